What follows belongs to an exercise in optimizing a design on an open flow for small area; a production flow would make more cautious choices. At most, simulation tests tie the RTL to the original design; equivalence was not proved. Order is by start time. A run may have started before the one above it ended, and the first run may already hold edits. Not every run is shown, and edits may drop behaviour that the tests do not exercise. Only the layout flow was run in runs 3 to 8; the RTL was not checked for function there. Power is estimated from default activity; no workload was simulated.

$ cat run.sh
#!/bin/bash
# synth_recipe.tcl (not shown) runs the flow's synth.tcl, then flattens the netlist and writes it again
# the make line also repeats each setting of config.mk as NAME=value (left out here)
make -C /OpenROAD-flow-scripts/flow DESIGN_CONFIG=/design/flow/config.mk WORK_HOME=/design/flow/orfs CLKGATE_MAP_FILE= SYNTH_SCRIPT=/design/flow/synth_recipe.tcl finish
$ cat config.mk
export PLATFORM = sky130hd
export DESIGN_NAME = Fine_Time_Synch
export DESIGN_NICKNAME = Fine_Time_Synch
export VERILOG_FILES = /design/flow/design.v
export SDC_FILE = /design/flow/constraint.sdc
export NUM_CORES = 4
export LEC_CHECK = 0
export CAP_MARGIN = 20
export CORE_MARGIN = 2
export CORE_UTILIZATION = 40
export SLEW_MARGIN = 20
$ cat constraint.sdc
create_clock -name core_clock -period 10.0 [get_ports {clk}]
set_input_delay 2.0000 -clock core_clock [delete_from_list [all_inputs] [get_ports {clk}]]
set_output_delay 2.0000 -clock core_clock [all_outputs]
set_load 0.01 [all_outputs]
$ cat design.v
`timescale 1ns / 1ps
module Signed_Mult_tap(
   input 	 	[1:0] rxin,		 
	input			[1:0] preamble,	 
	output 	 	[1:0] mult_out_Re, mult_out_Im   
    );
wire cmp1_Re = (rxin[0] == preamble[0]);
wire cmp2_Re = (rxin[1] == preamble[1]);
assign mult_out_Re[0] =  (cmp1_Re == cmp2_Re);
assign mult_out_Re[1] = ~(cmp1_Re |  cmp2_Re);
wire cmp1_Im = (rxin[1] == preamble[0]);
wire cmp2_Im = (rxin[0] == preamble[1]);
assign mult_out_Im[0] = ~(  cmp1_Im == cmp2_Im);
assign mult_out_Im[1] =  ((~cmp1_Im) & cmp2_Im);
endmodule
`timescale 1ns / 1ps
module Delay_reg #(parameter WIDTH = 32)(
	input 	clk,rst,
	input 	ena,
	input 	  [WIDTH - 1:0] dat_in,
	output reg [WIDTH - 1:0] dat_out
    );
always @(posedge clk) begin
	if(rst) 			dat_out <= {WIDTH{1'b0}};
	else if (ena) 	dat_out <= dat_in;	
end
endmodule
`timescale 1ns / 1ps
module Appr_Mag #(parameter WIDTH = 16)(
	input 						clk, rst, ena,
	input 	[WIDTH-1:0] 	real_in, imag_in,
	output	[WIDTH:0]		mag,
	output 						val
    );
reg	[WIDTH-1:0] real_abs, imag_abs;
reg	ena_abs;
always@(posedge clk)
begin	
	if(rst) begin
		ena_abs 	<= 1'b0;
		real_abs <= 0;
		imag_abs	<= 0;
		end
	else if(ena) begin
		ena_abs 	<= 1'b1;
		real_abs <= (real_in[WIDTH-1])? (~real_in + 1'b1): real_in;
		imag_abs	<= (imag_in[WIDTH-1])? (~imag_in + 1'b1): imag_in;
		end
	else ena_abs <= 1'b0;
end
assign	mag 	= (real_abs > imag_abs)? (real_abs + (imag_abs>>1)): (imag_abs + (real_abs>>1));
assign  	val	= ena_abs;
endmodule
`timescale 1ns / 1ps
module Signed_Correlator(
    input 	clk,rst,
	input 	ena,
	input 	[1:0] CR_in,	 
	output   [6:0] CR_out_Re, CR_out_Im
   );
localparam [127:0] SYNCH_KNOWN_COEFF = 128'h25e10b5fe7dea25873fac37d4a4960a8;
wire [1:0] Synch_known_coeff 	 [63:0];  
genvar ci;
generate
   for (ci=0; ci < 64; ci = ci + 1)
   begin: coeff_rom
			assign Synch_known_coeff[ci] = SYNCH_KNOWN_COEFF[2*ci+1:2*ci];
   end
endgenerate
wire 	[1:0] iCR_in = CR_in;
wire 			iena   = ena;
wire [1:0] tap_out_Re 	 [63:0];		
wire [1:0] tap_out_Im 	 [63:0];		
genvar ML_cnt;
generate
   for (ML_cnt=0; ML_cnt < 64; ML_cnt = ML_cnt + 1) 
   begin: ML_assign
			Signed_Mult_tap Signed_Mult_tap_ins(
				.rxin(iCR_in), 	 
				.preamble(Synch_known_coeff[ML_cnt][1:0]),  
				.mult_out_Re(tap_out_Re[ML_cnt]),  
				.mult_out_Im(tap_out_Im[ML_cnt])	 
				);				
   end
endgenerate	
wire [6:0] 	add_out_Re 	 [63:0];		 
wire [6:0] 	add_out_Im 	 [63:0];		 
assign 		add_out_Re[0] = {{5{tap_out_Re[0][1]}}, tap_out_Re[0]};
assign 		add_out_Im[0] = {{5{tap_out_Im[0][1]}}, tap_out_Im[0]};
wire [6:0] reg_out_Re [62:0];			 
wire [6:0] reg_out_Im [62:0];			 
genvar cnt;
generate
   for (cnt=0; cnt < 63; cnt = cnt + 1) 
   begin: AddCmpReg_ins				
			Delay_reg #(.WIDTH(7)) CR_Re_D(
					.clk(clk), 							.rst(rst),						.ena(iena),
					.dat_in(add_out_Re[cnt][6:0]),    		
					.dat_out(reg_out_Re[cnt][6:0])
					);		
			Delay_reg #(.WIDTH(7)) CR_Im_D(
					.clk(clk), 							.rst(rst),						.ena(iena),
					.dat_in(add_out_Im[cnt][6:0]),    		
					.dat_out(reg_out_Im[cnt][6:0])
					);					
			assign add_out_Re[cnt+1] = reg_out_Re[cnt] + {{5{tap_out_Re[cnt+1][1]}}, tap_out_Re[cnt+1]};
			assign add_out_Im[cnt+1] = reg_out_Im[cnt] + {{5{tap_out_Im[cnt+1][1]}}, tap_out_Im[cnt+1]};
   end
endgenerate	
assign CR_out_Re = add_out_Re[63][6:0];		
assign CR_out_Im = add_out_Im[63][6:0];	
endmodule
`timescale 1ns / 1ps
module Fine_Time_Synch(
   input clk, rst,
	input 				cyc_i, 
	input					stb_i,
	output 				ack_o,
	output reg [31:0]	dat_out,
	output reg			cyc_o, stb_o, 
	output				we_o,
	input					ack_i,
	input [31:0] 		dat_in,
	input 				dat_in_val,
	output reg			time_syn_run,	
	output 				out_halt
	);
reg	time_syn_done;	
wire 	fine_Time_ena = dat_in_val & time_syn_run;
reg 	cyc_i_pp;
always @(posedge clk)begin 
	if(rst) cyc_i_pp <= 1'b0;
	else    cyc_i_pp <= cyc_i;
end
always @(posedge clk)begin 
	if(rst) 									time_syn_run <= 1'b0;
	else if (cyc_i & (~cyc_i_pp)) 	time_syn_run <= 1'b1;
	else if (time_syn_done) 			time_syn_run <= 1'b0;
end
wire [1:0]	CR_in  = {dat_in[31], dat_in[15]};
wire [6:0] 	CR_out_Re, CR_out_Im;
Signed_Correlator Signed_Correlator_ins(
	.clk(clk), .rst(rst),
	.ena(fine_Time_ena),
	.CR_in(CR_in),				 
	.CR_out_Re(CR_out_Re), 
	.CR_out_Im(CR_out_Im)
   );
wire [7:0] CR_out_mag;
wire       CR_out_mag_val;
Appr_Mag #(.WIDTH(7)) CR_out_mag_ins(
	.clk(clk),  .rst(rst), .ena(fine_Time_ena),
	.real_in(CR_out_Re), 
	.imag_in(CR_out_Im),
	.mag(CR_out_mag),		
	.val(CR_out_mag_val)	 
    );
reg [6:0] CR_peak_dec_cnt;  
always @(posedge clk)begin 
	if(rst) 										CR_peak_dec_cnt <= 7'd0;
	else if (cyc_i & (~cyc_i_pp)) 		CR_peak_dec_cnt <= 7'd0;
	else if (fine_Time_ena) 				CR_peak_dec_cnt <= CR_peak_dec_cnt + 1'b1;
end
reg CR_peak_dec_ena;
always @(posedge clk)begin 
	if(rst) 										CR_peak_dec_ena <= 1'b0;
	else if (CR_peak_dec_cnt == 7'd63) 	CR_peak_dec_ena <= 1'b1;
	else if (CR_peak_dec_cnt == 7'd127)	CR_peak_dec_ena <= 1'b0;
end
reg [7:0] CR_max;
wire 		 CR_cmp = (CR_max < CR_out_mag);
always @(posedge clk)begin 
	if(rst)										CR_max	<= 8'd0;
	else if (cyc_i & (~cyc_i_pp)) 		CR_max	<= 8'd0;
	else if (CR_peak_dec_ena & CR_cmp) 	CR_max	<= CR_out_mag;
end
reg [5:0] syn_cnt;	 
always @(posedge clk)begin 
	if(rst)												syn_cnt	<= 6'b011111;
	else if (CR_peak_dec_cnt == 7'd63) 			syn_cnt	<= 6'b100000;
	else if (CR_peak_dec_ena & CR_cmp) 			syn_cnt	<= 6'b100000;
	else if (CR_out_mag_val & (syn_cnt[5])) 	syn_cnt	<= syn_cnt + 1'b1;
	else if (~cyc_i) 									syn_cnt	<= 6'b011111;
end
wire syn_dec = (syn_cnt == 6'b111110);
always @(posedge clk)begin 
	if(rst) 										time_syn_done <= 1'b0;
	else if (cyc_i & (~cyc_i_pp))			time_syn_done <= 1'b0;
	else if (syn_dec) 						time_syn_done <= 1'b1;
	else if (~cyc_i & (~dat_in_val) ) 	time_syn_done <= 1'b0;
end
always @(posedge clk)begin 
	if(rst) 	begin
			dat_out <= 32'b0;
			cyc_o	  <= 1'b0;
			stb_o	  <= 1'b0;
			end
	else if ((~out_halt) & time_syn_done) begin
			cyc_o	  <= 1'b1;
			dat_out <= dat_in;
			stb_o	  <= dat_in_val;
			end
	else if (~cyc_i & (~dat_in_val)) 	begin			
			cyc_o	  <= 1'b0;
			stb_o	  <= 1'b0;
			end
end
assign  out_halt 	= stb_o & (~ack_i);
assign  ack_o 		= (cyc_i & stb_i & (~out_halt));
assign  we_o 		= stb_o;
endmodule
==> summary.txt, run 1 <==
Floorplan
  • Std-Cell Rows: 144
  • Die width: 397 um
  • Die H: 397 um
  • Die area: approximately 0.16 sq mm
  • Starting density of the core: 40.2%
  • Core area: about 0.15 sq mm
  • # IOs: 76

Power and ir drop
  • Worst VDD drop: between 100 and 150 uV
  • Clock power share: 43.9%
  • Sw frac: 27.7%
  • Net Sw Power: between 2 and 3 mW
  • Part of the power in registers: approximately two fifths
  • Int Power: 6.97 mW
  • Power Density: 142 mW/mm^2
  • P_leak: 27.6 nW
  • Comb pwr share: around 15%

Layout
  • Fillers: 15200
  • Layout Nets: 8397
  • Multi-input gate area: roughly 0.039 sq mm
  • Share of layout cells above drive strength 1: 3.47%
  • ANT cells: 0
  • Most frequent cells in the layout: dfxtp_1 (936), a21oi_1 (906), ha_1 (771)
  • Commonest non-fill, non-tap cell in the layout: dfxtp_1
  • Layout area overhead: 10.0%
  • Seq. cell area: 0.0187 sq mm

STA
  • Worst clock skew: 17.0 ps
  • # setup viols final: 0
  • FMAX: 179 MHz
  • Hold Fails Final Rpt: 0
  • Minimum clock period: 5600 ps
  • Setup ws final: 4400 ps
  • Unrepaired setup endpoints after global routing: no
  • Slew at the pin with the worst max-slew slack: about 1100 ps
  • Slew Limit Headroom: 29.1%
  • Max Slew Vio Count: 0
  • Fraction of the cycle the final worst path needs: 56.0%
  • Final TNS setup: 0 ps

Placed design
  • GPL Wtd Cong: 0.766
  • Dpl ws: 3630 ps
  • HPWL Detailed: 83800 um
  • Buffers added on ports: 75

Clocking
  • PostCTS Resize Cnt: 0
  • CTS Sinks: 936
  • CTS clk-pin slew, worst paths: around 60 ps
  • Hold buffer count at CTS: 0
  • CTS Root Cell: clkbuf_16
  • TritonCTS clock tree: built
  • CTS Buf Count: 112
  • CTS Buffer Depth: 3
  • Post-CTS Setup Bufs: 0
  • H-tree depth: 3
  • Clock Latency Late Sink: 730 ps

Synthesis
  • Library cells used by synthesis: 66
  • Number of synthesized flops with an enable pin: 0
  • Post-synth ARST share: 0%
  • Mapped Area: approximately 0.062 sq mm
  • Syn_area_per_cell: between 8 and 9 sq um
  • Post-synthesis sequential area ratio: 30.4%
  • Seq cells post-synth: 936
  • Syn nets: 8544
  • Mapped Cells: 7597
  • Synthesis Warnings: 4
  • Predominant post-synthesis flop cell: dfxtp_1

Routing
  • First-pass iteration count of the detailed router: 5
  • Drt drc: 0
  • Met3 WL: 3570 um
  • Via-to-Cell Ratio: 5.24
  • Max layer used: met4
  • DR WL/cell: 14.2 um
  • DR vias: approximately 50000
  • Met2 Routed Length: 63200 um
  • Routed Antenna Nets: 0
  • WL met1: 66100 um
  • Wirelength, routed: 136000 um
  • Drt first-iter violations: 2475

Setup path
  • Slowest CP cell: clkdlybuf4s50_1
  • Crit path max fanout: 35
  • Startpoint Class: input pin
  • Worst Path Required: 10610 ps
  • CP delay by family, top: buffers and inverters
  • Worst path max stage delay: 670 ps
  • Worst-path cell chain: clkdlybuf4s50_1 -> inv_1 -> ha_4 -> inv_4 -> buf_4 -> ha_1 -> inv_1 -> fa_1 -> nor2b_1 -> o21ai_0 -> a21boi_0 -> o21a_1 -> o21ai_0 -> nor3b_1
  • CP endpoint kind: flip-flop
  • Critical path class: in -> reg
  • Arr. time, crit path: 6210 ps
  • Crit path buf inv count: 5

Global routing
  • Total track usage: 17.1%
  • Antenna violations before repair: 0
  • Vias in the first global route: 49200
  • First-pass GRT wire length: between 200000 and 250000 um
  • Largest net degree at the start of global routing: roughly 240
  • Grt ovf: 0

Job
  • Max-cap violations: 0

Worst hold path
  • Min-delay worst type: reg -> reg

Run status
  • Status: finished clean
## worst register-to-register path, stage by stage (launching register included)
cell and delay (ps):
dfxtp_1 430, inv_1 90, ha_1 330, a21oi_1 210
a21oi_2 100, o31ai_4 610, o21ai_1 160, o32a_1 250
ha_1 360, and3_4 210, o2111ai_1 120, a21oi_1 90
mux2i_1 600, buf_4 290, a21oi_2 140, a21o_1 220
## final timing paths
check | from | end | slack, ps | cells past startpoint
max | dat_in[15] | flip-flop | 4400 | 14
min | flip-flop | flip-flop | 450 | 2
max reg2reg | CR_out_mag_ins.imag_abs[2] | syn_cnt[1] | 5710 | 15
min reg2reg | flip-flop | flip-flop | 450 | 2
## area by class of cell
| type | instances | area share (%) |
|---|---|---|
| Multi-Input combinational cell | 5657 | 57.7 |
| Clock buffer | 178 | 4.99 |
| Timing Repair Buffer | 118 | 1.85 |
| Sequential cell | 936 | 27.6 |
| Clock inverter | 33 | 0.619 |
| Tap cell | 2044 | 3.77 |
| Inverter | 625 | 3.46 |
## sequential cells by signal (all words and copies together) (netlist names)
register / cells
CR_max: 8
CR_out_mag_ins.ena_abs: 1
CR_out_mag_ins.imag_abs: 7
CR_out_mag_ins.real_abs: 7
CR_peak_dec_cnt: 7
CR_peak_dec_ena: 1
Signed_Correlator_ins.AddCmpReg_ins.CR_Im_D.dat_out: 431
Signed_Correlator_ins.AddCmpReg_ins.CR_Re_D.dat_out: 431
cyc_i_pp: 1
cyc_o: 1
dat_out: 32
stb_o: 1
syn_cnt: 6
time_syn_done: 1
time_syn_run: 1
## synth_stat cells (121+ instances only)
cell,count,area [sq um]
o21bai_1,124,931
xnor2_1,252,2210
a211oi_1,144,1080
fa_1,134,2680
nor3_1,364,1820
nand3b_1,121,908
a21oi_1,906,4530
o21a_1,128,961
nand3_1,130,651
o21ai_0,383,1920
nor2b_1,243,1520
nand2_1,710,2670
clkbuf_1,296,1110
a21o_1,137,1030
dfxtp_1,936,18700
nor3b_1,129,968
inv_1,625,2350
ha_1,775,9700
nor2_1,514,1930
## layer usage
layer	global-route usage, %	up-vias
met4	4.29	0
li1	-	26100
met5	0	-
met2	29.9	441
met1	22.1	23500
met3	2.27	192
## power groups by stage
| stage | combinational [mW] | clock [mW] | sequential [mW] |
|---|---|---|---|
| final | 1.42 | 4.23 | 4.00 |
| after global routing | 1.63 | 4.50 | 4.02 |
| after CTS | 1.43 | 4.36 | 4.00 |
| after detailed placement | 1.42 | 0 | 4.08 |
| after global placement | 1.40 | 0 | 4.08 |
| after floorplan | 1.11 | 0 | 4.04 |
## through the flow
step,util [%],instance area [sq um],instances,power (mW),hold slack [ps]
CTS,44.2,67900,9590,9.79,456
global route,44.2,67900,9591,10.1,472
floorplan,-,61700,7597,5.15,436
global placement,41.7,64100,9379,5.47,441
detailed placement,41.7,64100,9379,5.50,447
finish,44.2,67900,9591,9.64,454
## logic make-up (layout without fill, tap and decap cells)
family	after synthesis	count (layout)	share of synthesized area, %
buf+inv	1004	954	6.25
compound gates	1887	1887	17.9
flops	936	936	30.4
mux	8	8	0.134
fa+ha+maj	909	909	20.1
simple gates	2591	2591	21.6
xor+xnor	262	262	3.73
==> inputs of run 2 (changes only) <==
==> design.v (replaced) <==
`timescale 1ns / 1ps
module Signed_Mult_tap(
   input 	 	[1:0] rxin,		 
	input			[1:0] preamble,	 
	output 	 	[1:0] mult_out_Re, mult_out_Im   
    );
wire cmp1_Re = (rxin[0] == preamble[0]);
wire cmp2_Re = (rxin[1] == preamble[1]);
assign mult_out_Re[0] =  (cmp1_Re == cmp2_Re);
assign mult_out_Re[1] = ~(cmp1_Re |  cmp2_Re);
wire cmp1_Im = (rxin[1] == preamble[0]);
wire cmp2_Im = (rxin[0] == preamble[1]);
assign mult_out_Im[0] = ~(  cmp1_Im == cmp2_Im);
assign mult_out_Im[1] =  ((~cmp1_Im) & cmp2_Im);
endmodule
`timescale 1ns / 1ps
module Delay_reg #(parameter WIDTH = 32)(
	input 	clk,
	input 	ena,
	input 	  [WIDTH - 1:0] dat_in,
	output reg [WIDTH - 1:0] dat_out
    );
always @(posedge clk) begin
	if (ena) 	dat_out <= dat_in;
end
endmodule
`timescale 1ns / 1ps
module Appr_Mag #(parameter WIDTH = 7)(
	input 						clk, rst, ena,
	input 	[WIDTH-1:0] 	real_in, imag_in,
	output reg [WIDTH-1:0]	mag,
	output reg					val
    );
wire [WIDTH-1:0] real_abs = real_in[WIDTH-1] ? (~real_in + 1'b1) : real_in;
wire [WIDTH-1:0] imag_abs = imag_in[WIDTH-1] ? (~imag_in + 1'b1) : imag_in;
wire [WIDTH-1:0] mag_c = (real_abs > imag_abs) ? (real_abs + (imag_abs >> 1)) : (imag_abs + (real_abs >> 1));
always @(posedge clk) begin
	if (rst) val <= 1'b0;
	else     val <= ena;
	if (ena) mag <= mag_c;
end
endmodule
module Signed_Correlator(
	input 	clk,
	input 	ena,
	input 	mask,
	input 	[1:0] CR_in,	 
	output  [6:0] CR_out_Re, CR_out_Im
   );
localparam [127:0] SYNCH_KNOWN_COEFF = 128'h25e10b5fe7dea25873fac37d4a4960a8;
wire [62:0] sr_re, sr_im;
Delay_reg #(.WIDTH(63)) SR_Re(.clk(clk), .ena(ena), .dat_in({CR_in[0], sr_re[62:1]}), .dat_out(sr_re));
Delay_reg #(.WIDTH(63)) SR_Im(.clk(clk), .ena(ena), .dat_in({CR_in[1], sr_im[62:1]}), .dat_out(sr_im));
wire e1 = ~sr_re[0] & ~mask;
wire e2 = ~sr_im[0] | mask;
wire [6:0] U, V;
wire fs1;
wire fc2;
wire fs3;
wire fc4;
wire fs5;
wire fc6;
wire fs7;
wire fc8;
wire fs9;
wire fc10;
wire fs11;
wire fc12;
wire fs13;
wire fc14;
wire fs15;
wire fc16;
wire fs17;
wire fc18;
wire fs19;
wire fc20;
wire fs21;
wire fc22;
wire fs23;
wire fc24;
wire fs25;
wire fc26;
wire fs27;
wire fc28;
wire fs29;
wire fc30;
wire fs31;
wire fc32;
wire fs33;
wire fc34;
wire fs35;
wire fc36;
wire fs37;
wire fc38;
wire fs39;
wire fc40;
wire fs41;
wire fc42;
wire fs43;
wire fc44;
wire fs45;
wire fc46;
wire fs47;
wire fc48;
wire fs49;
wire fc50;
wire fs51;
wire fc52;
wire fs53;
wire fc54;
wire fs55;
wire fc56;
wire fs57;
wire fc58;
wire fs59;
wire fc60;
wire fs61;
wire fc62;
wire hs63;
wire hc64;
wire fs65;
wire fc66;
wire fs67;
wire fc68;
wire fs69;
wire fc70;
wire fs71;
wire fc72;
wire fs73;
wire fc74;
wire fs75;
wire fc76;
wire fs77;
wire fc78;
wire fs79;
wire fc80;
wire fs81;
wire fc82;
wire fs83;
wire fc84;
wire fs85;
wire fc86;
wire fs87;
wire fc88;
wire fs89;
wire fc90;
wire fs91;
wire fc92;
wire fs93;
wire fc94;
wire hs95;
wire hc96;
wire fs97;
wire fc98;
wire fs99;
wire fc100;
wire fs101;
wire fc102;
wire fs103;
wire fc104;
wire fs105;
wire fc106;
wire fs107;
wire fc108;
wire fs109;
wire fc110;
wire hs111;
wire hc112;
wire fs113;
wire fc114;
wire fs115;
wire fc116;
wire fs117;
wire fc118;
wire hs119;
wire hc120;
wire fs121;
wire fc122;
wire hs123;
wire hc124;
wire hs125;
wire hc126;
wire fs127;
wire fc128;
wire fs129;
wire fc130;
wire fs131;
wire fc132;
wire fs133;
wire fc134;
wire fs135;
wire fc136;
wire fs137;
wire fc138;
wire fs139;
wire fc140;
wire fs141;
wire fc142;
wire fs143;
wire fc144;
wire fs145;
wire fc146;
wire fs147;
wire fc148;
wire fs149;
wire fc150;
wire fs151;
wire fc152;
wire fs153;
wire fc154;
wire fs155;
wire fc156;
wire fs157;
wire fc158;
wire fs159;
wire fc160;
wire fs161;
wire fc162;
wire fs163;
wire fc164;
wire fs165;
wire fc166;
wire fs167;
wire fc168;
wire fs169;
wire fc170;
wire fs171;
wire fc172;
wire fs173;
wire fc174;
wire fs175;
wire fc176;
wire fs177;
wire fc178;
wire fs179;
wire fc180;
wire fs181;
wire fc182;
wire fs183;
wire fc184;
wire fs185;
wire fc186;
wire fs187;
wire fc188;
wire hs189;
wire hc190;
wire fs191;
wire fc192;
wire fs193;
wire fc194;
wire fs195;
wire fc196;
wire fs197;
wire fc198;
wire fs199;
wire fc200;
wire fs201;
wire fc202;
wire fs203;
wire fc204;
wire fs205;
wire fc206;
wire fs207;
wire fc208;
wire fs209;
wire fc210;
wire fs211;
wire fc212;
wire fs213;
wire fc214;
wire fs215;
wire fc216;
wire fs217;
wire fc218;
wire fs219;
wire fc220;
wire hs221;
wire hc222;
wire fs223;
wire fc224;
wire fs225;
wire fc226;
wire fs227;
wire fc228;
wire fs229;
wire fc230;
wire fs231;
wire fc232;
wire fs233;
wire fc234;
wire fs235;
wire fc236;
wire hs237;
wire hc238;
wire fs239;
wire fc240;
wire fs241;
wire fc242;
wire fs243;
wire fc244;
wire hs245;
wire hc246;
wire fs247;
wire fc248;
wire hs249;
wire hc250;
wire hs251;
wire hc252;
assign fs1 = sr_im[1] ^ sr_im[2] ^ sr_im[3];
assign fc2 = (sr_im[1] & sr_im[2]) | (sr_im[3] & (sr_im[1] ^ sr_im[2]));
assign fs3 = sr_im[6] ^ sr_im[9] ^ sr_im[12];
assign fc4 = (sr_im[6] & sr_im[9]) | (sr_im[12] & (sr_im[6] ^ sr_im[9]));
assign fs5 = sr_im[13] ^ sr_re[17] ^ sr_re[18];
assign fc6 = (sr_im[13] & sr_re[17]) | (sr_re[18] & (sr_im[13] ^ sr_re[17]));
assign fs7 = sr_re[20] ^ sr_re[23] ^ sr_im[24];
assign fc8 = (sr_re[20] & sr_re[23]) | (sr_im[24] & (sr_re[20] ^ sr_re[23]));
assign fs9 = sr_im[25] ^ sr_re[26] ^ sr_re[27];
assign fc10 = (sr_im[25] & sr_re[26]) | (sr_re[27] & (sr_im[25] ^ sr_re[26]));
assign fs11 = sr_re[28] ^ sr_re[30] ^ sr_im[33];
assign fc12 = (sr_re[28] & sr_re[30]) | (sr_im[33] & (sr_re[28] ^ sr_re[30]));
assign fs13 = sr_im[36] ^ sr_im[38] ^ sr_im[39];
assign fc14 = (sr_im[36] & sr_im[38]) | (sr_im[39] & (sr_im[36] ^ sr_im[38]));
assign fs15 = sr_im[40] ^ sr_re[41] ^ sr_re[43];
assign fc16 = (sr_im[40] & sr_re[41]) | (sr_re[43] & (sr_im[40] ^ sr_re[41]));
assign fs17 = sr_re[44] ^ sr_im[46] ^ sr_re[47];
assign fc18 = (sr_re[44] & sr_im[46]) | (sr_re[47] & (sr_re[44] ^ sr_im[46]));
assign fs19 = sr_re[48] ^ sr_re[49] ^ sr_re[52];
assign fc20 = (sr_re[48] & sr_re[49]) | (sr_re[52] & (sr_re[48] ^ sr_re[49]));
assign fs21 = sr_im[53] ^ sr_im[58] ^ sr_re[59];
assign fc22 = (sr_im[53] & sr_im[58]) | (sr_re[59] & (sr_im[53] ^ sr_im[58]));
assign fs23 = sr_re[4] ^ sr_re[5] ^ sr_im[7];
assign fc24 = (sr_re[4] & sr_re[5]) | (sr_im[7] & (sr_re[4] ^ sr_re[5]));
assign fs25 = sr_im[8] ^ sr_re[10] ^ sr_im[11];
assign fc26 = (sr_im[8] & sr_re[10]) | (sr_im[11] & (sr_im[8] ^ sr_re[10]));
assign fs27 = sr_re[14] ^ sr_im[15] ^ sr_im[16];
assign fc28 = (sr_re[14] & sr_im[15]) | (sr_im[16] & (sr_re[14] ^ sr_im[15]));
assign fs29 = sr_im[19] ^ sr_re[21] ^ sr_re[22];
assign fc30 = (sr_im[19] & sr_re[21]) | (sr_re[22] & (sr_im[19] ^ sr_re[21]));
assign fs31 = sr_re[29] ^ sr_im[31] ^ sr_re[32];
assign fc32 = (sr_re[29] & sr_im[31]) | (sr_re[32] & (sr_re[29] ^ sr_im[31]));
assign fs33 = sr_im[34] ^ sr_im[35] ^ sr_re[37];
assign fc34 = (sr_im[34] & sr_im[35]) | (sr_re[37] & (sr_im[34] ^ sr_im[35]));
assign fs35 = sr_im[42] ^ sr_im[45] ^ sr_im[50];
assign fc36 = (sr_im[42] & sr_im[45]) | (sr_im[50] & (sr_im[42] ^ sr_im[45]));
assign fs37 = sr_im[51] ^ sr_re[54] ^ sr_re[55];
assign fc38 = (sr_im[51] & sr_re[54]) | (sr_re[55] & (sr_im[51] ^ sr_re[54]));
assign fs39 = sr_im[56] ^ sr_re[57] ^ sr_im[60];
assign fc40 = (sr_im[56] & sr_re[57]) | (sr_im[60] & (sr_im[56] ^ sr_re[57]));
assign fs41 = sr_im[62] ^ e1 ^ fs1;
assign fc42 = (sr_im[62] & e1) | (fs1 & (sr_im[62] ^ e1));
assign fs43 = fs3 ^ fs5 ^ fs7;
assign fc44 = (fs3 & fs5) | (fs7 & (fs3 ^ fs5));
assign fs45 = fs9 ^ fs11 ^ fs13;
assign fc46 = (fs9 & fs11) | (fs13 & (fs9 ^ fs11));
assign fs47 = fs15 ^ fs17 ^ fs19;
assign fc48 = (fs15 & fs17) | (fs19 & (fs15 ^ fs17));
assign fs49 = sr_im[61] ^ fs23 ^ fs25;
assign fc50 = (sr_im[61] & fs23) | (fs25 & (sr_im[61] ^ fs23));
assign fs51 = fs27 ^ fs29 ^ fs31;
assign fc52 = (fs27 & fs29) | (fs31 & (fs27 ^ fs29));
assign fs53 = fs33 ^ fs35 ^ fs37;
assign fc54 = (fs33 & fs35) | (fs37 & (fs33 ^ fs35));
assign fs55 = fs21 ^ fs41 ^ fs43;
assign fc56 = (fs21 & fs41) | (fs43 & (fs21 ^ fs41));
assign fs57 = fs39 ^ fs49 ^ fs51;
assign fc58 = (fs39 & fs49) | (fs51 & (fs39 ^ fs49));
assign fs59 = fs45 ^ fs47 ^ fs55;
assign fc60 = (fs45 & fs47) | (fs55 & (fs45 ^ fs47));
assign fs61 = fs53 ^ fs57 ^ CR_in[0];
assign fc62 = (fs53 & fs57) | (CR_in[0] & (fs53 ^ fs57));
assign hs63 = fs59 ^ ~fs61;
assign hc64 = fs59 & ~fs61;
assign fs65 = fc2 ^ fc4 ^ fc6;
assign fc66 = (fc2 & fc4) | (fc6 & (fc2 ^ fc4));
assign fs67 = fc8 ^ fc10 ^ fc12;
assign fc68 = (fc8 & fc10) | (fc12 & (fc8 ^ fc10));
assign fs69 = fc14 ^ fc16 ^ fc18;
assign fc70 = (fc14 & fc16) | (fc18 & (fc14 ^ fc16));
assign fs71 = fc24 ^ fc26 ^ fc28;
assign fc72 = (fc24 & fc26) | (fc28 & (fc24 ^ fc26));
assign fs73 = fc30 ^ fc32 ^ fc34;
assign fc74 = (fc30 & fc32) | (fc34 & (fc30 ^ fc32));
assign fs75 = fc36 ^ fc38 ^ fc40;
assign fc76 = (fc36 & fc38) | (fc40 & (fc36 ^ fc38));
assign fs77 = fc20 ^ fc22 ^ fc42;
assign fc78 = (fc20 & fc22) | (fc42 & (fc20 ^ fc22));
assign fs79 = fc44 ^ fc46 ^ fc48;
assign fc80 = (fc44 & fc46) | (fc48 & (fc44 ^ fc46));
assign fs81 = fs65 ^ fs67 ^ fs69;
assign fc82 = (fs65 & fs67) | (fs69 & (fs65 ^ fs67));
assign fs83 = fc50 ^ fc52 ^ fc54;
assign fc84 = (fc50 & fc52) | (fc54 & (fc50 ^ fc52));
assign fs85 = fs71 ^ fs73 ^ fs75;
assign fc86 = (fs71 & fs73) | (fs75 & (fs71 ^ fs73));
assign fs87 = fc56 ^ fs77 ^ fs79;
assign fc88 = (fc56 & fs77) | (fs79 & (fc56 ^ fs77));
assign fs89 = fc58 ^ fs83 ^ fs85;
assign fc90 = (fc58 & fs83) | (fs85 & (fc58 ^ fs83));
assign fs91 = fs81 ^ fc60 ^ fs87;
assign fc92 = (fs81 & fc60) | (fs87 & (fs81 ^ fc60));
assign fs93 = fs91 ^ hc64 ^ ~fs89;
assign fc94 = (fs91 & hc64) | (~fs89 & (fs91 ^ hc64));
assign hs95 = ~fc62 ^ fs93;
assign hc96 = ~fc62 & fs93;
assign fs97 = fc66 ^ fc68 ^ fc70;
assign fc98 = (fc66 & fc68) | (fc70 & (fc66 ^ fc68));
assign fs99 = fc72 ^ fc74 ^ fc76;
assign fc100 = (fc72 & fc74) | (fc76 & (fc72 ^ fc74));
assign fs101 = fc78 ^ fc80 ^ fc82;
assign fc102 = (fc78 & fc80) | (fc82 & (fc78 ^ fc80));
assign fs103 = fc84 ^ fc86 ^ fs99;
assign fc104 = (fc84 & fc86) | (fs99 & (fc84 ^ fc86));
assign fs105 = fs97 ^ fc88 ^ fs101;
assign fc106 = (fs97 & fc88) | (fs101 & (fs97 ^ fc88));
assign fs107 = fc92 ^ fs105 ^ fc94;
assign fc108 = (fc92 & fs105) | (fc94 & (fc92 ^ fs105));
assign fs109 = hc96 ^ fs107 ^ ~fc90;
assign fc110 = (hc96 & fs107) | (~fc90 & (hc96 ^ fs107));
assign hs111 = ~fs103 ^ fs109;
assign hc112 = ~fs103 & fs109;
assign fs113 = fc98 ^ fc102 ^ fc106;
assign fc114 = (fc98 & fc102) | (fc106 & (fc98 ^ fc102));
assign fs115 = fs113 ^ fc108 ^ fc110;
assign fc116 = (fs113 & fc108) | (fc110 & (fs113 ^ fc108));
assign fs117 = hc112 ^ fs115 ^ ~fc100;
assign fc118 = (hc112 & fs115) | (~fc100 & (hc112 ^ fs115));
assign hs119 = ~fc104 ^ fs117;
assign hc120 = ~fc104 & fs117;
assign fs121 = fc114 ^ fc116 ^ fc118;
assign fc122 = (fc114 & fc116) | (fc118 & (fc114 ^ fc116));
assign hs123 = hc120 ^ fs121;
assign hc124 = hc120 & fs121;
assign hs125 = fc122 ^ hc124;
assign hc126 = fc122 & hc124;
assign U = {hc126, hs125, hs123, hs119, hs111, hs95, hs63};
assign fs127 = sr_re[7] ^ sr_re[8] ^ sr_re[11];
assign fc128 = (sr_re[7] & sr_re[8]) | (sr_re[11] & (sr_re[7] ^ sr_re[8]));
assign fs129 = sr_re[15] ^ sr_re[16] ^ sr_im[17];
assign fc130 = (sr_re[15] & sr_re[16]) | (sr_im[17] & (sr_re[15] ^ sr_re[16]));
assign fs131 = sr_im[18] ^ sr_re[19] ^ sr_im[20];
assign fc132 = (sr_im[18] & sr_re[19]) | (sr_im[20] & (sr_im[18] ^ sr_re[19]));
assign fs133 = sr_im[23] ^ sr_im[26] ^ sr_im[27];
assign fc134 = (sr_im[23] & sr_im[26]) | (sr_im[27] & (sr_im[23] ^ sr_im[26]));
assign fs135 = sr_im[28] ^ sr_im[30] ^ sr_re[31];
assign fc136 = (sr_im[28] & sr_im[30]) | (sr_re[31] & (sr_im[28] ^ sr_im[30]));
assign fs137 = sr_re[34] ^ sr_re[35] ^ sr_im[41];
assign fc138 = (sr_re[34] & sr_re[35]) | (sr_im[41] & (sr_re[34] ^ sr_re[35]));
assign fs139 = sr_re[42] ^ sr_im[43] ^ sr_im[44];
assign fc140 = (sr_re[42] & sr_im[43]) | (sr_im[44] & (sr_re[42] ^ sr_im[43]));
assign fs141 = sr_re[45] ^ sr_im[47] ^ sr_im[48];
assign fc142 = (sr_re[45] & sr_im[47]) | (sr_im[48] & (sr_re[45] ^ sr_im[47]));
assign fs143 = sr_im[49] ^ sr_re[50] ^ sr_re[51];
assign fc144 = (sr_im[49] & sr_re[50]) | (sr_re[51] & (sr_im[49] ^ sr_re[50]));
assign fs145 = sr_im[52] ^ sr_re[56] ^ sr_im[59];
assign fc146 = (sr_im[52] & sr_re[56]) | (sr_im[59] & (sr_im[52] ^ sr_re[56]));
assign fs147 = sr_re[1] ^ sr_re[2] ^ sr_re[3];
assign fc148 = (sr_re[1] & sr_re[2]) | (sr_re[3] & (sr_re[1] ^ sr_re[2]));
assign fs149 = sr_im[4] ^ sr_im[5] ^ sr_re[6];
assign fc150 = (sr_im[4] & sr_im[5]) | (sr_re[6] & (sr_im[4] ^ sr_im[5]));
assign fs151 = sr_re[9] ^ sr_im[10] ^ sr_re[12];
assign fc152 = (sr_re[9] & sr_im[10]) | (sr_re[12] & (sr_re[9] ^ sr_im[10]));
assign fs153 = sr_re[13] ^ sr_im[14] ^ sr_im[21];
assign fc154 = (sr_re[13] & sr_im[14]) | (sr_im[21] & (sr_re[13] ^ sr_im[14]));
assign fs155 = sr_im[22] ^ sr_re[24] ^ sr_re[25];
assign fc156 = (sr_im[22] & sr_re[24]) | (sr_re[25] & (sr_im[22] ^ sr_re[24]));
assign fs157 = sr_im[29] ^ sr_im[32] ^ sr_re[33];
assign fc158 = (sr_im[29] & sr_im[32]) | (sr_re[33] & (sr_im[29] ^ sr_im[32]));
assign fs159 = sr_re[36] ^ sr_im[37] ^ sr_re[38];
assign fc160 = (sr_re[36] & sr_im[37]) | (sr_re[38] & (sr_re[36] ^ sr_im[37]));
assign fs161 = sr_re[39] ^ sr_re[40] ^ sr_re[46];
assign fc162 = (sr_re[39] & sr_re[40]) | (sr_re[46] & (sr_re[39] ^ sr_re[40]));
assign fs163 = sr_re[53] ^ sr_im[54] ^ sr_im[55];
assign fc164 = (sr_re[53] & sr_im[54]) | (sr_im[55] & (sr_re[53] ^ sr_im[54]));
assign fs165 = sr_im[57] ^ sr_re[58] ^ sr_re[62];
assign fc166 = (sr_im[57] & sr_re[58]) | (sr_re[62] & (sr_im[57] ^ sr_re[58]));
assign fs167 = sr_re[60] ^ sr_re[61] ^ e2;
assign fc168 = (sr_re[60] & sr_re[61]) | (e2 & (sr_re[60] ^ sr_re[61]));
assign fs169 = fs127 ^ fs129 ^ fs131;
assign fc170 = (fs127 & fs129) | (fs131 & (fs127 ^ fs129));
assign fs171 = fs133 ^ fs135 ^ fs137;
assign fc172 = (fs133 & fs135) | (fs137 & (fs133 ^ fs135));
assign fs173 = fs139 ^ fs141 ^ fs143;
assign fc174 = (fs139 & fs141) | (fs143 & (fs139 ^ fs141));
assign fs175 = fs147 ^ fs149 ^ fs151;
assign fc176 = (fs147 & fs149) | (fs151 & (fs147 ^ fs149));
assign fs177 = fs153 ^ fs155 ^ fs157;
assign fc178 = (fs153 & fs155) | (fs157 & (fs153 ^ fs155));
assign fs179 = fs159 ^ fs161 ^ fs163;
assign fc180 = (fs159 & fs161) | (fs163 & (fs159 ^ fs161));
assign fs181 = fs145 ^ fs167 ^ fs169;
assign fc182 = (fs145 & fs167) | (fs169 & (fs145 ^ fs167));
assign fs183 = fs165 ^ fs175 ^ fs177;
assign fc184 = (fs165 & fs175) | (fs177 & (fs165 ^ fs175));
assign fs185 = fs171 ^ fs173 ^ fs181;
assign fc186 = (fs171 & fs173) | (fs181 & (fs171 ^ fs173));
assign fs187 = fs179 ^ fs183 ^ CR_in[1];
assign fc188 = (fs179 & fs183) | (CR_in[1] & (fs179 ^ fs183));
assign hs189 = fs185 ^ ~fs187;
assign hc190 = fs185 & ~fs187;
assign fs191 = fc128 ^ fc130 ^ fc132;
assign fc192 = (fc128 & fc130) | (fc132 & (fc128 ^ fc130));
assign fs193 = fc134 ^ fc136 ^ fc138;
assign fc194 = (fc134 & fc136) | (fc138 & (fc134 ^ fc136));
assign fs195 = fc140 ^ fc142 ^ fc144;
assign fc196 = (fc140 & fc142) | (fc144 & (fc140 ^ fc142));
assign fs197 = fc148 ^ fc150 ^ fc152;
assign fc198 = (fc148 & fc150) | (fc152 & (fc148 ^ fc150));
assign fs199 = fc154 ^ fc156 ^ fc158;
assign fc200 = (fc154 & fc156) | (fc158 & (fc154 ^ fc156));
assign fs201 = fc160 ^ fc162 ^ fc164;
assign fc202 = (fc160 & fc162) | (fc164 & (fc160 ^ fc162));
assign fs203 = fc146 ^ fc168 ^ fc170;
assign fc204 = (fc146 & fc168) | (fc170 & (fc146 ^ fc168));
assign fs205 = fc172 ^ fc174 ^ fs191;
assign fc206 = (fc172 & fc174) | (fs191 & (fc172 ^ fc174));
assign fs207 = fc166 ^ fc176 ^ fc178;
assign fc208 = (fc166 & fc176) | (fc178 & (fc166 ^ fc176));
assign fs209 = fc180 ^ fs197 ^ fs199;
assign fc210 = (fc180 & fs197) | (fs199 & (fc180 ^ fs197));
assign fs211 = fs193 ^ fs195 ^ fc182;
assign fc212 = (fs193 & fs195) | (fc182 & (fs193 ^ fs195));
assign fs213 = fs201 ^ fc184 ^ fs207;
assign fc214 = (fs201 & fc184) | (fs207 & (fs201 ^ fc184));
assign fs215 = fs203 ^ fs205 ^ fc186;
assign fc216 = (fs203 & fs205) | (fc186 & (fs203 ^ fs205));
assign fs217 = fs209 ^ fs213 ^ fc188;
assign fc218 = (fs209 & fs213) | (fc188 & (fs209 ^ fs213));
assign fs219 = fs211 ^ fs215 ^ hc190;
assign fc220 = (fs211 & fs215) | (hc190 & (fs211 ^ fs215));
assign hs221 = ~fs217 ^ fs219;
assign hc222 = ~fs217 & fs219;
assign fs223 = fc192 ^ fc194 ^ fc196;
assign fc224 = (fc192 & fc194) | (fc196 & (fc192 ^ fc194));
assign fs225 = fc198 ^ fc200 ^ fc202;
assign fc226 = (fc198 & fc200) | (fc202 & (fc198 ^ fc200));
assign fs227 = fc204 ^ fc206 ^ fs223;
assign fc228 = (fc204 & fc206) | (fs223 & (fc204 ^ fc206));
assign fs229 = fc208 ^ fc210 ^ fs225;
assign fc230 = (fc208 & fc210) | (fs225 & (fc208 ^ fc210));
assign fs231 = fc212 ^ fs227 ^ fc216;
assign fc232 = (fc212 & fs227) | (fc216 & (fc212 ^ fs227));
assign fs233 = fc214 ^ fs229 ^ fc218;
assign fc234 = (fc214 & fs229) | (fc218 & (fc214 ^ fs229));
assign fs235 = fs231 ^ fc220 ^ hc222;
assign fc236 = (fs231 & fc220) | (hc222 & (fs231 ^ fc220));
assign hs237 = ~fs233 ^ fs235;
assign hc238 = ~fs233 & fs235;
assign fs239 = fc224 ^ fc228 ^ fc232;
assign fc240 = (fc224 & fc228) | (fc232 & (fc224 ^ fc228));
assign fs241 = fc226 ^ fc230 ^ fc234;
assign fc242 = (fc226 & fc230) | (fc234 & (fc226 ^ fc230));
assign fs243 = fs239 ^ fc236 ^ hc238;
assign fc244 = (fs239 & fc236) | (hc238 & (fs239 ^ fc236));
assign hs245 = ~fs241 ^ fs243;
assign hc246 = ~fs241 & fs243;
assign fs247 = fc240 ^ fc244 ^ hc246;
assign fc248 = (fc240 & fc244) | (hc246 & (fc240 ^ fc244));
assign hs249 = ~fc242 ^ fs247;
assign hc250 = ~fc242 & fs247;
assign hs251 = fc248 ^ hc250;
assign hc252 = fc248 & hc250;
assign V = {hc252, hs251, hs249, hs245, hs237, hs221, hs189};
wire [7:0] rc, ic;
wire [6:0] re_s, im_s;
assign rc[0] = 1'b0;
assign ic[0] = ~mask;
genvar i;
generate
	for (i = 0; i < 7; i = i + 1) begin: fin
		assign re_s[i]  = U[i] ^ V[i] ^ rc[i];
		assign rc[i+1]  = (U[i] & V[i]) | (rc[i] & (U[i] ^ V[i]));
		assign im_s[i]  = ~U[i] ^ V[i] ^ ic[i];
		assign ic[i+1]  = (~U[i] & V[i]) | (ic[i] & (~U[i] ^ V[i]));
	end
endgenerate
assign CR_out_Re = {~re_s[6], re_s[5:0]};
assign CR_out_Im = im_s;
endmodule
`timescale 1ns / 1ps
module Fine_Time_Synch(
   input clk, rst,
	input 				cyc_i, 
	input					stb_i,
	output 				ack_o,
	output reg [31:0]	dat_out,
	output reg			cyc_o, stb_o, 
	output				we_o,
	input					ack_i,
	input [31:0] 		dat_in,
	input 				dat_in_val,
	output reg			time_syn_run,	
	output 				out_halt
	);
reg	time_syn_done;	
wire 	fine_Time_ena = dat_in_val & time_syn_run;
reg 	cyc_i_pp;
always @(posedge clk)begin 
	if(rst) cyc_i_pp <= 1'b0;
	else    cyc_i_pp <= cyc_i;
end
wire cyc_rise = cyc_i & (~cyc_i_pp);
always @(posedge clk)begin 
	if(rst) 									time_syn_run <= 1'b0;
	else if (cyc_rise) 					time_syn_run <= 1'b1;
	else if (time_syn_done) 			time_syn_run <= 1'b0;
end
reg [6:0] CR_peak_dec_cnt;  
always @(posedge clk)begin 
	if(rst) 										CR_peak_dec_cnt <= 7'd0;
	else if (cyc_rise) 						CR_peak_dec_cnt <= 7'd0;
	else if (fine_Time_ena) 				CR_peak_dec_cnt <= CR_peak_dec_cnt + 1'b1;
end
wire cnt_63  = (CR_peak_dec_cnt == 7'd63);
wire cnt_127 = (CR_peak_dec_cnt == 7'd127);
reg CR_seen;
always @(posedge clk)begin 
	if(rst) 										CR_seen <= 1'b0;
	else if (cnt_63 | (cyc_rise & (fine_Time_ena | (|CR_peak_dec_cnt)))) CR_seen <= 1'b1;
end
wire [1:0]	CR_in  = {dat_in[31], dat_in[15]};
wire [6:0] 	CR_out_Re, CR_out_Im;
Signed_Correlator Signed_Correlator_ins(
	.clk(clk),
	.ena(fine_Time_ena),
	.mask(~CR_seen),
	.CR_in(CR_in),
	.CR_out_Re(CR_out_Re), 
	.CR_out_Im(CR_out_Im)
   );
wire [6:0] CR_out_mag;
wire       CR_out_mag_val;
Appr_Mag #(.WIDTH(7)) CR_out_mag_ins(
	.clk(clk),  .rst(rst), .ena(fine_Time_ena),
	.real_in(CR_out_Re), 
	.imag_in(CR_out_Im),
	.mag(CR_out_mag),		
	.val(CR_out_mag_val)	 
    );
reg CR_peak_dec_ena;
always @(posedge clk)begin 
	if(rst) 							CR_peak_dec_ena <= 1'b0;
	else if (cnt_63) 				CR_peak_dec_ena <= 1'b1;
	else if (cnt_127)				CR_peak_dec_ena <= 1'b0;
end
reg [6:0] CR_max;
wire 		 CR_cmp = (CR_max < CR_out_mag);
wire		 CR_new = CR_peak_dec_ena & CR_cmp;
always @(posedge clk)begin 
	if(rst)							CR_max	<= 7'd0;
	else if (cyc_rise) 			CR_max	<= 7'd0;
	else if (CR_new) 				CR_max	<= CR_out_mag;
end
reg       syn_run;
reg [4:0] syn_cnt;
always @(posedge clk)begin 
	if(rst)												syn_run	<= 1'b0;
	else if (cnt_63 | CR_new) 						syn_run	<= 1'b1;
	else if (CR_out_mag_val & syn_run) 			syn_run	<= ~(&syn_cnt);
	else if (~cyc_i) 									syn_run	<= 1'b0;
end
always @(posedge clk)begin 
	if (cnt_63 | CR_new) 							syn_cnt	<= 5'd0;
	else if (CR_out_mag_val) 						syn_cnt	<= syn_cnt + 1'b1;
end
wire syn_dec = syn_run & (syn_cnt == 5'b11110);
always @(posedge clk)begin 
	if(rst) 										time_syn_done <= 1'b0;
	else if (cyc_rise)						time_syn_done <= 1'b0;
	else if (syn_dec) 						time_syn_done <= 1'b1;
	else if (~cyc_i & (~dat_in_val) ) 	time_syn_done <= 1'b0;
end
always @(posedge clk)begin 
	if ((~out_halt) & time_syn_done)	dat_out <= dat_in;
end
always @(posedge clk)begin 
	if(rst) 	begin
			cyc_o	  <= 1'b0;
			stb_o	  <= 1'b0;
			end
	else if ((~out_halt) & time_syn_done) begin
			cyc_o	  <= 1'b1;
			stb_o	  <= dat_in_val;
			end
	else if (~cyc_i & (~dat_in_val)) 	begin			
			cyc_o	  <= 1'b0;
			stb_o	  <= 1'b0;
			end
end
assign  out_halt 	= stb_o & (~ack_i);
assign  ack_o 		= (cyc_i & stb_i & (~out_halt));
assign  we_o 		= stb_o;
endmodule
==> summary.txt, run 2 <==
Setup path
  • Total stage count of the critical path: 39 (+25)
  • Arr. time, crit path: 10020 ps (+3810 ps)
  • CP endpoint kind: flip-flop
  • Most used cell, CP: inv_2
  • Crit path buf inv count: 13 (+8)
  • Critical path class: reg -> reg
  • Crit path max fanout: 4 (-89%)
  • Worst Path Required: 10200 ps (-410 ps)
  • Slowest CP cell: fa_2
  • CP delay by family, top: adder cells
  • Worst reg2reg path depth: 39 (+24)
  • Worst path max stage delay: 630 ps (-40 ps)
  • Startpoint Class: flip-flop

Synthesis
  • Largest area contributor in the netlist: edfxtp_1
  • Post-synthesis sequential area ratio: 52.7% (+22 points)
  • Seq cells post-synth: 193 (-79%)
  • Mapped Area: 0.0105 sq mm (-83%)
  • Synthesis Warnings: 3 (-1)
  • Number of synthesized flops with an enable pin: 165 (+165)
  • Synth area leaders: edfxtp_1 (47%), fa_1 (24%), inv_1 (6.5%)
  • Mapped Cells: 721 (-91%)
  • Share of the synthesized area in the top cell type: 47.3% (+17 points)
  • Top post-synthesis cells by count: inv_1 (180), edfxtp_1 (165), fa_1 (126)
  • Most frequent cell after synthesis: inv_1
  • Library cells used by synthesis: 47 (-29%)
  • Predominant post-synthesis flop cell: edfxtp_1
  • Syn nets: 922 (-89%)
  • Syn_area_per_cell: 14.5 sq um (+79%)
  • Post-synth ARST share: 0% (unchanged)

Layout
  • Design Area, Final: 0.0125 sq mm (-82%)
  • Layout Nets: 1033 (-88%)
  • Fillers: 2241 (-85%)
  • Top flop regs: Signed_Correlator_ins.SR_Im.dat_out: 63 flops, Signed_Correlator_ins.SR_Re.dat_out: 63 flops, dat_out: 32 flops
  • ANT cells: 0 (unchanged)
  • Layout area overhead: 19.1%
  • Commonest non-fill, non-tap cell in the layout: inv_1
  • Share of layout cells above drive strength 1: 11.1% (+7.7 points)
  • Most frequent cells in the layout: inv_1 (169), edfxtp_1 (165), fa_1 (120)

Global routing
  • Largest net degree at the start of global routing: 73 (-70%)
  • Met3 Use GR: 3.48% (+1.2 points)
  • Busiest grt layer: met1
  • GR Util met1: 21.3% (-0.81 points)
  • Vias in the first global route: 5519 (-89%)
  • Antenna violations before repair: 0 (unchanged)
  • Grt ovf: 0 (unchanged)
  • Total track usage: 14.2% (-2.9 points)
  • GRT met2 Usage: 20.9% (-9.0 points)
  • First-pass GRT wire length: 29900 um (-87%)

Routing
  • Drt first-iter violations: 367 (-85%)
  • Drt drc: 0 (unchanged)
  • DR WL/cell: 15.8 um (+11%)
  • DR vias: 5369 (-89%)
  • First-pass iteration count of the detailed router: 4 (-1)
  • Wirelength, routed: 18600 um (-86%)
  • Via-to-Cell Ratio: 4.55 (-13%)
  • Routed Antenna Nets: 0 (unchanged)

STA
  • Setup ws final: 178 ps (-4230 ps)
  • Hold Fails Final Rpt: 0 (unchanged)
  • FMAX: 102 MHz (-43%)
  • Minimum clock period: 9820 ps (+4230 ps)
  • Worst Hold Slack: 451 ps (-3.47 ps)
  • Worst clock skew: 13.4 ps (-3.60 ps)
  • Final TNS setup: 0 ps (unchanged)
  • Slew at the pin with the worst max-slew slack: 982 ps (-81.0 ps)
  • Max Slew Vio Count: 0 (unchanged)
  • Fraction of the cycle the final worst path needs: 98.2% (+42 points)
  • # setup viols final: 0 (unchanged)
  • Slew Limit Headroom: 34.1% (+5.0 points)
  • Unrepaired setup endpoints after global routing: yes

Clocking
  • TritonCTS clock tree: built
  • Clock Latency Late Sink: 440 ps (-290 ps)
  • CTS Buf Count: 17 (-85%)
  • Hold buffer count at CTS: 0 (unchanged)
  • H-tree depth: 4 (+1)
  • CTS Buffer Depth: 2 (-1)
  • CTS clk-pin slew, worst paths: 80 ps (+20 ps)
  • CTS Root Cell: clkbuf_16
  • CTS Sinks: 193 (-79%)

Worst hold path
  • Min-delay worst type: reg -> reg
  • Hold path cells: 0 (-2)

Placed design
  • HPWL Detailed: 14500 um (-83%)
  • Dpl ws: -255 ps (-3890 ps)
  • Area post-placement: 0.0118 sq mm (-82%)
  • GPL Wtd Cong: 0.850 (+11%)
  • Buffers added on ports: 75 (unchanged)

Floorplan
  • Die H: 166 um (-58%)
  • Die width: 166 um (-58%)
  • Die area: 0.0275 sq mm (-83%)
  • # IOs: 76 (unchanged)
  • Starting density of the core: 40.5% (+0.33 points)
  • Std-Cell Rows: 59 (-59%)
  • Core area: 0.0258 sq mm (-83%)

Job
  • Max-cap violations: 0 (unchanged)

Run status
  • Status: finished clean
run 2: cell types whose count changed after synthesis, sizes merged, moves of 293 or more:
cell    before  now
dfxtp      936   28
a21oi      912   17
ha         775   37
nand2      710   16
nor2       514   34
inv        625  180
o21ai      385    7
nor3       366    4
clkbuf     296    3
run 2: logic make-up after synthesis:
family	count (synthesis)	share of synthesized area [%]
flip-flops	193	52.7
buffers and inverters	184	6.64
adder cells (fa/ha/maj)	169	29.1
AND/OR/NAND/NOR	82	3.68
AO/OA/AOI/OAI	43	2.67
XOR/XNOR	33	3.38
multiplexers	17	1.78
run 2: layer usage:
layer	up-vias	wire (um)	share of wire (%)
met4	0	205	1.1
li1	2533	-	-
met3	14	905	4.9
met1	2694	9330	50
met2	128	8150	44
met5	-	0	0
run 2: final timing paths:
kind,to,slack (ps),from
worst min-delay path,Signed_Correlator_ins.SR_Im.dat_out[19],450,Signed_Correlator_ins.SR_Im.dat_out[20]
worst max-delay path,CR_out_mag_ins.mag[1],180,Signed_Correlator_ins.SR_Re.dat_out[11]
worst min register to register,Signed_Correlator_ins.SR_Im.dat_out[19],450,Signed_Correlator_ins.SR_Im.dat_out[20]
worst max register to register,CR_out_mag_ins.mag[1],180,Signed_Correlator_ins.SR_Re.dat_out[11]
run 2: per-stage QoR:
step           util, %  instances
6_report          48.3       1180
3_3_place_gp      45.5       1145
5_1_grt           48.3       1180
2_1_floorplan        -        721
3_5_place_dp      45.5       1145
4_1_cts           48.0       1178
run 2: cell type report:
cell class / instances / area [sq um] / share of cell area (%)
flip-flops and latches: 193 / 5520 / 44.2
clock buffers: 17 / 425 / 3.41
well taps: 335 / 419 / 3.36
repair buffers: 96 / 916 / 7.35
inverters: 180 / 681 / 5.46
clock inverters: 15 / 199 / 1.60
multi-input cells: 344 / 4310 / 34.6
run 2: timing repair:
item	in CTS	in global routing
setup endpoints to repair	7	7
gates resized for setup	5	23
setup buffers	1	2
pin swaps	4	15
Power of run 2 is left out: the tool's default activity adds up to more than one toggle a clock period on the data nets, which glitch-free logic cannot reach.
==> inputs of run 3 (changes only) <==
==> design.v (replaced) <==
`timescale 1ns / 1ps
module Signed_Mult_tap(
   input 	 	[1:0] rxin,		 
	input			[1:0] preamble,	 
	output 	 	[1:0] mult_out_Re, mult_out_Im   
    );
wire cmp1_Re = (rxin[0] == preamble[0]);
wire cmp2_Re = (rxin[1] == preamble[1]);
assign mult_out_Re[0] =  (cmp1_Re == cmp2_Re);
assign mult_out_Re[1] = ~(cmp1_Re |  cmp2_Re);
wire cmp1_Im = (rxin[1] == preamble[0]);
wire cmp2_Im = (rxin[0] == preamble[1]);
assign mult_out_Im[0] = ~(  cmp1_Im == cmp2_Im);
assign mult_out_Im[1] =  ((~cmp1_Im) & cmp2_Im);
endmodule
`timescale 1ns / 1ps
module Delay_reg #(parameter WIDTH = 32)(
	input 	clk,
	input 	ena,
	input 	  [WIDTH - 1:0] dat_in,
	output reg [WIDTH - 1:0] dat_out
    );
always @(posedge clk) begin
	if (ena) 	dat_out <= dat_in;
end
endmodule
`timescale 1ns / 1ps
module Appr_Mag #(parameter WIDTH = 7)(
	input 						clk, rst, ena,
	input 	[WIDTH-1:0] 	mag_in,
	output reg [WIDTH-1:0]	mag,
	output reg					val
    );
always @(posedge clk) begin
	if (rst) val <= 1'b0;
	else     val <= ena;
	if (ena) mag <= mag_in;
end
endmodule
module Signed_Correlator(
	input 	clk,
	input 	ena,
	input 	mask,
	input 	[1:0] CR_in,	 
	output  [6:0] CR_out_Re, CR_out_Im,
	output  [6:0] CR_mag	 
   );
localparam [127:0] SYNCH_KNOWN_COEFF = 128'h25e10b5fe7dea25873fac37d4a4960a8;
wire [62:0] sr_re, sr_im;
Delay_reg #(.WIDTH(63)) SR_Re(.clk(clk), .ena(ena), .dat_in({CR_in[0], sr_re[62:1]}), .dat_out(sr_re));
Delay_reg #(.WIDTH(63)) SR_Im(.clk(clk), .ena(ena), .dat_in({CR_in[1], sr_im[62:1]}), .dat_out(sr_im));
wire e1 = ~sr_re[0] & ~mask;
wire e2 = ~sr_im[0] | mask;
wire [6:0] U, V;
wire s1;
wire c2;
wire s3;
wire c4;
wire s5;
wire c6;
wire s7;
wire c8;
wire s9;
wire c10;
wire s11;
wire c12;
wire s13;
wire c14;
wire s15;
wire c16;
wire s17;
wire c18;
wire s19;
wire c20;
wire s21;
wire c22;
wire s23;
wire c24;
wire s25;
wire c26;
wire s27;
wire c28;
wire s29;
wire c30;
wire s31;
wire c32;
wire s33;
wire c34;
wire s35;
wire c36;
wire s37;
wire c38;
wire s39;
wire c40;
wire s41;
wire c42;
wire s43;
wire c44;
wire s45;
wire c46;
wire s47;
wire c48;
wire s49;
wire c50;
wire s51;
wire c52;
wire s53;
wire c54;
wire s55;
wire c56;
wire s57;
wire c58;
wire s59;
wire c60;
wire s61;
wire c62;
wire s63;
wire c64;
wire s65;
wire c66;
wire s67;
wire c68;
wire s69;
wire c70;
wire s71;
wire c72;
wire s73;
wire c74;
wire s75;
wire c76;
wire s77;
wire c78;
wire s79;
wire c80;
wire s81;
wire c82;
wire s83;
wire c84;
wire s85;
wire c86;
wire s87;
wire c88;
wire s89;
wire c90;
wire s91;
wire c92;
wire s93;
wire c94;
wire s95;
wire c96;
wire s97;
wire c98;
wire s99;
wire c100;
wire s101;
wire c102;
wire s103;
wire c104;
wire s105;
wire c106;
wire s107;
wire c108;
wire s109;
wire c110;
wire s111;
wire c112;
wire s113;
wire c114;
wire s115;
wire c116;
wire s117;
wire c118;
wire s119;
wire c120;
wire s121;
wire c122;
wire s123;
wire c124;
wire s125;
wire c126;
wire s127;
wire c128;
wire s129;
wire c130;
wire s131;
wire c132;
wire s133;
wire c134;
wire s135;
wire c136;
wire s137;
wire c138;
wire s139;
wire c140;
wire s141;
wire c142;
wire s143;
wire c144;
wire s145;
wire c146;
wire s147;
wire c148;
wire s149;
wire c150;
wire s151;
wire c152;
wire s153;
wire c154;
wire s155;
wire c156;
wire s157;
wire c158;
wire s159;
wire c160;
wire s161;
wire c162;
wire s163;
wire c164;
wire s165;
wire c166;
wire s167;
wire c168;
wire s169;
wire c170;
wire s171;
wire c172;
wire s173;
wire c174;
wire s175;
wire c176;
wire s177;
wire c178;
wire s179;
wire c180;
wire s181;
wire c182;
wire s183;
wire c184;
wire s185;
wire c186;
wire s187;
wire c188;
wire s189;
wire c190;
wire s191;
wire c192;
wire s193;
wire c194;
wire s195;
wire c196;
wire s197;
wire c198;
wire s199;
wire c200;
wire s201;
wire c202;
wire s203;
wire c204;
wire s205;
wire c206;
wire s207;
wire c208;
wire s209;
wire c210;
wire s211;
wire c212;
wire s213;
wire c214;
wire s215;
wire c216;
wire s217;
wire c218;
wire s219;
wire c220;
wire s221;
wire c222;
wire s223;
wire c224;
wire s225;
wire c226;
wire s227;
wire c228;
wire s229;
wire c230;
wire s231;
wire c232;
wire s233;
wire c234;
wire s235;
wire c236;
wire s237;
wire c238;
wire s239;
wire c240;
wire s241;
wire c242;
wire s243;
wire c244;
wire s245;
wire c246;
wire s247;
wire c248;
wire s249;
wire c250;
wire s251;
wire c252;
wire s253;
wire c254;
wire s255;
wire c256;
wire s257;
wire c258;
wire s259;
wire c260;
wire s261;
wire c262;
wire s263;
wire c264;
wire s265;
wire c266;
wire s267;
wire c268;
wire s269;
wire c270;
wire s271;
wire c272;
wire s273;
wire c274;
wire s275;
wire c276;
wire s277;
wire c278;
wire s279;
wire c280;
Corr_FA fa1 (.a(sr_im[1]), .b(sr_im[2]), .c(sr_im[3]), .s(s1), .co(c2));
Corr_FA fa3 (.a(sr_im[6]), .b(sr_im[9]), .c(sr_im[12]), .s(s3), .co(c4));
Corr_FA fa5 (.a(sr_im[13]), .b(sr_re[17]), .c(sr_re[18]), .s(s5), .co(c6));
Corr_FA fa7 (.a(sr_re[20]), .b(sr_re[23]), .c(sr_im[24]), .s(s7), .co(c8));
Corr_FA fa9 (.a(sr_im[25]), .b(sr_re[26]), .c(sr_re[27]), .s(s9), .co(c10));
Corr_FA fa11 (.a(sr_re[28]), .b(sr_re[30]), .c(sr_im[33]), .s(s11), .co(c12));
Corr_FA fa13 (.a(sr_im[36]), .b(sr_im[38]), .c(sr_im[39]), .s(s13), .co(c14));
Corr_FA fa15 (.a(sr_im[40]), .b(sr_re[41]), .c(sr_re[43]), .s(s15), .co(c16));
Corr_FA fa17 (.a(sr_re[44]), .b(sr_im[46]), .c(sr_re[47]), .s(s17), .co(c18));
Corr_FA fa19 (.a(sr_re[48]), .b(sr_re[49]), .c(sr_re[52]), .s(s19), .co(c20));
Corr_FA fa21 (.a(sr_im[53]), .b(sr_im[58]), .c(sr_re[59]), .s(s21), .co(c22));
Corr_FA fa23 (.a(sr_re[4]), .b(sr_re[5]), .c(sr_im[7]), .s(s23), .co(c24));
Corr_FA fa25 (.a(sr_im[8]), .b(sr_re[10]), .c(sr_im[11]), .s(s25), .co(c26));
Corr_FA fa27 (.a(sr_re[14]), .b(sr_im[15]), .c(sr_im[16]), .s(s27), .co(c28));
Corr_FA fa29 (.a(sr_im[19]), .b(sr_re[21]), .c(sr_re[22]), .s(s29), .co(c30));
Corr_FA fa31 (.a(sr_re[29]), .b(sr_im[31]), .c(sr_re[32]), .s(s31), .co(c32));
Corr_FA fa33 (.a(sr_im[34]), .b(sr_im[35]), .c(sr_re[37]), .s(s33), .co(c34));
Corr_FA fa35 (.a(sr_im[42]), .b(sr_im[45]), .c(sr_im[50]), .s(s35), .co(c36));
Corr_FA fa37 (.a(sr_im[51]), .b(sr_re[54]), .c(sr_re[55]), .s(s37), .co(c38));
Corr_FA fa39 (.a(sr_im[56]), .b(sr_re[57]), .c(sr_im[60]), .s(s39), .co(c40));
Corr_FA fa41 (.a(sr_im[62]), .b(e1), .c(s1), .s(s41), .co(c42));
Corr_FA fa43 (.a(s3), .b(s5), .c(s7), .s(s43), .co(c44));
Corr_FA fa45 (.a(s9), .b(s11), .c(s13), .s(s45), .co(c46));
Corr_FA fa47 (.a(s15), .b(s17), .c(s19), .s(s47), .co(c48));
Corr_FA fa49 (.a(sr_im[61]), .b(s23), .c(s25), .s(s49), .co(c50));
Corr_FA fa51 (.a(s27), .b(s29), .c(s31), .s(s51), .co(c52));
Corr_FA fa53 (.a(s33), .b(s35), .c(s37), .s(s53), .co(c54));
Corr_FA fa55 (.a(s21), .b(s41), .c(s43), .s(s55), .co(c56));
Corr_FA fa57 (.a(s39), .b(s49), .c(s51), .s(s57), .co(c58));
Corr_FA fa59 (.a(s45), .b(s47), .c(s55), .s(s59), .co(c60));
Corr_FA fa61 (.a(s53), .b(CR_in[0]), .c(s57), .s(s61), .co(c62));
Corr_HA ha63 (.a(s59), .b(~s61), .s(s63), .co(c64));
Corr_FA fa65 (.a(c2), .b(c4), .c(c6), .s(s65), .co(c66));
Corr_FA fa67 (.a(c8), .b(c10), .c(c12), .s(s67), .co(c68));
Corr_FA fa69 (.a(c14), .b(c16), .c(c18), .s(s69), .co(c70));
Corr_FA fa71 (.a(c24), .b(c26), .c(c28), .s(s71), .co(c72));
Corr_FA fa73 (.a(c30), .b(c32), .c(c34), .s(s73), .co(c74));
Corr_FA fa75 (.a(c36), .b(c38), .c(c40), .s(s75), .co(c76));
Corr_FA fa77 (.a(c20), .b(c22), .c(c42), .s(s77), .co(c78));
Corr_FA fa79 (.a(c44), .b(c46), .c(c48), .s(s79), .co(c80));
Corr_FA fa81 (.a(s65), .b(s67), .c(s69), .s(s81), .co(c82));
Corr_FA fa83 (.a(c50), .b(c52), .c(c54), .s(s83), .co(c84));
Corr_FA fa85 (.a(s71), .b(s73), .c(s75), .s(s85), .co(c86));
Corr_FA fa87 (.a(c56), .b(s77), .c(s79), .s(s87), .co(c88));
Corr_FA fa89 (.a(c58), .b(s83), .c(s85), .s(s89), .co(c90));
Corr_FA fa91 (.a(s81), .b(c60), .c(s87), .s(s91), .co(c92));
Corr_FA fa93 (.a(c64), .b(s91), .c(~c62), .s(s93), .co(c94));
Corr_HA ha95 (.a(~s89), .b(s93), .s(s95), .co(c96));
Corr_FA fa97 (.a(c66), .b(c68), .c(c70), .s(s97), .co(c98));
Corr_FA fa99 (.a(c72), .b(c74), .c(c76), .s(s99), .co(c100));
Corr_FA fa101 (.a(c78), .b(c80), .c(c82), .s(s101), .co(c102));
Corr_FA fa103 (.a(c84), .b(c86), .c(s99), .s(s103), .co(c104));
Corr_FA fa105 (.a(s97), .b(c88), .c(s101), .s(s105), .co(c106));
Corr_FA fa107 (.a(c92), .b(s105), .c(c94), .s(s107), .co(c108));
Corr_FA fa109 (.a(c96), .b(s107), .c(~c90), .s(s109), .co(c110));
Corr_HA ha111 (.a(~s103), .b(s109), .s(s111), .co(c112));
Corr_FA fa113 (.a(c98), .b(c102), .c(c106), .s(s113), .co(c114));
Corr_FA fa115 (.a(s113), .b(c108), .c(c110), .s(s115), .co(c116));
Corr_FA fa117 (.a(c112), .b(s115), .c(~c100), .s(s117), .co(c118));
Corr_HA ha119 (.a(~c104), .b(s117), .s(s119), .co(c120));
Corr_FA fa121 (.a(c114), .b(c116), .c(c118), .s(s121), .co(c122));
Corr_HA ha123 (.a(c120), .b(s121), .s(s123), .co(c124));
Corr_HA ha125 (.a(c122), .b(c124), .s(s125), .co(c126));
Corr_FA fa127 (.a(sr_re[7]), .b(sr_re[8]), .c(sr_re[11]), .s(s127), .co(c128));
Corr_FA fa129 (.a(sr_re[15]), .b(sr_re[16]), .c(sr_im[17]), .s(s129), .co(c130));
Corr_FA fa131 (.a(sr_im[18]), .b(sr_re[19]), .c(sr_im[20]), .s(s131), .co(c132));
Corr_FA fa133 (.a(sr_im[23]), .b(sr_im[26]), .c(sr_im[27]), .s(s133), .co(c134));
Corr_FA fa135 (.a(sr_im[28]), .b(sr_im[30]), .c(sr_re[31]), .s(s135), .co(c136));
Corr_FA fa137 (.a(sr_re[34]), .b(sr_re[35]), .c(sr_im[41]), .s(s137), .co(c138));
Corr_FA fa139 (.a(sr_re[42]), .b(sr_im[43]), .c(sr_im[44]), .s(s139), .co(c140));
Corr_FA fa141 (.a(sr_re[45]), .b(sr_im[47]), .c(sr_im[48]), .s(s141), .co(c142));
Corr_FA fa143 (.a(sr_im[49]), .b(sr_re[50]), .c(sr_re[51]), .s(s143), .co(c144));
Corr_FA fa145 (.a(sr_im[52]), .b(sr_re[56]), .c(sr_im[59]), .s(s145), .co(c146));
Corr_FA fa147 (.a(sr_re[1]), .b(sr_re[2]), .c(sr_re[3]), .s(s147), .co(c148));
Corr_FA fa149 (.a(sr_im[4]), .b(sr_im[5]), .c(sr_re[6]), .s(s149), .co(c150));
Corr_FA fa151 (.a(sr_re[9]), .b(sr_im[10]), .c(sr_re[12]), .s(s151), .co(c152));
Corr_FA fa153 (.a(sr_re[13]), .b(sr_im[14]), .c(sr_im[21]), .s(s153), .co(c154));
Corr_FA fa155 (.a(sr_im[22]), .b(sr_re[24]), .c(sr_re[25]), .s(s155), .co(c156));
Corr_FA fa157 (.a(sr_im[29]), .b(sr_im[32]), .c(sr_re[33]), .s(s157), .co(c158));
Corr_FA fa159 (.a(sr_re[36]), .b(sr_im[37]), .c(sr_re[38]), .s(s159), .co(c160));
Corr_FA fa161 (.a(sr_re[39]), .b(sr_re[40]), .c(sr_re[46]), .s(s161), .co(c162));
Corr_FA fa163 (.a(sr_re[53]), .b(sr_im[54]), .c(sr_im[55]), .s(s163), .co(c164));
Corr_FA fa165 (.a(sr_im[57]), .b(sr_re[58]), .c(sr_re[62]), .s(s165), .co(c166));
Corr_FA fa167 (.a(sr_re[60]), .b(sr_re[61]), .c(e2), .s(s167), .co(c168));
Corr_FA fa169 (.a(s127), .b(s129), .c(s131), .s(s169), .co(c170));
Corr_FA fa171 (.a(s133), .b(s135), .c(s137), .s(s171), .co(c172));
Corr_FA fa173 (.a(s139), .b(s141), .c(s143), .s(s173), .co(c174));
Corr_FA fa175 (.a(s147), .b(s149), .c(s151), .s(s175), .co(c176));
Corr_FA fa177 (.a(s153), .b(s155), .c(s157), .s(s177), .co(c178));
Corr_FA fa179 (.a(s159), .b(s161), .c(s163), .s(s179), .co(c180));
Corr_FA fa181 (.a(s145), .b(s167), .c(s169), .s(s181), .co(c182));
Corr_FA fa183 (.a(s165), .b(s175), .c(s177), .s(s183), .co(c184));
Corr_FA fa185 (.a(s171), .b(s173), .c(s181), .s(s185), .co(c186));
Corr_FA fa187 (.a(s179), .b(CR_in[1]), .c(s183), .s(s187), .co(c188));
Corr_HA ha189 (.a(s185), .b(~s187), .s(s189), .co(c190));
Corr_FA fa191 (.a(c128), .b(c130), .c(c132), .s(s191), .co(c192));
Corr_FA fa193 (.a(c134), .b(c136), .c(c138), .s(s193), .co(c194));
Corr_FA fa195 (.a(c140), .b(c142), .c(c144), .s(s195), .co(c196));
Corr_FA fa197 (.a(c148), .b(c150), .c(c152), .s(s197), .co(c198));
Corr_FA fa199 (.a(c154), .b(c156), .c(c158), .s(s199), .co(c200));
Corr_FA fa201 (.a(c160), .b(c162), .c(c164), .s(s201), .co(c202));
Corr_FA fa203 (.a(c146), .b(c168), .c(c170), .s(s203), .co(c204));
Corr_FA fa205 (.a(c172), .b(c174), .c(s191), .s(s205), .co(c206));
Corr_FA fa207 (.a(c166), .b(c176), .c(c178), .s(s207), .co(c208));
Corr_FA fa209 (.a(c180), .b(s197), .c(s199), .s(s209), .co(c210));
Corr_FA fa211 (.a(s193), .b(s195), .c(c182), .s(s211), .co(c212));
Corr_FA fa213 (.a(s201), .b(c184), .c(s207), .s(s213), .co(c214));
Corr_FA fa215 (.a(s203), .b(s205), .c(c186), .s(s215), .co(c216));
Corr_FA fa217 (.a(s209), .b(c188), .c(s213), .s(s217), .co(c218));
Corr_FA fa219 (.a(s211), .b(c190), .c(s215), .s(s219), .co(c220));
Corr_HA ha221 (.a(~s217), .b(s219), .s(s221), .co(c222));
Corr_FA fa223 (.a(c192), .b(c194), .c(c196), .s(s223), .co(c224));
Corr_FA fa225 (.a(c198), .b(c200), .c(c202), .s(s225), .co(c226));
Corr_FA fa227 (.a(c204), .b(c206), .c(s223), .s(s227), .co(c228));
Corr_FA fa229 (.a(c208), .b(c210), .c(s225), .s(s229), .co(c230));
Corr_FA fa231 (.a(c212), .b(s227), .c(c216), .s(s231), .co(c232));
Corr_FA fa233 (.a(c214), .b(s229), .c(c218), .s(s233), .co(c234));
Corr_FA fa235 (.a(c220), .b(s231), .c(c222), .s(s235), .co(c236));
Corr_HA ha237 (.a(~s233), .b(s235), .s(s237), .co(c238));
Corr_FA fa239 (.a(c224), .b(c228), .c(c232), .s(s239), .co(c240));
Corr_FA fa241 (.a(c226), .b(c230), .c(c234), .s(s241), .co(c242));
Corr_FA fa243 (.a(s239), .b(c236), .c(c238), .s(s243), .co(c244));
Corr_HA ha245 (.a(~s241), .b(s243), .s(s245), .co(c246));
Corr_FA fa247 (.a(c240), .b(c244), .c(c246), .s(s247), .co(c248));
Corr_HA ha249 (.a(~c242), .b(s247), .s(s249), .co(c250));
Corr_HA ha251 (.a(c248), .b(c250), .s(s251), .co(c252));
Corr_HA ha253 (.a(s63), .b(s189), .s(s253), .co(c254));
Corr_FA fa255 (.a(s95), .b(s221), .c(c254), .s(s255), .co(c256));
Corr_FA fa257 (.a(s111), .b(s237), .c(c256), .s(s257), .co(c258));
Corr_FA fa259 (.a(s119), .b(s245), .c(c258), .s(s259), .co(c260));
Corr_FA fa261 (.a(s123), .b(s249), .c(c260), .s(s261), .co(c262));
Corr_FA fa263 (.a(s125), .b(s251), .c(c262), .s(s263), .co(c264));
Corr_FA fa265 (.a(c126), .b(c252), .c(c264), .s(s265), .co(c266));
Corr_FA fa267 (.a(~s189), .b(s63), .c(mask), .s(s267), .co(c268));
Corr_FA fa269 (.a(~s221), .b(s95), .c(c268), .s(s269), .co(c270));
Corr_FA fa271 (.a(~s237), .b(s111), .c(c270), .s(s271), .co(c272));
Corr_FA fa273 (.a(~s245), .b(s119), .c(c272), .s(s273), .co(c274));
Corr_FA fa275 (.a(~s249), .b(s123), .c(c274), .s(s275), .co(c276));
Corr_FA fa277 (.a(~s251), .b(s125), .c(c276), .s(s277), .co(c278));
Corr_FA fa279 (.a(~c252), .b(c126), .c(c278), .s(s279), .co(c280));
assign U = {c126, s125, s123, s119, s111, s95, s63};
assign V = {c252, s251, s249, s245, s237, s221, s189};
assign CR_out_Re = {~s265, s263, s261, s259, s257, s255, s253};
assign CR_out_Im = {~s279, ~s277, ~s275, ~s273, ~s271, ~s269, ~s267};
wire v_hi = V[6] | (V[5] & (|V[4:0]));                  
wire v_lo = ~V[6] & (~V[5] | (mask & ~(|V[4:0])));      
wire u_hi = U[6] | (U[5] & (mask | (|U[4:0])));         
wire u_lo = ~U[6] & ~U[5];                              
wire re_max = (v_hi & u_hi) | (v_lo & u_lo);
wire [6:0] mx = re_max ? CR_out_Re : CR_out_Im;
wire [6:0] mn = re_max ? CR_out_Im : CR_out_Re;
wire [5:0] mx_r = mx[5:0] ^ {6{mx[6]}};
wire [5:0] mn_r = mn[5:0] ^ {6{mn[6]}};
wire [6:0] mn_abs = mn_r + mn[6];
assign CR_mag = mx_r + mn_abs[6:1] + mx[6];
endmodule
module Corr_FA(input a, b, c, output s, co);
assign s  = a ^ b ^ c;
assign co = (a & b) | (c & (a ^ b));
endmodule
module Corr_HA(input a, b, output s, co);
assign s  = a ^ b;
assign co = a & b;
endmodule
`timescale 1ns / 1ps
module Fine_Time_Synch(
   input clk, rst,
	input 				cyc_i, 
	input					stb_i,
	output 				ack_o,
	output reg [31:0]	dat_out,
	output reg			cyc_o, stb_o, 
	output				we_o,
	input					ack_i,
	input [31:0] 		dat_in,
	input 				dat_in_val,
	output reg			time_syn_run,	
	output 				out_halt
	);
reg	time_syn_done;	
wire 	fine_Time_ena = dat_in_val & time_syn_run;
reg 	cyc_i_pp;
always @(posedge clk)begin 
	if(rst) cyc_i_pp <= 1'b0;
	else    cyc_i_pp <= cyc_i;
end
wire cyc_rise = cyc_i & (~cyc_i_pp);
always @(posedge clk)begin 
	if(rst) 									time_syn_run <= 1'b0;
	else if (cyc_rise) 					time_syn_run <= 1'b1;
	else if (time_syn_done) 			time_syn_run <= 1'b0;
end
reg [6:0] CR_peak_dec_cnt;  
always @(posedge clk)begin 
	if(rst) 										CR_peak_dec_cnt <= 7'd0;
	else if (cyc_rise) 						CR_peak_dec_cnt <= 7'd0;
	else if (fine_Time_ena) 				CR_peak_dec_cnt <= CR_peak_dec_cnt + 1'b1;
end
wire cnt_63  = (CR_peak_dec_cnt == 7'd63);
wire cnt_127 = (CR_peak_dec_cnt == 7'd127);
reg CR_seen;
always @(posedge clk)begin 
	if(rst) 										CR_seen <= 1'b0;
	else if (cnt_63 | (cyc_rise & (fine_Time_ena | (|CR_peak_dec_cnt)))) CR_seen <= 1'b1;
end
wire [1:0]	CR_in  = {dat_in[31], dat_in[15]};
wire [6:0] 	CR_out_Re, CR_out_Im, CR_mag_c;
Signed_Correlator Signed_Correlator_ins(
	.clk(clk),
	.ena(fine_Time_ena),
	.mask(~CR_seen),
	.CR_in(CR_in),
	.CR_out_Re(CR_out_Re), 
	.CR_out_Im(CR_out_Im),
	.CR_mag(CR_mag_c)
   );
wire [6:0] CR_out_mag;
wire       CR_out_mag_val;
Appr_Mag #(.WIDTH(7)) CR_out_mag_ins(
	.clk(clk),  .rst(rst), .ena(fine_Time_ena),
	.mag_in(CR_mag_c),
	.mag(CR_out_mag),		
	.val(CR_out_mag_val)	 
    );
reg CR_peak_dec_ena;
always @(posedge clk)begin 
	if(rst) 							CR_peak_dec_ena <= 1'b0;
	else if (cnt_63) 				CR_peak_dec_ena <= 1'b1;
	else if (cnt_127)				CR_peak_dec_ena <= 1'b0;
end
reg [6:0] CR_max;
wire 		 CR_cmp = (CR_max < CR_out_mag);
wire		 CR_new = CR_peak_dec_ena & CR_cmp;
always @(posedge clk)begin 
	if(rst)							CR_max	<= 7'd0;
	else if (cyc_rise) 			CR_max	<= 7'd0;
	else if (CR_new) 				CR_max	<= CR_out_mag;
end
reg       syn_run;
reg [4:0] syn_cnt;
always @(posedge clk)begin 
	if(rst)												syn_run	<= 1'b0;
	else if (cnt_63 | CR_new) 						syn_run	<= 1'b1;
	else if (CR_out_mag_val & syn_run) 			syn_run	<= ~(&syn_cnt);
	else if (~cyc_i) 									syn_run	<= 1'b0;
end
always @(posedge clk)begin 
	if (cnt_63 | CR_new) 							syn_cnt	<= 5'd0;
	else if (CR_out_mag_val) 						syn_cnt	<= syn_cnt + 1'b1;
end
wire syn_dec = syn_run & (syn_cnt == 5'b11110);
always @(posedge clk)begin 
	if(rst) 										time_syn_done <= 1'b0;
	else if (cyc_rise)						time_syn_done <= 1'b0;
	else if (syn_dec) 						time_syn_done <= 1'b1;
	else if (~cyc_i & (~dat_in_val) ) 	time_syn_done <= 1'b0;
end
always @(posedge clk)begin 
	if ((~out_halt) & time_syn_done)	dat_out <= dat_in;
end
always @(posedge clk)begin 
	if(rst) 	begin
			cyc_o	  <= 1'b0;
			stb_o	  <= 1'b0;
			end
	else if ((~out_halt) & time_syn_done) begin
			cyc_o	  <= 1'b1;
			stb_o	  <= dat_in_val;
			end
	else if (~cyc_i & (~dat_in_val)) 	begin			
			cyc_o	  <= 1'b0;
			stb_o	  <= 1'b0;
			end
end
assign  out_halt 	= stb_o & (~ack_i);
assign  ack_o 		= (cyc_i & stb_i & (~out_halt));
assign  we_o 		= stb_o;
endmodule
--- a/config.mk
+++ b/config.mk
@@ -11 +11,3 @@
 export SLEW_MARGIN = 20
+export SYNTH_HIERARCHICAL = 1
+export SYNTH_MINIMUM_KEEP_SIZE = 0
==> summary.txt, run 3 <==
Floorplan
  • Die width: 162 um (-2.4%)
  • Core area: 0.0244 sq mm (-5.6%)
  • Die area: 0.0262 sq mm (-4.7%)
  • Die H: 162 um (-2.4%)
  • # IOs: 76 (unchanged)
  • Std-Cell Rows: 57 (-3.4%)
  • Starting density of the core: 40.8% (+0.32 points)

STA
  • # setup viols final: 0 (unchanged)
  • Slew at the pin with the worst max-slew slack: 941 ps (-41.2 ps)
  • Slew Limit Headroom: 37.3% (+3.2 points)
  • Unrepaired setup endpoints after global routing: no
  • Final TNS setup: 0 ps (unchanged)
  • Worst clock skew: 15.3 ps (+1.94 ps)
  • Max Slew Vio Count: 0 (unchanged)
  • Minimum clock period: 9600 ps (-226 ps)
  • Hold Fails Final Rpt: 0 (unchanged)
  • Fraction of the cycle the final worst path needs: 96.0% (-2.3 points)
  • FMAX: 104 MHz (+2.4%)

Clocking
  • CTS clk-pin slew, worst paths: 80 ps (about the same)
  • CTS Buffer Depth: 2 (unchanged)
  • CTS Buf Count: 17 (unchanged)
  • TritonCTS clock tree: built
  • H-tree depth: 4 (unchanged)
  • Clock Latency Late Sink: 440 ps (about the same)
  • CTS Root Cell: clkbuf_16
  • CTS Sinks: 193 (unchanged)

Setup path
  • Crit path buf inv count: 2 (-11)
  • Arr. time, crit path: 9780 ps (-240 ps)
  • Critical path class: reg -> reg
  • Worst path max stage delay: 560 ps (-70 ps)
  • Most used cell, CP: fa_1
  • Worst Path Required: 10180 ps (-20 ps)
  • Crit path max fanout: 9 (+5)
  • Startpoint Class: flip-flop
  • Slowest CP cell: fa_1
  • CP delay by family, top: adder cells
  • CP endpoint kind: flip-flop
  • FF-to-FF setup slack: 400 ps (+230 ps)

Routing
  • Drt drc: 0 (unchanged)
  • DR WL/cell: 18.2 um (+15%)
  • Routed Antenna Nets: 0 (unchanged)
  • Drt first-iter violations: 483 (+32%)
  • Wirelength, routed: 18800 um (+0.97%)
  • Via-to-Cell Ratio: 4.93 (+8.4%)
  • First-pass iteration count of the detailed router: 4 (unchanged)
  • DR vias: 5102 (-5.0%)

Layout
  • Share of layout cells above drive strength 1: 7.46% (-3.7 points)
  • Seq. cell area: 0.00552 sq mm (unchanged)
  • Commonest non-fill, non-tap cell in the layout: edfxtp_1
  • Top flop regs: Signed_Correlator_ins.SR_Im.dat_out: 63 flops, Signed_Correlator_ins.SR_Re.dat_out: 63 flops, dat_out: 32 flops
  • Most frequent cells in the layout: edfxtp_1 (165), fa_1 (127), clkdlybuf4s50_1 (75)
  • ANT cells: 0 (unchanged)
  • Fillers: 2053 (-8.4%)
  • Layout area overhead: 17.8%
  • Layout Nets: 894 (-13%)
  • Multi-input gate area: 0.00424 sq mm (-1.8%)

Global routing
  • Grt ovf: 0 (unchanged)
  • Largest net degree at the start of global routing: 77 (+5.5%)
  • First-pass GRT wire length: 30000 um (+0.11%)
  • Total track usage: 15.2% (+0.93 points)
  • Antenna violations before repair: 0 (unchanged)
  • Vias in the first global route: 5481 (-0.69%)

Placed design
  • Buffers added on ports: 75 (unchanged)
  • GPL Wtd Cong: 0.834 (-1.9%)
  • HPWL Detailed: 14500 um (-0.29%)

Worst hold path
  • Min-delay worst type: reg -> reg

Synthesis
  • Mapped Cells: 606 (-16%)
  • Syn_area_per_cell: 16.4 sq um (+13%)
  • Syn nets: 802 (-13%)
  • Mapped Area: 0.00996 sq mm (-4.8%)
  • Synthesis Warnings: 9 (+6)

Job
  • Max-cap violations: 0 (unchanged)

Run status
  • Status: finished clean
[run 3: timing repair]
item,4_1_cts,5_1_grt
resized for setup,0,3
endpoints found under the setup margin,0,2
hold buffers,0,0
setup buffers,0,0
[run 3: metal layers]
| metal | up-vias | routed length (um) | track usage, % | share of wire (%) |
|---|---|---|---|---|
| met5 | - | 0 | 0 | 0 |
| met4 | 0 | 261 | 4.14 | 1.4 |
| met3 | 23 | 880 | 3.50 | 4.7 |
| met2 | 125 | 8910 | 23.9 | 47 |
| met1 | 2644 | 8720 | 21.3 | 46 |
| li1 | 2310 | - | - | - |
[run 3: tightest hold or removal path, delay by kind of cell (launching register included)]
kind	cells	cell delay [ps]
DFF	1	320
and+or+nand+nor	1	50
muxes	1	50
[run 3: through the flow]
| step | hold slack, ps | std cells | utilization, % | area [sq um] | setup WS [ps] |
|---|---|---|---|---|---|
| 2_1_floorplan | 435 | 606 | - | 9960 | 619 |
| 3_3_place_gp | 443 | 1003 | 45.5 | 11100 | 185 |
| 3_5_place_dp | 454 | 1003 | 45.5 | 11100 | 6.60 |
| 4_1_cts | 466 | 1034 | 48.1 | 11700 | 296 |
| 5_1_grt | 489 | 1034 | 48.1 | 11700 | 12.6 |
| 6_report | 467 | 1034 | 48.1 | 11700 | 403 |
[run 3: final cells by class]
type                       count  share of cell area (%)
sequential                   193                    47.0
tap                          324                    3.45
clock buffer                  17                    3.63
inverter                      43                    1.40
multi-input combinational    362                    36.1
clock inverter                14                    1.65
timing repair buffer          81                    6.78
[run 3: final timing paths]
check	from	endpoint	depth (start not counted)
worst min-delay path	CR_max[0]	CR_max[0]	2
worst max-delay path	Signed_Correlator_ins.SR_Re.dat_out[20]	CR_out_mag_ins.mag[5]	27
worst min register to register	CR_max[0]	CR_max[0]	2
worst max register to register	Signed_Correlator_ins.SR_Re.dat_out[20]	CR_out_mag_ins.mag[5]	27
Power of run 3 is left out for the same reason.
==> inputs of run 4 (changes only) <==
--- a/design.v
+++ b/design.v
@@ -27,8 +27,11 @@
 `timescale 1ns / 1ps
-module Appr_Mag #(parameter WIDTH = 7)(
+module Appr_Mag #(parameter WIDTH = 6)(
 	input 						clk, rst, ena,
-	input 	[WIDTH-1:0] 	mag_in,
-	output reg [WIDTH-1:0]	mag,
+	input 	[WIDTH-1:0] 	a_in, b_in,
+	input							half_in,
+	output	[WIDTH:0]		mag,
 	output reg					val
     );
+reg [WIDTH-1:0] a_abs, b_abs;
+reg             half;
 always @(posedge clk) begin
@@ -36,4 +39,23 @@
 	else     val <= ena;
-	if (ena) mag <= mag_in;
+	if (ena) begin
+		a_abs <= a_in;
+		b_abs <= b_in;
+		half  <= half_in;
+	end
 end
+wire [WIDTH:0] s;
+wire [WIDTH:0] sc;
+assign sc[0] = 1'b0;
+wire [WIDTH-1:0] m = (a_abs < b_abs) ? b_abs : a_abs;
+wire [WIDTH:0] mc;
+assign mc[0] = half;
+genvar i;
+generate
+	for (i = 0; i < WIDTH; i = i + 1) begin: add
+		Corr_FA fs (.a(a_abs[i]), .b(b_abs[i]), .c(sc[i]), .s(s[i]), .co(sc[i+1]));
+		Corr_FA fm (.a(m[i]), .b(s[i+1]), .c(mc[i]), .s(mag[i]), .co(mc[i+1]));
+	end
+endgenerate
+assign s[WIDTH] = sc[WIDTH];
+assign mag[WIDTH] = mc[WIDTH];
 endmodule
@@ -44,4 +66,3 @@
 	input 	[1:0] CR_in,	 
-	output  [6:0] CR_out_Re, CR_out_Im,
-	output  [6:0] CR_mag	 
+	output  [5:0] CR_A, CR_B
    );
@@ -52,3 +73,3 @@
 wire e1 = ~sr_re[0] & ~mask;
-wire e2 = ~sr_im[0] | mask;
+wire e2 = ~sr_im[0] & ~mask;
 wire [6:0] U, V;
@@ -306,30 +327,2 @@
 wire c252;
-wire s253;
-wire c254;
-wire s255;
-wire c256;
-wire s257;
-wire c258;
-wire s259;
-wire c260;
-wire s261;
-wire c262;
-wire s263;
-wire c264;
-wire s265;
-wire c266;
-wire s267;
-wire c268;
-wire s269;
-wire c270;
-wire s271;
-wire c272;
-wire s273;
-wire c274;
-wire s275;
-wire c276;
-wire s277;
-wire c278;
-wire s279;
-wire c280;
 Corr_FA fa1 (.a(sr_im[1]), .b(sr_im[2]), .c(sr_im[3]), .s(s1), .co(c2));
@@ -460,31 +453,20 @@
 Corr_HA ha251 (.a(c248), .b(c250), .s(s251), .co(c252));
-Corr_HA ha253 (.a(s63), .b(s189), .s(s253), .co(c254));
-Corr_FA fa255 (.a(s95), .b(s221), .c(c254), .s(s255), .co(c256));
-Corr_FA fa257 (.a(s111), .b(s237), .c(c256), .s(s257), .co(c258));
-Corr_FA fa259 (.a(s119), .b(s245), .c(c258), .s(s259), .co(c260));
-Corr_FA fa261 (.a(s123), .b(s249), .c(c260), .s(s261), .co(c262));
-Corr_FA fa263 (.a(s125), .b(s251), .c(c262), .s(s263), .co(c264));
-Corr_FA fa265 (.a(c126), .b(c252), .c(c264), .s(s265), .co(c266));
-Corr_FA fa267 (.a(~s189), .b(s63), .c(mask), .s(s267), .co(c268));
-Corr_FA fa269 (.a(~s221), .b(s95), .c(c268), .s(s269), .co(c270));
-Corr_FA fa271 (.a(~s237), .b(s111), .c(c270), .s(s271), .co(c272));
-Corr_FA fa273 (.a(~s245), .b(s119), .c(c272), .s(s273), .co(c274));
-Corr_FA fa275 (.a(~s249), .b(s123), .c(c274), .s(s275), .co(c276));
-Corr_FA fa277 (.a(~s251), .b(s125), .c(c276), .s(s277), .co(c278));
-Corr_FA fa279 (.a(~c252), .b(c126), .c(c278), .s(s279), .co(c280));
 assign U = {c126, s125, s123, s119, s111, s95, s63};
 assign V = {c252, s251, s249, s245, s237, s221, s189};
-assign CR_out_Re = {~s265, s263, s261, s259, s257, s255, s253};
-assign CR_out_Im = {~s279, ~s277, ~s275, ~s273, ~s271, ~s269, ~s267};
-wire v_hi = V[6] | (V[5] & (|V[4:0]));                  
-wire v_lo = ~V[6] & (~V[5] | (mask & ~(|V[4:0])));      
-wire u_hi = U[6] | (U[5] & (mask | (|U[4:0])));         
-wire u_lo = ~U[6] & ~U[5];                              
-wire re_max = (v_hi & u_hi) | (v_lo & u_lo);
-wire [6:0] mx = re_max ? CR_out_Re : CR_out_Im;
-wire [6:0] mn = re_max ? CR_out_Im : CR_out_Re;
-wire [5:0] mx_r = mx[5:0] ^ {6{mx[6]}};
-wire [5:0] mn_r = mn[5:0] ^ {6{mn[6]}};
-wire [6:0] mn_abs = mn_r + mn[6];
-assign CR_mag = mx_r + mn_abs[6:1] + mx[6];
+wire sa = ~U[6] & ~U[5];
+wire sb = ~V[6] & ~V[5];
+wire [5:0] oa = {U[6], U[4:0] ^ {5{sa}}};
+wire [5:0] ob = {V[6], V[4:0] ^ {5{sb}}};
+wire [5:0] ca, cb;
+Corr_HA haA0 (.a(oa[0]), .b(sa & ~mask), .s(CR_A[0]), .co(ca[1]));
+Corr_HA haB0 (.a(ob[0]), .b(sb & ~mask), .s(CR_B[0]), .co(cb[1]));
+genvar i;
+generate
+	for (i = 1; i < 5; i = i + 1) begin: inc
+		Corr_HA haA (.a(oa[i]), .b(ca[i]), .s(CR_A[i]), .co(ca[i+1]));
+		Corr_HA haB (.a(ob[i]), .b(cb[i]), .s(CR_B[i]), .co(cb[i+1]));
+	end
+endgenerate
+assign CR_A[5] = oa[5] | ca[5];
+assign CR_B[5] = ob[5] | cb[5];
 endmodule
@@ -540,3 +522,4 @@
 wire [1:0]	CR_in  = {dat_in[31], dat_in[15]};
-wire [6:0] 	CR_out_Re, CR_out_Im, CR_mag_c;
+wire [5:0] 	CR_A, CR_B;
+wire			CR_mask = ~(CR_seen | cnt_63);
 Signed_Correlator Signed_Correlator_ins(
@@ -544,7 +527,6 @@
 	.ena(fine_Time_ena),
-	.mask(~CR_seen),
+	.mask(CR_mask),
 	.CR_in(CR_in),
-	.CR_out_Re(CR_out_Re), 
-	.CR_out_Im(CR_out_Im),
-	.CR_mag(CR_mag_c)
+	.CR_A(CR_A),
+	.CR_B(CR_B)
    );
@@ -552,5 +534,5 @@
 wire       CR_out_mag_val;
-Appr_Mag #(.WIDTH(7)) CR_out_mag_ins(
+Appr_Mag #(.WIDTH(6)) CR_out_mag_ins(
 	.clk(clk),  .rst(rst), .ena(fine_Time_ena),
-	.mag_in(CR_mag_c),
+	.a_in(CR_A), .b_in(CR_B), .half_in(CR_mask),
 	.mag(CR_out_mag),		
==> summary.txt, run 4 <==
Routing
  • DR vias: 4503 (-12%)
  • Wirelength, routed: 17600 um (-6.2%)
  • Routed Antenna Nets: 0 (unchanged)
  • Via-to-Cell Ratio: 4.70 (-4.8%)
  • Drt drc: 0 (unchanged)
  • DR WL/cell: 18.4 um (+1.1%)
  • Drt first-iter violations: 287 (-41%)
  • First-pass iteration count of the detailed router: 4 (unchanged)

Setup path
  • Slowest CP cell: fa_1
  • FF-to-FF setup slack: 1630 ps (+1230 ps)
  • Worst Path Required: 10180 ps (about the same)
  • Startpoint Class: flip-flop
  • Worst reg2reg path depth: 25 (-7.4%)
  • Reg-to-Reg End: CR_out_mag_ins.a_abs[5]
  • Critical path class: reg -> reg
  • Reg2reg start: CR_peak_dec_cnt[0]
  • CP endpoint kind: flip-flop
  • Worst path max stage delay: 570 ps (about the same)
  • Crit. Startpoint: CR_peak_dec_cnt[0]
  • Most used cell, CP: fa_1
  • Crit path max fanout: 8 (-1)
  • Arr. time, crit path: 8540 ps (-1240 ps)

Synthesis
  • Mapped Area: 0.00972 sq mm (-2.4%)
  • Syn_area_per_cell: 18.3 sq um (+11%)
  • Predominant post-synthesis flop cell: edfxtp_1
  • Number of synthesized flops with an enable pin: 171
  • Post-synthesis sequential area ratio: 58.6%
  • Most frequent cell after synthesis: edfxtp_1
  • Seq cells post-synth: 199
  • Synth area leaders: edfxtp_1 (53%), fa_1 (26%), dfxtp_1 (5.8%)
  • Syn nets: 734 (-8.5%)
  • Post-synth ARST share: 0%
  • Mapped Cells: 532 (-12%)
  • Top post-synthesis cells by count: edfxtp_1 (171), fa_1 (126), ha_1 (38)
  • Share of the synthesized area in the top cell type: 52.8%
  • Largest area contributor in the netlist: edfxtp_1
  • Library cells used by synthesis: 39
  • Synthesis Warnings: 9 (unchanged)

Floorplan
  • # IOs: 76 (unchanged)
  • Starting density of the core: 40.3% (-0.51 points)
  • Die H: 160 um (-1.2%)
  • Die area: 0.0256 sq mm (-2.3%)
  • Std-Cell Rows: 57 (unchanged)
  • Core area: 0.0241 sq mm (-1.2%)
  • Die width: 160 um (-1.2%)

Layout
  • Layout area overhead: 18.2%
  • Commonest non-fill, non-tap cell in the layout: edfxtp_1
  • ANT cells: 0 (unchanged)
  • Post-layout util: 47.6% (-0.46 points)
  • Most frequent cells in the layout: edfxtp_1 (171), fa_1 (126), clkdlybuf4s50_1 (75)
  • Share of layout cells above drive strength 1: 8.03% (+0.57 points)
  • Layout Nets: 824 (-7.8%)
  • Top flop regs: Signed_Correlator_ins.SR_Im.dat_out: 63 flops, Signed_Correlator_ins.SR_Re.dat_out: 63 flops, dat_out: 32 flops

Clocking
  • CTS Sinks: 199 (+3.1%)
  • CTS Buffer Depth: 2 (unchanged)
  • TritonCTS clock tree: built
  • Post-CTS Setup Bufs: 0 (unchanged)
  • CTS Root Cell: clkbuf_16
  • PostCTS Resize Cnt: 0 (unchanged)
  • Clock Latency Late Sink: 430 ps (about the same)
  • CTS clk-pin slew, worst paths: 70 ps (about the same)
  • Hold buffer count at CTS: 0 (unchanged)
  • H-tree depth: 4 (unchanged)
  • CTS Buf Count: 17 (unchanged)

STA
  • Final TNS setup: 0 ps (unchanged)
  • Worst clock skew: 11.0 ps (-4.32 ps)
  • Fraction of the cycle the final worst path needs: 83.7% (-12 points)
  • Slew Limit Headroom: 29.1% (-8.2 points)
  • Hold Fails Final Rpt: 0 (unchanged)
  • Slew at the pin with the worst max-slew slack: 1060 ps (+122 ps)
  • Minimum clock period: 8370 ps (-1230 ps)
  • Max Slew Vio Count: 0 (unchanged)
  • Setup ws final: 1630 ps (+1230 ps)
  • FMAX: 120 MHz (+15%)
  • Unrepaired setup endpoints after global routing: no
  • # setup viols final: 0 (unchanged)

Placed design
  • GPL Wtd Cong: 0.856 (+2.6%)
  • Buffers added on ports: 75 (unchanged)
  • Dpl ws: 1600 ps (+1600 ps)
  • HPWL Detailed: 13500 um (-6.7%)

Global routing
  • Largest net degree at the start of global routing: 88 (+14%)
  • Antenna violations before repair: 1 (+1)
  • First-pass GRT wire length: 28300 um (-5.6%)
  • Total track usage: 14.7% (-0.41 points)
  • Vias in the first global route: 5035 (-8.1%)
  • Grt ovf: 0 (unchanged)

Worst hold path
  • Hold path cells: 2 (unchanged)
  • Hold path start: CR_max[5]
  • Hold Path End: CR_max[5]
  • Min-delay worst type: reg -> reg

Run status
  • Status: finished clean

Job
  • Max-cap violations: 0 (unchanged)
==> run 4: modules after synthesis, one instance, submodules excluded, a selection <==
module             area [sq um]  flops+latches
Fine_Time_Synch            2330             59
Signed_Correlator           185              0
Corr_FA                    20.0              0
Corr_HA                    12.5              0
==> run 4: how the worst max path moves through the flow <==
stage	cells after the start	slack, ps	endpoint
CTS	25	1600	CR_out_mag_ins.a_abs[5]
global route	25	1180	CR_out_mag_ins.a_abs[5]
floorplan	25	2130	CR_out_mag_ins.a_abs[5]
detailed placement	25	1600	CR_out_mag_ins.a_abs[5]
finish	25	1630	CR_out_mag_ins.a_abs[5]
global placement	25	1850	CR_out_mag_ins.a_abs[5]
==> run 4: metrics by stage <==
step | instance area [sq um] | hold WS [ps] | instances
floorplan | 9720 | 435 | 532
global placement | 10800 | 445 | 927
detailed placement | 10800 | 454 | 927
CTS | 11500 | 469 | 959
global route | 11500 | 484 | 959
finish | 11500 | 468 | 959
==> run 4: logic make-up (layout without fill, tap and decap cells) <==
logic type	Yosys count	after routing	synth area share, %
multiplexers	14	14	1.52
buffers and inverters	37	140	1.69
AO/OA/AOI/OAI	25	25	1.75
XOR/XNOR	18	18	1.62
other	1	1	0.0386
flip-flops	199	199	58.6
adder cells (fa/ha/maj)	164	164	30.8
AND/OR/NAND/NOR	74	74	3.94
==> run 4: final cells by class <==
class / instances / area (sq um)
Clock buffer: 17 / 425
Clock inverter: 15 / 215
Fill cell: 2095 / 12600
Inverter: 31 / 119
Multi-Input combinational cell: 296 / 3860
Sequential cell: 199 / 5700
Tap cell: 324 / 405
Timing Repair Buffer: 77 / 766
==> run 4: critical path: cells and delay by family (launching register included) <==
kind / cells / cell delay (ps)
fa+ha+maj: 18 / 6230
simple gates: 6 / 1440
xor+xnor: 1 / 100
flops: 1 / 390
==> run 4: routing by layer <==
layer  up-vias  global-route usage, %  share of wire [%]
li1       2043                      -                  -
met1      2379                   19.7                 45
met2        71                   25.0                 51
met3        10                   3.06                3.2
met4         0                   3.44               0.85
met5         -                      0                  0
Power of run 4 is not shown: the default activity estimate is doubtful for this run.
==> inputs of run 5 (changes only) <==
--- a/config.mk
+++ b/config.mk
@@ -10,2 +10,3 @@
 export CORE_UTILIZATION = 40
+export CTS_BUF_LIST = sky130_fd_sc_hd__clkbuf_4 sky130_fd_sc_hd__clkbuf_8
 export SLEW_MARGIN = 20
==> summary.txt, run 5 <==
Synthesis
  • Most frequent cell after synthesis: edfxtp_1
  • Post-synthesis sequential area ratio: 58.6% (unchanged)
  • Mapped Area: 0.00972 sq mm (unchanged)
  • Largest area contributor in the netlist: edfxtp_1
  • Synthesis Warnings: 9 (unchanged)
  • Library cells used by synthesis: 39 (unchanged)
  • Syn_area_per_cell: 18.3 sq um (unchanged)
  • Mapped Cells: 532 (unchanged)
  • Top post-synthesis cells by count: edfxtp_1 (171), fa_1 (126), ha_1 (38)
  • Share of the synthesized area in the top cell type: 52.8% (unchanged)
  • Seq cells post-synth: 199 (unchanged)
  • Synth area leaders: edfxtp_1 (53%), fa_1 (26%), dfxtp_1 (5.8%)
  • Syn nets: 734 (unchanged)
  • Predominant post-synthesis flop cell: edfxtp_1
  • Number of synthesized flops with an enable pin: 171 (unchanged)
  • Post-synth ARST share: 0% (unchanged)

Clocking
  • TritonCTS clock tree: built
  • H-tree depth: 4 (unchanged)
  • Post-CTS Setup Bufs: 0 (unchanged)
  • Hold buffer count at CTS: 0 (unchanged)
  • CTS Buf Count: 17 (unchanged)
  • CTS Buffer Depth: 2 (unchanged)
  • PostCTS Resize Cnt: 0 (unchanged)
  • Clock Latency Late Sink: 470 ps (+40 ps)
  • CTS clk-pin slew, worst paths: 100 ps (+30 ps)
  • CTS Sinks: 199 (unchanged)
  • CTS Root Cell: clkbuf_8

Routing
  • Wirelength, routed: 17500 um (-0.41%)
  • Drt first-iter violations: 233 (-19%)
  • DR vias: 4543 (+0.89%)
  • Routed Antenna Nets: 0 (unchanged)
  • First-pass iteration count of the detailed router: 4 (unchanged)
  • Via-to-Cell Ratio: 4.74 (+0.89%)
  • DR WL/cell: 18.3 um (-0.41%)
  • Drt drc: 0 (unchanged)

Worst hold path
  • Hold Path End: CR_max[5]
  • Min-delay worst type: reg -> reg
  • Hold path cells: 2 (unchanged)
  • Hold path start: CR_max[5]

Layout
  • Layout area overhead: 16.2%
  • Most frequent cells in the layout: edfxtp_1 (171), fa_1 (126), clkdlybuf4s50_1 (75)
  • Layout Nets: 824 (unchanged)
  • Post-layout util: 46.9% (-0.79 points)
  • Design Area, Final: 0.0113 sq mm (-1.7%)
  • Final Instance Count excl. Fillers: 959 (unchanged)
  • Commonest non-fill, non-tap cell in the layout: edfxtp_1
  • Fillers: 2110 (+0.72%)
  • Top flop regs: Signed_Correlator_ins.SR_Im.dat_out: 63 flops, Signed_Correlator_ins.SR_Re.dat_out: 63 flops, dat_out: 32 flops
  • ANT cells: 0 (unchanged)
  • Share of layout cells above drive strength 1: 8.03% (unchanged)

Floorplan
  • Die area: 0.0256 sq mm (unchanged)
  • Core area: 0.0241 sq mm (unchanged)
  • Std-Cell Rows: 57 (unchanged)
  • # IOs: 76 (unchanged)
  • Starting density of the core: 40.3% (unchanged)
  • Die width: 160 um (unchanged)
  • Die H: 160 um (unchanged)

Setup path
  • Reg-to-Reg End: CR_out_mag_ins.a_abs[5]
  • FF-to-FF setup slack: 1630 ps (about the same)
  • CP endpoint kind: flip-flop
  • Worst Path Required: 10220 ps (+40 ps)
  • Crit path max fanout: 8 (unchanged)
  • Arr. time, crit path: 8590 ps (+50 ps)
  • Critical path class: reg -> reg
  • Reg2reg start: CR_peak_dec_cnt[0]
  • Worst reg2reg path depth: 25 (unchanged)
  • Startpoint Class: flip-flop

Placed design
  • GPL Wtd Cong: 0.856 (unchanged)
  • Buffers added on ports: 75 (unchanged)
  • HPWL Detailed: 13500 um (unchanged)
  • Area post-placement: 0.0108 sq mm (unchanged)
  • Placed cell count: 927 (unchanged)

Global routing
  • Vias in the first global route: 5008 (-0.54%)
  • Largest net degree at the start of global routing: 88 (unchanged)
  • Total track usage: 14.7% (-0.028 points)
  • First-pass GRT wire length: 28200 um (-0.22%)
  • Antenna violations before repair: 1 (unchanged)
  • Grt ovf: 0 (unchanged)

STA
  • Max Slew Vio Count: 0 (unchanged)
  • Final TNS setup: 0 ps (unchanged)
  • Hold Fails Final Rpt: 0 (unchanged)
  • Slew Limit Headroom: 29.6% (+0.53 points)
  • FMAX: 119 MHz (about the same)
  • Fraction of the cycle the final worst path needs: 83.7% (about the same)
  • Minimum clock period: 8370 ps (+6.15 ps)
  • Worst clock skew: 16.5 ps (+5.53 ps)
  • Slew at the pin with the worst max-slew slack: 1060 ps (-7.94 ps)
  • # setup viols final: 0 (unchanged)
  • Unrepaired setup endpoints after global routing: no

Job
  • Max-cap violations: 0 (unchanged)

Run status
  • Status: finished clean
## run 5: cell counts after synthesis
No cell type changed its count.
## run 5: final cells by class
class	count	area, sq um	share of cell area [%]
Clock buffer	17	234	2.07
Timing Repair Buffer	77	766	6.78
Clock inverter	15	215	1.91
Sequential cell	199	5700	50.4
Inverter	31	119	1.05
Multi-Input combinational cell	296	3860	34.2
Tap cell	324	405	3.59
## run 5: how the worst max path moves through the flow
| stage | start | end | cells after the start |
|---|---|---|---|
| after global routing | CR_peak_dec_cnt[0] | CR_out_mag_ins.a_abs[5] | 25 |
| after global placement | CR_peak_dec_cnt[0] | CR_out_mag_ins.a_abs[5] | 25 |
| final | CR_peak_dec_cnt[0] | CR_out_mag_ins.a_abs[5] | 25 |
| after floorplan | CR_peak_dec_cnt[0] | CR_out_mag_ins.a_abs[5] | 25 |
| after detailed placement | CR_peak_dec_cnt[0] | CR_out_mag_ins.a_abs[5] | 25 |
| after CTS | CR_peak_dec_cnt[0] | CR_out_mag_ins.a_abs[5] | 25 |
## run 5: routing by layer
metal / track usage [%] / wire length, um
met4: 3.19 / 134
met3: 3.06 / 570
met2: 25.1 / 8960
met5: 0 / 0
met1: 19.7 / 7860
## run 5: per-stage QoR
stage	worst slack, ps	hold slack (ps)
2_1_floorplan	2130	435
3_5_place_dp	1600	454
4_1_cts	1600	474
5_1_grt	1180	492
3_3_place_gp	1850	445
6_report	1630	473
## run 5: critical path: stages, from the launching register on
cell and delay, ps:
dfxtp_1 400, ha_1 210, nand3_1 200, nor3_4 370, nor2_1 200, nor2_1 190, fa_1 460, fa_1 440
fa_1 570, fa_1 450, fa_1 430, fa_1 470, fa_1 430, fa_1 470, fa_1 430, fa_1 440
ha_1 200, ha_1 330, nor2_4 210, xor2_1 100, ha_1 200, ha_1 180, ha_1 180, ha_1 180
ha_1 170, or2_2 270
## run 5: kinds of logic after synthesis
family,Yosys count,synth area share (%)
simple gates,74,3.94
compound gates,25,1.75
xor+xnor,18,1.62
buf+inv,37,1.69
fa+ha+maj,164,30.8
flops,199,58.6
other cells,1,0.0386
mux,14,1.52
## run 5: modules after synthesis (local to each module, per instance), a selection
| module | times used | flip-flops and latches | cell area, sq um | cells |
|---|---|---|---|---|
| Signed_Correlator | 1 | 0 | 185 | 30 |
| Fine_Time_Synch | 1 | 59 | 2330 | 188 |
| Corr_FA | 126 | 0 | 20.0 | 1 |
| Corr_HA | 22 | 0 | 12.5 | 1 |
Power of run 5 is not shown: the default activity estimate is doubtful for this run.
==> inputs of run 6 (changes only) <==
--- a/config.mk
+++ b/config.mk
@@ -7,3 +7,3 @@
 export LEC_CHECK = 0
-export CAP_MARGIN = 20
+export CAP_MARGIN = 0
 export CORE_MARGIN = 2
@@ -11,3 +11,3 @@
 export CTS_BUF_LIST = sky130_fd_sc_hd__clkbuf_4 sky130_fd_sc_hd__clkbuf_8
-export SLEW_MARGIN = 20
+export SLEW_MARGIN = 0
 export SYNTH_HIERARCHICAL = 1
==> summary.txt, run 6 <==
Global routing
  • Total track usage: 14.7% (unchanged)
  • First-pass GRT wire length: 28200 um (unchanged)
  • Vias in the first global route: 5008 (unchanged)
  • Antenna violations before repair: 1 (unchanged)
  • Largest net degree at the start of global routing: 88 (unchanged)
  • Grt ovf: 0 (unchanged)

Clocking
  • Hold buffer count at CTS: 0 (unchanged)
  • H-tree depth: 4 (unchanged)
  • CTS Sinks: 199 (unchanged)
  • Clock Latency Late Sink: 470 ps (about the same)
  • CTS Root Cell: clkbuf_8
  • CTS Buffer Depth: 2 (unchanged)
  • CTS Buf Count: 17 (unchanged)
  • TritonCTS clock tree: built
  • CTS clk-pin slew, worst paths: 100 ps (about the same)
  • PostCTS Resize Cnt: 0 (unchanged)
  • Post-CTS Setup Bufs: 0 (unchanged)

Synthesis
  • Share of the synthesized area in the top cell type: 52.8% (unchanged)
  • Most frequent cell after synthesis: edfxtp_1
  • Synthesis Warnings: 9 (unchanged)
  • Post-synth ARST share: 0% (unchanged)
  • Library cells used by synthesis: 39 (unchanged)
  • Post-synthesis sequential area ratio: 58.6% (unchanged)
  • Seq cells post-synth: 199 (unchanged)
  • Mapped Cells: 532 (unchanged)
  • Predominant post-synthesis flop cell: edfxtp_1
  • Largest area contributor in the netlist: edfxtp_1
  • Synth area leaders: edfxtp_1 (53%), fa_1 (26%), dfxtp_1 (5.8%)
  • Mapped Area: 0.00972 sq mm (unchanged)
  • Number of synthesized flops with an enable pin: 171 (unchanged)
  • Top post-synthesis cells by count: edfxtp_1 (171), fa_1 (126), ha_1 (38)
  • Syn nets: 734 (unchanged)
  • Syn_area_per_cell: 18.3 sq um (unchanged)

Routing
  • DR vias: 4543 (unchanged)
  • Drt first-iter violations: 233 (unchanged)
  • Via-to-Cell Ratio: 4.74 (unchanged)
  • Wirelength, routed: 17500 um (unchanged)
  • Routed Antenna Nets: 0 (unchanged)
  • Drt drc: 0 (unchanged)
  • DR WL/cell: 18.3 um (unchanged)
  • First-pass iteration count of the detailed router: 4 (unchanged)

Layout
  • Final Instance Count excl. Fillers: 959 (unchanged)
  • Layout Nets: 824 (unchanged)
  • Layout area overhead: 16.2% (unchanged)
  • Commonest non-fill, non-tap cell in the layout: edfxtp_1
  • Top flop regs: Signed_Correlator_ins.SR_Im.dat_out: 63 flops, Signed_Correlator_ins.SR_Re.dat_out: 63 flops, dat_out: 32 flops
  • Design Area, Final: 0.0113 sq mm (unchanged)
  • ANT cells: 0 (unchanged)
  • Most frequent cells in the layout: edfxtp_1 (171), fa_1 (126), clkdlybuf4s50_1 (75)
  • Share of layout cells above drive strength 1: 8.03% (unchanged)

STA
  • # setup viols final: 0 (unchanged)
  • Hold Fails Final Rpt: 0 (unchanged)
  • Worst clock skew: 16.5 ps (unchanged)
  • Final TNS setup: 0 ps (unchanged)
  • Fraction of the cycle the final worst path needs: 83.7% (unchanged)
  • Slew at the pin with the worst max-slew slack: 1060 ps (unchanged)
  • FMAX: 119 MHz (unchanged)
  • Slew Limit Headroom: 29.6% (unchanged)
  • Minimum clock period: 8370 ps (unchanged)
  • Worst Hold Slack: 473 ps (unchanged)
  • Max Slew Vio Count: 0 (unchanged)
  • Unrepaired setup endpoints after global routing: no

Floorplan
  • Starting density of the core: 40.3% (unchanged)
  • Std-Cell Rows: 57 (unchanged)
  • # IOs: 76 (unchanged)
  • Die H: 160 um (unchanged)
  • Die area: 0.0256 sq mm (unchanged)
  • Core area: 0.0241 sq mm (unchanged)
  • Die width: 160 um (unchanged)

Placed design
  • Placed cell count: 927 (unchanged)
  • HPWL Detailed: 13500 um (unchanged)
  • Area post-placement: 0.0108 sq mm (unchanged)
  • GPL Wtd Cong: 0.856 (unchanged)
  • Buffers added on ports: 75 (unchanged)

Setup path
  • CP endpoint kind: flip-flop
  • Worst path max stage delay: 570 ps (about the same)
  • Crit path max fanout: 8 (unchanged)
  • Crit path buf inv count: 0 (unchanged)
  • Startpoint Class: flip-flop
  • Critical path class: reg -> reg
  • Slowest CP cell: fa_1
  • Most used cell, CP: fa_1
  • Worst Path Required: 10220 ps (about the same)
  • Arr. time, crit path: 8590 ps (about the same)
  • CP delay by family, top: adder cells

Job
  • Max-cap violations: 0 (unchanged)

Run status
  • Status: finished clean

Worst hold path
  • Min-delay worst type: reg -> reg
## run 6: kinds of logic (layout without fill, tap and decap cells)
family                   count (synthesis)  count (layout)  synth area share, %
multiplexers                            14              14                 1.52
XOR/XNOR                                18              18                 1.62
AND/OR/NAND/NOR                         74              74                 3.94
buffers and inverters                   37             140                 1.69
AO/OA/AOI/OAI                           25              25                 1.75
adder cells (fa/ha/maj)                164             164                 30.8
other                                    1               1               0.0386
flip-flops                             199             199                 58.6
## run 6: final timing paths
path	start	endpoint	cells past startpoint	slack [ps]
max	CR_peak_dec_cnt[0]	CR_out_mag_ins.a_abs[5]	25	1630
min reg2reg	CR_max[5]	CR_max[5]	2	470
min	CR_max[5]	CR_max[5]	2	470
max reg2reg	CR_peak_dec_cnt[0]	CR_out_mag_ins.a_abs[5]	25	1630
## run 6: worst reg2reg max path, stage by stage, from the launching register on
cell     delay [ps]
dfxtp_1         400
ha_1            210
nand3_1         200
nor3_4          370
nor2_1          200
nor2_1          190
fa_1            460
fa_1            440
fa_1            570
fa_1            450
fa_1            430
fa_1            470
fa_1            430
fa_1            470
fa_1            430
fa_1            440
ha_1            200
ha_1            330
nor2_4          210
xor2_1          100
ha_1            200
ha_1            180
ha_1            180
ha_1            180
ha_1            170
or2_2           270
## run 6: area by class of cell
class                      count  area (sq um)
clock buffer                  17           234
multi-input combinational    296          3860
timing repair buffer          77           766
tap                          324           405
fill                        2110         12800
clock inverter                15           215
inverter                      31           119
sequential                   199          5700
## run 6: per-stage QoR
step | utilization, % | setup WS (ps)
after floorplan | - | 2130
after global placement | 45.0 | 1850
after detailed placement | 45.0 | 1600
after CTS | 46.9 | 1600
after global routing | 46.9 | 1180
final | 46.9 | 1630
## run 6: routing by layer
metal / GRT usage, % / part of all wire (%) / vias to the layer above
met3: 3.06 / 3.3 / 8
li1: - / - / 2038
met5: 0 / 0 / -
met1: 19.7 / 45 / 2416
met4: 3.19 / 0.76 / 0
met2: 25.1 / 51 / 81
## run 6: Yosys stat by module (local to each module, per instance), excerpt
module / copies in the design / area, sq um / flip-flops and latches / cells
Corr_FA: 126 / 20.0 / 0 / 1
Corr_HA: 22 / 12.5 / 0 / 1
Fine_Time_Synch: 1 / 2330 / 59 / 188
Signed_Correlator: 1 / 185 / 0 / 30
Power of run 6 is not shown: the default activity estimate is doubtful for this run.
==> inputs of run 7 (changes only) <==
--- a/config.mk
+++ b/config.mk
@@ -10,3 +10,5 @@
 export CORE_UTILIZATION = 40
-export CTS_BUF_LIST = sky130_fd_sc_hd__clkbuf_4 sky130_fd_sc_hd__clkbuf_8
+export CTS_BUF_LIST = sky130_fd_sc_hd__clkbuf_8
+export CTS_CLUSTER_DIAMETER = 120
+export CTS_CLUSTER_SIZE = 40
 export SLEW_MARGIN = 0
==> summary.txt, run 7 <==
Synthesis
  • Predominant post-synthesis flop cell: edfxtp_1
  • Synth Area in Compound Gates: 1.75% (unchanged)
  • Syn nets: 734 (unchanged)
  • Share of the synthesized area in the top cell type: 52.8% (unchanged)
  • Adder-Cell Fraction of Synth Area: 30.8% (unchanged)
  • Synth area leaders: edfxtp_1 (53%), fa_1 (26%), dfxtp_1 (5.8%)
  • Post-synthesis mux area share: 1.52% (unchanged)
  • Mapped Area: 0.00972 sq mm (unchanged)
  • Synth Area in Simple Gates: 3.94% (unchanged)
  • Library cells used by synthesis: 39 (unchanged)
  • Post-synthesis sequential area ratio: 58.6% (unchanged)
  • Syn_area_per_cell: 18.3 sq um (unchanged)
  • Largest area contributor in the netlist: edfxtp_1
  • Post-synth ARST share: 0% (unchanged)
  • Mapped Cells: 532 (unchanged)
  • Most frequent cell after synthesis: edfxtp_1
  • Post-Synth XOR/XNOR Area: 1.62% (unchanged)
  • Largest family of logic cells by synthesized area: adder cells
  • Number of synthesized flops with an enable pin: 171 (unchanged)
  • Top post-synthesis cells by count: edfxtp_1 (171), fa_1 (126), ha_1 (38)
  • Synthesis Warnings: 9 (unchanged)
  • Seq cells post-synth: 199 (unchanged)

Routing
  • Routed Antenna Nets: 0 (unchanged)
  • Via-to-Cell Ratio: 4.74 (unchanged)
  • Drt first-iter violations: 233 (unchanged)
  • DR WL/cell: 18.3 um (unchanged)
  • DR vias: 4543 (unchanged)
  • First-pass iteration count of the detailed router: 4 (unchanged)
  • Wirelength, routed: 17500 um (unchanged)
  • Drt drc: 0 (unchanged)

Job
  • Max-cap violations: 0 (unchanged)

Floorplan
  • Core area: 0.0241 sq mm (unchanged)
  • Die width: 160 um (unchanged)
  • # IOs: 76 (unchanged)
  • Starting density of the core: 40.3% (unchanged)
  • Std-Cell Rows: 57 (unchanged)
  • Die H: 160 um (unchanged)
  • Die area: 0.0256 sq mm (unchanged)

Worst hold path
  • Hold path cells: 2 (unchanged)
  • Hold path start: CR_max[5]
  • Hold Path End: CR_max[5]
  • Min-delay worst type: reg -> reg

STA
  • Max Slew Vio Count: 0 (unchanged)
  • Worst clock skew: 16.5 ps (unchanged)
  • Slew Limit Headroom: 29.6% (unchanged)
  • Minimum clock period: 8370 ps (unchanged)
  • Slew at the pin with the worst max-slew slack: 1060 ps (unchanged)
  • Final TNS setup: 0 ps (unchanged)
  • Worst Hold Slack: 473 ps (unchanged)
  • Hold Fails Final Rpt: 0 (unchanged)
  • Unrepaired setup endpoints after global routing: no
  • Fraction of the cycle the final worst path needs: 83.7% (unchanged)
  • Setup ws final: 1630 ps (unchanged)
  • # setup viols final: 0 (unchanged)
  • FMAX: 119 MHz (unchanged)

Layout
  • Share of layout cells above drive strength 1: 8.03% (unchanged)
  • Commonest non-fill, non-tap cell in the layout: edfxtp_1
  • Layout Nets: 824 (unchanged)
  • Layout area overhead: 16.2% (unchanged)
  • Seq. cell area: 0.00570 sq mm (unchanged)
  • Fillers: 2110 (unchanged)
  • ANT cells: 0 (unchanged)
  • Multi-input gate area: 0.00386 sq mm (unchanged)
  • Most frequent cells in the layout: edfxtp_1 (171), fa_1 (126), clkdlybuf4s50_1 (75)
  • Top flop regs: Signed_Correlator_ins.SR_Im.dat_out: 63 flops, Signed_Correlator_ins.SR_Re.dat_out: 63 flops, dat_out: 32 flops

Clocking
  • PostCTS Resize Cnt: 0 (unchanged)
  • CTS Sinks: 199 (unchanged)
  • CTS Buf Count: 17 (unchanged)
  • H-tree depth: 4 (unchanged)
  • CTS Buffer Depth: 2 (unchanged)
  • Hold buffer count at CTS: 0 (unchanged)
  • TritonCTS clock tree: built
  • CTS Root Cell: clkbuf_8
  • Post-CTS Setup Bufs: 0 (unchanged)
  • CTS clk-pin slew, worst paths: 100 ps (about the same)
  • Clock Latency Late Sink: 470 ps (about the same)

Setup path
  • Startpoint Class: flip-flop
  • Crit path max fanout: 8 (unchanged)
  • Reg-to-Reg End: CR_out_mag_ins.a_abs[5]
  • Worst Path Required: 10220 ps (about the same)
  • Critical path class: reg -> reg
  • Reg2reg start: CR_peak_dec_cnt[0]
  • Worst reg2reg path depth: 25 (unchanged)
  • FF-to-FF setup slack: 1630 ps (about the same)
  • Arr. time, crit path: 8590 ps (about the same)
  • CP endpoint kind: flip-flop

Placed design
  • Buffers added on ports: 75 (unchanged)
  • Dpl ws: 1600 ps (unchanged)
  • HPWL Detailed: 13500 um (unchanged)
  • GPL Wtd Cong: 0.856 (unchanged)

Global routing
  • Total track usage: 14.7% (unchanged)
  • Antenna violations before repair: 1 (unchanged)
  • Grt ovf: 0 (unchanged)
  • Vias in the first global route: 5008 (unchanged)
  • First-pass GRT wire length: 28200 um (unchanged)
  • Largest net degree at the start of global routing: 88 (unchanged)

Run status
  • Status: finished clean
## run 7: cell counts after synthesis
Identical to the previous run, type by type.
## run 7: area by class of cell
type | instances | share of cell area (%)
Timing Repair Buffer | 77 | 6.78
Tap cell | 324 | 3.59
Sequential cell | 199 | 50.4
Clock inverter | 15 | 1.91
Clock buffer | 17 | 2.07
Inverter | 31 | 1.05
Multi-Input combinational cell | 296 | 34.2
## run 7: worst max-delay path by stage
stage / start / end / slack (ps) / cells after the start
floorplan: CR_peak_dec_cnt[0] / CR_out_mag_ins.a_abs[5] / 2130 / 25
global placement: CR_peak_dec_cnt[0] / CR_out_mag_ins.a_abs[5] / 1850 / 25
detailed placement: CR_peak_dec_cnt[0] / CR_out_mag_ins.a_abs[5] / 1600 / 25
CTS: CR_peak_dec_cnt[0] / CR_out_mag_ins.a_abs[5] / 1600 / 25
global route: CR_peak_dec_cnt[0] / CR_out_mag_ins.a_abs[5] / 1180 / 25
finish: CR_peak_dec_cnt[0] / CR_out_mag_ins.a_abs[5] / 1630 / 25
## run 7: stage by stage
stage / instances / util [%] / area (sq um)
final: 959 / 46.9 / 11300
after global routing: 959 / 46.9 / 11300
after CTS: 959 / 46.9 / 11300
after detailed placement: 927 / 45.0 / 10800
after global placement: 927 / 45.0 / 10800
after floorplan: 532 / - / 9720
## run 7: kinds of logic after synthesis
logic type,count (synthesis)
flip-flops,199
adder cells (fa/ha/maj),164
AND/OR/NAND/NOR,74
buffers and inverters,37
AO/OA/AOI/OAI,25
XOR/XNOR,18
multiplexers,14
other,1
## run 7: metal layers
metal | share of wire [%] | global-route usage [%]
met5 | 0 | 0
met3 | 3.3 | 3.06
met1 | 45 | 19.7
met2 | 51 | 25.1
met4 | 0.76 | 3.19
## run 7: modules after synthesis (local to each module, per instance), a selection
module             flops+latches  times used  cell area, sq um  cells
Corr_FA                        0         126              20.0      1
Corr_HA                        0          22              12.5      1
Fine_Time_Synch               59           1              2330    188
Signed_Correlator              0           1               185     30
## run 7: worst max-delay path: stages (launching register included)
cell and delay (ps):
dfxtp_1 400, ha_1 210, nand3_1 200, nor3_4 370
nor2_1 200, nor2_1 190, fa_1 460, fa_1 440
fa_1 570, fa_1 450, fa_1 430, fa_1 470
fa_1 430, fa_1 470, fa_1 430, fa_1 440
ha_1 200, ha_1 330, nor2_4 210, xor2_1 100
ha_1 200, ha_1 180, ha_1 180, ha_1 180
ha_1 170, or2_2 270
Power of run 7 is not shown: the default activity estimate is doubtful for this run.
==> inputs of run 8 (changes only) <==
==> flow/run.sh (new file) <==
#!/bin/bash
# Standard layout (standard.sh, unchanged synthesis) with two knobs
# that ORFS reads from the environment:
#  - port buffers use the smallest buffer cell instead of the resizer's pick
#  - clock tree synthesis without dummy load cells
# The make output goes to flow.log in the work folder (ORFS keeps each
# tool's own log under orfs/logs/).
set -euo pipefail
export BUFFER_PORTS_ARGS="-buffer_cell sky130_fd_sc_hd__buf_1"
export CTS_ARGS="-sink_clustering_enable -repair_clock_nets -dont_use_dummy_load -buf_list sky130_fd_sc_hd__clkbuf_8"
bash standard.sh > flow.log 2>&1
==> standard.sh (new file) <==
#!/bin/bash
# synth_recipe.tcl (not shown) runs the flow's synth.tcl, then flattens the netlist and writes it again
# the make line also repeats each setting of config.mk as NAME=value (left out here)
make -C /OpenROAD-flow-scripts/flow DESIGN_CONFIG=/design/flow/config.mk WORK_HOME=/design/flow/orfs CLKGATE_MAP_FILE= SYNTH_SCRIPT=/design/flow/synth_recipe.tcl "${@:-finish}"
--- a/config.mk
+++ b/config.mk
@@ -7,3 +7,3 @@
 export LEC_CHECK = 0
-export CAP_MARGIN = 0
+export CAP_MARGIN = 20
 export CORE_MARGIN = 2
@@ -11,5 +11,3 @@
 export CTS_BUF_LIST = sky130_fd_sc_hd__clkbuf_8
-export CTS_CLUSTER_DIAMETER = 120
-export CTS_CLUSTER_SIZE = 40
-export SLEW_MARGIN = 0
+export SLEW_MARGIN = 20
 export SYNTH_HIERARCHICAL = 1
removed: run.sh
==> summary.txt, run 8 <==
Global routing
  • Total track usage: 13.8% (-0.95 points)
  • Antenna violations before repair: 0 (-1)
  • Vias in the first global route: 4916 (-1.8%)
  • First-pass GRT wire length: 26600 um (-5.9%)
  • Largest net degree at the start of global routing: 89 (+1.1%)
  • Grt ovf: 0 (unchanged)

Setup path
  • Worst reg2reg path depth: 25 (unchanged)
  • CP endpoint kind: flip-flop
  • Most used cell, CP: fa_1
  • Crit. Startpoint: CR_peak_dec_cnt[0]
  • Crit path capture: CR_out_mag_ins.a_abs[5]
  • CP delay by family, top: adder cells
  • Startpoint Class: flip-flop
  • Total stage count of the critical path: 25 (unchanged)
  • Worst path max stage delay: 570 ps (about the same)
  • Critical path class: reg -> reg
  • Slowest CP cell: fa_1
  • FF-to-FF setup slack: 1630 ps (about the same)
  • Worst Path Required: 10180 ps (-40 ps)
  • Crit path buf inv count: 0 (unchanged)
  • Arr. time, crit path: 8550 ps (-40 ps)
  • Reg2reg start: CR_peak_dec_cnt[0]
  • Crit path max fanout: 8 (unchanged)
  • Reg-to-Reg End: CR_out_mag_ins.a_abs[5]

Clocking
  • CTS Buf Count: 17 (unchanged)
  • CTS clk-pin slew, worst paths: 110 ps (about the same)
  • TritonCTS clock tree: built
  • CTS Sinks: 199 (unchanged)
  • Post-CTS Setup Bufs: 0 (unchanged)
  • H-tree depth: 4 (unchanged)
  • CTS Buffer Depth: 2 (unchanged)
  • PostCTS Resize Cnt: 0 (unchanged)
  • CTS Root Cell: clkbuf_8
  • Clock Latency Late Sink: 470 ps (about the same)
  • Hold buffer count at CTS: 0 (unchanged)

Synthesis
  • Synth area leaders: edfxtp_1 (53%), fa_1 (26%), dfxtp_1 (5.8%)
  • Predominant post-synthesis flop cell: edfxtp_1
  • Top post-synthesis cells by count: edfxtp_1 (171), fa_1 (126), ha_1 (38)
  • Post-synth ARST share: 0% (unchanged)
  • Post-synthesis sequential area ratio: 58.6% (unchanged)
  • Number of synthesized flops with an enable pin: 171 (unchanged)
  • Syn nets: 734 (unchanged)
  • Seq cells post-synth: 199 (unchanged)
  • Share of the synthesized area in the top cell type: 52.8% (unchanged)
  • Mapped Area: 0.00972 sq mm (unchanged)
  • Largest area contributor in the netlist: edfxtp_1
  • Most frequent cell after synthesis: edfxtp_1
  • Syn_area_per_cell: 18.3 sq um (unchanged)
  • Synthesis Warnings: 9 (unchanged)
  • Mapped Cells: 532 (unchanged)
  • Library cells used by synthesis: 39 (unchanged)

Layout
  • Layout area overhead: 9.13%
  • Commonest non-fill, non-tap cell in the layout: edfxtp_1
  • Share of layout cells above drive strength 1: 5.82% (-2.2 points)
  • ANT cells: 0 (unchanged)
  • Most frequent cells in the layout: edfxtp_1 (171), fa_1 (126), buf_1 (75)
  • Post-layout util: 44.0% (-2.9 points)
  • Layout Nets: 823 (-0.12%)
  • Top flop regs: Signed_Correlator_ins.SR_Im.dat_out: 63 flops, Signed_Correlator_ins.SR_Re.dat_out: 63 flops, dat_out: 32 flops

Routing
  • Routed Antenna Nets: 0 (unchanged)
  • DR vias: 4514 (-0.64%)
  • Drt drc: 0 (unchanged)
  • Wirelength, routed: 16600 um (-5.4%)
  • Drt first-iter violations: 336 (+44%)
  • Via-to-Cell Ratio: 4.79 (+1.0%)
  • DR WL/cell: 17.6 um (-3.8%)
  • First-pass iteration count of the detailed router: 5 (+1)

STA
  • Slew at the pin with the worst max-slew slack: 840 ps (-215 ps)
  • FMAX: 119 MHz (about the same)
  • Worst Hold Slack: 472 ps (-1.07 ps)
  • Hold Fails Final Rpt: 0 (unchanged)
  • Worst clock skew: 41.1 ps (+24.6 ps)
  • Final TNS setup: 0 ps (unchanged)
  • Slew Limit Headroom: 43.8% (+14 points)
  • Max Slew Vio Count: 0 (unchanged)
  • # setup viols final: 0 (unchanged)
  • Unrepaired setup endpoints after global routing: no
  • Minimum clock period: 8370 ps (-2.51 ps)
  • Setup ws final: 1630 ps (+2.51 ps)
  • Fraction of the cycle the final worst path needs: 83.7% (about the same)

Floorplan
  • Die H: 160 um (unchanged)
  • Die area: 0.0256 sq mm (unchanged)
  • Die width: 160 um (unchanged)
  • Core area: 0.0241 sq mm (unchanged)
  • Std-Cell Rows: 57 (unchanged)
  • # IOs: 76 (unchanged)
  • Starting density of the core: 40.3% (unchanged)

Placed design
  • Buffers added on ports: 75 (unchanged)
  • Dpl ws: 1620 ps (+12.7 ps)
  • GPL Wtd Cong: 0.828 (-3.3%)
  • HPWL Detailed: 12900 um (-3.9%)

Worst hold path
  • Hold path start: CR_max[3]
  • Min-delay worst type: reg -> reg

Run status
  • Status: finished clean

Job
  • Max-cap violations: 0 (unchanged)
[run 8: routing by layer]
metal,wire length [um],up-vias,GRT usage [%]
met5,0,-,0
met4,278,0,4.01
met3,683,20,3.19
met2,8090,107,22.1
met1,7540,2370,19.0
li1,-,2017,-
[run 8: stage by stage]
stage                     area, sq um  std cells
final                           10600        943
after global routing            10600        943
after CTS                       10600        943
after detailed placement        10400        926
after global placement          10400        926
after floorplan                  9720        532
[run 8: modules after synthesis, one instance, submodules excluded, excerpt]
module	cell area, sq um	flops+latches	cells	times used
Corr_FA	20.0	0	1	126
Corr_HA	12.5	0	1	22
Fine_Time_Synch	2330	59	188	1
Signed_Correlator	185	0	30	1
[run 8: worst reg2reg max path, cell delays in order, from the launching register on]
cell and delay (ps):
dfxtp_1 410, ha_1 190, nand3_1 180, nor3_4 360, nor2_1 190, nor2_1 210
fa_1 480, fa_1 430, fa_1 570, fa_1 430, fa_1 430, fa_1 470
fa_1 420, fa_1 460, fa_1 440, fa_1 450, ha_1 190, ha_1 320
nor2_4 200, xor2_1 100, ha_1 200, ha_1 180, ha_1 180, ha_1 180
ha_1 160, or2_2 270
[run 8: worst min path at each step]
stage | end | slack, ps | cells after the start
after floorplan | CR_max[0] | 440 | 2
after global placement | CR_max[0] | 440 | 2
after detailed placement | Signed_Correlator_ins.SR_Im.dat_out[43] | 460 | 0
after CTS | Signed_Correlator_ins.SR_Re.dat_out[51] | 470 | 0
after global routing | Signed_Correlator_ins.SR_Re.dat_out[51] | 490 | 0
final | CR_max[3] | 470 | 2
[run 8: final cells by class]
type / count / area (sq um)
Timing Repair Buffer: 76 / 293
Multi-Input combinational cell: 296 / 3860
Sequential cell: 199 / 5700
Fill cell: 2129 / 13500
Inverter: 31 / 119
Tap cell: 324 / 405
Clock buffer: 17 / 234
[run 8: cells by family (layout without fill, tap and decap cells)]
group | after synthesis | after routing | share of synthesized area (%)
compound gates | 25 | 25 | 1.75
xor+xnor | 18 | 18 | 1.62
fa+ha+maj | 164 | 164 | 30.8
buf+inv | 37 | 124 | 1.69
flops | 199 | 199 | 58.6
mux | 14 | 14 | 1.52
other cells | 1 | 1 | 0.0386
simple gates | 74 | 74 | 3.94
Power of run 8 is not shown: the default activity estimate is doubtful for this run.
==> inputs of run 9 (changes only) <==
--- a/design.v
+++ b/design.v
@@ -47,4 +47,12 @@
 wire [WIDTH:0] sc;
-assign sc[0] = 1'b0;
-wire [WIDTH-1:0] m = (a_abs < b_abs) ? b_abs : a_abs;
+Corr_HA fs0 (.a(a_abs[0]), .b(b_abs[0]), .s(s[0]), .co(sc[1]));
+wire [WIDTH:0] lt;
+assign lt[0] = 1'b0;
+genvar j;
+generate
+	for (j = 0; j < WIDTH; j = j + 1) begin: cmp
+		assign lt[j+1] = (~a_abs[j] & b_abs[j]) | (~a_abs[j] & lt[j]) | (b_abs[j] & lt[j]);
+	end
+endgenerate
+wire [WIDTH-1:0] m = lt[WIDTH] ? b_abs : a_abs;
 wire [WIDTH:0] mc;
@@ -54,3 +62,5 @@
 	for (i = 0; i < WIDTH; i = i + 1) begin: add
-		Corr_FA fs (.a(a_abs[i]), .b(b_abs[i]), .c(sc[i]), .s(s[i]), .co(sc[i+1]));
+		if (i > 0) begin: hi
+			Corr_FA fs (.a(a_abs[i]), .b(b_abs[i]), .c(sc[i]), .s(s[i]), .co(sc[i+1]));
+		end
 		Corr_FA fm (.a(m[i]), .b(s[i+1]), .c(mc[i]), .s(mag[i]), .co(mc[i+1]));
@@ -347,6 +357,6 @@
 Corr_FA fa39 (.a(sr_im[56]), .b(sr_re[57]), .c(sr_im[60]), .s(s39), .co(c40));
-Corr_FA fa41 (.a(sr_im[62]), .b(e1), .c(s1), .s(s41), .co(c42));
-Corr_FA fa43 (.a(s3), .b(s5), .c(s7), .s(s43), .co(c44));
-Corr_FA fa45 (.a(s9), .b(s11), .c(s13), .s(s45), .co(c46));
-Corr_FA fa47 (.a(s15), .b(s17), .c(s19), .s(s47), .co(c48));
+Corr_FA fa41 (.a(sr_im[62]), .b(s1), .c(s3), .s(s41), .co(c42));
+Corr_FA fa43 (.a(s5), .b(s7), .c(s9), .s(s43), .co(c44));
+Corr_FA fa45 (.a(s11), .b(s13), .c(s15), .s(s45), .co(c46));
+Corr_FA fa47 (.a(s17), .b(s19), .c(s21), .s(s47), .co(c48));
 Corr_FA fa49 (.a(sr_im[61]), .b(s23), .c(s25), .s(s49), .co(c50));
@@ -354,5 +364,5 @@
 Corr_FA fa53 (.a(s33), .b(s35), .c(s37), .s(s53), .co(c54));
-Corr_FA fa55 (.a(s21), .b(s41), .c(s43), .s(s55), .co(c56));
+Corr_FA fa55 (.a(s41), .b(s43), .c(s45), .s(s55), .co(c56));
 Corr_FA fa57 (.a(s39), .b(s49), .c(s51), .s(s57), .co(c58));
-Corr_FA fa59 (.a(s45), .b(s47), .c(s55), .s(s59), .co(c60));
+Corr_FA fa59 (.a(s47), .b(e1), .c(s55), .s(s59), .co(c60));
 Corr_FA fa61 (.a(s53), .b(CR_in[0]), .c(s57), .s(s61), .co(c62));
@@ -410,6 +420,6 @@
 Corr_FA fa165 (.a(sr_im[57]), .b(sr_re[58]), .c(sr_re[62]), .s(s165), .co(c166));
-Corr_FA fa167 (.a(sr_re[60]), .b(sr_re[61]), .c(e2), .s(s167), .co(c168));
-Corr_FA fa169 (.a(s127), .b(s129), .c(s131), .s(s169), .co(c170));
-Corr_FA fa171 (.a(s133), .b(s135), .c(s137), .s(s171), .co(c172));
-Corr_FA fa173 (.a(s139), .b(s141), .c(s143), .s(s173), .co(c174));
+Corr_FA fa167 (.a(sr_re[60]), .b(sr_re[61]), .c(s127), .s(s167), .co(c168));
+Corr_FA fa169 (.a(s129), .b(s131), .c(s133), .s(s169), .co(c170));
+Corr_FA fa171 (.a(s135), .b(s137), .c(s139), .s(s171), .co(c172));
+Corr_FA fa173 (.a(s141), .b(s143), .c(s145), .s(s173), .co(c174));
 Corr_FA fa175 (.a(s147), .b(s149), .c(s151), .s(s175), .co(c176));
@@ -417,5 +427,5 @@
 Corr_FA fa179 (.a(s159), .b(s161), .c(s163), .s(s179), .co(c180));
-Corr_FA fa181 (.a(s145), .b(s167), .c(s169), .s(s181), .co(c182));
+Corr_FA fa181 (.a(s167), .b(s169), .c(s171), .s(s181), .co(c182));
 Corr_FA fa183 (.a(s165), .b(s175), .c(s177), .s(s183), .co(c184));
-Corr_FA fa185 (.a(s171), .b(s173), .c(s181), .s(s185), .co(c186));
+Corr_FA fa185 (.a(s173), .b(e2), .c(s181), .s(s185), .co(c186));
 Corr_FA fa187 (.a(s179), .b(CR_in[1]), .c(s183), .s(s187), .co(c188));
@@ -496,27 +506,24 @@
 reg	time_syn_done;	
+genvar i;
 wire 	fine_Time_ena = dat_in_val & time_syn_run;
 reg 	cyc_i_pp;
-always @(posedge clk)begin 
-	if(rst) cyc_i_pp <= 1'b0;
-	else    cyc_i_pp <= cyc_i;
-end
+always @(posedge clk) cyc_i_pp <= ~rst & cyc_i;
 wire cyc_rise = cyc_i & (~cyc_i_pp);
-always @(posedge clk)begin 
-	if(rst) 									time_syn_run <= 1'b0;
-	else if (cyc_rise) 					time_syn_run <= 1'b1;
-	else if (time_syn_done) 			time_syn_run <= 1'b0;
-end
-reg [6:0] CR_peak_dec_cnt;  
-always @(posedge clk)begin 
-	if(rst) 										CR_peak_dec_cnt <= 7'd0;
-	else if (cyc_rise) 						CR_peak_dec_cnt <= 7'd0;
-	else if (fine_Time_ena) 				CR_peak_dec_cnt <= CR_peak_dec_cnt + 1'b1;
-end
-wire cnt_63  = (CR_peak_dec_cnt == 7'd63);
-wire cnt_127 = (CR_peak_dec_cnt == 7'd127);
+always @(posedge clk) time_syn_run <= ~rst & (cyc_rise | (time_syn_run & ~time_syn_done));
+reg  [6:0] CR_peak_dec_cnt;
+wire [7:0] cnt_c;
+wire [6:0] cnt_inc;
+assign cnt_c[0] = fine_Time_ena;
+generate
+	for (i = 0; i < 7; i = i + 1) begin: cnt_add
+		Corr_HA cnt_ha (.a(CR_peak_dec_cnt[i]), .b(cnt_c[i]), .s(cnt_inc[i]), .co(cnt_c[i+1]));
+	end
+endgenerate
+always @(posedge clk) CR_peak_dec_cnt <= (rst | cyc_rise) ? 7'd0 : cnt_inc;
+wire cnt_lo63 = &CR_peak_dec_cnt[5:0];
+wire cnt_63   = cnt_lo63 & ~CR_peak_dec_cnt[6];
+wire cnt_127  = cnt_lo63 &  CR_peak_dec_cnt[6];
 reg CR_seen;
-always @(posedge clk)begin 
-	if(rst) 										CR_seen <= 1'b0;
-	else if (cnt_63 | (cyc_rise & (fine_Time_ena | (|CR_peak_dec_cnt)))) CR_seen <= 1'b1;
-end
+always @(posedge clk)
+	CR_seen <= ~rst & (CR_seen | cnt_63 | (cyc_rise & (fine_Time_ena | (|CR_peak_dec_cnt))));
 wire [1:0]	CR_in  = {dat_in[31], dat_in[15]};
@@ -541,50 +548,40 @@
 reg CR_peak_dec_ena;
-always @(posedge clk)begin 
-	if(rst) 							CR_peak_dec_ena <= 1'b0;
-	else if (cnt_63) 				CR_peak_dec_ena <= 1'b1;
-	else if (cnt_127)				CR_peak_dec_ena <= 1'b0;
-end
+always @(posedge clk) CR_peak_dec_ena <= ~rst & (cnt_63 | (CR_peak_dec_ena & ~cnt_127));
 reg [6:0] CR_max;
-wire 		 CR_cmp = (CR_max < CR_out_mag);
+wire [7:0] cmp_lt;
+assign cmp_lt[0] = 1'b0;
+generate
+	for (i = 0; i < 7; i = i + 1) begin: cmp
+		assign cmp_lt[i+1] = (~CR_max[i] & CR_out_mag[i]) | (~CR_max[i] & cmp_lt[i]) | (CR_out_mag[i] & cmp_lt[i]);
+	end
+endgenerate
+wire 		 CR_cmp = cmp_lt[7];
 wire		 CR_new = CR_peak_dec_ena & CR_cmp;
-always @(posedge clk)begin 
-	if(rst)							CR_max	<= 7'd0;
-	else if (cyc_rise) 			CR_max	<= 7'd0;
-	else if (CR_new) 				CR_max	<= CR_out_mag;
-end
-reg       syn_run;
-reg [4:0] syn_cnt;
-always @(posedge clk)begin 
-	if(rst)												syn_run	<= 1'b0;
-	else if (cnt_63 | CR_new) 						syn_run	<= 1'b1;
-	else if (CR_out_mag_val & syn_run) 			syn_run	<= ~(&syn_cnt);
-	else if (~cyc_i) 									syn_run	<= 1'b0;
-end
-always @(posedge clk)begin 
-	if (cnt_63 | CR_new) 							syn_cnt	<= 5'd0;
-	else if (CR_out_mag_val) 						syn_cnt	<= syn_cnt + 1'b1;
-end
+always @(posedge clk)
+	CR_max <= (rst | cyc_rise) ? 7'd0 : (CR_new ? CR_out_mag : CR_max);
+wire       syn_set = cnt_63 | CR_new;
+reg        syn_run;
+reg  [4:0] syn_cnt;
+wire [5:0] syn_c;
+wire [4:0] syn_inc;
+assign syn_c[0] = CR_out_mag_val;
+generate
+	for (i = 0; i < 5; i = i + 1) begin: syn_add
+		Corr_HA syn_ha (.a(syn_cnt[i]), .b(syn_c[i]), .s(syn_inc[i]), .co(syn_c[i+1]));
+	end
+endgenerate
+always @(posedge clk) syn_cnt <= syn_set ? 5'd0 : syn_inc;
+always @(posedge clk)
+	syn_run <= ~rst & (syn_set | (syn_run & (CR_out_mag_val ? ~syn_c[5] : cyc_i)));
 wire syn_dec = syn_run & (syn_cnt == 5'b11110);
-always @(posedge clk)begin 
-	if(rst) 										time_syn_done <= 1'b0;
-	else if (cyc_rise)						time_syn_done <= 1'b0;
-	else if (syn_dec) 						time_syn_done <= 1'b1;
-	else if (~cyc_i & (~dat_in_val) ) 	time_syn_done <= 1'b0;
-end
-always @(posedge clk)begin 
-	if ((~out_halt) & time_syn_done)	dat_out <= dat_in;
-end
-always @(posedge clk)begin 
-	if(rst) 	begin
-			cyc_o	  <= 1'b0;
-			stb_o	  <= 1'b0;
-			end
-	else if ((~out_halt) & time_syn_done) begin
-			cyc_o	  <= 1'b1;
-			stb_o	  <= dat_in_val;
-			end
-	else if (~cyc_i & (~dat_in_val)) 	begin			
-			cyc_o	  <= 1'b0;
-			stb_o	  <= 1'b0;
-			end
+always @(posedge clk)
+	time_syn_done <= ~rst & ~cyc_rise & (syn_dec | (time_syn_done & (cyc_i | dat_in_val)));
+wire out_load = (~out_halt) & time_syn_done;
+wire out_clr  = ~cyc_i & (~dat_in_val);
+always @(posedge clk)begin 
+	if (out_load)	dat_out <= dat_in;
+end
+always @(posedge clk) begin
+	cyc_o <= ~rst & (out_load | (cyc_o & ~out_clr));
+	stb_o <= ~rst & (out_load ? dat_in_val : (stb_o & ~out_clr));
 end
--- a/flow/run.sh
+++ b/flow/run.sh
@@ -9,3 +9,3 @@
 export BUFFER_PORTS_ARGS="-buffer_cell sky130_fd_sc_hd__buf_1"
-export CTS_ARGS="-sink_clustering_enable -repair_clock_nets -dont_use_dummy_load -buf_list sky130_fd_sc_hd__clkbuf_8"
+export CTS_ARGS="-sink_clustering_enable -repair_clock_nets -dont_use_dummy_load -buf_list sky130_fd_sc_hd__clkbuf_8 -sink_clustering_size 10 -sink_clustering_max_diameter 60"
 bash standard.sh > flow.log 2>&1
--- a/config.mk
+++ b/config.mk
@@ -10,3 +10,2 @@
 export CORE_UTILIZATION = 40
-export CTS_BUF_LIST = sky130_fd_sc_hd__clkbuf_8
 export SLEW_MARGIN = 20
==> summary.txt, run 9 <==
Floorplan
  • Die H: 158 um (-0.92%)
  • Std-Cell Rows: 56 (-1.8%)
  • Die area: 0.0251 sq mm (-1.8%)
  • Die width: 158 um (-0.92%)
  • Core area: 0.0235 sq mm (-2.6%)
  • Starting density of the core: 40.6% (+0.31 points)
  • # IOs: 76 (unchanged)

Placed design
  • GPL Wtd Cong: 0.808 (-2.4%)
  • Buffers added on ports: 75 (unchanged)
  • Placed cell count: 894 (-3.5%)
  • HPWL Detailed: 12900 um (-0.36%)
  • Dpl ws: 2120 ps (+501 ps)

Global routing
  • Largest net degree at the start of global routing: 82 (-7.9%)
  • Grt ovf: 0 (unchanged)
  • First-pass GRT wire length: 25400 um (-4.4%)
  • Total track usage: 14.1% (+0.30 points)
  • Antenna violations before repair: 0 (unchanged)
  • Vias in the first global route: 4733 (-3.7%)

Synthesis
  • Number of synthesized flops with an enable pin: 171 (unchanged)
  • Syn_area_per_cell: 18.9 sq um (+3.6%)
  • Seq cells post-synth: 199 (unchanged)
  • Post-synthesis sequential area ratio: 59.7% (+1.1 points)
  • Synth area leaders: edfxtp_1 (54%), fa_1 (26%), dfxtp_1 (5.9%)
  • Most frequent cell after synthesis: edfxtp_1
  • Mapped Cells: 504 (-5.3%)
  • Mapped Area: 0.00954 sq mm (-1.9%)
  • Top post-synthesis cells by count: edfxtp_1 (171), fa_1 (125), ha_1 (35)
  • Synthesis Warnings: 9 (unchanged)
  • Largest area contributor in the netlist: edfxtp_1
  • Syn nets: 702 (-4.4%)
  • Predominant post-synthesis flop cell: edfxtp_1
  • Post-synth ARST share: 0% (unchanged)
  • Library cells used by synthesis: 40 (+2.6%)
  • Share of the synthesized area in the top cell type: 53.8% (+1.0 points)

Setup path
  • Worst reg2reg path depth: 21 (-16%)
  • Most used cell, CP: fa_1
  • Worst path max stage delay: 560 ps (about the same)
  • Critical path class: reg -> reg
  • Crit. Startpoint: Signed_Correlator_ins.SR_Im.dat_out[13]
  • Reg-to-Reg End: CR_out_mag_ins.a_abs[5]
  • FF-to-FF setup slack: 2130 ps (+500 ps)
  • CP delay by family, top: adder cells
  • Worst Path Required: 10180 ps (about the same)
  • Slowest CP cell: fa_1
  • Crit path buf inv count: 0 (unchanged)
  • Crit path max fanout: 5 (-3)
  • Worst-path cell chain: fa_1 -> fa_1 -> fa_1 -> fa_1 -> fa_1 -> fa_1 -> fa_1 -> fa_1 -> fa_1 -> fa_1 -> fa_1 -> ha_1 -> ha_1 -> nor2_4 -> xor2_1 -> ha_1 -> ha_1 -> ha_1 -> ha_1 -> ha_1 -> or2_2
  • Crit path capture: CR_out_mag_ins.a_abs[5]
  • Reg2reg start: Signed_Correlator_ins.SR_Im.dat_out[13]
  • CP endpoint kind: flip-flop
  • Startpoint Class: flip-flop
  • Total stage count of the critical path: 21 (-16%)
  • Arr. time, crit path: 8050 ps (-500 ps)

Layout
  • Fillers: 2026 (-4.8%)
  • Multi-input gate area: 0.00370 sq mm (-4.1%)
  • Layout Nets: 792 (-3.8%)
  • Most frequent cells in the layout: edfxtp_1 (171), fa_1 (125), buf_1 (75)
  • Top flop regs: Signed_Correlator_ins.SR_Im.dat_out: 63 flops, Signed_Correlator_ins.SR_Re.dat_out: 63 flops, dat_out: 32 flops
  • ANT cells: 0 (unchanged)
  • Share of layout cells above drive strength 1: 5.24% (-0.58 points)
  • Final Instance Count excl. Fillers: 911 (-3.4%)
  • Layout area overhead: 9.30%
  • Commonest non-fill, non-tap cell in the layout: edfxtp_1
  • Seq. cell area: 0.00570 sq mm (unchanged)

Clocking
  • CTS Root Cell: clkbuf_8
  • CTS Buf Count: 17 (unchanged)
  • CTS Buffer Depth: 2 (unchanged)
  • Post-CTS Setup Bufs: 0 (unchanged)
  • TritonCTS clock tree: built
  • Clock Latency Late Sink: 470 ps (about the same)
  • CTS Sinks: 199 (unchanged)
  • H-tree depth: 4 (unchanged)
  • PostCTS Resize Cnt: 0 (unchanged)
  • Hold buffer count at CTS: 0 (unchanged)
  • CTS clk-pin slew, worst paths: 100 ps (about the same)

Routing
  • Drt first-iter violations: 266 (-21%)
  • Wirelength, routed: 16400 um (-1.4%)
  • DR vias: 4342 (-3.8%)
  • Via-to-Cell Ratio: 4.77 (-0.43%)
  • Drt drc: 0 (unchanged)
  • Routed Antenna Nets: 0 (unchanged)
  • DR WL/cell: 18.0 um (+2.1%)
  • First-pass iteration count of the detailed router: 4 (-1)

STA
  • Slew Limit Headroom: 34.5% (-9.3 points)
  • FMAX: 127 MHz (+6.4%)
  • Max Slew Vio Count: 0 (unchanged)
  • # setup viols final: 0 (unchanged)
  • Hold Fails Final Rpt: 0 (unchanged)
  • Setup ws final: 2130 ps (+504 ps)
  • Unrepaired setup endpoints after global routing: no
  • Final TNS setup: 0 ps (unchanged)
  • Slew at the pin with the worst max-slew slack: 982 ps (+142 ps)
  • Minimum clock period: 7870 ps (-504 ps)
  • Fraction of the cycle the final worst path needs: 78.7% (-5.0 points)
  • Worst clock skew: 46.3 ps (+5.16 ps)
  • Worst Hold Slack: 464 ps (-7.29 ps)

Job
  • Max-cap violations: 0 (unchanged)

Worst hold path
  • Min-delay worst type: reg -> reg

Run status
  • Status: finished clean
run 9: worst reg2reg max path: stages, from the launching register on:
cell	delay, ps
edfxtp_1	440
fa_1	530
fa_1	540
fa_1	450
fa_1	560
fa_1	450
fa_1	420
fa_1	470
fa_1	420
fa_1	470
fa_1	420
fa_1	450
ha_1	190
ha_1	320
nor2_4	210
xor2_1	100
ha_1	210
ha_1	180
ha_1	180
ha_1	180
ha_1	170
or2_2	260
run 9: cells by family after synthesis:
kind of cell | share of synthesized area, %
flip-flops | 59.7
AO/OA/AOI/OAI | 1.90
AND/OR/NAND/NOR | 3.84
XOR/XNOR | 0.918
adder cells (fa/ha/maj) | 30.9
multiplexers | 1.22
buffers and inverters | 1.46
run 9: area by class of cell:
cell class | instances | area share, %
flip-flops and latches | 199 | 54.6
multi-input cells | 273 | 35.5
well taps | 319 | 3.83
repair buffers | 76 | 2.77
clock buffers | 17 | 2.24
inverters | 27 | 0.996
run 9: worst min-delay path by stage:
stage	cells after the start	endpoint	start	slack, ps
2_1_floorplan	2	CR_max[1]	CR_max[1]	430
3_3_place_gp	2	CR_max[1]	CR_max[1]	440
3_5_place_dp	2	CR_max[5]	CR_max[5]	450
4_1_cts	2	CR_max[5]	CR_max[5]	470
5_1_grt	0	Signed_Correlator_ins.SR_Im.dat_out[58]	Signed_Correlator_ins.SR_Im.dat_out[59]	480
6_report	2	CR_max[5]	CR_max[5]	460
run 9: through the flow:
stage | util, % | area, sq um
global route | 44.4 | 10400
detailed placement | 43.4 | 10200
floorplan | - | 9540
global placement | 43.4 | 10200
CTS | 44.4 | 10400
finish | 44.4 | 10400
run 9: routing by layer:
| metal | routed length [um] | global-route usage (%) |
|---|---|---|
| met2 | 8030 | 23.1 |
| met3 | 1090 | 3.43 |
| met5 | 0 | 0 |
| met4 | 200 | 3.99 |
| met1 | 7030 | 18.8 |
run 9: Yosys stat by module, one instance, submodules excluded, a selection:
| module | area [sq um] | copies in the design |
|---|---|---|
| Corr_FA | 20.0 | 125 |
| Signed_Correlator | 185 | 1 |
| Fine_Time_Synch | 2040 | 1 |
| Corr_HA | 12.5 | 35 |
Power of run 9 is not shown: the default activity estimate is doubtful for this run.
==> inputs of run 10 (changes only) <==
--- a/flow/run.sh
+++ b/flow/run.sh
@@ -9,3 +9,3 @@
 export BUFFER_PORTS_ARGS="-buffer_cell sky130_fd_sc_hd__buf_1"
-export CTS_ARGS="-sink_clustering_enable -repair_clock_nets -dont_use_dummy_load -buf_list sky130_fd_sc_hd__clkbuf_8 -sink_clustering_size 10 -sink_clustering_max_diameter 60"
+export CTS_ARGS="-sink_clustering_enable -repair_clock_nets -dont_use_dummy_load -buf_list sky130_fd_sc_hd__clkbuf_16"
 bash standard.sh > flow.log 2>&1
==> summary.txt, run 10 <==
STA
  • Slew Limit Headroom: 34.9% (+0.37 points)
  • Minimum clock period: 7840 ps (-25.1 ps)
  • FMAX: 128 MHz (+0.32%)
  • Worst clock skew: 29.6 ps (-16.7 ps)
  • Max Slew Vio Count: 0 (unchanged)
  • # setup viols final: 0 (unchanged)
  • Fraction of the cycle the final worst path needs: 78.4% (-0.25 points)
  • Unrepaired setup endpoints after global routing: no
  • Hold Fails Final Rpt: 0 (unchanged)
  • Final TNS setup: 0 ps (unchanged)
  • Worst Hold Slack: 461 ps (-3.13 ps)
  • Slew at the pin with the worst max-slew slack: 976 ps (-5.61 ps)

Global routing
  • GRT met2 Usage: 23.2% (+0.083 points)
  • Vias in the first global route: 4756 (+0.49%)
  • First-pass GRT wire length: 25600 um (+0.63%)
  • Grt ovf: 0 (unchanged)
  • GR Util met1: 18.9% (+0.11 points)
  • Largest net degree at the start of global routing: 82 (unchanged)
  • Met3 Use GR: 3.43% (unchanged)
  • Antenna violations before repair: 0 (unchanged)
  • Busiest grt layer: met2
  • Total track usage: 14.1% (+0.025 points)

Synthesis
  • Synth area leaders: edfxtp_1 (54%), fa_1 (26%), dfxtp_1 (5.9%)
  • Top post-synthesis cells by count: edfxtp_1 (171), fa_1 (125), ha_1 (35)
  • Mapped Area: 0.00954 sq mm (unchanged)
  • Syn_area_per_cell: 18.9 sq um (unchanged)
  • Seq cells post-synth: 199 (unchanged)
  • Largest area contributor in the netlist: edfxtp_1
  • Most frequent cell after synthesis: edfxtp_1
  • Post-synthesis sequential area ratio: 59.7% (unchanged)
  • Synthesis Warnings: 9 (unchanged)
  • Syn nets: 702 (unchanged)
  • Post-synth ARST share: 0% (unchanged)
  • Number of synthesized flops with an enable pin: 171 (unchanged)
  • Predominant post-synthesis flop cell: edfxtp_1
  • Mapped Cells: 504 (unchanged)
  • Library cells used by synthesis: 40 (unchanged)
  • Share of the synthesized area in the top cell type: 53.8% (unchanged)

Layout
  • Layout Nets: 792 (unchanged)
  • Layout area overhead: 11.3%
  • Multi-input gate area: 0.00370 sq mm (unchanged)
  • Fillers: 2004 (-1.1%)
  • Seq. cell area: 0.00570 sq mm (unchanged)
  • Most frequent cells in the layout: edfxtp_1 (171), fa_1 (125), buf_1 (75)
  • ANT cells: 0 (unchanged)
  • Commonest non-fill, non-tap cell in the layout: edfxtp_1
  • Top flop regs: Signed_Correlator_ins.SR_Im.dat_out: 63 flops, Signed_Correlator_ins.SR_Re.dat_out: 63 flops, dat_out: 32 flops
  • Share of layout cells above drive strength 1: 5.24% (unchanged)

Setup path
  • Worst reg2reg path depth: 21 (unchanged)
  • Reg2reg start: Signed_Correlator_ins.SR_Im.dat_out[13]
  • Crit path max fanout: 5 (unchanged)
  • Worst Path Required: 10160 ps (-20 ps)
  • Arr. time, crit path: 8000 ps (-50 ps)
  • Critical path class: reg -> reg
  • CP endpoint kind: flip-flop
  • FF-to-FF setup slack: 2160 ps (+30 ps)
  • Startpoint Class: flip-flop
  • Crit. Startpoint: Signed_Correlator_ins.SR_Im.dat_out[13]

Worst hold path
  • Hold path start: CR_max[5]
  • Hold path cells: 2 (unchanged)
  • Min-delay worst type: reg -> reg

Clocking
  • H-tree depth: 4 (unchanged)
  • TritonCTS clock tree: built
  • Post-CTS Setup Bufs: 0 (unchanged)
  • CTS Buffer Depth: 2 (unchanged)
  • CTS Buf Count: 17 (unchanged)
  • Clock Latency Late Sink: 430 ps (-40 ps)
  • Hold buffer count at CTS: 0 (unchanged)
  • CTS clk-pin slew, worst paths: 70 ps (-30 ps)
  • CTS Root Cell: clkbuf_16
  • CTS Sinks: 199 (unchanged)
  • PostCTS Resize Cnt: 0 (unchanged)

Routing
  • Wirelength, routed: 16400 um (+0.40%)
  • Via-to-Cell Ratio: 4.79 (+0.48%)
  • DR WL/cell: 18.0 um (+0.40%)
  • Drt drc: 0 (unchanged)
  • DR vias: 4363 (+0.48%)
  • First-pass iteration count of the detailed router: 5 (+1)
  • Routed Antenna Nets: 0 (unchanged)
  • Drt first-iter violations: 296 (+11%)

Floorplan
  • Die H: 158 um (unchanged)
  • Die width: 158 um (unchanged)
  • Std-Cell Rows: 56 (unchanged)
  • Starting density of the core: 40.6% (unchanged)
  • # IOs: 76 (unchanged)
  • Die area: 0.0251 sq mm (unchanged)
  • Core area: 0.0235 sq mm (unchanged)

Placed design
  • HPWL Detailed: 12900 um (unchanged)
  • Buffers added on ports: 75 (unchanged)
  • GPL Wtd Cong: 0.808 (unchanged)

Job
  • Max-cap violations: 0 (unchanged)

Run status
  • Status: finished clean
run 10: Yosys stat by module (local to each module, per instance), a selection:
| module | times used | cell area (sq um) | flip-flops and latches |
|---|---|---|---|
| Corr_FA | 125 | 20.0 | 0 |
| Fine_Time_Synch | 1 | 2040 | 59 |
| Corr_HA | 35 | 12.5 | 0 |
| Signed_Correlator | 1 | 185 | 0 |
run 10: kinds of logic after synthesis:
group	synth area share, %
flip-flops	59.7
adder cells (fa/ha/maj)	30.9
AND/OR/NAND/NOR	3.84
buffers and inverters	1.46
AO/OA/AOI/OAI	1.90
multiplexers	1.22
XOR/XNOR	0.918
run 10: critical path: stages, from the launching register on:
cell and delay, ps:
edfxtp_1 430, fa_1 530, fa_1 540, fa_1 450, fa_1 560, fa_1 450
fa_1 420, fa_1 470, fa_1 410, fa_1 460, fa_1 420, fa_1 450
ha_1 190, ha_1 320, nor2_4 210, xor2_1 100, ha_1 210, ha_1 180
ha_1 180, ha_1 180, ha_1 170, or2_2 260
run 10: cell type report:
type / count / share of cell area, %
clock buffers: 17 / 4.01
well taps: 319 / 3.76
inverters: 27 / 0.978
multi-input cells: 273 / 34.9
repair buffers: 76 / 2.72
flip-flops and latches: 199 / 53.6
run 10: layer usage:
metal,up-vias,wire (um)
li1,1949,-
met1,2272,7160
met2,125,8080
met3,17,998
met4,0,189
met5,-,0
run 10: path summary, 6_finish.rpt:
check,end
setup / recovery,CR_out_mag_ins.a_abs[5]
hold / removal,CR_max[5]
setup reg to reg,CR_out_mag_ins.a_abs[5]
hold reg to reg,CR_max[5]
run 10: through the flow:
| stage | utilization (%) | setup slack, ps | area, sq um | std cells |
|---|---|---|---|---|
| 3_3_place_gp | 43.4 | 2250 | 10200 | 894 |
| 6_report | 45.2 | 2160 | 10600 | 911 |
| 5_1_grt | 45.2 | 1880 | 10600 | 911 |
| 4_1_cts | 45.2 | 2100 | 10600 | 911 |
| 2_1_floorplan | - | 2420 | 9540 | 504 |
| 3_5_place_dp | 43.4 | 2120 | 10200 | 894 |
Power of run 10 is not shown: the default activity estimate is doubtful for this run.

-- separate check: timing with driven ports --
The results above use ideal ports. As a check the final layouts listed here were re-extracted and re-timed, cells and wires unchanged.
Step 1 (the two cells are an assumption about what drives the block):
set clk [get_ports {clk}]
set_driving_cell -lib_cell sky130_fd_sc_hd__clkbuf_16 $clk
set_driving_cell -lib_cell sky130_fd_sc_hd__buf_2 [delete_from_list [all_inputs] $clk]
Step 2 times the ports against the registers' clock, not the clock port: input delays grow and output delays shrink by t, the midpoint of the rising clock arrivals with the driver on.
Three values: no drivers, after step 1, after step 2; two values: the first two.
run	t (ns)	slack for setup (ns)	hold slack, ns	worst slew at a driven data input, ns
run 1	0.793	4.405 / 4.451 / 3.658	0.454 / 0.454 / 0.454	0.05
run 2	0.486	0.178 / 0.178 / -0.070	0.451 / 0.451 / 0.451	0.05
run 3	0.476	0.403 / 0.403 / 0.070	0.467 / 0.467 / 0.467	0.05
run 4	0.474	1.633 / 1.633 / 1.633	0.468 / 0.468 / 0.468	0.05
run 5	0.498	1.627 / 1.627 / 1.627	0.473 / 0.473 / 0.473	0.05
run 6	0.498	1.627 / 1.627 / 1.627	0.473 / 0.473 / 0.473	0.05
run 7	0.498	1.627 / 1.627 / 1.627	0.473 / 0.473 / 0.473	0.05
run 8	0.489	1.629 / 1.629 / 1.629	0.472 / 0.472 / 0.472	0.04
run 9	0.490	2.134 / 2.134 / 2.134	0.464 / 0.464 / 0.464	0.04
run 10	0.465	2.159 / 2.159 / 2.159	0.461 / 0.461 / 0.461	0.04
With both steps, setup timing fails in run 2, where it was met with ideal ports. The setup slack of run 1, which loses most, moves by +0.046 ns with the drivers and by -0.747 ns with both steps.
